This design comes from an exercise in tuning for small area, a short achievable clock period and few clock cycles on the open sky130 flow, not from production work.
At most, simulation tests tie the RTL to the original design; equivalence was not proved.
Runs are listed by start time; runs that overlapped did not see each other's results, and the first one shown may already differ from the original design.
Not every run is shown, and edits may drop behaviour that the tests do not exercise.
Only the layout flow was run in runs 2 to 12, 15 and 22; the RTL was not checked for function there.
Power figures rest on the tool's default switching activity, not on a simulated workload.

## design/flow/config.mk

```make
export PLATFORM = sky130hd
export DESIGN_NAME = ALU
export DESIGN_NICKNAME = ALU
export VERILOG_FILES = /design/flow/design.v
export SDC_FILE = /design/flow/constraint.sdc
export NUM_CORES = 4
export LEC_CHECK = 0
export CAP_MARGIN = 20
export CORE_MARGIN = 2
export CORE_UTILIZATION = 40
export PLACE_DENSITY = 0.6
export SLEW_MARGIN = 20
```

## design/flow/design.v

```verilog
module ALU #(
    parameter DATA_W = 32
)
(
    input                       i_clk,    
    input                       i_rst_n,  
    input                       i_valid,  
    input [DATA_W - 1 : 0]      i_A,      
    input [DATA_W - 1 : 0]      i_B,      
    input [         2 : 0]      i_inst,   
    output [2*DATA_W - 1 : 0]   o_data,   
    output                      o_done    
);
    parameter S_IDLE           = 2'd0;
    parameter S_ONE_CYCLE_OP   = 2'd1;
    parameter S_MULTI_CYCLE_OP = 2'd2;
    parameter ADD  = 3'd0;
    parameter SUB  = 3'd1;
    parameter AND  = 3'd2;
    parameter OR   = 3'd3;
    parameter SLT  = 3'd4;
    parameter SRA  = 3'd5;
    parameter MUL  = 3'd6;
    parameter DIV  = 3'd7;
    reg done, done_nxt;
    reg [2*DATA_W - 1 : 0] shift_register, shift_register_nxt;
    reg [4:0] counter , counter_nxt;
    reg [32:0] alu_out;
    reg div_control;
    reg  [1: 0] state, state_nxt;  
    reg  [DATA_W-1: 0] operand_a, operand_a_nxt;
    reg  [DATA_W-1: 0] operand_b, operand_b_nxt;
    reg  [2: 0] inst, inst_nxt;
    assign o_done = done;
    assign o_data = shift_register;
    always @(*) begin
        if (i_valid) begin
            operand_a_nxt = i_A;
            operand_b_nxt = i_B;
            inst_nxt      = i_inst;
        end
        else begin
            operand_a_nxt = operand_a;
            operand_b_nxt = operand_b;
            inst_nxt      = inst;
        end
    end
    always @(*) begin
        case(state)
            S_IDLE: begin
                if (i_valid) begin
                    if (i_inst <= 3'd5) begin
                        state_nxt = S_ONE_CYCLE_OP;
                    end else begin
                        state_nxt = S_MULTI_CYCLE_OP;
                    end
                end else begin
                    state_nxt = S_IDLE;
                end
            end
            S_ONE_CYCLE_OP: begin
                state_nxt = S_IDLE;
            end
            S_MULTI_CYCLE_OP: begin
                if (counter == 5'd31) begin
                    state_nxt = S_IDLE;
                end else begin
                    state_nxt = state;
                end
            end
            default : state_nxt = state;
        endcase
    end
    always @(*) begin
        if (state == S_MULTI_CYCLE_OP) begin
            counter_nxt = counter + 1'b1;
        end else begin
            counter_nxt = 5'b0;
        end
    end
    always @(*) begin
        div_control = 1'b0;
        alu_out = 33'd0;
        case(state)
            S_ONE_CYCLE_OP: begin
                div_control = 1'b0;
                if (inst == ADD) begin
                    alu_out = $signed(shift_register[31:0]) + $signed(operand_b);
                    if ($signed(shift_register[31:0]) > 0 && $signed(operand_b) > 0 && $signed(alu_out[31:0]) < 0) begin
                        alu_out[31:0] = {1'b0, {31{1'b1}}};
                    end else if ($signed(shift_register[31:0]) < 0 && $signed(operand_b) < 0 && $signed(alu_out[31:0]) >= 0) begin
                        alu_out[31:0] = {1'b1, {31{1'b0}}};
                    end else begin
                        alu_out[31:0] = $signed(shift_register[31:0]) + $signed(operand_b);
                    end
                end 
                else if (inst == SUB) begin
                    alu_out = $signed(shift_register[31:0]) - $signed(operand_b);
                    if ($signed(shift_register[31:0]) >= 0 && $signed(operand_b) < 0 && $signed(alu_out[31:0]) < 0) begin
                        alu_out[31:0] = {1'b0, {31{1'b1}}};
                    end else if ($signed(shift_register[31:0]) < 0 && $signed(operand_b) > 0 && $signed(alu_out[31:0]) > 0) begin
                        alu_out[31:0] = {1'b1, {31{1'b0}}};
                    end else begin
                        alu_out[31:0] = $signed(shift_register[31:0]) - $signed(operand_b);
                    end 
                end 
                else if (inst == AND) begin
                    alu_out[31:0] = shift_register[31:0] & operand_b;
                end 
                else if (inst == OR) begin
                    alu_out[31:0] = shift_register[31:0] | operand_b;
                end 
                else if (inst == SLT) begin
                    if ($signed(shift_register[31:0]) < $signed(operand_b)) begin
                        alu_out = 33'd1;
                    end else begin
                        alu_out = 33'd0;
                    end
                end
                else begin
                    alu_out[31:0] = $signed(shift_register[31:0]) >>> operand_b;
                end
            end
            S_MULTI_CYCLE_OP: begin
                if (inst == MUL) begin
                    div_control = 1'b0;
                    if (shift_register[0] == 1'b1) begin
                        alu_out = shift_register[63:32] + operand_b;
                    end else begin
                        alu_out = shift_register[63:32];
                    end
                end
                else begin
                    div_control = shift_register[63:32] >= operand_b;
                    if (div_control) begin
                        alu_out = shift_register[63:32] - operand_b;
                    end else begin
                        alu_out = shift_register[63:32];
                    end
                end
            end
            default: begin
                div_control = 1'b0;
                alu_out = 33'd0;
            end
        endcase
    end
    always @(*) begin
        case(state) 
            S_ONE_CYCLE_OP: begin
                done_nxt = 1'b1;
            end
            S_MULTI_CYCLE_OP: begin
                if (counter == 31) begin
                    done_nxt = 1'b1;
                end else begin
                    done_nxt = 1'b0;
                end
            end
            default: done_nxt = 1'b0;
        endcase
    end
    always @(*) begin
        shift_register_nxt = shift_register;
        case(state)
            S_IDLE: begin
                if (i_valid) begin
                    if (i_inst == DIV) begin
                        shift_register_nxt = {31'd0, i_A, 1'b0};
                    end else begin
                        shift_register_nxt = {32'd0, i_A};
                    end
                end else begin
                    shift_register_nxt = 64'd0;
                end
            end
            S_ONE_CYCLE_OP: begin
                shift_register_nxt = {{32{1'b0}}, alu_out[31:0]}; 
            end
            S_MULTI_CYCLE_OP: begin
                if (inst == MUL) begin
                    shift_register_nxt = {alu_out, shift_register[31:1]};
                end else begin
                    if (div_control) begin
                        shift_register_nxt[32:0] = {shift_register[31:0], 1'b1};
                    end else begin
                        shift_register_nxt[32:0] = {shift_register[31:0], 1'b0};
                    end
                    if (counter == 31) begin
                        shift_register_nxt[63:32] = alu_out;
                    end else begin
                        shift_register_nxt[63:33] = alu_out[30:0];
                    end
                end
            end
            default: begin
                shift_register_nxt = shift_register;
            end
        endcase
    end
    always @(posedge i_clk or negedge i_rst_n) begin
        if (!i_rst_n) begin
            state       <= S_IDLE;
            operand_a   <= 32'd0;
            operand_b   <= 32'd0;
            inst        <= 3'd0;
            done        <= 1'b0;
            counter     <= 5'd0;
            shift_register <= 64'd0;
        end else begin
            state       <= state_nxt;
            operand_a   <= operand_a_nxt;
            operand_b   <= operand_b_nxt;
            inst        <= inst_nxt;
            done        <= done_nxt;
            counter     <= counter_nxt;
            shift_register <= shift_register_nxt;
        end
    end
endmodule
```

## design/flow/run.sh

```bash
#!/bin/bash
# synth_recipe.tcl (not shown) runs the flow's synth.tcl, then flattens the netlist and writes it again
# the make line also repeats each setting of config.mk as NAME=value (left out here)
make -C /OpenROAD-flow-scripts/flow DESIGN_CONFIG=/design/flow/config.mk WORK_HOME=/design/flow/orfs CLKGATE_MAP_FILE= SYNTH_SCRIPT=/design/flow/synth_recipe.tcl finish
```

## design/flow/constraint.sdc

```tcl
create_clock -name core_clock -period 8.0 [get_ports {i_clk}]
set_input_delay 1.6000 -clock core_clock [delete_from_list [all_inputs] [get_ports {i_clk}]]
set_output_delay 1.6000 -clock core_clock [all_outputs]
set_load 0.01 [all_outputs]
```

==> results of run 1 <==
## final cells by class
class / instances / area (µm²) / share of cell area
inverters: 142 / 533 / 0.0256
clock buffers: 9 / 225 / 0.0108
multi-input cells: 2199 / 14800 / 0.709
diodes: 4 / 10.0 / 0.000481
well taps: 607 / 759 / 0.0365
clock inverters: 7 / 116 / 0.00559
flip-flops and latches: 107 / 2680 / 0.129
repair buffers: 186 / 1740 / 0.0834
## placed cells by master, fill, tap and decap left out, drive strengths merged, types with 23 or more instances in the layout
cell	count
a31oi	37
nand2b	28
a211oi	58
nor4	40
nor2b	32
a221oi	23
o22ai	58
nor3	75
clkdlybuf4s50	132
inv	141
xnor2	60
mux2i	72
a21oi	263
nand4	23
nor2	278
ha	165
o21ai	203
nand2	228
buf	54
o211ai	42
a21o	32
o31ai	31
nand3	45
dfrtp	107
## worst reg2reg max path, stage by stage, from the launching register on
cell	delay, ps
dfrtp_2	420
inv_1	620
ha_1	580
o211ai_1	260
a21oi_1	110
o21ai_0	760
nand2_1	260
a21oi_2	380
o41a_1	720
o21ai_0	620
o21ai_0	370
a21oi_1	180
a31oi_1	610
o21ai_0	230
a21boi_0	190
## worst paths after layout
check,start,endpoint,slack (ps),cells after the start
min in group asynchronous,i_rst_n,operand_b[1],1270,1
max in group asynchronous,i_rst_n,shift_register[58],5320,2
worst max-delay path,operand_b[2],shift_register[23],1580,14
worst min register to register,counter[0],counter[0],470,1
worst max register to register,operand_b[2],shift_register[23],1580,14
worst min-delay path,counter[0],counter[0],470,1
## logic make-up (layout without fill, tap and decap cells)
family,count (synthesis),count (layout),share of synthesized area
AOI/OAI and AO/OA,1018,1018,0.367
xor gates and xnor gates,71,71,0.0334
adders and majority gates,169,169,0.115
buffers and inverters,320,344,0.0668
DFF,107,107,0.144
muxes,93,93,0.0587
other,0,4,0
and+or+nand+nor,848,848,0.215
## registers in the layout (all words and copies together), names as in the netlist
signal,flops
done,1
counter,5
operand_b,32
inst,3
shift_register,64
state,2
## layer usage
metal / share of wire / global-route usage / vias to the layer above
met1: 0.40 / 0.581 / 11300
met3: 0.10 / 0.0842 / 313
met5: 0.00012 / 0 / -
met4: 0.066 / 0.252 / 2
li1: - / - / 9854
met2: 0.43 / 0.668 / 1708
## synth_stat cells, types with 32 or more instances
cell,n
xnor2_1,60
nand3_1,44
o211ai_1,41
o22ai_1,58
inv_1,134
clkbuf_1,148
nor3_1,74
a211oi_1,56
a31oi_1,37
dfrtp_1,107
nor4_1,38
nor2_1,278
nor2b_1,32
nand2_1,228
a21oi_1,258
mux2i_1,72
ha_1,165
a21o_1,32
o21ai_0,198
## power by group
part | total, µW | switching (µW) | internal, µW
Clock | 561 | 276 | 285
Combinational | 2890 | 1960 | 936
Sequential | 773 | 179 | 593
## stage by stage
stage	hold slack [ps]	power [µW]	instance area, µm²	setup slack, ps	util
2_1_floorplan	425	2410	18600	3430	-
3_3_place_gp	452	3530	20400	1980	0.441
3_5_place_dp	467	3520	20400	1960	0.442
4_1_cts	480	4080	20800	1940	0.449
5_1_grt	503	4370	20800	1570	0.450
6_report	468	4230	20800	1580	0.450
==> results.py, run 1 <==
metrics = {
    "run_status": {
        "outcome": "timing/DRC/antenna clean",
    },
    "detailed_routing": {
        "wire_per_inst_um": 33.3,
        "vias": 23200,
        "antenna_left": 0,
        "drt_iter0_drc": 3618,
        "route.detailed.drc": 0,
        "wl_um": 109000,
        "drt-vias-per-instance": 7.10,
        "first_pass_iters": 7,
    },
    "logic_synthesis": {
        "syn_nets": 2865,
        "seq_area_frac_synth": 0.144,
        "ys_ff_latch": 107,
        "ys.warnings.count": 1,
        "ys_async_sr_fraction": 1.00,
        "synth.area.top_cells": "dfrtp_1, ha_1, a21oi_1, nor2_1, o21ai_0",
        "syn_avg_cell_area_um2": 7.09,
        "synth_ff_type": "dfrtp_1",
        "postSynthCellCount": 2626,
        "syn_area_mm2": 0.0186,
        "yosysUniqueCellTypes": 102,
        "synth_top_cell_by_area": "dfrtp_1",
        "synth_edf_count": 0,
        "synth_top_area_share": 0.144,
    },
    "place": {
        "place_congestion": 1.07,
        "port_buffers": 134,
        "placed_cells": 3241,
        "dp.final_hpwl_um": 85600,
    },
    "clock_tree": {
        "hold_buffers": 0,
        "htreeDepth": 3,
        "postCtsResizedCells": 0,
        "clkSlewWorstSetupHoldPaths_ps": 100,
        "cts_tree": "built",
        "post_cts_buffers": 0,
        "cts_root_buf": "clkbuf_16",
        "clk_path_buf_depth": 2,
        "cts_sinks": 107,
        "numCtsBuffers": 9,
        "insertion_delay_ps": 410,
    },
    "critical_path": {
        "critPathCaptureType": "register",
        "cp_data_required_time_ps": 8260,
        "arrival_ps": 6680,
        "cp_max_fo": 17,
        "critPathSlowestCell": "o21ai_0",
        "crit_path_max_incr_delay_ps": 760,
        "path_buf_inv": 1,
        "startpoint_type": "register",
        "crit_path_frequent_cell": "o21ai_0",
        "cpLargestDelayFamily": "compound AO/OA/AOI/OAI gates",
        "crit_type": "register to register",
        "crit_chain": "inv_1, ha_1, o211ai_1, a21oi_1, o21ai_0, nand2_1, a21oi_2, o41a_1, o21ai_0, o21ai_0, a21oi_1, a31oi_1, o21ai_0, a21boi_0",
    },
    "global_route": {
        "grt_usage": 0.440,
        "grt_pass1_wl_um": 154000,
        "grt_pass1_vias": 21300,
        "antenna_found_initial": 3,
        "grt_max_degree": 70,
        "grt.overflow.total": 0,
    },
    "cells_and_area": {
        "drive_above_1_share": 0.0589,
        "n_fill_cell": 4891,
        "fin_cells": 3261,
        "area_growth_pct": 11.8,
        "final_nets": 2884,
    },
    "floorplan": {
        "rows": 79,
        "die_area_mm2": 0.0483,
        "initial_core_util": 0.402,
        "core-area_mm2": 0.0463,
        "fp.dieH_um": 220,
        "pin_count": 135,
        "die_w_um": 220,
    },
    "sta": {
        "fin_worst_skew_ps": 21.9,
        "drv_slew": 0,
        "finalCritPeriodShare": 0.803,
        "slew_headroom": 0.184,
        "tightest_slew_ps": 1210,
        "hold_viol_final": 0,
        "rsz0062_at_grt": "false",
        "fin_crit_ps": 6420,
        "setup_violations": 0,
        "fmax_mhz": 156,
        "setup_tns_ps": 0,
    },
    "hold_path": {
        "hp-class": "register to register",
    },
    "run": {
        "maxCapViolations": 0,
    },
    "power_and_ir_drop": {
        "vdd_drop_max_v": 0.000110,
        "p_leak_uw": 0.00862,
        "power_density_mw_per_mm2": 203,
    },
}
Testbench counts, summed over its fixed seeds: cycles 45,816.
==> run 2: changes to the inputs <==
==> design/flow/design.v (replaced) <==
module ALU #(
    parameter DATA_W = 32
)
(
    input                       i_clk,    
    input                       i_rst_n,  
    input                       i_valid,  
    input [DATA_W - 1 : 0]      i_A,      
    input [DATA_W - 1 : 0]      i_B,      
    input [         2 : 0]      i_inst,   
    output [2*DATA_W - 1 : 0]   o_data,   
    output                      o_done    
);
    localparam ADD  = 3'd0;
    localparam SUB  = 3'd1;
    localparam AND  = 3'd2;
    localparam OR   = 3'd3;
    localparam SLT  = 3'd4;
    localparam SRA  = 3'd5;
    localparam MUL  = 3'd6;
    localparam DIV  = 3'd7;
    reg        s_ex;     
    reg        s_mul;    
    reg        s_mulf;   
    reg        s_div;    
    reg        s_al;     
    reg        done;
    reg [63:0] R;        
    reg [31:0] D;        
    reg [31:0] C;        
    reg        ci;       
    reg [2:0]  inst;
    reg [4:0]  cnt;
    wire idle = ~(s_ex | s_mul | s_mulf | s_div);
    assign o_done = done;
    assign o_data = R;
    wire [31:0] Rhi = R[63:32];
    wire [31:0] Rlo = R[31:0];
    wire        sub  = s_div | (inst == SUB) | (inst == SLT);
    wire [31:0] ax   = (s_div | s_mulf) ? Rhi : Rlo;
    wire [31:0] ay   = (s_mulf ? C : D) ^ {32{sub & ~s_mulf}};
    wire        acin = s_mulf ? ci : sub;
    wire [32:0] asum = {1'b0, ax} + {1'b0, ay} + {32'd0, acin};
    wire        ovf  = (ax[31] == ay[31]) & (asum[31] != ax[31]);
    wire [31:0] sat  = ovf ? {ax[31], {31{~ax[31]}}} : asum[31:0];
    wire [4:0]  shamt = (|D[31:5]) ? 5'd31 : D[4:0];
    wire [31:0] sra  = $signed(Rlo) >>> shamt;
    reg  [31:0] res;
    always @(*) begin
        case (inst)
            AND:     res = Rlo & D;
            OR:      res = Rlo | D;
            SLT:     res = {31'd0, asum[31] ^ ovf};
            SRA:     res = sra;
            default: res = sat;
        endcase
    end
    wire [35:0] pp0 = {4'd0, D & {32{Rlo[0]}}};
    wire [35:0] pp1 = {3'd0, D & {32{Rlo[1]}}, ci};
    wire [35:0] pp2 = {2'd0, D & {32{Rlo[2]}}, 2'd0};
    wire [35:0] pp3 = {1'd0, D & {32{Rlo[3]}}, 3'd0};
    wire [35:0] ps  = {4'd0, Rhi};
    wire [35:0] pc  = {4'd0, C};
    wire [35:0] a1 = pp0 ^ pp1 ^ pp2;
    wire [35:0] b1 = {(pp0 & pp1) | (pp0 & pp2) | (pp1 & pp2), 1'b0};
    wire [35:0] a2 = pp3 ^ ps ^ pc;
    wire [35:0] b2 = {(pp3 & ps) | (pp3 & pc) | (ps & pc), 1'b0};
    wire [35:0] a3 = a1 ^ b1 ^ a2;
    wire [35:0] b3 = {(a1 & b1) | (a1 & a2) | (b1 & a2), 1'b0};
    wire [35:0] mu = a3 ^ b3 ^ b2;
    wire [35:0] mv = {(a3 & b3) | (a3 & b2) | (b3 & b2), 1'b0};
    wire [4:0]  mlo = {1'b0, mu[3:0]} + {1'b0, mv[3:0]};
    wire [31:0] m0 = Rhi;
    wire [31:0] m1 = m0 | (m0 >> 1);
    wire [31:0] m2 = m1 | (m1 >> 2);
    wire [31:0] m3 = m2 | (m2 >> 4);
    wire [31:0] m4 = m3 | (m3 >> 8);
    wire [31:0] mA = m4 | (m4 >> 16);
    wire dzero = ~|D;
    wire ok8   = ~|(D & ~(mA >> 8));
    wire ok1   = ~|(D & ~(mA >> 1));
    wire q     = asum[32];
    always @(posedge i_clk or negedge i_rst_n) begin
        if (!i_rst_n) begin
            s_ex   <= 1'b0;
            s_mul  <= 1'b0;
            s_mulf <= 1'b0;
            s_div  <= 1'b0;
            s_al   <= 1'b0;
            done   <= 1'b0;
        end else begin
            done <= 1'b0;
            if (idle) begin
                if (i_valid) begin
                    s_ex  <= (i_inst != MUL) & (i_inst != DIV);
                    s_mul <= (i_inst == MUL);
                    s_div <= (i_inst == DIV);
                    s_al  <= 1'b0;
                end
            end
            if (s_ex) begin
                s_ex <= 1'b0;
                done <= 1'b1;
            end
            if (s_mul && cnt == 5'd7) begin
                s_mul  <= 1'b0;
                s_mulf <= 1'b1;
            end
            if (s_mulf) begin
                s_mulf <= 1'b0;
                done   <= 1'b1;
            end
            if (s_div) begin
                if (!s_al) begin
                    if (dzero) begin
                        s_div <= 1'b0;
                        done  <= 1'b1;
                    end else if (!ok8 && !ok1) begin
                        s_al <= 1'b1;
                        if (cnt == 5'd0) begin
                            s_div <= 1'b0;
                            done  <= 1'b1;
                        end
                    end
                end else if (cnt == 5'd0) begin
                    s_div <= 1'b0;
                    done  <= 1'b1;
                end
            end
        end
    end
    always @(posedge i_clk) begin
        if (idle) begin
            R    <= (i_inst == DIV) ? {i_A, 32'd0} : {32'd0, i_A};
            D    <= i_B;
            C    <= 32'd0;
            ci   <= 1'b0;
            inst <= i_inst;
            cnt  <= 5'd0;
        end
        if (s_ex) begin
            R <= {32'd0, res};
        end
        if (s_mul) begin
            R   <= {mu[35:4], mlo[3:0], Rlo[31:4]};
            C   <= mv[35:4];
            ci  <= mlo[4];
            cnt <= cnt + 5'd1;
        end
        if (s_mulf) begin
            R[63:32] <= asum[31:0];
        end
        if (s_div) begin
            if (!s_al && dzero) begin
                R[31:0] <= 32'hffffffff;
            end else if (!s_al && ok8) begin
                D   <= D << 8;
                cnt <= cnt + 5'd8;
            end else if (!s_al && ok1) begin
                D   <= D << 1;
                cnt <= cnt + 5'd1;
            end else begin
                if (q) R[63:32] <= asum[31:0];
                R[31:0] <= {Rlo[30:0], q};
                D   <= D >> 1;
                cnt <= cnt - 5'd1;
            end
        end
    end
endmodule
==> run 2 against run 1 <==
  * Still clean
  * Via count is 15% lower
  * Sequential share of layout area is 2.8 points higher
  * Wire length is 21% lower
  * Cell count is 3.9% lower
  * Worst setup slack worse by 38 ps
  * Global-route usage is 8.1 points lower
  * Fmax is 0.58% lower
  * Register-to-register slack worse by 40 ps
  * Synthesized area hardly changed
  * Critical endpoint is now R[0]
  * Largest cell class unchanged
==> results.py, run 2 <==
metrics = {
    "sta": {
        "tightest_slew_ps": 1110,
        "setup_tns_ps": 0,
        "finalCritPeriodShare": 0.808,
        "fin_crit_ps": 6460,
        "setup_violations": 0,
        "hold_viol_final": 0,
        "rsz0062_at_grt": "false",
        "fmax_mhz": 155,
        "fin_worst_skew_ps": 10.5,
        "drv_slew": 0,
        "slew_headroom": 0.260,
    },
    "place": {
        "port_buffers": 134,
        "dpl_cell_area_mm2": 0.0204,
        "place_congestion": 1.01,
        "dp.final_hpwl_um": 63400,
    },
    "critical_path": {
        "cp_max_fo": 36,
        "arrival_ps": 6830,
        "startpoint_type": "register",
        "critPathCaptureType": "register",
        "cp_data_required_time_ps": 8370,
        "crit_type": "register to register",
    },
    "floorplan": {
        "rows": 79,
        "die_area_mm2": 0.0483,
        "core-area_mm2": 0.0463,
        "initial_core_util": 0.402,
        "die_w_um": 220,
        "pin_count": 135,
        "fp.dieH_um": 220,
    },
    "logic_synthesis": {
        "synth_common_cells": "nand2_1, a21oi_1, nor2_1",
        "synth_top_cell_by_area": "fa_1",
        "synth_top_area_share": 0.138,
        "synthAdderAreaFrac": 0.182,
        "synthMostInstantiatedCell": "nand2_1",
        "synth_top_family_by_area": "compound AO/OA/AOI/OAI gates",
        "syn_area_mm2": 0.0186,
        "seq_area_frac_synth": 0.176,
        "synth.area.top_cells": "fa_1, dfxtp_1, edfxtp_1, nand2_1, a21oi_1",
        "yosysUniqueCellTypes": 88,
        "synthMuxAreaShare": 0.0607,
        "postSynthCellCount": 2517,
        "synth_ff_type": "dfxtp_1",
        "syn_nets": 2759,
        "ys.warnings.count": 1,
        "yosys.area_share.xor_xnor": 0.0315,
        "syn_avg_cell_area_um2": 7.40,
        "synth_edf_count": 39,
        "synth-simple-area-share": 0.229,
        "ys_async_sr_fraction": 0.0420,
        "synth_compound_area_frac": 0.230,
        "ys_ff_latch": 143,
    },
    "global_route": {
        "grt_usage": 0.359,
        "grt_pass1_vias": 18900,
        "grt_max_degree": 70,
        "grt_pass1_wl_um": 128000,
        "use_met1": 0.482,
        "gr-usage-met3": 0.0657,
        "top_usage_layer": "met2",
        "grtUsageMet2": 0.544,
        "grt.overflow.total": 0,
        "antenna_found_initial": 2,
    },
    "cells_and_area": {
        "reg.largest.list": "R x64, C x32, D x32",
        "design_area_mm2": 0.0210,
        "drive_above_1_share": 0.0606,
        "area_growth_pct": 12.9,
        "regMostFlops": "R",
        "final_nets": 2755,
        "n_fill_cell": 4721,
        "layout_commonest_cell": "nand2_1",
        "fin_util": 0.454,
        "final_cell_mix": "nand2_1, a21oi_1, nor2_1, inv_1, o21ai_0",
        "largest_reg_flops": 64,
    },
    "clock_tree": {
        "htreeDepth": 4,
        "cts_root_buf": "clkbuf_16",
        "cts_sinks": 143,
        "clkSlewWorstSetupHoldPaths_ps": 70,
        "post_cts_buffers": 0,
        "hold_buffers": 0,
        "numCtsBuffers": 17,
        "insertion_delay_ps": 480,
        "cts_tree": "built",
        "clk_path_buf_depth": 2,
        "postCtsResizedCells": 0,
    },
    "hold_path": {
        "hp-class": "register to register",
    },
    "detailed_routing": {
        "wire_per_inst_um": 27.5,
        "route.detailed.drc": 0,
        "drt-vias-per-instance": 6.30,
        "antenna_left": 0,
        "first_pass_iters": 6,
        "wl_um": 86100,
        "drt_iter0_drc": 2483,
        "vias": 19700,
    },
    "run": {
        "maxCapViolations": 0,
    },
    "run_status": {
        "outcome": "timing/DRC/antenna clean",
    },
}
==> run 2: stage by stage <==
stage	instances	hold WS, ps	setup slack, ps
3_3_place_gp	3101	596	1830
3_5_place_dp	3101	618	1760
6_report	3135	625	1540
2_1_floorplan	2517	489	2040
4_1_cts	3133	634	1730
5_1_grt	3133	675	1250
==> run 2: cell families after synthesis <==
family	Yosys count
adder cells (fa/ha/maj)	200
flip-flops	143
AO/OA/AOI/OAI	686
buffers and inverters	424
XOR/XNOR	67
AND/OR/NAND/NOR	888
multiplexers	109
==> run 2: routing by layer <==
layer / vias up / wire, µm
met5: - / 0
met4: 0 / 5140
li1: 8680 / -
met3: 229 / 8910
met2: 1186 / 37400
met1: 9643 / 34700
==> run 2: area by class of cell <==
class / instances / area [µm²] / area share
multi-input cells: 1950 / 13700 / 0.652
diodes: 2 / 5.00 / 0.000238
flip-flops and latches: 143 / 3290 / 0.156
repair buffers: 207 / 1890 / 0.0899
clock inverters: 4 / 95.1 / 0.00453
clock buffers: 28 / 538 / 0.0256
well taps: 607 / 759 / 0.0361
inverters: 194 / 728 / 0.0347
==> run 2: path summary, 6_finish.rpt <==
kind	from	end	slack [ps]	cells past startpoint
max	s_div	R[0]	1540	21
min	cnt[4]	cnt[4]	620	2
max reg2reg	s_div	R[0]	1540	21
min reg2reg	cnt[4]	cnt[4]	620	2
max in group asynchronous	i_rst_n	s_mul	6130	1
min in group asynchronous	i_rst_n	s_mul	1470	1
==> run 2: worst max-delay path: stages (launching register included) <==
cell and delay [ps]:
dfrtp_1 450, buf_4 310, or2_2 650, nand2_1 150, a21boi_0 170, fa_1 450, nand2b_1 180, a21oi_1 360
o21ai_0 280, a311oi_1 370, o21ai_0 250, o221a_2 330, o21ai_0 180, a21oi_1 120, fa_1 640, xnor2_1 110
nor2_1 640, buf_4 280, o21ai_0 80, nand2_1 110, a31oi_1 40, o22a_1 180
Power of run 2 is not shown: the default activity estimate is doubtful for this run.
==> run 3: changes to the inputs <==
==> design/flow/design.v (replaced) <==
module ALU #(
    parameter DATA_W = 32
)
(
    input                       i_clk,    
    input                       i_rst_n,  
    input                       i_valid,  
    input [DATA_W - 1 : 0]      i_A,      
    input [DATA_W - 1 : 0]      i_B,      
    input [         2 : 0]      i_inst,   
    output [2*DATA_W - 1 : 0]   o_data,   
    output                      o_done    
);
    localparam ADD  = 3'd0;
    localparam SUB  = 3'd1;
    localparam AND  = 3'd2;
    localparam OR   = 3'd3;
    localparam SLT  = 3'd4;
    localparam SRA  = 3'd5;
    localparam MUL  = 3'd6;
    localparam DIV  = 3'd7;
    reg        s_ex;     
    reg        s_mul;    
    reg        s_div;    
    reg        s_al;     
    reg        done;
    reg [63:0] R;        
    reg [31:0] D;        
    reg [2:0]  inst;
    reg [4:0]  cnt;
    wire idle = ~(s_ex | s_mul | s_div);
    assign o_done = done;
    assign o_data = R;
    wire [31:0] Rhi = R[63:32];
    wire [31:0] Rlo = R[31:0];
    wire        sub = s_div | (inst == SUB) | (inst == SLT);
    wire [32:0] y1  = s_mul ? {1'b0, D & {32{Rlo[0]}}} : {1'b0, D ^ {32{sub}}};
    wire [32:0] y2  = {D & {32{s_mul & Rlo[1]}}, 1'b0};
    wire [32:0] x0  = {1'b0, Rhi};
    wire [32:0] cs  = x0 ^ y1 ^ y2;
    wire [33:0] cc  = {(x0 & y1) | (x0 & y2) | (y1 & y2), 1'b0};
    wire [33:0] sum = {1'b0, cs} + cc + {33'd0, sub};
    wire        ovf = (Rhi[31] == y1[31]) & (sum[31] != Rhi[31]);
    wire [31:0] sat = ovf ? {Rhi[31], {31{~Rhi[31]}}} : sum[31:0];
    wire [4:0]  shamt = (|D[31:5]) ? 5'd31 : D[4:0];
    wire [31:0] sra = $signed(Rhi) >>> shamt;
    reg  [31:0] res;
    always @(*) begin
        case (inst)
            SLT:     res = {31'd0, sum[31] ^ ovf};
            SRA:     res = sra;
            default: res = sat;
        endcase
    end
    wire [31:0] m0 = Rhi;
    wire [31:0] m1 = m0 | (m0 >> 1);
    wire [31:0] m2 = m1 | (m1 >> 2);
    wire [31:0] m3 = m2 | (m2 >> 4);
    wire [31:0] m4 = m3 | (m3 >> 8);
    wire [31:0] mA = m4 | (m4 >> 16);
    wire dzero = ~|D;
    wire ok8   = ~|(D & ~(mA >> 8));
    wire ok1   = ~|(D & ~(mA >> 1));
    wire q     = sum[32];
    wire i_logic = (i_inst == AND) | (i_inst == OR);
    wire [31:0] ld_lo = (i_inst == AND) ? (i_A & i_B) :
                        (i_inst == OR)  ? (i_A | i_B) :
                        (i_A & {32{i_inst != DIV}});
    wire [31:0] ld_hi = i_A & {32{~i_logic & (i_inst != MUL)}};
    always @(posedge i_clk or negedge i_rst_n) begin
        if (!i_rst_n) begin
            s_ex  <= 1'b0;
            s_mul <= 1'b0;
            s_div <= 1'b0;
            s_al  <= 1'b0;
            done  <= 1'b0;
        end else begin
            done <= 1'b0;
            if (idle && i_valid) begin
                s_ex  <= ~i_logic & (i_inst != MUL) & (i_inst != DIV);
                s_mul <= (i_inst == MUL);
                s_div <= (i_inst == DIV);
                s_al  <= 1'b0;
                done  <= i_logic;
            end
            if (s_ex) begin
                s_ex <= 1'b0;
                done <= 1'b1;
            end
            if (s_mul && cnt == 5'd15) begin
                s_mul <= 1'b0;
                done  <= 1'b1;
            end
            if (s_div) begin
                if (!s_al) begin
                    if (dzero) begin
                        s_div <= 1'b0;
                        done  <= 1'b1;
                    end else if (!ok8 && !ok1) begin
                        s_al <= 1'b1;
                        if (cnt == 5'd0) begin
                            s_div <= 1'b0;
                            done  <= 1'b1;
                        end
                    end
                end else if (cnt == 5'd0) begin
                    s_div <= 1'b0;
                    done  <= 1'b1;
                end
            end
        end
    end
    always @(posedge i_clk) begin
        if (idle) begin
            R    <= {ld_hi, ld_lo};
            D    <= i_B;
            inst <= i_inst;
            cnt  <= 5'd0;
        end
        if (s_ex) begin
            R <= {32'd0, res};
        end
        if (s_mul) begin
            R   <= {sum[33:2], sum[1:0], Rlo[31:2]};
            cnt <= cnt + 5'd1;
        end
        if (s_div) begin
            if (!s_al && dzero) begin
                R[31:0] <= 32'hffffffff;
            end else if (!s_al && ok8) begin
                D   <= D << 8;
                cnt <= cnt + 5'd8;
            end else if (!s_al && ok1) begin
                D   <= D << 1;
                cnt <= cnt + 5'd1;
            end else begin
                if (q) R[63:32] <= sum[31:0];
                R[31:0] <= {Rlo[30:0], q};
                D   <= D >> 1;
                cnt <= cnt - 5'd1;
            end
        end
    end
endmodule
--- a/design/flow/config.mk
+++ b/design/flow/config.mk
@@ -9,4 +9,5 @@
 export CORE_MARGIN = 2
 export CORE_UTILIZATION = 40
 export PLACE_DENSITY = 0.6
+export SETUP_SLACK_MARGIN = 4.0
 export SLEW_MARGIN = 20
==> run 3 against run 2 <==
  * Clock skew rose by 7.1 ps
  * Wire length fell by 24%
  * Critical path type unchanged
  * Worst setup slack improved by 1500 ps
  * Utilization rose by 4.8 points
  * Largest cell class unchanged
  * Via count fell by 21%
  * Synthesized cell count fell by 26%
  * Hold slack got worse by 64 ps
  * Highest routed layer is now met5
==> results.py, run 3 <==
metrics = {
    "cells_and_area": {
        "final_cell_mix": "nand2_1, a21oi_1, nor2_1, clkdlybuf4s50_1, inv_1",
        "reg.largest.list": "R x64, D x32, cnt x5",
        "multi_input_area_mm2": 0.0102,
        "area_growth_pct": 22.9,
        "drive_above_1_share": 0.140,
        "largest_reg_flops": 64,
        "layout_commonest_cell": "nand2_1",
        "regArea_mm2": 0.00227,
        "regMostFlops": "R",
        "n_fill_cell": 3223,
        "fin_util": 0.502,
        "final_nets": 2065,
    },
    "sta": {
        "setup_ws_ps": 3010,
        "finalCritPeriodShare": 0.623,
        "slew_headroom": 0.295,
        "tightest_slew_ps": 1050,
        "hold_viol_final": 0,
        "fmax_mhz": 201,
        "setup_tns_ps": 0,
        "rsz0062_at_grt": "true",
        "fin_crit_ps": 4990,
        "holdWs_ps": 560,
        "fin_worst_skew_ps": 17.7,
        "drv_slew": 0,
        "setup_violations": 0,
    },
    "critical_path": {
        "cp_data_required_time_ps": 8270,
        "cp_max_fo": 8,
        "startpoint_type": "register",
        "crit_type": "register to register",
        "critPathCaptureType": "register",
        "arrival_ps": 5260,
    },
    "logic_synthesis": {
        "postSynthCellCount": 1851,
        "synth_compound_area_frac": 0.332,
        "synth_top_cell_by_area": "dfxtp_1",
        "synth_top_family_by_area": "compound AO/OA/AOI/OAI gates",
        "synth_edf_count": 6,
        "synth_top_area_share": 0.151,
        "syn_area_mm2": 0.0130,
        "synth-simple-area-share": 0.211,
        "synth_ff_type": "dfxtp_1",
        "seq_area_frac_synth": 0.175,
        "yosys.area_share.xor_xnor": 0.0200,
        "syn_nets": 1992,
        "ys.warnings.count": 1,
        "synth_common_cells": "nand2_1, a21oi_1, nor2_1",
        "ys_ff_latch": 109,
        "synthMuxAreaShare": 0.0832,
        "synthAdderAreaFrac": 0.0871,
        "ys_async_sr_fraction": 0.0459,
        "yosysUniqueCellTypes": 95,
        "syn_avg_cell_area_um2": 7.00,
        "synth.area.top_cells": "dfxtp_1, a21oi_1, nand2_1, mux2i_1, fa_1",
        "synthMostInstantiatedCell": "nand2_1",
    },
    "floorplan": {
        "core-area_mm2": 0.0317,
        "initial_core_util": 0.409,
        "rows": 65,
        "die_w_um": 184,
        "die_area_mm2": 0.0339,
        "pin_count": 135,
        "fp.dieH_um": 184,
    },
    "detailed_routing": {
        "wl_um": 65000,
        "drt_iter0_drc": 2354,
        "vias": 15700,
        "route.detailed.drc": 0,
        "drt-vias-per-instance": 6.72,
        "antenna_left": 0,
        "first_pass_iters": 9,
        "wire_per_inst_um": 27.9,
    },
    "clock_tree": {
        "clk_path_buf_depth": 2,
        "cts_sinks": 109,
        "clkSlewWorstSetupHoldPaths_ps": 90,
        "cts_tree": "built",
        "insertion_delay_ps": 400,
        "numCtsBuffers": 9,
        "cts_root_buf": "clkbuf_16",
        "htreeDepth": 3,
    },
    "place": {
        "port_buffers": 134,
        "pre_cts_slack_ps": 2110,
        "place_congestion": 1.05,
        "dp.final_hpwl_um": 47100,
    },
    "global_route": {
        "grt_pass1_wl_um": 94400,
        "grt.overflow.total": 0,
        "antenna_found_initial": 4,
        "grt_usage": 0.375,
        "grt_max_degree": 82,
        "grt_pass1_vias": 14500,
    },
    "run": {
        "maxCapViolations": 0,
    },
    "run_status": {
        "outcome": "timing/DRC/antenna clean",
    },
    "hold_path": {
        "hp-class": "register to register",
    },
}
run 3: cell types whose count changed after synthesis, moves of 46 or more:
| cell | before | now |
|---|---|---|
| fa_1 | 128 | 32 |
| nand2_1 | 309 | 263 |
| and2_1 | 161 | 9 |
| inv_1 | 191 | 119 |
| clkbuf_1 | 186 | 113 |
| o21ai_0 | 171 | 117 |
run 3: repair_timing:
action,in CTS,in global routing
endpoints found under the setup margin,68,64
hold buffers,0,0
gates resized for setup,53,81
cloned,2,1
pin swaps,22,40
buffers inserted,30,20
run 3: area by class of cell:
class	instances	share of cell area
antenna	1	0.000157
clock buffer	12	0.0167
clock inverter	4	0.00189
inverter	122	0.0288
multi-input combinational	1457	0.642
sequential	109	0.143
tap	402	0.0316
timing repair buffer	225	0.136
run 3: worst max-delay path, stage by stage (launching register included):
cell	delay [ps]
edfxtp_1	450
xnor2_2	220
o21bai_4	80
buf_12	160
o21ai_4	250
buf_12	170
a21oi_4	50
fa_1	590
inv_2	60
ha_4	280
a211oi_4	60
o211ai_1	320
nand3_2	190
a2111oi_4	470
buf_4	190
o31a_1	170
or2_4	170
o41ai_4	80
buf_6	180
nand2b_4	140
a311oi_4	410
a21oi_1	130
run 3: worst paths after layout:
kind / from / end / slack, ps / cells past startpoint
worst max-delay path: inst[0] / R[10] / 3010 / 21
worst min-delay path: R[22] / R[23] / 560 / 2
worst max register to register: inst[0] / R[10] / 3010 / 21
worst min register to register: R[22] / R[23] / 560 / 2
max in group asynchronous: i_rst_n / s_mul / 6330 / 1
min in group asynchronous: i_rst_n / s_al / 1430 / 1
run 3: metrics by stage:
stage / instances / instance area [µm²]
2_1_floorplan: 1851 / 13200
3_3_place_gp: 2262 / 14600
3_5_place_dp: 2262 / 14600
5_1_grt: 2332 / 15900
4_1_cts: 2310 / 15400
6_report: 2332 / 15900
run 3: metal layers:
layer | share of wire | up-vias | track usage | routed length, µm
met5 | 0.00078 | - | 0 | 51
met4 | 0.043 | 8 | 0.156 | 2770
met3 | 0.13 | 204 | 0.0882 | 8280
met2 | 0.43 | 1131 | 0.572 | 28200
met1 | 0.40 | 7432 | 0.506 | 25800
li1 | - | 6888 | - | -
run 3: kinds of logic (layout without fill, tap and decap cells):
group / Yosys count / after routing
buffers and inverters: 287 / 363
muxes: 94 / 94
AOI/OAI and AO/OA: 658 / 659
xor gates and xnor gates: 28 / 28
and+or+nand+nor: 604 / 605
adders and majority gates: 71 / 71
DFF: 109 / 109
other: 0 / 1
Power of run 3 is left out: the tool's default activity adds up to more than one toggle a clock period on the data nets, which glitch-free logic cannot reach.
==> run 4: changes to the inputs <==
==> design/flow/design.v (replaced) <==
module ALU #(
    parameter DATA_W = 32
)
(
    input                       i_clk,    
    input                       i_rst_n,  
    input                       i_valid,  
    input [DATA_W - 1 : 0]      i_A,      
    input [DATA_W - 1 : 0]      i_B,      
    input [         2 : 0]      i_inst,   
    output [2*DATA_W - 1 : 0]   o_data,   
    output                      o_done    
);
    localparam ADD  = 3'd0;
    localparam SUB  = 3'd1;
    localparam AND  = 3'd2;
    localparam OR   = 3'd3;
    localparam SLT  = 3'd4;
    localparam SRA  = 3'd5;
    localparam MUL  = 3'd6;
    localparam DIV  = 3'd7;
    reg        s_ex;     
    reg        s_mul;    
    reg        s_mulf;   
    reg        s_div;    
    reg        s_al;     
    reg        done;
    reg [63:0] R;        
    reg        Sx;       
    reg [31:0] D;        
    reg        Dx;       
    reg        f_sub;    
    reg        f_slt;    
    reg [4:0]  cnt;
    wire idle = ~(s_ex | s_mul | s_mulf | s_div);
    assign o_done = done;
    assign o_data = R;
    wire [31:0] Rhi = R[63:32];
    wire [31:0] Rlo = R[31:0];
    reg b0_one, b0_two, b0_neg, b1_one, b1_two, b1_neg;
    function [2:0] booth;   
        input hi, mid, lo;
        booth = {mid ^ lo, (hi & ~mid & ~lo) | (~hi & mid & lo), hi};
    endfunction
    wire [36:0] dext = {{5{Dx}}, D};
    wire [36:0] p0 = (({37{b0_one}} & dext) | ({37{b0_two}} & {dext[35:0], 1'b0})) ^ {37{b0_neg}};
    wire [36:0] p1m = (({37{b1_one}} & dext) | ({37{b1_two}} & {dext[35:0], 1'b0})) ^ {37{b1_neg}};
    wire [36:0] p1 = {p1m[34:0], b1_neg, b0_neg};
    wire [36:0] x0 = {{5{Sx}}, Rhi};
    wire [36:0] cs = x0 ^ p0 ^ p1;
    wire [36:0] cc = {(x0[35:0] & p0[35:0]) | (x0[35:0] & p1[35:0]) | (p0[35:0] & p1[35:0]), b1_neg};
    wire [36:0] T  = cs + cc + {36'd0, b1_neg};
    wire        ovf = T[32] ^ T[31];
    wire [31:0] sat = ovf ? {T[36], {31{~T[36]}}} : T[31:0];
    wire [31:0] res = f_slt ? {31'd0, T[36]} : sat;
    wire [31:0] m0 = Rhi;
    wire [31:0] m1 = m0 | (m0 >> 1);
    wire [31:0] m2 = m1 | (m1 >> 2);
    wire [31:0] m3 = m2 | (m2 >> 4);
    wire [31:0] m4 = m3 | (m3 >> 8);
    wire [31:0] mA = m4 | (m4 >> 16);
    wire dzero = ~|D;
    wire ok8   = ~|(D & ~(mA >> 8));
    wire ok1   = ~|(D & ~(mA >> 1));
    wire q     = ~T[36];
    wire i_and = (i_inst == AND);
    wire i_or  = (i_inst == OR);
    wire i_sra = (i_inst == SRA);
    wire i_mul = (i_inst == MUL);
    wire i_div = (i_inst == DIV);
    wire i_one = i_and | i_or | i_sra;             
    wire i_sgn = ~i_one & ~i_mul & ~i_div;          
    wire [4:0]  shamt = (|i_B[31:5]) ? 5'd31 : i_B[4:0];
    wire [31:0] i_sr  = $signed(i_A) >>> shamt;
    wire [31:0] ld_lo = i_and ? (i_A & i_B) :
                        i_or  ? (i_A | i_B) :
                        i_sra ? i_sr :
                        (i_A & {32{~i_div}});
    wire [31:0] ld_hi = i_A & {32{i_sgn | i_div}};
    always @(posedge i_clk or negedge i_rst_n) begin
        if (!i_rst_n) begin
            s_ex   <= 1'b0;
            s_mul  <= 1'b0;
            s_mulf <= 1'b0;
            s_div  <= 1'b0;
            s_al   <= 1'b0;
            done   <= 1'b0;
        end else begin
            done <= 1'b0;
            if (idle && i_valid) begin
                s_ex  <= i_sgn;
                s_mul <= i_mul;
                s_div <= i_div;
                s_al  <= 1'b0;
                done  <= i_one;
            end
            if (s_ex) begin
                s_ex <= 1'b0;
                done <= 1'b1;
            end
            if (s_mul && cnt == 5'd7) begin
                s_mul  <= 1'b0;
                s_mulf <= Rlo[3];
                done   <= ~Rlo[3];
            end
            if (s_mulf) begin
                s_mulf <= 1'b0;
                done   <= 1'b1;
            end
            if (s_div) begin
                if (!s_al) begin
                    if (dzero) begin
                        s_div <= 1'b0;
                        done  <= 1'b1;
                    end else if (!ok8 && !ok1) begin
                        s_al <= 1'b1;
                        if (cnt == 5'd0) begin
                            s_div <= 1'b0;
                            done  <= 1'b1;
                        end
                    end
                end else if (cnt == 5'd0) begin
                    s_div <= 1'b0;
                    done  <= 1'b1;
                end
            end
        end
    end
    always @(posedge i_clk) begin
        if (idle) begin
            R     <= {ld_hi, ld_lo};
            Sx    <= i_sgn & i_A[31];
            D     <= i_B;
            Dx    <= i_sgn & i_B[31];
            f_sub <= (i_inst == SUB) | (i_inst == SLT);
            f_slt <= (i_inst == SLT);
            cnt   <= 5'd0;
            if (i_mul) begin
                {b0_one, b0_two, b0_neg} <= booth(i_A[1], i_A[0], 1'b0);
                {b1_one, b1_two, b1_neg} <= booth(i_A[3], i_A[2], i_A[1]);
            end else begin
                {b0_one, b0_two, b0_neg} <= {1'b1, 1'b0, i_div | (i_inst == SUB) | (i_inst == SLT)};
                {b1_one, b1_two, b1_neg} <= 3'b000;
            end
        end
        if (s_ex) begin
            R <= {32'd0, res};
        end
        if (s_mul) begin
            R   <= {T[35:4], T[3:0], Rlo[31:4]};
            Sx  <= T[36];
            cnt <= cnt + 5'd1;
            if (cnt == 5'd7) begin
                {b0_one, b0_two, b0_neg} <= {Rlo[3], 2'b00};
                {b1_one, b1_two, b1_neg} <= 3'b000;
            end else begin
                {b0_one, b0_two, b0_neg} <= booth(Rlo[5], Rlo[4], Rlo[3]);
                {b1_one, b1_two, b1_neg} <= booth(Rlo[7], Rlo[6], Rlo[5]);
            end
        end
        if (s_mulf) begin
            R[63:32] <= T[31:0];
        end
        if (s_div) begin
            if (!s_al && dzero) begin
                R[31:0] <= 32'hffffffff;
            end else if (!s_al && ok8) begin
                D   <= D << 8;
                cnt <= cnt + 5'd8;
            end else if (!s_al && ok1) begin
                D   <= D << 1;
                cnt <= cnt + 5'd1;
            end else begin
                if (q) R[63:32] <= T[31:0];
                R[31:0] <= {Rlo[30:0], q};
                D   <= D >> 1;
                cnt <= cnt - 5'd1;
            end
        end
    end
endmodule
--- a/design/flow/config.mk
+++ b/design/flow/config.mk
@@ -7,7 +7,7 @@
 export LEC_CHECK = 0
 export CAP_MARGIN = 20
 export CORE_MARGIN = 2
-export CORE_UTILIZATION = 40
-export PLACE_DENSITY = 0.6
+export CORE_UTILIZATION = 35
+export PLACE_DENSITY = 0.5
 export SETUP_SLACK_MARGIN = 4.0
 export SLEW_MARGIN = 20
==> run 4 against run 3 <==
  * Clock skew down 8.1 ps
  * Worst setup slack better by 410 ps
  * Register-to-register slack better by 410 ps
  * Synthesized area up 9.7%
  * Die area up 25%
==> results.py, run 4 <==
metrics = {
    "global_route": {
        "grt_pass1_wl_um": 115000,
        "grt.overflow.total": 0,
        "grt_max_degree": 50,
        "antenna_found_initial": 1,
        "grt_pass1_vias": 16900,
        "grt_usage": 0.371,
    },
    "sta": {
        "setup_ws_ps": 3420,
        "tightest_slew_ps": 1130,
        "hold_viol_final": 0,
        "fin_worst_skew_ps": 9.54,
        "setup_tns_ps": 0,
        "fin_crit_ps": 4580,
        "setup_violations": 0,
        "slew_headroom": 0.243,
        "finalCritPeriodShare": 0.572,
        "fmax_mhz": 218,
        "rsz0062_at_grt": "true",
        "drv_slew": 0,
    },
    "place": {
        "dp.final_hpwl_um": 55800,
        "port_buffers": 134,
        "pre_cts_slack_ps": 1920,
        "place_congestion": 0.952,
    },
    "detailed_routing": {
        "vias": 17800,
        "wire_per_inst_um": 30.9,
        "drt_iter0_drc": 2408,
        "route.detailed.drc": 0,
        "wl_um": 80400,
        "first_pass_iters": 9,
        "drt-vias-per-instance": 6.83,
        "antenna_left": 0,
    },
    "critical_path": {
        "arrival_ps": 4900,
        "crit_type": "input pin to register",
        "r2r-start": "b1_one",
        "rr_endpoint": "R[20]",
        "r2r_slack_ps": 3420,
        "cp_max_fo": 5,
        "rr_worst_depth": 17,
        "critPathCaptureType": "register",
        "startpoint_type": "input pin",
        "cp_data_required_time_ps": 8330,
    },
    "run_status": {
        "outcome": "timing/DRC/antenna clean",
    },
    "cells_and_area": {
        "n_fill_cell": 3891,
        "reg.largest.list": "R x64, D x32, cnt x5",
        "regMostFlops": "R",
        "antenna_cells": 0,
        "final_cell_mix": "nor2_1, a21oi_1, nand2_1, clkdlybuf4s50_1, o21ai_0",
        "final_nets": 2209,
        "largest_reg_flops": 64,
        "drive_above_1_share": 0.223,
        "area_growth_pct": 36.1,
        "layout_commonest_cell": "nor2_1",
    },
    "clock_tree": {
        "cts_sinks": 116,
        "htreeDepth": 4,
        "clkSlewWorstSetupHoldPaths_ps": 60,
        "hold_buffers": 0,
        "clk_path_buf_depth": 2,
        "numCtsBuffers": 17,
        "cts_root_buf": "clkbuf_16",
        "insertion_delay_ps": 440,
        "cts_tree": "built",
    },
    "logic_synthesis": {
        "synth_common_cells": "nor2_1, a21oi_1, clkbuf_1",
        "ys_ff_latch": 116,
        "seq_area_frac_synth": 0.174,
        "synth_top_cell_by_area": "dfxtp_1",
        "yosysUniqueCellTypes": 84,
        "synth_top_area_share": 0.138,
        "syn_avg_cell_area_um2": 7.34,
        "ys_async_sr_fraction": 0.0517,
        "synthMostInstantiatedCell": "nor2_1",
        "syn_area_mm2": 0.0142,
        "postSynthCellCount": 1938,
        "synth_edf_count": 12,
        "syn_nets": 2084,
        "synth_ff_type": "dfxtp_1",
        "synth.area.top_cells": "dfxtp_1, a21oi_1, mux2i_1, xnor2_1, fa_1",
        "ys.warnings.count": 1,
    },
    "floorplan": {
        "die_area_mm2": 0.0422,
        "die_w_um": 206,
        "pin_count": 135,
        "fp.dieH_um": 206,
        "rows": 73,
        "initial_core_util": 0.356,
        "core-area_mm2": 0.0399,
    },
    "run": {
        "maxCapViolations": 0,
    },
    "hold_path": {
        "hold_depth": 2,
        "worstHoldStart": "R[1]",
        "min_to": "R[2]",
        "hp-class": "register to register",
    },
}
==> run 4: cell types whose count changed in the layout (fill, tap and decap cells not counted), sizes merged, moves of 18 or more <==
cell           delta
a211oi           -26
a21oi            -33
a22oi            +69
a32oi            +18
buf              +73
clkdlybuf4s50    -28
dlygate4sd2      +19
inv              -54
nand2           -113
nor2             +19
xnor2            +67
==> run 4: worst max path at each step <==
stage	start	endpoint	cells past startpoint
2_1_floorplan	i_B[16]	R[0]	13
3_3_place_gp	i_B[16]	R[17]	11
3_5_place_dp	i_B[16]	R[15]	11
4_1_cts	b1_one	R[54]	17
5_1_grt	b1_one	R[58]	18
6_report	i_B[16]	R[14]	13
==> run 4: cell families (layout without fill, tap and decap cells) <==
logic type | after synthesis | after routing | synth area share
buffers and inverters | 256 | 391 | 0.0704
XOR/XNOR | 105 | 105 | 0.0647
adder cells (fa/ha/maj) | 81 | 81 | 0.0889
AND/OR/NAND/NOR | 547 | 549 | 0.178
AO/OA/AOI/OAI | 734 | 735 | 0.352
multiplexers | 99 | 99 | 0.0720
flip-flops | 116 | 116 | 0.174
==> run 4: layout make-up <==
cell class                      count  area, µm²  share of cell area
Clock inverter                     13        181             0.00938
Inverter                           65        246              0.0127
Tap cell                          525        657              0.0340
Sequential cell                   116       2490               0.129
Clock buffer                       19        433              0.0224
Timing Repair Buffer              294       3130               0.162
Multi-Input combinational cell   1569      12200               0.631
==> run 4: through the flow <==
step / util / instances / hold slack (ps) / cell area, µm²
finish: 0.485 / 2601 / 553 / 19300
global route: 0.485 / 2601 / 581 / 19300
CTS: 0.469 / 2583 / 546 / 18700
detailed placement: 0.400 / 2448 / 531 / 16000
global placement: 0.400 / 2448 / 539 / 16000
floorplan: - / 1938 / 481 / 14500
==> run 4: routing by layer <==
metal	track usage	part of all wire	vias up
li1	-	-	7564
met1	0.480	0.39	8606
met2	0.567	0.44	1276
met3	0.0749	0.10	313
met4	0.228	0.067	2
met5	0	0.00015	-
==> run 4: critical path, stage by stage <==
cell      delay (ps)
buf_8            110
or4_4            610
or4_4            590
nor2_8           200
buf_12           130
buf_16           110
mux2i_1          220
mux2_4           190
mux2i_2           90
o22a_1           270
a31oi_2          240
o221ai_1         170
o32a_1           360
==> run 4: repair_timing <==
| item | 4_1_cts | 5_1_grt |
|---|---|---|
| setup endpoints to repair | 70 | 69 |
| gates cloned | 14 | 3 |
| pin swaps | 81 | 24 |
| resized for setup | 284 | 102 |
| buffers inserted | 89 | 15 |
Power of run 4 is left out for the same reason.
==> run 5: changes to the inputs <==
--- a/design/flow/design.v
+++ b/design/flow/design.v
@@ -33,8 +33,14 @@
     reg        f_slt;    
     reg [4:0]  cnt;
     wire idle = ~(s_ex | s_mul | s_mulf | s_div);
+    reg        fmt_sat;  
+    reg        fmt_slt;  
+    reg        fmt_sgn;  
     assign o_done = done;
-    assign o_data = R;
+    assign o_data[63:32] = R[63:32];
+    assign o_data[31]    = fmt_sat ? fmt_sgn : R[31] & ~fmt_slt;
+    assign o_data[30:1]  = fmt_sat ? {30{~fmt_sgn}} : R[30:1] & {30{~fmt_slt}};
+    assign o_data[0]     = fmt_sat ? ~fmt_sgn : (fmt_slt ? fmt_sgn : R[0]);
     wire [31:0] Rhi = R[63:32];
     wire [31:0] Rlo = R[31:0];
     reg b0_one, b0_two, b0_neg, b1_one, b1_two, b1_neg;
@@ -50,9 +56,6 @@
     wire [36:0] cs = x0 ^ p0 ^ p1;
     wire [36:0] cc = {(x0[35:0] & p0[35:0]) | (x0[35:0] & p1[35:0]) | (p0[35:0] & p1[35:0]), b1_neg};
     wire [36:0] T  = cs + cc + {36'd0, b1_neg};
-    wire        ovf = T[32] ^ T[31];
-    wire [31:0] sat = ovf ? {T[36], {31{~T[36]}}} : T[31:0];
-    wire [31:0] res = f_slt ? {31'd0, T[36]} : sat;
     wire [31:0] m0 = Rhi;
     wire [31:0] m1 = m0 | (m0 >> 1);
     wire [31:0] m2 = m1 | (m1 >> 2);
@@ -60,7 +63,7 @@
     wire [31:0] m4 = m3 | (m3 >> 8);
     wire [31:0] mA = m4 | (m4 >> 16);
     wire dzero = ~|D;
-    wire ok8   = ~|(D & ~(mA >> 8));
+    wire ok4   = ~|(D & ~(mA >> 4));
     wire ok1   = ~|(D & ~(mA >> 1));
     wire q     = ~T[36];
     wire i_and = (i_inst == AND);
@@ -112,7 +115,7 @@
                     if (dzero) begin
                         s_div <= 1'b0;
                         done  <= 1'b1;
-                    end else if (!ok8 && !ok1) begin
+                    end else if (!ok4 && !ok1) begin
                         s_al <= 1'b1;
                         if (cnt == 5'd0) begin
                             s_div <= 1'b0;
@@ -143,8 +146,11 @@
                 {b1_one, b1_two, b1_neg} <= 3'b000;
             end
         end
+        fmt_sat <= s_ex & ~f_slt & (T[32] ^ T[31]);
+        fmt_slt <= s_ex & f_slt;
+        fmt_sgn <= T[36];
         if (s_ex) begin
-            R <= {32'd0, res};
+            R <= {32'd0, T[31:0]};
         end
         if (s_mul) begin
             R   <= {T[35:4], T[3:0], Rlo[31:4]};
@@ -164,9 +170,9 @@
         if (s_div) begin
             if (!s_al && dzero) begin
                 R[31:0] <= 32'hffffffff;
-            end else if (!s_al && ok8) begin
-                D   <= D << 8;
-                cnt <= cnt + 5'd8;
+            end else if (!s_al && ok4) begin
+                D   <= D << 4;
+                cnt <= cnt + 5'd4;
             end else if (!s_al && ok1) begin
                 D   <= D << 1;
                 cnt <= cnt + 5'd1;
--- a/design/flow/config.mk
+++ b/design/flow/config.mk
@@ -9,5 +9,4 @@
 export CORE_MARGIN = 2
 export CORE_UTILIZATION = 35
 export PLACE_DENSITY = 0.5
-export SETUP_SLACK_MARGIN = 4.0
 export SLEW_MARGIN = 20
==> run 5 against run 4 <==
  * Still clean on timing, DRC and antenna
  * Sequential share of layout area increased by 2.0 points
  * Global-route usage is 2.2 points lower
  * Die area grew 6.1%
  * Clock skew increased by 7.1 ps
  * Worst setup slack got worse by 1300 ps
  * Largest cell class unchanged
  * Highest routed layer is now met4
==> results.py, run 5 <==
metrics = {
    "clock_tree": {
        "post_cts_buffers": 0,
        "insertion_delay_ps": 450,
        "postCtsResizedCells": 0,
        "clk_path_buf_depth": 2,
        "cts_sinks": 119,
        "clkSlewWorstSetupHoldPaths_ps": 60,
        "hold_buffers": 0,
        "cts_tree": "built",
        "cts_root_buf": "clkbuf_16",
        "numCtsBuffers": 17,
        "htreeDepth": 4,
    },
    "floorplan": {
        "pin_count": 135,
        "initial_core_util": 0.353,
        "die_w_um": 212,
        "core-area_mm2": 0.0428,
        "fp.dieH_um": 212,
        "die_area_mm2": 0.0448,
        "rows": 76,
    },
    "sta": {
        "drv_slew": 0,
        "hold_viol_final": 0,
        "rsz0062_at_grt": "false",
        "slew_headroom": 0.218,
        "fmax_mhz": 170,
        "tightest_slew_ps": 1160,
        "setup_tns_ps": 0,
        "fin_crit_ps": 5900,
        "finalCritPeriodShare": 0.737,
        "fin_worst_skew_ps": 16.6,
        "setup_violations": 0,
    },
    "logic_synthesis": {
        "synthMuxAreaShare": 0.107,
        "postSynthCellCount": 2009,
        "ys_async_sr_fraction": 0.0504,
        "syn_nets": 2159,
        "synth_top_cell_by_area": "dfxtp_1",
        "syn_avg_cell_area_um2": 7.51,
        "synth_ff_type": "dfxtp_1",
        "synth.area.top_cells": "dfxtp_1, mux2i_1, xnor2_1, fa_1, o21ai_0",
        "synth_edf_count": 11,
        "synth_top_family_by_area": "compound AO/OA/AOI/OAI gates",
        "synth_top_area_share": 0.135,
        "synthAdderAreaFrac": 0.0837,
        "yosysUniqueCellTypes": 96,
        "ys.warnings.count": 1,
        "syn_area_mm2": 0.0151,
        "synth-simple-area-share": 0.159,
        "ys_ff_latch": 119,
        "yosys.area_share.xor_xnor": 0.0615,
        "synth_common_cells": "nand2_1, clkbuf_1, nor2_1",
        "synthMostInstantiatedCell": "nand2_1",
        "synth_compound_area_frac": 0.330,
        "seq_area_frac_synth": 0.167,
    },
    "detailed_routing": {
        "route.detailed.drc": 0,
        "drt_iter0_drc": 2130,
        "first_pass_iters": 10,
        "drt-vias-per-instance": 6.66,
        "vias": 16900,
        "wire_per_inst_um": 31.1,
        "antenna_left": 0,
        "wl_um": 79100,
    },
    "run_status": {
        "outcome": "timing/DRC/antenna clean",
    },
    "cells_and_area": {
        "area_growth_pct": 12.9,
        "largest_reg_flops": 64,
        "reg.largest.list": "R x64, D x32, cnt x5",
        "final_nets": 2134,
        "regMostFlops": "R",
        "final_cell_mix": "nand2_1, o21ai_0, nor2_1, mux2i_1, a21oi_1",
        "drive_above_1_share": 0.0746,
        "layout_commonest_cell": "nand2_1",
    },
    "place": {
        "dp.final_hpwl_um": 59300,
        "place_congestion": 1.00,
        "port_buffers": 134,
    },
    "critical_path": {
        "cp_data_required_time_ps": 8390,
        "startpoint_type": "input pin",
        "cp_max_fo": 24,
        "crit_type": "input pin to register",
        "critPathCaptureType": "register",
        "arrival_ps": 6280,
    },
    "global_route": {
        "grt_pass1_wl_um": 114000,
        "grt_usage": 0.349,
        "antenna_found_initial": 1,
        "grt_max_degree": 65,
        "grt.overflow.total": 0,
        "grt_pass1_vias": 16000,
    },
    "hold_path": {
        "hp-class": "register to register",
    },
    "run": {
        "maxCapViolations": 0,
    },
}
[run 5: critical path, stage by stage]
cell and delay [ps]:
clkdlybuf4s50_1 670, nor4_2 1080, nand3_1 400, nor2_4 570
buf_4 450, nor2_1 120, a22oi_1 300, o21a_1 170
o221ai_1 110, a21oi_1 400, o311ai_0 240, a21oi_1 160
[run 5: per-stage QoR]
stage / cells / util / area, µm² / hold WS, ps / worst slack [ps]
after global placement: 2511 / 0.385 / 16500 / 462 / 1750
final: 2544 / 0.398 / 17000 / 490 / 2100
after floorplan: 2009 / - / 15100 / 407 / 3210
after global routing: 2543 / 0.398 / 17000 / 476 / 2020
after CTS: 2543 / 0.398 / 17000 / 471 / 2310
after detailed placement: 2511 / 0.385 / 16500 / 454 / 1840
[run 5: worst paths after layout]
path                       cells after the start  endpoint     from  slack (ps)
setup reg to reg                              16     R[35]   b0_one        2550
setup / recovery                              12     R[10]  i_B[14]        2100
hold reg to reg                                1   fmt_sat    f_slt         490
min in group asynchronous                      1     s_mul  i_rst_n        1430
hold / removal                                 1   fmt_sat    f_slt         490
max in group asynchronous                      1      s_ex  i_rst_n        6270
[run 5: layout make-up]
| cell class | instances | area, µm² |
|---|---|---|
| fill | 4484 | 25700 |
| multi-input combinational | 1580 | 11200 |
| sequential | 119 | 2520 |
| timing repair buffer | 182 | 1700 |
| tap | 546 | 683 |
| clock buffer | 20 | 489 |
| inverter | 84 | 315 |
| clock inverter | 12 | 87.6 |
| antenna | 1 | 2.50 |
[run 5: kinds of logic (layout without fill, tap and decap cells)]
logic type                 count (synthesis)  count (layout)
muxes                                    157             157
and+or+nand+nor                          506             506
other                                      0               1
AOI/OAI and AO/OA                        731             731
adders and majority gates                 80              80
DFF                                      119             119
xor gates and xnor gates                 106             106
buffers and inverters                    310             298
[run 5: routing by layer]
metal	vias up	GRT usage	wire [µm]
met2	1005	0.532	34000
li1	7374	-	-
met5	-	0	0
met1	8312	0.461	33000
met3	240	0.0573	6740
met4	0	0.215	5420
Power of run 5 is left out for the same reason.
==> run 6: changes to the inputs <==
--- a/design/flow/config.mk
+++ b/design/flow/config.mk
@@ -5,6 +5,7 @@
 export SDC_FILE = /design/flow/constraint.sdc
 export NUM_CORES = 4
 export LEC_CHECK = 0
+export ABC_AREA = 1
 export CAP_MARGIN = 20
 export CORE_MARGIN = 2
 export CORE_UTILIZATION = 35
==> run 6 against run 5 <==
  * Fmax rose by 4.6%
  * Global-route usage rose by 0.17 points
  * Wire length rose by 6.4%
  * Utilization rose by 0.65 points
  * Critical path depth rose by 6
  * Still clean
  * Cell area rose by 5.5%
  * Clock skew fell by 5.0 ps
  * Die area rose by 4.9%
  * Cell count rose by 28%
==> results.py, run 6 <==
metrics = {
    "clock_tree": {
        "htreeDepth": 4,
        "cts_tree": "built",
        "cts_root_buf": "clkbuf_16",
        "numCtsBuffers": 17,
        "cts_sinks": 119,
        "hold_buffers": 0,
        "postCtsResizedCells": 0,
        "insertion_delay_ps": 460,
        "clkSlewWorstSetupHoldPaths_ps": 60,
        "clk_path_buf_depth": 2,
        "post_cts_buffers": 0,
    },
    "detailed_routing": {
        "drt_iter0_drc": 2238,
        "antenna_left": 0,
        "vias": 19600,
        "wl_um": 84200,
        "drt-vias-per-instance": 5.99,
        "wire_per_inst_um": 25.8,
        "route.detailed.drc": 0,
        "first_pass_iters": 6,
    },
    "logic_synthesis": {
        "synth_common_cells": "nand2_1, inv_1, nand3_1",
        "synth_edf_count": 11,
        "ys_ff_latch": 119,
        "yosysUniqueCellTypes": 56,
        "synth_top_area_share": 0.159,
        "synth_top_cell_by_area": "nand2_1",
        "ys_async_sr_fraction": 0.0504,
        "synthAdderAreaFrac": 0.0797,
        "postSynthCellCount": 2655,
        "syn_avg_cell_area_um2": 5.97,
        "ys.warnings.count": 1,
        "synth.area.top_cells": "nand2_1, dfxtp_1, inv_1, nand3_1, o21ai_0",
        "yosys.area_share.xor_xnor": 0.0574,
        "synthMuxAreaShare": 0.000632,
        "syn_area_mm2": 0.0158,
        "synth_compound_area_frac": 0.255,
        "synth-simple-area-share": 0.312,
        "synthMostInstantiatedCell": "nand2_1",
        "seq_area_frac_synth": 0.159,
        "syn_nets": 2805,
        "synth_top_family_by_area": "simple AND/OR/NAND/NOR gates",
        "synth_ff_type": "dfxtp_1",
    },
    "sta": {
        "tightest_slew_ps": 1220,
        "hold_viol_final": 0,
        "setup_violations": 0,
        "slew_headroom": 0.173,
        "drv_slew": 0,
        "fin_worst_skew_ps": 11.6,
        "setup_tns_ps": 0,
        "fin_crit_ps": 5640,
        "rsz0062_at_grt": "false",
        "fmax_mhz": 177,
        "finalCritPeriodShare": 0.705,
    },
    "global_route": {
        "use_met1": 0.459,
        "grt_max_degree": 82,
        "grt_pass1_vias": 18500,
        "antenna_found_initial": 2,
        "grt_usage": 0.351,
        "gr-usage-met3": 0.0534,
        "grtUsageMet2": 0.566,
        "grt.overflow.total": 0,
        "top_usage_layer": "met2",
        "grt_pass1_wl_um": 122000,
    },
    "critical_path": {
        "critPathCaptureType": "register",
        "startpoint_type": "input pin",
        "arrival_ps": 6040,
        "cp_data_required_time_ps": 8400,
        "cp_max_fo": 48,
        "crit_type": "input pin to register",
    },
    "place": {
        "place_congestion": 1.04,
        "port_buffers": 134,
        "dp.final_hpwl_um": 67600,
    },
    "cells_and_area": {
        "reg.largest.list": "R x64, D x32, cnt x5",
        "final_cell_mix": "nand2_1, inv_1, nand3_1, nor2_1, o21ai_0",
        "layout_commonest_cell": "nand2_1",
        "drive_above_1_share": 0.0389,
        "regMostFlops": "R",
        "area_growth_pct": 13.5,
        "largest_reg_flops": 64,
        "final_nets": 2812,
    },
    "floorplan": {
        "core-area_mm2": 0.0444,
        "die_area_mm2": 0.0470,
        "pin_count": 135,
        "fp.dieH_um": 217,
        "die_w_um": 217,
        "rows": 77,
        "initial_core_util": 0.357,
    },
    "hold_path": {
        "hp-class": "register to register",
    },
    "run": {
        "maxCapViolations": 0,
    },
    "run_status": {
        "outcome": "timing/DRC/antenna clean",
    },
}
[run 6: changes by cell type in the layout (fill, tap and decap cells not counted), moves of 23 or more]
| cell | previous run | this run |
|---|---|---|
| o22ai_1 | 17 | 86 |
| inv_1 | 79 | 332 |
| a22oi_1 | 74 | 10 |
| nor2_1 | 137 | 180 |
| a21o_1 | 43 | 2 |
| mux2i_1 | 136 | 1 |
| a221oi_1 | 29 | 6 |
| xor2_1 | 21 | 94 |
| o21ai_0 | 139 | 174 |
| a21oi_1 | 135 | 160 |
| nand2_1 | 152 | 673 |
| xnor2_1 | 85 | 8 |
| o211ai_1 | 11 | 47 |
| nand3_1 | 37 | 189 |
[run 6: final timing paths]
path | from | to | slack [ps] | cells past startpoint
worst max-delay path | i_B[28] | R[8] | 2360 | 18
worst min-delay path | f_slt | fmt_sat | 460 | 1
worst max register to register | b0_one | R[61] | 2460 | 18
worst min register to register | f_slt | fmt_sat | 460 | 1
max in group asynchronous | i_rst_n | s_mul | 6350 | 1
min in group asynchronous | i_rst_n | s_mul | 1400 | 1
[run 6: area by class of cell]
type | instances | area, µm²
fill | 4889 | 26400
multi-input combinational | 2014 | 11200
sequential | 119 | 2520
timing repair buffer | 165 | 1570
inverter | 345 | 1300
tap | 592 | 741
clock buffer | 21 | 482
clock inverter | 11 | 135
antenna | 1 | 2.50
[run 6: logic make-up after synthesis]
kind of cell	after synthesis
and+or+nand+nor	1164
AOI/OAI and AO/OA	666
buffers and inverters	522
DFF	119
xor gates and xnor gates	103
adders and majority gates	80
muxes	1
[run 6: per-stage QoR]
step            util  setup slack (ps)  instances  hold WS [ps]  area [µm²]
3_3_place_gp   0.391              1930       3235           465       17400
6_report       0.405              2360       3268           465       18000
3_5_place_dp   0.391              2010       3235           459       17400
5_1_grt        0.405              2120       3267           486       18000
2_1_floorplan      -              4110       2655           414       15800
4_1_cts        0.405              2470       3267           471       18000
[run 6: routing by layer]
layer / vias up / share of wire / routed length [µm]
met3: 157 / 0.085 / 7160
li1: 8946 / - / -
met2: 1123 / 0.45 / 38000
met4: 0 / 0.050 / 4230
met5: - / 0 / 0
met1: 9335 / 0.41 / 34800
[run 6: critical path: stages]
cell             delay (ps)
clkdlybuf4s50_1         430
nor2_1                  110
nand2_1                 190
inv_1                   100
nand2_1                  50
nor2_1                  180
nand3_2                 790
o21ai_0                1020
nand2_1                 180
nand3_1                 140
a21oi_1                  90
o21ai_0                 620
nand2_1                 110
nand2_1                 110
nand2_1                  50
nand2_1                  60
nand3_1                 100
nand2_1                  70
Power of run 6 is left out for the same reason.
==> run 7: changes to the inputs <==
--- a/design/flow/config.mk
+++ b/design/flow/config.mk
@@ -5,9 +5,9 @@
 export SDC_FILE = /design/flow/constraint.sdc
 export NUM_CORES = 4
 export LEC_CHECK = 0
-export ABC_AREA = 1
 export CAP_MARGIN = 20
 export CORE_MARGIN = 2
 export CORE_UTILIZATION = 35
 export PLACE_DENSITY = 0.5
+export SETUP_SLACK_MARGIN = 3.3
 export SLEW_MARGIN = 20
==> run 7 against run 6 <==
  * Via count decreased by 13%
  * Critical path depth decreased by 5
  * Synthesized area fell by 4.7%
  * Cell area up 1.6%
  * Cell count shrank 20%
  * Critical path type unchanged
  * Utilization grew 2.2 points
  * Sequential cell count is the same
  * Still clean on timing, DRC and antenna
  * Sequential share of layout area is 0.19 points lower
  * Worst setup slack improved by 990 ps
  * Fmax rose by 21%
  * Global-route usage decreased by 0.58 points
  * Critical endpoint is now R[5]
  * Hold slack got worse by 6.1 ps
==> results.py, run 7 <==
metrics = {
    "hold_path": {
        "worstHoldStart": "f_slt",
        "hp-class": "register to register",
    },
    "sta": {
        "setup_tns_ps": 0,
        "setup_ws_ps": 3360,
        "finalCritPeriodShare": 0.580,
        "drv_slew": 0,
        "tightest_slew_ps": 1130,
        "hold_viol_final": 0,
        "setup_violations": 0,
        "fin_worst_skew_ps": 22.9,
        "rsz0062_at_grt": "true",
        "slew_headroom": 0.244,
        "fmax_mhz": 215,
        "fin_crit_ps": 4640,
    },
    "global_route": {
        "grt_max_degree": 73,
        "grt_usage": 0.345,
        "grt.overflow.total": 0,
        "grt_pass1_vias": 16000,
        "antenna_found_initial": 0,
        "grt_pass1_wl_um": 113000,
    },
    "place": {
        "pre_cts_slack_ps": 1740,
        "dp.final_hpwl_um": 58000,
        "place_congestion": 0.995,
        "port_buffers": 134,
    },
    "clock_tree": {
        "cts_root_buf": "clkbuf_16",
        "numCtsBuffers": 17,
        "cts_tree": "built",
        "cts_sinks": 119,
        "insertion_delay_ps": 460,
        "clk_path_buf_depth": 2,
        "clkSlewWorstSetupHoldPaths_ps": 60,
        "htreeDepth": 4,
        "hold_buffers": 0,
    },
    "detailed_routing": {
        "top_layer": "met4",
        "wire_per_inst_um": 30.3,
        "wl_met3_um": 6180,
        "wl_met1_um": 32700,
        "wl_um": 79000,
        "vias": 17100,
        "drt-vias-per-instance": 6.55,
        "met2_length_um": 34900,
        "antenna_left": 0,
        "drt_iter0_drc": 2295,
        "first_pass_iters": 8,
        "route.detailed.drc": 0,
    },
    "logic_synthesis": {
        "seq_area_frac_synth": 0.167,
        "synthMostInstantiatedCell": "nand2_1",
        "ys_async_sr_fraction": 0.0504,
        "synth_ff_type": "dfxtp_1",
        "ys.warnings.count": 1,
        "synth_top_area_share": 0.135,
        "yosysUniqueCellTypes": 96,
        "synth.area.top_cells": "dfxtp_1, mux2i_1, xnor2_1, fa_1, o21ai_0",
        "postSynthCellCount": 2009,
        "ys_ff_latch": 119,
        "synth_common_cells": "nand2_1, clkbuf_1, nor2_1",
        "syn_area_mm2": 0.0151,
        "synth_edf_count": 11,
        "syn_nets": 2159,
        "synth_top_cell_by_area": "dfxtp_1",
        "syn_avg_cell_area_um2": 7.51,
    },
    "critical_path": {
        "crit_start": "i_B[7]",
        "crit_path_max_incr_delay_ps": 700,
        "crit_type": "input pin to register",
        "endpoint": "R[5]",
        "cp_max_fo": 7,
        "cp_data_required_time_ps": 8330,
        "critPathSlowestCell": "clkdlybuf4s50_1",
        "r2r_slack_ps": 3460,
        "critPathCaptureType": "register",
        "arrival_ps": 4970,
        "r2r-start": "s_ex",
        "startpoint_type": "input pin",
        "rr_worst_depth": 10,
        "crit_path_frequent_cell": "buf_4",
        "crit_chain": "clkdlybuf4s50_1, nor4_2, nand3_2, nor2_4, buf_4, buf_4, mux2i_2, mux2i_1, o22a_1, a31oi_1, o21ai_0, a221oi_1, nor2_1",
        "rr_endpoint": "R[63]",
    },
    "floorplan": {
        "core-area_mm2": 0.0428,
        "die_area_mm2": 0.0448,
        "fp.dieH_um": 212,
        "rows": 76,
        "die_w_um": 212,
        "initial_core_util": 0.353,
        "pin_count": 135,
    },
    "cells_and_area": {
        "largest_reg_flops": 64,
        "antenna_cells": 0,
        "final_cell_mix": "nand2_1, nor2_1, o21ai_0, a21oi_1, mux2i_1",
        "regMostFlops": "R",
        "multi_input_area_mm2": 0.0118,
        "final_nets": 2200,
        "layout_commonest_cell": "nand2_1",
        "area_growth_pct": 21.0,
        "regArea_mm2": 0.00253,
        "reg.largest.list": "R x64, D x32, cnt x5",
        "drive_above_1_share": 0.137,
        "n_fill_cell": 4349,
    },
    "run_status": {
        "outcome": "timing/DRC/antenna clean",
    },
    "run": {
        "maxCapViolations": 0,
    },
}
==> run 7: changes by cell type after synthesis, moves of 64 or more <==
| cell | before | now |
|---|---|---|
| xnor2_1 | 8 | 85 |
| a22oi_1 | 10 | 74 |
| inv_1 | 333 | 80 |
| xor2_1 | 94 | 21 |
| nand2_1 | 673 | 152 |
| mux2i_1 | 1 | 136 |
| o22ai_1 | 86 | 17 |
| nand3_1 | 191 | 37 |
==> run 7: worst max-delay path, delay by kind of cell <==
kind / cells / cell delay (ps)
buffers and inverters: 3 / 1070
AOI/OAI and AO/OA: 4 / 1000
and+or+nand+nor: 4 / 830
muxes: 2 / 460
==> run 7: kinds of logic after synthesis <==
logic type | synth area share
AOI/OAI and AO/OA | 0.330
xor gates and xnor gates | 0.0615
adders and majority gates | 0.0837
buffers and inverters | 0.0913
DFF | 0.167
muxes | 0.107
and+or+nand+nor | 0.159
==> run 7: worst min-delay path by stage <==
stage / endpoint / cells after the start / slack, ps
final: fmt_sat / 1 / 460
after global routing: fmt_sat / 1 / 470
after CTS: fmt_sat / 1 / 460
after floorplan: fmt_sat / 1 / 410
after global placement: fmt_sat / 1 / 430
after detailed placement: fmt_sat / 1 / 460
==> run 7: cell type report <==
class,count,area share
Tap cell,546,0.0374
Clock buffer,22,0.0260
Timing Repair Buffer,245,0.132
Multi-Input combinational cell,1583,0.644
Clock inverter,10,0.00514
Sequential cell,119,0.138
Inverter,84,0.0176
==> run 7: metrics by stage <==
stage / hold WS [ps] / instances / utilization / instance area, µm²
floorplan: 407 / 2009 / - / 15100
global placement: 431 / 2499 / 0.382 / 16400
global route: 473 / 2609 / 0.427 / 18300
finish: 459 / 2609 / 0.427 / 18300
CTS: 456 / 2566 / 0.411 / 17600
detailed placement: 463 / 2500 / 0.383 / 16400
==> run 7: per-layer routing <==
layer  vias up  track usage
met1      8328        0.457
met3       241       0.0476
met5         -            0
met4         0        0.186
li1       7505            -
met2      1010        0.543
==> run 7: repair_timing <==
action	4_1_cts	5_1_grt
resized for setup	55	72
gates cloned	3	2
setup endpoints to repair	67	60
setup buffers	31	41
pin swaps	14	14
Power of run 7 is left out for the same reason.
==> run 8: changes to the inputs <==
--- a/design/flow/config.mk
+++ b/design/flow/config.mk
@@ -5,9 +5,10 @@
 export SDC_FILE = /design/flow/constraint.sdc
 export NUM_CORES = 4
 export LEC_CHECK = 0
+export ABC_AREA = 1
 export CAP_MARGIN = 20
 export CORE_MARGIN = 2
 export CORE_UTILIZATION = 35
 export PLACE_DENSITY = 0.5
-export SETUP_SLACK_MARGIN = 3.3
+export SETUP_SLACK_MARGIN = 4.0
 export SLEW_MARGIN = 20
==> run 8 against run 7 <==
  * Synthesized area increased by 5.0%
  * Cell area increased by 20%
  * Register-to-register slack improved by 390 ps
  * Count of clock-buffer cells in the layout decreased by 1
  * Clock skew decreased by 10 ps
  * Largest cell class unchanged
  * Critical path depth increased by 8
==> results.py, run 8 <==
metrics = {
    "clock_tree": {
        "hold_buffers": 0,
        "insertion_delay_ps": 460,
        "numCtsBuffers": 17,
        "cts_root_buf": "clkbuf_16",
        "cts_tree": "built",
        "htreeDepth": 4,
        "clk_path_buf_depth": 2,
        "clkSlewWorstSetupHoldPaths_ps": 60,
        "cts_sinks": 119,
    },
    "run": {
        "maxCapViolations": 0,
    },
    "logic_synthesis": {
        "syn_avg_cell_area_um2": 5.97,
        "postSynthCellCount": 2655,
        "synth_edf_count": 11,
        "synth_ff_type": "dfxtp_1",
        "yosysUniqueCellTypes": 56,
        "ys.warnings.count": 1,
        "syn_area_mm2": 0.0158,
        "synth_common_cells": "nand2_1, inv_1, nand3_1",
        "ys_async_sr_fraction": 0.0504,
        "synth.area.top_cells": "nand2_1, dfxtp_1, inv_1, nand3_1, o21ai_0",
        "syn_nets": 2805,
        "synth_top_cell_by_area": "nand2_1",
        "synth_top_area_share": 0.159,
        "ys_ff_latch": 119,
        "synthMostInstantiatedCell": "nand2_1",
        "seq_area_frac_synth": 0.159,
    },
    "cells_and_area": {
        "regMostFlops": "R",
        "multi_input_area_mm2": 0.0135,
        "reg.largest.list": "R x64, D x32, cnt x5",
        "layout_commonest_cell": "nand2_1",
        "fin_util": 0.494,
        "fin_cells": 3425,
        "final_cell_mix": "nand2_1, inv_1, nand3_1, nor2_1",
        "n_fill_cell": 4480,
        "drive_above_1_share": 0.208,
        "regArea_mm2": 0.00253,
        "area_growth_pct": 38.4,
        "largest_reg_flops": 64,
        "final_nets": 2969,
    },
    "critical_path": {
        "critPathCaptureType": "register",
        "critPathSlowestCell": "fa_1",
        "startpoint_type": "register",
        "crit_path_frequent_cell": "buf_12",
        "cp_max_fo": 10,
        "cp_data_required_time_ps": 8350,
        "r2r_slack_ps": 3850,
        "arrival_ps": 4500,
        "crit_chain": "clkinvlp_4, buf_12, buf_4, o22ai_2, xor2_1, fa_1, ha_4, nand2_2, nor2_1, nand4_1, nand2_1, nand4_1, nand2_2, xor2_4, buf_12, nand3_4, buf_12, nand2_8, nand2_1, o21ai_2, inv_1",
        "crit_type": "register to register",
        "crit_path_max_incr_delay_ps": 500,
        "path_buf_inv": 6,
        "cpLargestDelayFamily": "simple AND/OR/NAND/NOR gates",
    },
    "detailed_routing": {
        "drt-vias-per-instance": 6.10,
        "route.detailed.drc": 0,
        "wl_um": 93000,
        "drt_iter0_drc": 2630,
        "wire_per_inst_um": 27.1,
        "first_pass_iters": 6,
        "antenna_left": 0,
        "vias": 20900,
    },
    "sta": {
        "tightest_slew_ps": 1050,
        "hold_viol_final": 0,
        "drv_slew": 0,
        "rsz0062_at_grt": "true",
        "finalCritPeriodShare": 0.519,
        "setup_violations": 0,
        "slew_headroom": 0.288,
        "fmax_mhz": 241,
        "fin_worst_skew_ps": 12.6,
        "fin_crit_ps": 4150,
        "setup_tns_ps": 0,
    },
    "global_route": {
        "grt_pass1_wl_um": 130000,
        "grt_pass1_vias": 19400,
        "grt_usage": 0.373,
        "antenna_found_initial": 4,
        "grt_max_degree": 82,
        "grt.overflow.total": 0,
    },
    "place": {
        "placed_cells": 3235,
        "port_buffers": 134,
        "dp.final_hpwl_um": 67600,
        "place_congestion": 1.04,
    },
    "floorplan": {
        "initial_core_util": 0.357,
        "rows": 77,
        "pin_count": 135,
        "die_area_mm2": 0.0470,
        "die_w_um": 217,
        "core-area_mm2": 0.0444,
        "fp.dieH_um": 217,
    },
    "hold_path": {
        "hp-class": "register to register",
    },
    "run_status": {
        "outcome": "timing/DRC/antenna clean",
    },
}
-- run 8: per-layer routing --
layer  part of all wire  global-route usage
met1               0.39               0.476
met3              0.090              0.0587
met5                  0                   0
met4              0.066               0.207
met2               0.45               0.603
-- run 8: logic make-up after synthesis --
group	Yosys count	synth area share
flip-flops	119	0.159
XOR/XNOR	103	0.0574
AO/OA/AOI/OAI	666	0.255
AND/OR/NAND/NOR	1164	0.312
multiplexers	1	0.000632
adder cells (fa/ha/maj)	80	0.0797
buffers and inverters	522	0.135
-- run 8: what timing repair did --
action,in CTS,in global routing
cloned,17,14
resized for setup,241,337
setup endpoints to repair,100,76
setup buffers,71,55
pin swaps,43,146
-- run 8: area by class of cell --
cell class              instances  area share
clock buffers                  21      0.0220
inverters                     345      0.0619
repair inverters               11     0.00377
clock inverters                11     0.00616
multi-input cells            2025       0.616
repair buffers                300       0.141
flip-flops and latches        119       0.115
diodes                          1    0.000114
well taps                     592      0.0338
-- run 8: worst paths after layout --
check,start,end,cells past startpoint
worst max-delay path,b1_one,R[63],21
worst min-delay path,f_slt,fmt_sat,1
worst max register to register,b1_one,R[63],21
worst min register to register,f_slt,fmt_sat,1
max in group asynchronous,i_rst_n,s_mul,1
min in group asynchronous,i_rst_n,s_div,1
-- run 8: worst register-to-register path: cells and delay by family (launching register included) --
kind	cells	cell delay (ps)
xor+xnor	2	380
compound gates	2	210
simple gates	9	1270
flops	1	460
buf+inv	6	860
fa+ha+maj	2	850
-- run 8: metrics by stage --
| step | setup WS [ps] | hold slack, ps | cell area, µm² |
|---|---|---|---|
| after floorplan | 4110 | 414 | 15800 |
| after global placement | 1930 | 465 | 17400 |
| after detailed placement | 2010 | 459 | 17400 |
| after CTS | 3950 | 462 | 19800 |
| after global routing | 3710 | 477 | 21900 |
| final | 3850 | 463 | 21900 |
Power of run 8 is left out for the same reason.
==> run 9: changes to the inputs <==
--- a/design/flow/design.v
+++ b/design/flow/design.v
@@ -19,7 +19,6 @@
     localparam SRA  = 3'd5;
     localparam MUL  = 3'd6;
     localparam DIV  = 3'd7;
-    reg        s_ex;     
     reg        s_mul;    
     reg        s_mulf;   
     reg        s_div;    
@@ -28,19 +27,27 @@
     reg [63:0] R;        
     reg        Sx;       
     reg [31:0] D;        
-    reg        Dx;       
-    reg        f_sub;    
-    reg        f_slt;    
     reg [4:0]  cnt;
-    wire idle = ~(s_ex | s_mul | s_mulf | s_div);
-    reg        fmt_sat;  
+    reg        fmt_add;  
     reg        fmt_slt;  
-    reg        fmt_sgn;  
+    reg        c16;      
+    wire idle = ~(s_mul | s_mulf | s_div);
+    wire [16:0] o_hi  = {R[31], R[31:16]} + {D[31], D[31:16]} + {16'd0, c16};
+    wire        o_sgn = o_hi[16];
+    wire        o_ovf = o_hi[16] ^ o_hi[15];
+    reg  [31:0] o_lo;
+    always @(*) begin
+        if (fmt_slt)
+            o_lo = {31'd0, o_sgn};
+        else if (fmt_add & o_ovf)
+            o_lo = {o_sgn, {31{~o_sgn}}};
+        else if (fmt_add)
+            o_lo = {o_hi[15:0], R[15:0]};
+        else
+            o_lo = R[31:0];
+    end
     assign o_done = done;
-    assign o_data[63:32] = R[63:32];
-    assign o_data[31]    = fmt_sat ? fmt_sgn : R[31] & ~fmt_slt;
-    assign o_data[30:1]  = fmt_sat ? {30{~fmt_sgn}} : R[30:1] & {30{~fmt_slt}};
-    assign o_data[0]     = fmt_sat ? ~fmt_sgn : (fmt_slt ? fmt_sgn : R[0]);
+    assign o_data = {R[63:32], o_lo};
     wire [31:0] Rhi = R[63:32];
     wire [31:0] Rlo = R[31:0];
     reg b0_one, b0_two, b0_neg, b1_one, b1_two, b1_neg;
@@ -48,7 +55,7 @@
         input hi, mid, lo;
         booth = {mid ^ lo, (hi & ~mid & ~lo) | (~hi & mid & lo), hi};
     endfunction
-    wire [36:0] dext = {{5{Dx}}, D};
+    wire [36:0] dext = {5'd0, D};
     wire [36:0] p0 = (({37{b0_one}} & dext) | ({37{b0_two}} & {dext[35:0], 1'b0})) ^ {37{b0_neg}};
     wire [36:0] p1m = (({37{b1_one}} & dext) | ({37{b1_two}} & {dext[35:0], 1'b0})) ^ {37{b1_neg}};
     wire [36:0] p1 = {p1m[34:0], b1_neg, b0_neg};
@@ -71,18 +78,21 @@
     wire i_sra = (i_inst == SRA);
     wire i_mul = (i_inst == MUL);
     wire i_div = (i_inst == DIV);
-    wire i_one = i_and | i_or | i_sra;             
-    wire i_sgn = ~i_one & ~i_mul & ~i_div;          
+    wire i_slt = (i_inst == SLT);
+    wire i_sub = (i_inst == SUB) | i_slt;
+    wire i_as  = ~i_and & ~i_or & ~i_sra & ~i_mul & ~i_div;    
+    wire [31:0] i_bx  = i_B ^ {32{i_sub}};
+    wire [16:0] i_sum = {1'b0, i_A[15:0]} + {1'b0, i_bx[15:0]} + {16'd0, i_sub};
     wire [4:0]  shamt = (|i_B[31:5]) ? 5'd31 : i_B[4:0];
     wire [31:0] i_sr  = $signed(i_A) >>> shamt;
     wire [31:0] ld_lo = i_and ? (i_A & i_B) :
                         i_or  ? (i_A | i_B) :
                         i_sra ? i_sr :
-                        (i_A & {32{~i_div}});
-    wire [31:0] ld_hi = i_A & {32{i_sgn | i_div}};
+                        i_div ? 32'd0 :
+                        i_mul ? i_A : {i_A[31:16], i_sum[15:0]};
+    wire [31:0] ld_hi = i_A & {32{i_div}};
     always @(posedge i_clk or negedge i_rst_n) begin
         if (!i_rst_n) begin
-            s_ex   <= 1'b0;
             s_mul  <= 1'b0;
             s_mulf <= 1'b0;
             s_div  <= 1'b0;
@@ -91,15 +101,10 @@
         end else begin
             done <= 1'b0;
             if (idle && i_valid) begin
-                s_ex  <= i_sgn;
                 s_mul <= i_mul;
                 s_div <= i_div;
                 s_al  <= 1'b0;
-                done  <= i_one;
-            end
-            if (s_ex) begin
-                s_ex <= 1'b0;
-                done <= 1'b1;
+                done  <= ~i_mul & ~i_div;
             end
             if (s_mul && cnt == 5'd7) begin
                 s_mul  <= 1'b0;
@@ -130,27 +135,21 @@
         end
     end
     always @(posedge i_clk) begin
+        fmt_add <= idle & i_valid & i_as & ~i_slt;
+        fmt_slt <= idle & i_valid & i_slt;
+        c16     <= i_sum[16];
         if (idle) begin
             R     <= {ld_hi, ld_lo};
-            Sx    <= i_sgn & i_A[31];
-            D     <= i_B;
-            Dx    <= i_sgn & i_B[31];
-            f_sub <= (i_inst == SUB) | (i_inst == SLT);
-            f_slt <= (i_inst == SLT);
+            Sx    <= 1'b0;
+            D     <= {i_bx[31:16], i_B[15:0]};
             cnt   <= 5'd0;
             if (i_mul) begin
                 {b0_one, b0_two, b0_neg} <= booth(i_A[1], i_A[0], 1'b0);
                 {b1_one, b1_two, b1_neg} <= booth(i_A[3], i_A[2], i_A[1]);
             end else begin
-                {b0_one, b0_two, b0_neg} <= {1'b1, 1'b0, i_div | (i_inst == SUB) | (i_inst == SLT)};
+                {b0_one, b0_two, b0_neg} <= 3'b101;
                 {b1_one, b1_two, b1_neg} <= 3'b000;
             end
-        end
-        fmt_sat <= s_ex & ~f_slt & (T[32] ^ T[31]);
-        fmt_slt <= s_ex & f_slt;
-        fmt_sgn <= T[36];
-        if (s_ex) begin
-            R <= {32'd0, T[31:0]};
         end
         if (s_mul) begin
             R   <= {T[35:4], T[3:0], Rlo[31:4]};
==> design/flow/config.mk (replaced) <==
export PLATFORM = sky130hd
export DESIGN_NAME = ALU
export DESIGN_NICKNAME = ALU
export VERILOG_FILES = /design/flow/design.v
export SDC_FILE = /design/flow/constraint.sdc
export NUM_CORES = 4
export LEC_CHECK = 0
export CAP_MARGIN = 20
export CORE_MARGIN = 2
export CORE_UTILIZATION = 35
export PLACE_DENSITY = 0.5
export SETUP_SLACK_MARGIN = 3.3
export SLEW_MARGIN = 20
==> run 9 against run 8 <==
  * Count of clock-buffer cells in the layout is 3 higher
  * Synthesized cell count decreased by 15%
  * Register-to-register slack worse by 450 ps
==> results.py, run 9 <==
metrics = {
    "critical_path": {
        "cp_max_fo": 9,
        "critPathCaptureType": "output pin",
        "crit_type": "register to output pin",
        "cp_data_required_time_ps": 6400,
        "arrival_ps": 3460,
        "startpoint_type": "register",
    },
    "clock_tree": {
        "cts_root_buf": "clkbuf_16",
        "numCtsBuffers": 17,
        "insertion_delay_ps": 450,
        "clkSlewWorstSetupHoldPaths_ps": 60,
        "htreeDepth": 4,
        "cts_tree": "built",
        "cts_sinks": 116,
        "clk_path_buf_depth": 2,
    },
    "global_route": {
        "grt_usage": 0.320,
        "grt_max_degree": 55,
        "grt_pass1_wl_um": 119000,
        "antenna_found_initial": 3,
        "grt_pass1_vias": 18200,
        "grt.overflow.total": 0,
    },
    "logic_synthesis": {
        "synthMostInstantiatedCell": "nand2_1",
        "syn_avg_cell_area_um2": 7.44,
        "syn_nets": 2429,
        "seq_area_frac_synth": 0.146,
        "synth_top_cell_by_area": "dfxtp_1",
        "synth_common_cells": "nand2_1, a21oi_1, clkbuf_1",
        "synth_edf_count": 9,
        "syn_area_mm2": 0.0167,
        "yosysUniqueCellTypes": 92,
        "ys.warnings.count": 1,
        "synth.area.top_cells": "dfxtp_1, xnor2_1, ha_1, mux2i_1, nand2_1",
        "postSynthCellCount": 2244,
        "ys_ff_latch": 116,
        "ys_async_sr_fraction": 0.0431,
        "synth_top_area_share": 0.122,
        "synth_ff_type": "dfxtp_1",
    },
    "cells_and_area": {
        "layout_commonest_cell": "nand2_1",
        "area_growth_pct": 22.1,
        "regMostFlops": "R",
        "fin_util": 0.430,
        "drive_above_1_share": 0.178,
        "final_nets": 2491,
        "final_cell_mix": "nand2_1, a21oi_1, inv_1, o21ai_0, nor2_1",
        "largest_reg_flops": 64,
        "design_area_mm2": 0.0204,
        "reg.largest.list": "R x64, D x32, cnt x5",
        "n_fill_cell": 4935,
    },
    "run": {
        "maxCapViolations": 0,
    },
    "run_status": {
        "outcome": "timing/DRC/antenna clean",
    },
    "sta": {
        "slew_headroom": 0.218,
        "setup_tns_ps": 0,
        "fmax_mhz": 198,
        "tightest_slew_ps": 1170,
        "fin_worst_skew_ps": 10.1,
        "setup_ws_ps": 2940,
        "hold_viol_final": 0,
        "setup_violations": 0,
        "drv_slew": 0,
        "fin_crit_ps": 5060,
        "finalCritPeriodShare": 0.632,
        "rsz0062_at_grt": "true",
    },
    "floorplan": {
        "die_w_um": 222,
        "rows": 80,
        "fp.dieH_um": 222,
        "pin_count": 135,
        "initial_core_util": 0.352,
        "core-area_mm2": 0.0474,
        "die_area_mm2": 0.0495,
    },
    "detailed_routing": {
        "wl_um": 81900,
        "drt_iter0_drc": 2428,
        "drt-vias-per-instance": 6.46,
        "route.detailed.drc": 0,
        "wire_per_inst_um": 27.9,
        "vias": 19000,
        "first_pass_iters": 7,
        "antenna_left": 0,
    },
    "hold_path": {
        "hp-class": "register to register",
    },
    "place": {
        "dpl_cell_area_mm2": 0.0183,
        "dp.final_hpwl_um": 57700,
        "pre_cts_slack_ps": 1820,
        "port_buffers": 134,
        "place_congestion": 0.985,
    },
}
[run 9: cell count changes after synthesis, moves of 47 or more]
cell and delta:
a22oi_1 +55, clkbuf_1 +50, inv_1 -186, mux2i_1 +86
nand2_1 -447, nand3_1 -148, nor2_1 -47, o22ai_1 -54
xnor2_1 +109, xor2_1 -49
[run 9: cell type report]
class / instances / area, µm² / area share
tap: 615 / 769 / 0.0377
timing repair buffer: 271 / 2610 / 0.128
antenna: 1 / 2.50 / 0.000123
multi-input combinational: 1750 / 13300 / 0.653
clock inverter: 8 / 93.8 / 0.00460
inverter: 150 / 602 / 0.0295
clock buffer: 24 / 504 / 0.0247
sequential: 116 / 2490 / 0.122
[run 9: timing repair]
action	4_1_cts	5_1_grt
setup endpoints to repair	97	82
endpoints found under the hold margin	0	0
setup buffers	50	22
hold buffers	0	0
resized for setup	270	108
pin swaps	31	29
gates cloned	7	3
[run 9: through the flow]
stage | std cells | hold WS (ps)
after CTS | 2909 | 555
after detailed placement | 2820 | 542
after floorplan | 2244 | 501
final | 2935 | 559
after global placement | 2820 | 531
after global routing | 2934 | 575
[run 9: logic make-up (layout without fill, tap and decap cells)]
group | count (synthesis) | after routing | synth area share
AO/OA/AOI/OAI | 746 | 746 | 0.299
AND/OR/NAND/NOR | 580 | 581 | 0.163
buffers and inverters | 379 | 453 | 0.0949
XOR/XNOR | 162 | 162 | 0.0850
multiplexers | 141 | 141 | 0.106
adder cells (fa/ha/maj) | 120 | 120 | 0.106
flip-flops | 116 | 116 | 0.146
other | 0 | 1 | 0
[run 9: layer usage]
| layer | up-vias | GRT usage | wire length [µm] |
|---|---|---|---|
| met3 | 280 | 0.0623 | 8330 |
| li1 | 8303 | - | - |
| met4 | 2 | 0.185 | 5260 |
| met1 | 9125 | 0.420 | 33000 |
| met5 | - | 0 | 8 |
| met2 | 1258 | 0.488 | 35300 |
[run 9: final timing paths]
check | start | slack, ps | cells after the start | to
max in group asynchronous | i_rst_n | 6270 | 1 | s_mul
min reg2reg | s_al | 560 | 1 | s_al
min in group asynchronous | i_rst_n | 1440 | 1 | s_div
max | D[16] | 2940 | 16 | o_data[27]
min | s_al | 560 | 1 | s_al
max reg2reg | b1_one | 3400 | 17 | R[37]
[run 9: worst max-delay path, cell delays in order (launching register included)]
cell and delay, ps:
dfxtp_4 360, fa_2 410, a21o_1 180, a21oi_2 160
o21a_1 190, o21ai_2 90, nand2_1 100, o2111ai_2 130
o211ai_1 170, buf_4 170, mux2i_4 230, buf_4 140
buf_6 100, nand2b_4 80, buf_12 150, a211oi_2 180
buf_2 170
Power of run 9 is left out for the same reason.
==> run 10: changes to the inputs <==
--- a/design/flow/design.v
+++ b/design/flow/design.v
@@ -20,7 +20,6 @@
     localparam MUL  = 3'd6;
     localparam DIV  = 3'd7;
     reg        s_mul;    
-    reg        s_mulf;   
     reg        s_div;    
     reg        s_al;     
     reg        done;
@@ -31,7 +30,7 @@
     reg        fmt_add;  
     reg        fmt_slt;  
     reg        c16;      
-    wire idle = ~(s_mul | s_mulf | s_div);
+    wire idle = ~(s_mul | s_div);
     wire [16:0] o_hi  = {R[31], R[31:16]} + {D[31], D[31:16]} + {16'd0, c16};
     wire        o_sgn = o_hi[16];
     wire        o_ovf = o_hi[16] ^ o_hi[15];
@@ -50,19 +49,23 @@
     assign o_data = {R[63:32], o_lo};
     wire [31:0] Rhi = R[63:32];
     wire [31:0] Rlo = R[31:0];
-    reg b0_one, b0_two, b0_neg, b1_one, b1_two, b1_neg;
+    reg b0_one, b0_two, b0_neg, b1_one, b1_two, b1_neg, b2_one, b2_two, b2_neg;
     function [2:0] booth;   
         input hi, mid, lo;
         booth = {mid ^ lo, (hi & ~mid & ~lo) | (~hi & mid & lo), hi};
     endfunction
-    wire [36:0] dext = {5'd0, D};
-    wire [36:0] p0 = (({37{b0_one}} & dext) | ({37{b0_two}} & {dext[35:0], 1'b0})) ^ {37{b0_neg}};
-    wire [36:0] p1m = (({37{b1_one}} & dext) | ({37{b1_two}} & {dext[35:0], 1'b0})) ^ {37{b1_neg}};
-    wire [36:0] p1 = {p1m[34:0], b1_neg, b0_neg};
-    wire [36:0] x0 = {{5{Sx}}, Rhi};
-    wire [36:0] cs = x0 ^ p0 ^ p1;
-    wire [36:0] cc = {(x0[35:0] & p0[35:0]) | (x0[35:0] & p1[35:0]) | (p0[35:0] & p1[35:0]), b1_neg};
-    wire [36:0] T  = cs + cc + {36'd0, b1_neg};
+    wire [38:0] dext = {7'd0, D};
+    wire [38:0] p0  = (({39{b0_one}} & dext) | ({39{b0_two}} & {dext[37:0], 1'b0})) ^ {39{b0_neg}};
+    wire [38:0] p1m = (({39{b1_one}} & dext) | ({39{b1_two}} & {dext[37:0], 1'b0})) ^ {39{b1_neg}};
+    wire [38:0] p2m = (({39{b2_one}} & dext) | ({39{b2_two}} & {dext[37:0], 1'b0})) ^ {39{b2_neg}};
+    wire [38:0] p1 = {p1m[36:0], b2_neg, b0_neg};
+    wire [38:0] p2 = {p2m[34:0], b2_neg, b2_neg, b1_neg, b1_neg};
+    wire [38:0] x0 = {{7{Sx}}, Rhi};
+    wire [38:0] s1 = x0 ^ p0 ^ p1;
+    wire [38:0] c1 = {(x0[37:0] & p0[37:0]) | (x0[37:0] & p1[37:0]) | (p0[37:0] & p1[37:0]), b2_neg};
+    wire [38:0] s2 = s1 ^ c1 ^ p2;
+    wire [38:0] c2 = {(s1[37:0] & c1[37:0]) | (s1[37:0] & p2[37:0]) | (c1[37:0] & p2[37:0]), b2_neg};
+    wire [38:0] T  = s2 + c2 + {38'd0, b1_neg};
     wire [31:0] m0 = Rhi;
     wire [31:0] m1 = m0 | (m0 >> 1);
     wire [31:0] m2 = m1 | (m1 >> 2);
@@ -72,7 +75,7 @@
     wire dzero = ~|D;
     wire ok4   = ~|(D & ~(mA >> 4));
     wire ok1   = ~|(D & ~(mA >> 1));
-    wire q     = ~T[36];
+    wire q     = ~T[38];
     wire i_and = (i_inst == AND);
     wire i_or  = (i_inst == OR);
     wire i_sra = (i_inst == SRA);
@@ -94,7 +97,6 @@
     always @(posedge i_clk or negedge i_rst_n) begin
         if (!i_rst_n) begin
             s_mul  <= 1'b0;
-            s_mulf <= 1'b0;
             s_div  <= 1'b0;
             s_al   <= 1'b0;
             done   <= 1'b0;
@@ -106,14 +108,9 @@
                 s_al  <= 1'b0;
                 done  <= ~i_mul & ~i_div;
             end
-            if (s_mul && cnt == 5'd7) begin
-                s_mul  <= 1'b0;
-                s_mulf <= Rlo[3];
-                done   <= ~Rlo[3];
-            end
-            if (s_mulf) begin
-                s_mulf <= 1'b0;
-                done   <= 1'b1;
+            if (s_mul && cnt == 5'd5) begin
+                s_mul <= 1'b0;
+                done  <= 1'b1;
             end
             if (s_div) begin
                 if (!s_al) begin
@@ -146,25 +143,31 @@
             if (i_mul) begin
                 {b0_one, b0_two, b0_neg} <= booth(i_A[1], i_A[0], 1'b0);
                 {b1_one, b1_two, b1_neg} <= booth(i_A[3], i_A[2], i_A[1]);
+                {b2_one, b2_two, b2_neg} <= booth(i_A[5], i_A[4], i_A[3]);
             end else begin
                 {b0_one, b0_two, b0_neg} <= 3'b101;
                 {b1_one, b1_two, b1_neg} <= 3'b000;
+                {b2_one, b2_two, b2_neg} <= 3'b000;
             end
         end
         if (s_mul) begin
-            R   <= {T[35:4], T[3:0], Rlo[31:4]};
-            Sx  <= T[36];
             cnt <= cnt + 5'd1;
-            if (cnt == 5'd7) begin
-                {b0_one, b0_two, b0_neg} <= {Rlo[3], 2'b00};
-                {b1_one, b1_two, b1_neg} <= 3'b000;
+            if (cnt == 5'd5) begin
+                R  <= {T[33:2], T[1:0], Rlo[31:2]};
+                Sx <= T[38];
             end else begin
-                {b0_one, b0_two, b0_neg} <= booth(Rlo[5], Rlo[4], Rlo[3]);
-                {b1_one, b1_two, b1_neg} <= booth(Rlo[7], Rlo[6], Rlo[5]);
+                R  <= {T[37:6], T[5:0], Rlo[31:6]};
+                Sx <= T[38];
             end
-        end
-        if (s_mulf) begin
-            R[63:32] <= T[31:0];
+            if (cnt == 5'd4) begin
+                {b0_one, b0_two, b0_neg} <= booth(Rlo[7], Rlo[6], Rlo[5]);
+                {b1_one, b1_two, b1_neg} <= {Rlo[7], 2'b00};
+                {b2_one, b2_two, b2_neg} <= 3'b000;
+            end else begin
+                {b0_one, b0_two, b0_neg} <= booth(Rlo[7], Rlo[6], Rlo[5]);
+                {b1_one, b1_two, b1_neg} <= booth(Rlo[9], Rlo[8], Rlo[7]);
+                {b2_one, b2_two, b2_neg} <= booth(Rlo[11], Rlo[10], Rlo[9]);
+            end
         end
         if (s_div) begin
             if (!s_al && dzero) begin
==> run 10 against run 9 <==
  * Still clean on timing, DRC and antenna
  * Global-route usage fell by 1.5 points
  * First-iteration DRC count fell by 1.7%
  * Sequential share of layout area fell by 0.87 points
  * Critical path type unchanged
  * Critical endpoint is now o_data[6]
==> results.py, run 10 <==
metrics = {
    "run_status": {
        "outcome": "timing/DRC/antenna clean",
    },
    "sta": {
        "fin_worst_skew_ps": 14.0,
        "tightest_slew_ps": 1150,
        "hold_viol_final": 0,
        "finalCritPeriodShare": 0.664,
        "fin_crit_ps": 5320,
        "fmax_mhz": 188,
        "slew_headroom": 0.234,
        "setup_violations": 0,
        "rsz0062_at_grt": "true",
        "setup_tns_ps": 0,
        "setup_ws_ps": 2680,
        "drv_slew": 0,
    },
    "logic_synthesis": {
        "yosysUniqueCellTypes": 84,
        "ys.warnings.count": 1,
        "synth_common_cells": "nand2_1, a21oi_1, clkbuf_1",
        "syn_nets": 2549,
        "synth_edf_count": 12,
        "synth_top_cell_by_area": "dfxtp_1",
        "synthMostInstantiatedCell": "nand2_1",
        "syn_area_mm2": 0.0181,
        "synth_top_area_share": 0.113,
        "syn_avg_cell_area_um2": 7.79,
        "ys_async_sr_fraction": 0.0339,
        "postSynthCellCount": 2324,
        "ys_ff_latch": 118,
        "seq_area_frac_synth": 0.138,
        "synth.area.top_cells": "dfxtp_1, fa_1, xnor2_1, a22oi_1, mux2i_1",
        "synth_ff_type": "dfxtp_1",
    },
    "cells_and_area": {
        "regArea_mm2": 0.00255,
        "reg.largest.list": "R x64, D x32, cnt x5",
        "final_cell_mix": "nand2_1, a21oi_1, xnor2_1, o21ai_0, a22oi_1",
        "n_fill_cell": 5085,
        "multi_input_area_mm2": 0.0154,
        "layout_commonest_cell": "nand2_1",
        "largest_reg_flops": 64,
        "regMostFlops": "R",
        "drive_above_1_share": 0.192,
        "design_area_mm2": 0.0226,
        "area_growth_pct": 24.6,
        "final_nets": 2601,
    },
    "critical_path": {
        "arrival_ps": 3720,
        "crit_type": "register to output pin",
        "cpLargestDelayFamily": "compound AO/OA/AOI/OAI gates",
        "critPathSlowestCell": "fa_2",
        "cp_max_fo": 5,
        "critPathCaptureType": "output pin",
        "startpoint_type": "register",
        "crit_chain": "fa_2, inv_2, fa_2, nor2b_2, o21a_1, o21ai_2, a21oi_4, o311ai_4, a21oi_2, buf_4, a32oi_4, o32ai_2, buf_6, buf_6, buf_12, o21a_1, buf_2",
        "cp_data_required_time_ps": 6400,
        "crit_path_max_incr_delay_ps": 400,
        "path_buf_inv": 6,
    },
    "clock_tree": {
        "cts_sinks": 118,
        "htreeDepth": 4,
        "clk_path_buf_depth": 2,
        "insertion_delay_ps": 460,
        "hold_buffers": 0,
        "cts_root_buf": "clkbuf_16",
        "clkSlewWorstSetupHoldPaths_ps": 60,
        "cts_tree": "built",
        "numCtsBuffers": 17,
    },
    "floorplan": {
        "initial_core_util": 0.354,
        "pin_count": 135,
        "rows": 83,
        "fp.dieH_um": 231,
        "die_area_mm2": 0.0536,
        "core-area_mm2": 0.0512,
        "die_w_um": 231,
    },
    "place": {
        "port_buffers": 134,
        "pre_cts_slack_ps": 1840,
        "place_congestion": 0.998,
        "dp.final_hpwl_um": 61200,
        "dpl_cell_area_mm2": 0.0197,
    },
    "global_route": {
        "grt.overflow.total": 0,
        "grt_pass1_wl_um": 123000,
        "grt_pass1_vias": 18800,
        "antenna_found_initial": 4,
        "grt_usage": 0.304,
        "grt_max_degree": 59,
    },
    "detailed_routing": {
        "drt-vias-per-instance": 6.43,
        "antenna_left": 0,
        "drt_iter0_drc": 2386,
        "first_pass_iters": 6,
        "vias": 19800,
        "route.detailed.drc": 0,
        "wire_per_inst_um": 27.8,
        "wl_um": 85400,
    },
    "run": {
        "maxCapViolations": 0,
    },
    "hold_path": {
        "hp-class": "register to register",
    },
}
## run 10: cell type report
cell class | count | area share
flip-flops and latches | 118 | 0.113
well taps | 680 | 0.0377
multi-input cells | 1867 | 0.683
clock inverters | 7 | 0.00521
clock buffers | 24 | 0.0223
repair buffers | 267 | 0.120
diodes | 6 | 0.000666
inverters | 105 | 0.0177
## run 10: metal layers
metal	up-vias	wire length, µm	global-route usage
met1	9696	35100	0.406
met4	0	4610	0.145
met3	256	7230	0.0464
met2	1139	38500	0.480
li1	8665	-	-
met5	-	0	0
## run 10: cell families after synthesis
kind of cell               after synthesis  synth area share
adders and majority gates              161             0.142
AOI/OAI and AO/OA                      837             0.309
DFF                                    118             0.138
muxes                                  142            0.0970
and+or+nand+nor                        525             0.138
xor gates and xnor gates               201            0.0972
buffers and inverters                  340            0.0789
## run 10: final timing paths
check                      startpoint         to  slack, ps  cells after the start
setup / recovery                R[16]  o_data[6]       2680                     17
hold / removal                   R[4]       R[5]        590                      2
setup reg to reg               b0_one      R[57]       3070                     19
hold reg to reg                  R[4]       R[5]        590                      2
max in group asynchronous     i_rst_n       done       6430                      1
min in group asynchronous     i_rst_n      s_div       1370                      1
## run 10: per-stage QoR
stage,cells,utilization,hold slack (ps)
final,3074,0.441,592
after global routing,3068,0.440,621
after CTS,3034,0.419,585
after detailed placement,2953,0.385,577
after global placement,2953,0.385,588
after floorplan,2324,-,482
## run 10: timing repair
action                                  4_1_cts  5_1_grt
buffers inserted                             45       26
endpoints found under the hold margin         0        0
endpoints found under the setup margin       97       91
gates resized for setup                     313      168
pin swaps                                    44       59
cloned                                        5        8
## run 10: worst register-to-register path: cells and delay by family, from the launching register on
family,cells,cell delay [ps]
fa+ha+maj,3,1280
flops,1,510
buf+inv,4,670
compound gates,9,2050
simple gates,2,140
xor+xnor,1,170
Power of run 10 is left out for the same reason.
==> run 11: changes to the inputs <==
--- a/design/flow/design.v
+++ b/design/flow/design.v
@@ -29,11 +29,11 @@
     reg [4:0]  cnt;
     reg        fmt_add;  
     reg        fmt_slt;  
-    reg        c16;      
+    reg        c24;      
     wire idle = ~(s_mul | s_div);
-    wire [16:0] o_hi  = {R[31], R[31:16]} + {D[31], D[31:16]} + {16'd0, c16};
-    wire        o_sgn = o_hi[16];
-    wire        o_ovf = o_hi[16] ^ o_hi[15];
+    wire [8:0]  o_hi  = {R[31], R[31:24]} + {D[31], D[31:24]} + {8'd0, c24};
+    wire        o_sgn = o_hi[8];
+    wire        o_ovf = o_hi[8] ^ o_hi[7];
     reg  [31:0] o_lo;
     always @(*) begin
         if (fmt_slt)
@@ -41,7 +41,7 @@
         else if (fmt_add & o_ovf)
             o_lo = {o_sgn, {31{~o_sgn}}};
         else if (fmt_add)
-            o_lo = {o_hi[15:0], R[15:0]};
+            o_lo = {o_hi[7:0], R[23:0]};
         else
             o_lo = R[31:0];
     end
@@ -85,14 +85,14 @@
     wire i_sub = (i_inst == SUB) | i_slt;
     wire i_as  = ~i_and & ~i_or & ~i_sra & ~i_mul & ~i_div;    
     wire [31:0] i_bx  = i_B ^ {32{i_sub}};
-    wire [16:0] i_sum = {1'b0, i_A[15:0]} + {1'b0, i_bx[15:0]} + {16'd0, i_sub};
+    wire [24:0] i_sum = {1'b0, i_A[23:0]} + {1'b0, i_bx[23:0]} + {24'd0, i_sub};
     wire [4:0]  shamt = (|i_B[31:5]) ? 5'd31 : i_B[4:0];
     wire [31:0] i_sr  = $signed(i_A) >>> shamt;
     wire [31:0] ld_lo = i_and ? (i_A & i_B) :
                         i_or  ? (i_A | i_B) :
                         i_sra ? i_sr :
                         i_div ? 32'd0 :
-                        i_mul ? i_A : {i_A[31:16], i_sum[15:0]};
+                        i_mul ? i_A : {i_A[31:24], i_sum[23:0]};
     wire [31:0] ld_hi = i_A & {32{i_div}};
     always @(posedge i_clk or negedge i_rst_n) begin
         if (!i_rst_n) begin
@@ -134,11 +134,11 @@
     always @(posedge i_clk) begin
         fmt_add <= idle & i_valid & i_as & ~i_slt;
         fmt_slt <= idle & i_valid & i_slt;
-        c16     <= i_sum[16];
+        c24     <= i_sum[24];
         if (idle) begin
             R     <= {ld_hi, ld_lo};
             Sx    <= 1'b0;
-            D     <= {i_bx[31:16], i_B[15:0]};
+            D     <= {i_bx[31:24], i_B[23:0]};
             cnt   <= 5'd0;
             if (i_mul) begin
                 {b0_one, b0_two, b0_neg} <= booth(i_A[1], i_A[0], 1'b0);
==> run 11 against run 10 <==
  * Critical path depth unchanged
  * Cell area increased by 6.6%
  * Synthesized cell count increased by 4.6%
  * Wire length increased by 22%
  * Synthesized area increased by 1.1%
  * Clock skew increased by 1.5 ps
==> results.py, run 11 <==
metrics = {
    "critical_path": {
        "path_buf_inv": 5,
        "cpLargestDelayFamily": "compound AO/OA/AOI/OAI gates",
        "r2r-start": "b1_two",
        "rr_worst_depth": 20,
        "crit_type": "register to output pin",
        "cp_data_required_time_ps": 6400,
        "critPathSlowestCell": "fa_2",
        "startpoint_type": "register",
        "cp_max_fo": 8,
        "cp.depth": 17,
        "critPathCaptureType": "output pin",
        "crit_chain": "fa_2, inv_2, fa_2, nor2b_4, o21ai_2, a21boi_2, o21ai_1, nand2b_1, a211o_1, mux2i_4, and2_4, a21oi_4, buf_6, buf_8, buf_6, o211a_1, buf_2",
        "crit_start": "R[24]",
        "arrival_ps": 3600,
        "crit_path_max_incr_delay_ps": 420,
    },
    "floorplan": {
        "initial_core_util": 0.355,
        "fp.dieH_um": 233,
        "pin_count": 135,
        "core-area_mm2": 0.0515,
        "die_area_mm2": 0.0541,
        "rows": 83,
        "die_w_um": 233,
    },
    "clock_tree": {
        "insertion_delay_ps": 500,
        "cts_root_buf": "clkbuf_16",
        "htreeDepth": 4,
        "clk_path_buf_depth": 2,
        "cts_sinks": 118,
        "numCtsBuffers": 17,
        "hold_buffers": 0,
        "cts_tree": "built",
        "clkSlewWorstSetupHoldPaths_ps": 60,
    },
    "logic_synthesis": {
        "ys.warnings.count": 1,
        "synth_top_area_share": 0.112,
        "synth_ff_type": "dfxtp_1",
        "ys_ff_latch": 118,
        "syn_avg_cell_area_um2": 7.53,
        "synthAdderAreaFrac": 0.140,
        "syn_nets": 2657,
        "ys_async_sr_fraction": 0.0339,
        "yosysUniqueCellTypes": 85,
        "synthMostInstantiatedCell": "nand2_1",
        "synth_edf_count": 12,
        "synthMuxAreaShare": 0.0757,
        "synth-simple-area-share": 0.157,
        "synth_top_cell_by_area": "dfxtp_1",
        "syn_area_mm2": 0.0183,
        "synth.area.top_cells": "dfxtp_1, fa_1, xnor2_1, a21oi_1, a22oi_1",
        "seq_area_frac_synth": 0.137,
        "synth_common_cells": "nand2_1, a21oi_1, clkbuf_1",
        "yosys.area_share.xor_xnor": 0.0923,
        "synth_top_family_by_area": "compound AO/OA/AOI/OAI gates",
        "postSynthCellCount": 2432,
        "synth_compound_area_frac": 0.319,
    },
    "place": {
        "dpl_cell_area_mm2": 0.0201,
        "port_buffers": 134,
        "place_congestion": 1.06,
        "pre_cts_slack_ps": 1800,
        "placed_cells": 3076,
        "dp.final_hpwl_um": 71800,
    },
    "sta": {
        "fin_crit_ps": 5200,
        "slew_headroom": 0.217,
        "finalCritPeriodShare": 0.650,
        "fin_worst_skew_ps": 15.5,
        "setup_ws_ps": 2800,
        "rsz0062_at_grt": "true",
        "fmax_mhz": 192,
        "drv_slew": 0,
        "setup_violations": 0,
        "hold_viol_final": 0,
        "setup_tns_ps": 0,
        "tightest_slew_ps": 1170,
    },
    "global_route": {
        "grt_pass1_wl_um": 146000,
        "grt_max_degree": 61,
        "antenna_found_initial": 2,
        "grt_pass1_vias": 20600,
        "grt_usage": 0.374,
        "grt.overflow.total": 0,
    },
    "hold_path": {
        "worstHoldStart": "R[22]",
        "hold_depth": 2,
        "hp-class": "register to register",
    },
    "cells_and_area": {
        "final_nets": 2790,
        "largest_reg_flops": 64,
        "layout_commonest_cell": "nand2_1",
        "design_area_mm2": 0.0241,
        "area_growth_pct": 31.4,
        "drive_above_1_share": 0.226,
        "final_cell_mix": "nand2_1, a21oi_1, buf_4, xnor2_1, nor2_1",
        "regMostFlops": "R",
        "fin_cells": 3260,
        "reg.largest.list": "R x64, D x32, cnt x5",
    },
    "detailed_routing": {
        "route.detailed.drc": 0,
        "wire_per_inst_um": 32.0,
        "wl_um": 104000,
        "vias": 21800,
        "drt-vias-per-instance": 6.69,
        "antenna_left": 0,
        "drt_iter0_drc": 2813,
        "first_pass_iters": 7,
    },
    "run_status": {
        "outcome": "timing/DRC/antenna clean",
    },
    "run": {
        "maxCapViolations": 0,
    },
}
==> run 11: changes by cell type in the layout (fill, tap and decap cells not counted), moves of 12 or more <==
cell	delta
nand3_1	+19
buf_4	+66
o211ai_1	-14
a211oi_1	+12
o21ai_0	-25
mux2i_1	-24
a31oi_1	+15
a21oi_1	+21
xnor2_1	-12
nor2_1	+15
nand2_1	+51
==> run 11: worst min-delay path, cell delays in order, from the launching register on <==
cell	delay, ps
dfxtp_1	370
nor2_1	130
a21oi_1	50
==> run 11: worst paths after layout <==
check	endpoint	slack, ps
max in group asynchronous	s_div	6450
worst max register to register	R[63]	3030
worst max-delay path	o_data[24]	2800
min in group asynchronous	s_al	1340
worst min register to register	R[23]	590
worst min-delay path	R[23]	590
==> run 11: layer usage <==
metal  GRT usage  up-vias  part of all wire
li1            -     9238                 -
met1       0.463    10700              0.38
met2       0.581     1483              0.44
met3      0.0843      398              0.10
met4       0.249        0             0.082
met5           0        -                 0
==> run 11: area by class of cell <==
| type | instances | area (µm²) |
|---|---|---|
| Antenna cell | 2 | 5.00 |
| Clock buffer | 19 | 433 |
| Clock inverter | 13 | 181 |
| Fill cell | 5124 | 27500 |
| Inverter | 107 | 412 |
| Multi-Input combinational cell | 1967 | 16000 |
| Sequential cell | 118 | 2540 |
| Tap cell | 680 | 851 |
| Timing Repair Buffer | 354 | 3610 |
==> run 11: stage by stage <==
stage / utilization / hold slack [ps]
after CTS: 0.447 / 587
after floorplan: - / 454
final: 0.467 / 587
after global routing: 0.467 / 602
after detailed placement: 0.390 / 573
after global placement: 0.390 / 581
==> run 11: cell families after synthesis <==
group / after synthesis
AO/OA/AOI/OAI: 875
AND/OR/NAND/NOR: 627
buffers and inverters: 349
XOR/XNOR: 193
adder cells (fa/ha/maj): 159
flip-flops: 118
multiplexers: 111
==> run 11: repair_timing <==
| item | CTS | global route |
|---|---|---|
| gates cloned | 17 | 4 |
| endpoints found under the hold margin | 0 | 0 |
| endpoints found under the setup margin | 98 | 88 |
| pin swaps | 105 | 70 |
| buffers inserted | 103 | 26 |
| gates resized for setup | 413 | 153 |
Power of run 11 is left out for the same reason.
==> run 12: changes to the inputs <==
--- a/design/flow/design.v
+++ b/design/flow/design.v
@@ -20,6 +20,7 @@
     localparam MUL  = 3'd6;
     localparam DIV  = 3'd7;
     reg        s_mul;    
+    reg        s_mulf;   
     reg        s_div;    
     reg        s_al;     
     reg        done;
@@ -30,7 +31,7 @@
     reg        fmt_add;  
     reg        fmt_slt;  
     reg        c24;      
-    wire idle = ~(s_mul | s_div);
+    wire idle = ~(s_mul | s_mulf | s_div);
     wire [8:0]  o_hi  = {R[31], R[31:24]} + {D[31], D[31:24]} + {8'd0, c24};
     wire        o_sgn = o_hi[8];
     wire        o_ovf = o_hi[8] ^ o_hi[7];
@@ -49,23 +50,19 @@
     assign o_data = {R[63:32], o_lo};
     wire [31:0] Rhi = R[63:32];
     wire [31:0] Rlo = R[31:0];
-    reg b0_one, b0_two, b0_neg, b1_one, b1_two, b1_neg, b2_one, b2_two, b2_neg;
+    reg b0_one, b0_two, b0_neg, b1_one, b1_two, b1_neg;
     function [2:0] booth;   
         input hi, mid, lo;
         booth = {mid ^ lo, (hi & ~mid & ~lo) | (~hi & mid & lo), hi};
     endfunction
-    wire [38:0] dext = {7'd0, D};
-    wire [38:0] p0  = (({39{b0_one}} & dext) | ({39{b0_two}} & {dext[37:0], 1'b0})) ^ {39{b0_neg}};
-    wire [38:0] p1m = (({39{b1_one}} & dext) | ({39{b1_two}} & {dext[37:0], 1'b0})) ^ {39{b1_neg}};
-    wire [38:0] p2m = (({39{b2_one}} & dext) | ({39{b2_two}} & {dext[37:0], 1'b0})) ^ {39{b2_neg}};
-    wire [38:0] p1 = {p1m[36:0], b2_neg, b0_neg};
-    wire [38:0] p2 = {p2m[34:0], b2_neg, b2_neg, b1_neg, b1_neg};
-    wire [38:0] x0 = {{7{Sx}}, Rhi};
-    wire [38:0] s1 = x0 ^ p0 ^ p1;
-    wire [38:0] c1 = {(x0[37:0] & p0[37:0]) | (x0[37:0] & p1[37:0]) | (p0[37:0] & p1[37:0]), b2_neg};
-    wire [38:0] s2 = s1 ^ c1 ^ p2;
-    wire [38:0] c2 = {(s1[37:0] & c1[37:0]) | (s1[37:0] & p2[37:0]) | (c1[37:0] & p2[37:0]), b2_neg};
-    wire [38:0] T  = s2 + c2 + {38'd0, b1_neg};
+    wire [36:0] dext = {5'd0, D};
+    wire [36:0] p0 = (({37{b0_one}} & dext) | ({37{b0_two}} & {dext[35:0], 1'b0})) ^ {37{b0_neg}};
+    wire [36:0] p1m = (({37{b1_one}} & dext) | ({37{b1_two}} & {dext[35:0], 1'b0})) ^ {37{b1_neg}};
+    wire [36:0] p1 = {p1m[34:0], b1_neg, b0_neg};
+    wire [36:0] x0 = {{5{Sx}}, Rhi};
+    wire [36:0] cs = x0 ^ p0 ^ p1;
+    wire [36:0] cc = {(x0[35:0] & p0[35:0]) | (x0[35:0] & p1[35:0]) | (p0[35:0] & p1[35:0]), b1_neg};
+    wire [36:0] T  = cs + cc + {36'd0, b1_neg};
     wire [31:0] m0 = Rhi;
     wire [31:0] m1 = m0 | (m0 >> 1);
     wire [31:0] m2 = m1 | (m1 >> 2);
@@ -75,7 +72,7 @@
     wire dzero = ~|D;
     wire ok4   = ~|(D & ~(mA >> 4));
     wire ok1   = ~|(D & ~(mA >> 1));
-    wire q     = ~T[38];
+    wire q     = ~T[36];
     wire i_and = (i_inst == AND);
     wire i_or  = (i_inst == OR);
     wire i_sra = (i_inst == SRA);
@@ -86,8 +83,8 @@
     wire i_as  = ~i_and & ~i_or & ~i_sra & ~i_mul & ~i_div;    
     wire [31:0] i_bx  = i_B ^ {32{i_sub}};
     wire [24:0] i_sum = {1'b0, i_A[23:0]} + {1'b0, i_bx[23:0]} + {24'd0, i_sub};
-    wire [4:0]  shamt = (|i_B[31:5]) ? 5'd31 : i_B[4:0];
-    wire [31:0] i_sr  = $signed(i_A) >>> shamt;
+    wire [31:0] i_sh  = $signed(i_A) >>> i_B[4:0];
+    wire [31:0] i_sr  = (|i_B[31:5]) ? {32{i_A[31]}} : i_sh;
     wire [31:0] ld_lo = i_and ? (i_A & i_B) :
                         i_or  ? (i_A | i_B) :
                         i_sra ? i_sr :
@@ -97,6 +94,7 @@
     always @(posedge i_clk or negedge i_rst_n) begin
         if (!i_rst_n) begin
             s_mul  <= 1'b0;
+            s_mulf <= 1'b0;
             s_div  <= 1'b0;
             s_al   <= 1'b0;
             done   <= 1'b0;
@@ -108,9 +106,14 @@
                 s_al  <= 1'b0;
                 done  <= ~i_mul & ~i_div;
             end
-            if (s_mul && cnt == 5'd5) begin
-                s_mul <= 1'b0;
-                done  <= 1'b1;
+            if (s_mul && cnt == 5'd7) begin
+                s_mul  <= 1'b0;
+                s_mulf <= Rlo[3];
+                done   <= ~Rlo[3];
+            end
+            if (s_mulf) begin
+                s_mulf <= 1'b0;
+                done   <= 1'b1;
             end
             if (s_div) begin
                 if (!s_al) begin
@@ -143,31 +146,25 @@
             if (i_mul) begin
                 {b0_one, b0_two, b0_neg} <= booth(i_A[1], i_A[0], 1'b0);
                 {b1_one, b1_two, b1_neg} <= booth(i_A[3], i_A[2], i_A[1]);
-                {b2_one, b2_two, b2_neg} <= booth(i_A[5], i_A[4], i_A[3]);
             end else begin
                 {b0_one, b0_two, b0_neg} <= 3'b101;
                 {b1_one, b1_two, b1_neg} <= 3'b000;
-                {b2_one, b2_two, b2_neg} <= 3'b000;
             end
         end
         if (s_mul) begin
+            R   <= {T[35:4], T[3:0], Rlo[31:4]};
+            Sx  <= T[36];
             cnt <= cnt + 5'd1;
-            if (cnt == 5'd5) begin
-                R  <= {T[33:2], T[1:0], Rlo[31:2]};
-                Sx <= T[38];
+            if (cnt == 5'd7) begin
+                {b0_one, b0_two, b0_neg} <= {Rlo[3], 2'b00};
+                {b1_one, b1_two, b1_neg} <= 3'b000;
             end else begin
-                R  <= {T[37:6], T[5:0], Rlo[31:6]};
-                Sx <= T[38];
+                {b0_one, b0_two, b0_neg} <= booth(Rlo[5], Rlo[4], Rlo[3]);
+                {b1_one, b1_two, b1_neg} <= booth(Rlo[7], Rlo[6], Rlo[5]);
             end
-            if (cnt == 5'd4) begin
-                {b0_one, b0_two, b0_neg} <= booth(Rlo[7], Rlo[6], Rlo[5]);
-                {b1_one, b1_two, b1_neg} <= {Rlo[7], 2'b00};
-                {b2_one, b2_two, b2_neg} <= 3'b000;
-            end else begin
-                {b0_one, b0_two, b0_neg} <= booth(Rlo[7], Rlo[6], Rlo[5]);
-                {b1_one, b1_two, b1_neg} <= booth(Rlo[9], Rlo[8], Rlo[7]);
-                {b2_one, b2_two, b2_neg} <= booth(Rlo[11], Rlo[10], Rlo[9]);
-            end
+        end
+        if (s_mulf) begin
+            R[63:32] <= T[31:0];
         end
         if (s_div) begin
             if (!s_al && dzero) begin
==> run 12 against run 11 <==
  * Utilization decreased by 4.3 points
  * Worst setup slack improved by 110 ps
  * Global-route usage decreased by 6.6 points
  * Non-clock buffer count decreased by 96
  * Hold slack got worse by 28 ps
  * Synthesized area decreased by 11%
  * Sequential share of layout area increased by 2.0 points
  * Register-to-register slack improved by 340 ps
  * Clock skew increased by 2.4 ps
  * Fmax increased by 2.1%
  * Sequential cell count decreased by 2
  * Cell area decreased by 18%
  * Largest cell class unchanged
==> results.py, run 12 <==
metrics = {
    "sta": {
        "fin_crit_ps": 5090,
        "setup_violations": 0,
        "hold_viol_final": 0,
        "fin_worst_skew_ps": 18.0,
        "rsz0062_at_grt": "true",
        "setup_tns_ps": 0,
        "slew_headroom": 0.323,
        "drv_slew": 0,
        "tightest_slew_ps": 1010,
        "finalCritPeriodShare": 0.636,
        "fmax_mhz": 196,
    },
    "logic_synthesis": {
        "synth_top_area_share": 0.125,
        "syn_nets": 2403,
        "synth_common_cells": "nor2_1, nand2_1, a21oi_1",
        "syn_avg_cell_area_um2": 7.37,
        "yosysUniqueCellTypes": 99,
        "ys_ff_latch": 116,
        "ys.warnings.count": 1,
        "synth_edf_count": 9,
        "seq_area_frac_synth": 0.149,
        "synth_top_cell_by_area": "dfxtp_1",
        "postSynthCellCount": 2218,
        "syn_area_mm2": 0.0163,
        "synthMostInstantiatedCell": "nor2_1",
        "synth.area.top_cells": "dfxtp_1, xnor2_1, ha_1, a21oi_1, nor2_1",
        "ys_async_sr_fraction": 0.0431,
        "synth_ff_type": "dfxtp_1",
    },
    "critical_path": {
        "r2r-start": "b1_two",
        "startpoint_type": "register",
        "arrival_ps": 3490,
        "crit_type": "register to output pin",
        "critPathCaptureType": "output pin",
        "crit_start": "c24",
        "cp_max_fo": 6,
        "cp_data_required_time_ps": 6400,
    },
    "clock_tree": {
        "htreeDepth": 4,
        "clk_path_buf_depth": 2,
        "hold_buffers": 0,
        "clkSlewWorstSetupHoldPaths_ps": 70,
        "cts_root_buf": "clkbuf_16",
        "numCtsBuffers": 17,
        "insertion_delay_ps": 450,
        "cts_tree": "built",
        "cts_sinks": 116,
    },
    "floorplan": {
        "rows": 79,
        "die_area_mm2": 0.0484,
        "core-area_mm2": 0.0464,
        "pin_count": 135,
        "die_w_um": 220,
        "initial_core_util": 0.352,
        "fp.dieH_um": 220,
    },
    "detailed_routing": {
        "vias": 18100,
        "wl_um": 76100,
        "antenna_left": 0,
        "drt_iter0_drc": 1957,
        "route.detailed.drc": 0,
        "wire_per_inst_um": 26.2,
        "first_pass_iters": 6,
        "drt-vias-per-instance": 6.26,
    },
    "place": {
        "port_buffers": 134,
        "place_congestion": 0.972,
        "dp.final_hpwl_um": 55300,
    },
    "global_route": {
        "grt.overflow.total": 0,
        "grt_pass1_wl_um": 111000,
        "antenna_found_initial": 4,
        "grt_max_degree": 56,
        "grt_usage": 0.308,
        "grt_pass1_vias": 17200,
    },
    "hold_path": {
        "hp-class": "register to register",
        "worstHoldStart": "R[24]",
    },
    "cells_and_area": {
        "area_growth_pct": 20.3,
        "final_cell_mix": "nand2_1, nor2_1, a21oi_1, inv_1, o21ai_0",
        "layout_commonest_cell": "nand2_1",
        "reg.largest.list": "R x64, D x32, cnt x5",
        "final_nets": 2464,
        "largest_reg_flops": 64,
        "antenna_cells": 0,
        "regMostFlops": "R",
        "drive_above_1_share": 0.162,
    },
    "run_status": {
        "outcome": "timing/DRC/antenna clean",
    },
    "run": {
        "maxCapViolations": 0,
    },
}
[run 12: per-layer routing]
layer / track usage / vias to the layer above / share of wire / wire length (µm)
li1: - / 8174 / - / -
met1: 0.405 / 8846 / 0.42 / 31600
met2: 0.496 / 943 / 0.45 / 34400
met3: 0.0385 / 169 / 0.079 / 5980
met4: 0.157 / 4 / 0.053 / 4060
met5: 0 / - / 0.00032 / 24
[run 12: timing repair]
item | in CTS | in global routing
gates resized for setup | 218 | 119
setup buffers | 54 | 24
gates cloned | 6 | 1
pin swaps | 29 | 52
setup endpoints to repair | 90 | 83
[run 12: cells by family (layout without fill, tap and decap cells)]
kind of cell,after synthesis,in the layout,synth area share
AO/OA/AOI/OAI,732,733,0.307
XOR/XNOR,158,158,0.0847
adder cells (fa/ha/maj),121,121,0.109
buffers and inverters,370,442,0.0969
flip-flops,116,116,0.149
multiplexers,97,97,0.0825
AND/OR/NAND/NOR,624,625,0.171
[run 12: worst max-delay path: stages (launching register included)]
cell and delay [ps]:
dfxtp_4 370, fa_2 400, inv_2 70, fa_2 210, nor2b_2 50, o21ai_2 140, a21boi_2 80, o21a_1 220
o21ai_2 180, a21boi_2 80, or3_4 390, a21oi_4 210, buf_6 130, buf_6 80, buf_6 110, nor2_1 40
nor2_1 110, buf_2 130
[run 12: final cells by class]
| cell class | count | area (µm²) |
|---|---|---|
| clock buffer | 17 | 425 |
| clock inverter | 15 | 179 |
| sequential | 116 | 2460 |
| timing repair buffer | 258 | 2390 |
| inverter | 152 | 584 |
| multi-input combinational | 1734 | 12900 |
| tap | 607 | 759 |
| fill | 4805 | 26700 |
[run 12: final timing paths]
path / to / slack [ps] / depth (start not counted)
min in group asynchronous: s_div / 1460 / 1
max in group asynchronous: s_mul / 6210 / 1
worst min register to register: R[25] / 560 / 2
worst max-delay path: o_data[3] / 2910 / 17
worst max register to register: R[59] / 3370 / 18
worst min-delay path: R[25] / 560 / 2
[run 12: through the flow]
| step | utilization | instance area [µm²] | cells | hold WS [ps] | setup slack, ps |
|---|---|---|---|---|---|
| floorplan | - | 16500 | 2218 | 478 | 3260 |
| global placement | 0.384 | 17800 | 2782 | 551 | 1980 |
| detailed placement | 0.384 | 17800 | 2782 | 549 | 1900 |
| CTS | 0.411 | 19100 | 2874 | 553 | 2960 |
| global route | 0.424 | 19700 | 2899 | 577 | 2780 |
| finish | 0.424 | 19700 | 2899 | 559 | 2910 |
Power of run 12 is left out for the same reason.
==> run 13: changes to the inputs <==
--- a/design/flow/design.v
+++ b/design/flow/design.v
@@ -19,6 +19,7 @@
     localparam SRA  = 3'd5;
     localparam MUL  = 3'd6;
     localparam DIV  = 3'd7;
+    reg        s_ex;     
     reg        s_mul;    
     reg        s_mulf;   
     reg        s_div;    
@@ -27,27 +28,19 @@
     reg [63:0] R;        
     reg        Sx;       
     reg [31:0] D;        
+    reg        Dx;       
+    reg        f_sub;    
+    reg        f_slt;    
     reg [4:0]  cnt;
-    reg        fmt_add;  
+    wire idle = ~(s_ex | s_mul | s_mulf | s_div);
+    reg        fmt_sat;  
     reg        fmt_slt;  
-    reg        c24;      
-    wire idle = ~(s_mul | s_mulf | s_div);
-    wire [8:0]  o_hi  = {R[31], R[31:24]} + {D[31], D[31:24]} + {8'd0, c24};
-    wire        o_sgn = o_hi[8];
-    wire        o_ovf = o_hi[8] ^ o_hi[7];
-    reg  [31:0] o_lo;
-    always @(*) begin
-        if (fmt_slt)
-            o_lo = {31'd0, o_sgn};
-        else if (fmt_add & o_ovf)
-            o_lo = {o_sgn, {31{~o_sgn}}};
-        else if (fmt_add)
-            o_lo = {o_hi[7:0], R[23:0]};
-        else
-            o_lo = R[31:0];
-    end
+    reg        fmt_sgn;  
     assign o_done = done;
-    assign o_data = {R[63:32], o_lo};
+    assign o_data[63:32] = R[63:32];
+    assign o_data[31]    = fmt_sat ? fmt_sgn : R[31] & ~fmt_slt;
+    assign o_data[30:1]  = fmt_sat ? {30{~fmt_sgn}} : R[30:1] & {30{~fmt_slt}};
+    assign o_data[0]     = fmt_sat ? ~fmt_sgn : (fmt_slt ? fmt_sgn : R[0]);
     wire [31:0] Rhi = R[63:32];
     wire [31:0] Rlo = R[31:0];
     reg b0_one, b0_two, b0_neg, b1_one, b1_two, b1_neg;
@@ -55,7 +48,7 @@
         input hi, mid, lo;
         booth = {mid ^ lo, (hi & ~mid & ~lo) | (~hi & mid & lo), hi};
     endfunction
-    wire [36:0] dext = {5'd0, D};
+    wire [36:0] dext = {{5{Dx}}, D};
     wire [36:0] p0 = (({37{b0_one}} & dext) | ({37{b0_two}} & {dext[35:0], 1'b0})) ^ {37{b0_neg}};
     wire [36:0] p1m = (({37{b1_one}} & dext) | ({37{b1_two}} & {dext[35:0], 1'b0})) ^ {37{b1_neg}};
     wire [36:0] p1 = {p1m[34:0], b1_neg, b0_neg};
@@ -78,21 +71,18 @@
     wire i_sra = (i_inst == SRA);
     wire i_mul = (i_inst == MUL);
     wire i_div = (i_inst == DIV);
-    wire i_slt = (i_inst == SLT);
-    wire i_sub = (i_inst == SUB) | i_slt;
-    wire i_as  = ~i_and & ~i_or & ~i_sra & ~i_mul & ~i_div;    
-    wire [31:0] i_bx  = i_B ^ {32{i_sub}};
-    wire [24:0] i_sum = {1'b0, i_A[23:0]} + {1'b0, i_bx[23:0]} + {24'd0, i_sub};
+    wire i_one = i_and | i_or | i_sra;             
+    wire i_sgn = ~i_one & ~i_mul & ~i_div;          
     wire [31:0] i_sh  = $signed(i_A) >>> i_B[4:0];
     wire [31:0] i_sr  = (|i_B[31:5]) ? {32{i_A[31]}} : i_sh;
     wire [31:0] ld_lo = i_and ? (i_A & i_B) :
                         i_or  ? (i_A | i_B) :
                         i_sra ? i_sr :
-                        i_div ? 32'd0 :
-                        i_mul ? i_A : {i_A[31:24], i_sum[23:0]};
-    wire [31:0] ld_hi = i_A & {32{i_div}};
+                        (i_A & {32{~i_div}});
+    wire [31:0] ld_hi = i_A & {32{i_sgn | i_div}};
     always @(posedge i_clk or negedge i_rst_n) begin
         if (!i_rst_n) begin
+            s_ex   <= 1'b0;
             s_mul  <= 1'b0;
             s_mulf <= 1'b0;
             s_div  <= 1'b0;
@@ -101,10 +91,15 @@
         end else begin
             done <= 1'b0;
             if (idle && i_valid) begin
+                s_ex  <= i_sgn;
                 s_mul <= i_mul;
                 s_div <= i_div;
                 s_al  <= 1'b0;
-                done  <= ~i_mul & ~i_div;
+                done  <= i_one;
+            end
+            if (s_ex) begin
+                s_ex <= 1'b0;
+                done <= 1'b1;
             end
             if (s_mul && cnt == 5'd7) begin
                 s_mul  <= 1'b0;
@@ -135,21 +130,27 @@
         end
     end
     always @(posedge i_clk) begin
-        fmt_add <= idle & i_valid & i_as & ~i_slt;
-        fmt_slt <= idle & i_valid & i_slt;
-        c24     <= i_sum[24];
         if (idle) begin
             R     <= {ld_hi, ld_lo};
-            Sx    <= 1'b0;
-            D     <= {i_bx[31:24], i_B[23:0]};
+            Sx    <= i_sgn & i_A[31];
+            D     <= i_B;
+            Dx    <= i_sgn & i_B[31];
+            f_sub <= (i_inst == SUB) | (i_inst == SLT);
+            f_slt <= (i_inst == SLT);
             cnt   <= 5'd0;
             if (i_mul) begin
                 {b0_one, b0_two, b0_neg} <= booth(i_A[1], i_A[0], 1'b0);
                 {b1_one, b1_two, b1_neg} <= booth(i_A[3], i_A[2], i_A[1]);
             end else begin
-                {b0_one, b0_two, b0_neg} <= 3'b101;
+                {b0_one, b0_two, b0_neg} <= {1'b1, 1'b0, i_div | (i_inst == SUB) | (i_inst == SLT)};
                 {b1_one, b1_two, b1_neg} <= 3'b000;
             end
+        end
+        fmt_sat <= s_ex & ~f_slt & (T[32] ^ T[31]);
+        fmt_slt <= s_ex & f_slt;
+        fmt_sgn <= T[36];
+        if (s_ex) begin
+            R <= {32'd0, T[31:0]};
         end
         if (s_mul) begin
             R   <= {T[35:4], T[3:0], Rlo[31:4]};
==> run 13 against run 12 <==
  * Count of clock-buffer cells in the layout is 2 higher
  * Sequential share of layout area grew 2.3 points
  * Via count is 12% lower
  * Hold slack worse by 130 ps
  * Sequential cell count increased by 3
  * Synthesized cell count fell by 15%
  * Cell count shrank 16%
  * Non-clock buffer count fell by 74
  * Register-to-register slack better by 40 ps
  * Critical path type is now input pin to register
==> results.py, run 13 <==
metrics = {
    "critical_path": {
        "startpoint_type": "input pin",
        "rr_worst_depth": 15,
        "crit_path_frequent_cell": "a21oi_1",
        "critPathCaptureType": "register",
        "crit_path_max_incr_delay_ps": 660,
        "crit_chain": "clkdlybuf4s50_1, nor4_1, nand4_1, or3_1, o211ai_1, a21oi_1, or4_1, o21ai_0, a221oi_1, a21oi_1",
        "crit_type": "input pin to register",
        "critPathSlowestCell": "clkdlybuf4s50_1",
        "arrival_ps": 5000,
        "cp_max_fo": 7,
        "cp_data_required_time_ps": 8370,
    },
    "logic_synthesis": {
        "postSynthCellCount": 1892,
        "syn_avg_cell_area_um2": 7.79,
        "synth_edf_count": 11,
        "synth_top_cell_by_area": "dfxtp_1",
        "synth_common_cells": "a21oi_1, nand2_1, clkbuf_1",
        "yosysUniqueCellTypes": 91,
        "ys_async_sr_fraction": 0.0504,
        "seq_area_frac_synth": 0.171,
        "syn_area_mm2": 0.0147,
        "syn_nets": 2042,
        "synth_top_area_share": 0.139,
        "ys_ff_latch": 119,
        "synthMostInstantiatedCell": "a21oi_1",
        "synth_ff_type": "dfxtp_1",
        "ys.warnings.count": 1,
        "synth.area.top_cells": "dfxtp_1, a21oi_1, mux2i_1, xnor2_1, mux4_2",
    },
    "sta": {
        "setup_violations": 0,
        "fmax_mhz": 216,
        "slew_headroom": 0.228,
        "tightest_slew_ps": 1160,
        "fin_worst_skew_ps": 15.4,
        "drv_slew": 0,
        "setup_tns_ps": 0,
        "rsz0062_at_grt": "false",
        "hold_viol_final": 0,
        "fin_crit_ps": 4630,
        "finalCritPeriodShare": 0.578,
    },
    "floorplan": {
        "die_area_mm2": 0.0438,
        "rows": 75,
        "core-area_mm2": 0.0418,
        "initial_core_util": 0.353,
        "die_w_um": 209,
        "pin_count": 135,
        "fp.dieH_um": 209,
    },
    "detailed_routing": {
        "antenna_left": 0,
        "first_pass_iters": 9,
        "vias": 16000,
        "wire_per_inst_um": 29.1,
        "drt-vias-per-instance": 6.54,
        "wl_um": 71000,
        "drt_iter0_drc": 2249,
        "route.detailed.drc": 0,
    },
    "cells_and_area": {
        "drive_above_1_share": 0.123,
        "reg.largest.list": "R x64, D x32, cnt x5",
        "regArea_mm2": 0.00253,
        "antenna_cells": 0,
        "regMostFlops": "R",
        "final_nets": 2037,
        "layout_commonest_cell": "a21oi_1",
        "final_cell_mix": "a21oi_1, nand2_1, clkdlybuf4s50_1, o21ai_0, nor2_1",
        "n_fill_cell": 4184,
        "area_growth_pct": 16.1,
        "largest_reg_flops": 64,
        "multi_input_area_mm2": 0.0112,
    },
    "global_route": {
        "grt_pass1_wl_um": 103000,
        "grt.overflow.total": 0,
        "antenna_found_initial": 3,
        "grt_max_degree": 61,
        "grt_usage": 0.316,
        "grt_pass1_vias": 14800,
    },
    "clock_tree": {
        "clk_path_buf_depth": 2,
        "htreeDepth": 4,
        "clkSlewWorstSetupHoldPaths_ps": 70,
        "cts_root_buf": "clkbuf_16",
        "cts_tree": "built",
        "numCtsBuffers": 17,
        "cts_sinks": 119,
        "insertion_delay_ps": 450,
    },
    "place": {
        "port_buffers": 134,
        "dp.final_hpwl_um": 53000,
        "place_congestion": 0.981,
    },
    "run_status": {
        "outcome": "timing/DRC/antenna clean",
    },
    "run": {
        "maxCapViolations": 0,
    },
    "hold_path": {
        "hp-class": "register to register",
        "hold_depth": 1,
    },
}
## run 13: changes by cell type after synthesis, moves of 13 or more
cell,change
nor2_1,-109
inv_1,-66
nand2_1,-61
ha_1,-32
o21ai_0,-31
and3_1,+29
mux2_2,+28
xor2_1,-27
a311o_1,-25
mux2i_1,+25
xnor2_1,-23
o22ai_1,-21
a221oi_1,+14
buf_1,+13
## run 13: area by class of cell
type / count / area share
inverters: 85 / 0.0188
repair buffers: 184 / 0.105
multi-input cells: 1480 / 0.652
clock buffers: 19 / 0.0259
clock inverters: 13 / 0.0112
well taps: 539 / 0.0394
flip-flops and latches: 119 / 0.148
## run 13: worst paths after layout
check | slack, ps | startpoint | end
min in group asynchronous | 1550 | i_rst_n | done
setup / recovery | 3370 | i_B[30] | R[0]
max in group asynchronous | 6010 | i_rst_n | s_mul
hold / removal | 430 | f_slt | fmt_sat
hold reg to reg | 430 | f_slt | fmt_sat
setup reg to reg | 3410 | b0_one | R[63]
## run 13: worst max-delay path, delay by kind of cell
family,cells,cell delay (ps)
compound gates,5,870
buf+inv,1,660
simple gates,4,1860
## run 13: per-layer routing
layer | vias up | share of wire | track usage
li1 | 6990 | - | -
met1 | 7820 | 0.42 | 0.435
met2 | 978 | 0.43 | 0.476
met3 | 165 | 0.097 | 0.0601
met4 | 4 | 0.050 | 0.146
met5 | - | 0.00076 | 0
## run 13: timing repair
| action | CTS | global route |
|---|---|---|
| cloned | 1 | 1 |
| endpoints found under the setup margin | 49 | 56 |
| resized for setup | 12 | 42 |
| hold endpoints to repair | 0 | 0 |
| pin swaps | 1 | 3 |
| hold buffers | 0 | 0 |
| buffers inserted | 17 | 5 |
## run 13: per-stage QoR
step | area, µm² | util | setup WS, ps | hold WS [ps] | std cells
floorplan | 14700 | - | 3340 | 406 | 1892
global placement | 16000 | 0.384 | 2650 | 425 | 2383
detailed placement | 16000 | 0.384 | 2570 | 437 | 2383
CTS | 16900 | 0.404 | 3310 | 436 | 2433
global route | 17100 | 0.410 | 3270 | 448 | 2439
finish | 17100 | 0.410 | 3370 | 432 | 2439
## run 13: logic make-up after synthesis
group,count (synthesis),share of synthesized area
DFF,119,0.171
and+or+nand+nor,495,0.163
AOI/OAI and AO/OA,639,0.291
buffers and inverters,295,0.0871
muxes,155,0.137
xor gates and xnor gates,108,0.0642
adders and majority gates,81,0.0864
Testbench counts for the RTL of run 13, summed over its fixed seeds: cycles 13,895.
Power of run 13 is left out for the same reason.
==> run 14: changes to the inputs <==
--- a/design/flow/design.v
+++ b/design/flow/design.v
@@ -19,7 +19,6 @@
     localparam SRA  = 3'd5;
     localparam MUL  = 3'd6;
     localparam DIV  = 3'd7;
-    reg        s_ex;     
     reg        s_mul;    
     reg        s_mulf;   
     reg        s_div;    
@@ -28,19 +27,29 @@
     reg [63:0] R;        
     reg        Sx;       
     reg [31:0] D;        
-    reg        Dx;       
-    reg        f_sub;    
-    reg        f_slt;    
     reg [4:0]  cnt;
-    wire idle = ~(s_ex | s_mul | s_mulf | s_div);
-    reg        fmt_sat;  
+    reg        fmt_add;  
     reg        fmt_slt;  
-    reg        fmt_sgn;  
+    reg        c24;      
+    reg        sg0, sg1;  
+    reg        ov0, ov1;  
+    wire idle = ~(s_mul | s_mulf | s_div);
+    wire [7:0]  o_top = c24 ? D[31:24] : R[31:24];
+    wire        o_sgn = c24 ? sg1 : sg0;
+    wire        o_ovf = c24 ? ov1 : ov0;
+    reg  [31:0] o_lo;
+    always @(*) begin
+        if (fmt_slt)
+            o_lo = {31'd0, o_sgn};
+        else if (fmt_add & o_ovf)
+            o_lo = {o_sgn, {31{~o_sgn}}};
+        else if (fmt_add)
+            o_lo = {o_top, R[23:0]};
+        else
+            o_lo = R[31:0];
+    end
     assign o_done = done;
-    assign o_data[63:32] = R[63:32];
-    assign o_data[31]    = fmt_sat ? fmt_sgn : R[31] & ~fmt_slt;
-    assign o_data[30:1]  = fmt_sat ? {30{~fmt_sgn}} : R[30:1] & {30{~fmt_slt}};
-    assign o_data[0]     = fmt_sat ? ~fmt_sgn : (fmt_slt ? fmt_sgn : R[0]);
+    assign o_data = {R[63:32], o_lo};
     wire [31:0] Rhi = R[63:32];
     wire [31:0] Rlo = R[31:0];
     reg b0_one, b0_two, b0_neg, b1_one, b1_two, b1_neg;
@@ -48,7 +57,7 @@
         input hi, mid, lo;
         booth = {mid ^ lo, (hi & ~mid & ~lo) | (~hi & mid & lo), hi};
     endfunction
-    wire [36:0] dext = {{5{Dx}}, D};
+    wire [36:0] dext = {5'd0, D};
     wire [36:0] p0 = (({37{b0_one}} & dext) | ({37{b0_two}} & {dext[35:0], 1'b0})) ^ {37{b0_neg}};
     wire [36:0] p1m = (({37{b1_one}} & dext) | ({37{b1_two}} & {dext[35:0], 1'b0})) ^ {37{b1_neg}};
     wire [36:0] p1 = {p1m[34:0], b1_neg, b0_neg};
@@ -71,18 +80,23 @@
     wire i_sra = (i_inst == SRA);
     wire i_mul = (i_inst == MUL);
     wire i_div = (i_inst == DIV);
-    wire i_one = i_and | i_or | i_sra;             
-    wire i_sgn = ~i_one & ~i_mul & ~i_div;          
+    wire i_slt = (i_inst == SLT);
+    wire i_sub = (i_inst == SUB) | i_slt;
+    wire i_as  = ~i_and & ~i_or & ~i_sra & ~i_mul & ~i_div;    
+    wire [31:0] i_bx  = i_B ^ {32{i_sub}};
+    wire [24:0] i_sum = {1'b0, i_A[23:0]} + {1'b0, i_bx[23:0]} + {24'd0, i_sub};
+    wire [8:0]  i_hi0 = {i_A[31], i_A[31:24]} + {i_bx[31], i_bx[31:24]};
+    wire [8:0]  i_hi1 = {i_A[31], i_A[31:24]} + {i_bx[31], i_bx[31:24]} + 9'd1;
     wire [31:0] i_sh  = $signed(i_A) >>> i_B[4:0];
     wire [31:0] i_sr  = (|i_B[31:5]) ? {32{i_A[31]}} : i_sh;
     wire [31:0] ld_lo = i_and ? (i_A & i_B) :
                         i_or  ? (i_A | i_B) :
                         i_sra ? i_sr :
-                        (i_A & {32{~i_div}});
-    wire [31:0] ld_hi = i_A & {32{i_sgn | i_div}};
+                        i_div ? 32'd0 :
+                        i_mul ? i_A : {i_hi0[7:0], i_sum[23:0]};
+    wire [31:0] ld_hi = i_A & {32{i_div}};
     always @(posedge i_clk or negedge i_rst_n) begin
         if (!i_rst_n) begin
-            s_ex   <= 1'b0;
             s_mul  <= 1'b0;
             s_mulf <= 1'b0;
             s_div  <= 1'b0;
@@ -91,15 +105,10 @@
         end else begin
             done <= 1'b0;
             if (idle && i_valid) begin
-                s_ex  <= i_sgn;
                 s_mul <= i_mul;
                 s_div <= i_div;
                 s_al  <= 1'b0;
-                done  <= i_one;
-            end
-            if (s_ex) begin
-                s_ex <= 1'b0;
-                done <= 1'b1;
+                done  <= ~i_mul & ~i_div;
             end
             if (s_mul && cnt == 5'd7) begin
                 s_mul  <= 1'b0;
@@ -130,27 +139,25 @@
         end
     end
     always @(posedge i_clk) begin
+        fmt_add <= idle & i_valid & i_as & ~i_slt;
+        fmt_slt <= idle & i_valid & i_slt;
+        c24     <= i_sum[24];
+        sg0     <= i_hi0[8];
+        sg1     <= i_hi1[8];
+        ov0     <= i_hi0[8] ^ i_hi0[7];
+        ov1     <= i_hi1[8] ^ i_hi1[7];
         if (idle) begin
             R     <= {ld_hi, ld_lo};
-            Sx    <= i_sgn & i_A[31];
-            D     <= i_B;
-            Dx    <= i_sgn & i_B[31];
-            f_sub <= (i_inst == SUB) | (i_inst == SLT);
-            f_slt <= (i_inst == SLT);
+            Sx    <= 1'b0;
+            D     <= {(i_as ? i_hi1[7:0] : i_B[31:24]), i_B[23:0]};
             cnt   <= 5'd0;
             if (i_mul) begin
                 {b0_one, b0_two, b0_neg} <= booth(i_A[1], i_A[0], 1'b0);
                 {b1_one, b1_two, b1_neg} <= booth(i_A[3], i_A[2], i_A[1]);
             end else begin
-                {b0_one, b0_two, b0_neg} <= {1'b1, 1'b0, i_div | (i_inst == SUB) | (i_inst == SLT)};
+                {b0_one, b0_two, b0_neg} <= 3'b101;
                 {b1_one, b1_two, b1_neg} <= 3'b000;
             end
-        end
-        fmt_sat <= s_ex & ~f_slt & (T[32] ^ T[31]);
-        fmt_slt <= s_ex & f_slt;
-        fmt_sgn <= T[36];
-        if (s_ex) begin
-            R <= {32'd0, T[31:0]};
         end
         if (s_mul) begin
             R   <= {T[35:4], T[3:0], Rlo[31:4]};
==> run 14 against run 13 <==
  * Still clean
  * Sequential share of layout area decreased by 1.8 points
  * Synthesized area increased by 15%
  * Via count increased by 16%
  * Cell area increased by 14%
  * Global-route usage decreased by 1.7 points
  * Non-clock buffer count increased by 17
  * Synthesized cell count increased by 21%
  * Die area increased by 15%
  * Wire length increased by 8.1%
  * Fmax decreased by 1.8%
==> results.py, run 14 <==
metrics = {
    "sta": {
        "hold_viol_final": 0,
        "fin_crit_ps": 4710,
        "finalCritPeriodShare": 0.589,
        "rsz0062_at_grt": "false",
        "drv_slew": 0,
        "fin_worst_skew_ps": 10.6,
        "tightest_slew_ps": 1050,
        "setup_tns_ps": 0,
        "setup_violations": 0,
        "fmax_mhz": 212,
        "slew_headroom": 0.300,
    },
    "global_route": {
        "grt_pass1_wl_um": 114000,
        "antenna_found_initial": 1,
        "grt_usage": 0.299,
        "grt.overflow.total": 0,
        "grt_max_degree": 60,
        "grt_pass1_vias": 17800,
    },
    "run_status": {
        "outcome": "timing/DRC/antenna clean",
    },
    "floorplan": {
        "die_area_mm2": 0.0503,
        "core-area_mm2": 0.0478,
        "pin_count": 135,
        "rows": 80,
        "die_w_um": 224,
        "initial_core_util": 0.355,
        "fp.dieH_um": 224,
    },
    "logic_synthesis": {
        "synth_common_cells": "nand2_1, nor2_1, a21oi_1",
        "postSynthCellCount": 2293,
        "ys_async_sr_fraction": 0.0417,
        "syn_nets": 2479,
        "synth.area.top_cells": "dfxtp_1, xnor2_1, ha_1, nand2_1, a21oi_1",
        "ys_ff_latch": 120,
        "syn_area_mm2": 0.0170,
        "synth_top_cell_by_area": "dfxtp_1",
        "yosysUniqueCellTypes": 98,
        "synth_edf_count": 9,
        "ys.warnings.count": 1,
        "seq_area_frac_synth": 0.148,
        "synth_top_area_share": 0.125,
        "synthMostInstantiatedCell": "nand2_1",
        "synth_ff_type": "dfxtp_1",
        "syn_avg_cell_area_um2": 7.40,
    },
    "clock_tree": {
        "insertion_delay_ps": 460,
        "cts_root_buf": "clkbuf_16",
        "cts_sinks": 120,
        "htreeDepth": 4,
        "cts_tree": "built",
        "numCtsBuffers": 17,
        "clk_path_buf_depth": 2,
        "clkSlewWorstSetupHoldPaths_ps": 70,
    },
    "critical_path": {
        "crit_path_max_incr_delay_ps": 930,
        "crit_type": "input pin to register",
        "critPathSlowestCell": "clkdlybuf4s50_1",
        "cp_data_required_time_ps": 8330,
        "crit_chain": "clkdlybuf4s50_1, mux4_2, mux2_2, mux2i_1, nand2_1, a221oi_1, o21ai_0, o311ai_0, a31oi_1",
        "cp_max_fo": 9,
        "startpoint_type": "input pin",
        "critPathCaptureType": "register",
        "arrival_ps": 5040,
    },
    "detailed_routing": {
        "wl_um": 76700,
        "antenna_left": 0,
        "vias": 18400,
        "wire_per_inst_um": 26.3,
        "first_pass_iters": 6,
        "route.detailed.drc": 0,
        "drt-vias-per-instance": 6.31,
        "drt_iter0_drc": 2034,
    },
    "place": {
        "dpl_cell_area_mm2": 0.0183,
        "port_buffers": 134,
        "dp.final_hpwl_um": 57300,
        "place_congestion": 0.966,
    },
    "cells_and_area": {
        "largest_reg_flops": 64,
        "final_cell_mix": "nand2_1, nor2_1, a21oi_1, inv_1, clkdlybuf4s50_1",
        "area_growth_pct": 15.1,
        "design_area_mm2": 0.0195,
        "regMostFlops": "R",
        "n_fill_cell": 4990,
        "reg.largest.list": "R x64, D x32, cnt x5",
        "final_nets": 2481,
        "drive_above_1_share": 0.102,
        "layout_commonest_cell": "nand2_1",
    },
    "run": {
        "maxCapViolations": 0,
    },
    "hold_path": {
        "hp-class": "register to register",
    },
}
run 14: cell count changes after synthesis, sizes merged, moves of 34 or more:
cell / change
a31oi: +34
ha: +34
inv: +64
mux2i: -36
nand2: +67
nor2: +100
run 14: kinds of logic after synthesis:
logic type	share of synthesized area
buffers and inverters	0.0934
muxes	0.0809
AOI/OAI and AO/OA	0.313
xor gates and xnor gates	0.0862
and+or+nand+nor	0.175
adders and majority gates	0.103
DFF	0.148
run 14: area by class of cell:
type | instances | area (µm²) | area share
Antenna cell | 1 | 2.50 | 0.000128
Clock buffer | 19 | 464 | 0.0238
Clock inverter | 12 | 115 | 0.00589
Inverter | 149 | 576 | 0.0295
Multi-Input combinational cell | 1805 | 13100 | 0.671
Sequential cell | 120 | 2530 | 0.129
Tap cell | 615 | 769 | 0.0394
Timing Repair Buffer | 201 | 1970 | 0.101
Timing Repair inverter | 1 | 5.00 | 0.000256
run 14: path summary, 6_finish.rpt:
| path | from | to | slack (ps) | cells after the start |
|---|---|---|---|---|
| max in group asynchronous | i_rst_n | s_mul | 6370 | 1 |
| worst min-delay path | R[15] | R[11] | 560 | 2 |
| worst min register to register | R[15] | R[11] | 560 | 2 |
| min in group asynchronous | i_rst_n | done | 1390 | 1 |
| worst max register to register | b1_neg | R[62] | 3490 | 17 |
| worst max-delay path | i_A[16] | R[16] | 3290 | 9 |
run 14: per-stage QoR:
stage | hold slack [ps] | util | std cells | setup WS [ps]
floorplan | 457 | - | 2293 | 3300
global placement | 537 | 0.383 | 2857 | 1960
detailed placement | 548 | 0.383 | 2857 | 1860
CTS | 558 | 0.405 | 2916 | 3310
global route | 589 | 0.408 | 2922 | 3280
finish | 563 | 0.408 | 2923 | 3290
run 14: critical path, delay by kind of cell:
| kind | cells | cell delay [ps] |
|---|---|---|
| multiplexers | 3 | 1230 |
| AO/OA/AOI/OAI | 4 | 1180 |
| buffers and inverters | 1 | 930 |
| AND/OR/NAND/NOR | 1 | 100 |
run 14: timing repair:
action | in CTS | in global routing
gates cloned | 2 | 1
setup endpoints to repair | 71 | 49
setup buffers | 26 | 4
hold buffers | 0 | 0
gates resized for setup | 41 | 39
pin swaps | 13 | 15
run 14: routing by layer:
| metal | part of all wire | up-vias | global-route usage |
|---|---|---|---|
| met4 | 0.045 | 2 | 0.135 |
| met3 | 0.067 | 171 | 0.0376 |
| li1 | - | 8383 | - |
| met5 | 0.00017 | - | 0 |
| met2 | 0.47 | 865 | 0.495 |
| met1 | 0.42 | 9013 | 0.388 |
Testbench counts for the RTL of run 14, summed over its fixed seeds: cycles 12,085.
Power of run 14 is left out for the same reason.
==> run 15: changes to the inputs <==
--- a/design/flow/design.v
+++ b/design/flow/design.v
@@ -71,7 +71,6 @@
     wire [31:0] m3 = m2 | (m2 >> 4);
     wire [31:0] m4 = m3 | (m3 >> 8);
     wire [31:0] mA = m4 | (m4 >> 16);
-    wire dzero = ~|D;
     wire ok4   = ~|(D & ~(mA >> 4));
     wire ok1   = ~|(D & ~(mA >> 1));
     wire q     = ~T[36];
@@ -82,6 +81,8 @@
     wire i_div = (i_inst == DIV);
     wire i_slt = (i_inst == SLT);
     wire i_sub = (i_inst == SUB) | i_slt;
+    wire i_bz  = ~|i_B;                                
+    wire i_dlt = (i_A < i_B);                          
     wire i_as  = ~i_and & ~i_or & ~i_sra & ~i_mul & ~i_div;    
     wire [31:0] i_bx  = i_B ^ {32{i_sub}};
     wire [24:0] i_sum = {1'b0, i_A[23:0]} + {1'b0, i_bx[23:0]} + {24'd0, i_sub};
@@ -92,7 +93,7 @@
     wire [31:0] ld_lo = i_and ? (i_A & i_B) :
                         i_or  ? (i_A | i_B) :
                         i_sra ? i_sr :
-                        i_div ? 32'd0 :
+                        i_div ? {32{i_bz}} :
                         i_mul ? i_A : {i_hi0[7:0], i_sum[23:0]};
     wire [31:0] ld_hi = i_A & {32{i_div}};
     always @(posedge i_clk or negedge i_rst_n) begin
@@ -106,9 +107,9 @@
             done <= 1'b0;
             if (idle && i_valid) begin
                 s_mul <= i_mul;
-                s_div <= i_div;
+                s_div <= i_div & ~i_dlt & ~i_bz;
                 s_al  <= 1'b0;
-                done  <= ~i_mul & ~i_div;
+                done  <= ~i_mul & (~i_div | i_dlt | i_bz);
             end
             if (s_mul && cnt == 5'd7) begin
                 s_mul  <= 1'b0;
@@ -121,10 +122,7 @@
             end
             if (s_div) begin
                 if (!s_al) begin
-                    if (dzero) begin
-                        s_div <= 1'b0;
-                        done  <= 1'b1;
-                    end else if (!ok4 && !ok1) begin
+                    if (!ok4 && !ok1) begin
                         s_al <= 1'b1;
                         if (cnt == 5'd0) begin
                             s_div <= 1'b0;
@@ -175,9 +173,7 @@
             R[63:32] <= T[31:0];
         end
         if (s_div) begin
-            if (!s_al && dzero) begin
-                R[31:0] <= 32'hffffffff;
-            end else if (!s_al && ok4) begin
+            if (!s_al && ok4) begin
                 D   <= D << 4;
                 cnt <= cnt + 5'd4;
             end else if (!s_al && ok1) begin
==> run 15 against run 14 <==
  * Die area grew 6.4%
  * Sequential cell count is the same
  * Via count grew 4.2%
  * First-iteration DRC count grew 24%
  * Register-to-register slack worse by 20 ps
  * Critical path type unchanged
  * Clock skew about the same
==> results.py, run 15 <==
metrics = {
    "run_status": {
        "outcome": "timing/DRC/antenna clean",
    },
    "clock_tree": {
        "htreeDepth": 4,
        "cts_tree": "built",
        "insertion_delay_ps": 470,
        "numCtsBuffers": 17,
        "hold_buffers": 0,
        "clkSlewWorstSetupHoldPaths_ps": 60,
        "cts_sinks": 120,
        "cts_root_buf": "clkbuf_16",
        "clk_path_buf_depth": 2,
    },
    "floorplan": {
        "pin_count": 135,
        "rows": 83,
        "core-area_mm2": 0.0512,
        "die_area_mm2": 0.0535,
        "fp.dieH_um": 231,
        "die_w_um": 231,
        "initial_core_util": 0.353,
    },
    "detailed_routing": {
        "drt-vias-per-instance": 6.18,
        "antenna_left": 0,
        "met2_length_um": 37000,
        "vias": 19200,
        "drt_iter0_drc": 2529,
        "wl_met3_um": 6880,
        "first_pass_iters": 9,
        "wl_met1_um": 33600,
        "route.detailed.drc": 0,
        "top_layer": "met4",
        "wl_um": 81700,
        "wire_per_inst_um": 26.3,
    },
    "place": {
        "port_buffers": 134,
        "place_congestion": 0.976,
        "dp.final_hpwl_um": 61000,
    },
    "critical_path": {
        "startpoint_type": "input pin",
        "critPathCaptureType": "register",
        "crit_type": "input pin to register",
        "cp_max_fo": 12,
        "cp_data_required_time_ps": 8350,
        "arrival_ps": 4960,
    },
    "sta": {
        "tightest_slew_ps": 951,
        "holdWs_ps": 524,
        "finalCritPeriodShare": 0.576,
        "hold_viol_final": 0,
        "fin_worst_skew_ps": 10.8,
        "fin_crit_ps": 4610,
        "drv_slew": 0,
        "setup_violations": 0,
        "setup_tns_ps": 0,
        "rsz0062_at_grt": "false",
        "slew_headroom": 0.364,
        "fmax_mhz": 217,
    },
    "logic_synthesis": {
        "seq_area_frac_synth": 0.159,
        "postSynthCellCount": 2400,
        "syn_area_mm2": 0.0181,
        "syn_nets": 2680,
        "synth_edf_count": 44,
        "ys_ff_latch": 120,
        "ys_async_sr_fraction": 0.0417,
        "syn_avg_cell_area_um2": 7.53,
        "synth_top_area_share": 0.120,
        "synth.area.top_cells": "ha_1, dfxtp_1, edfxtp_1, xnor2_1, nand2_1",
        "yosysUniqueCellTypes": 87,
        "synth_top_cell_by_area": "ha_1",
        "synthMostInstantiatedCell": "nand2_1",
        "ys.warnings.count": 1,
        "synth_common_cells": "nand2_1, inv_1, nor2_1",
        "synth_ff_type": "dfxtp_1",
    },
    "hold_path": {
        "hp-class": "register to register",
    },
    "global_route": {
        "grt_max_degree": 60,
        "grt_usage": 0.298,
        "grt_pass1_wl_um": 120000,
        "grt_pass1_vias": 18600,
        "grt.overflow.total": 0,
        "antenna_found_initial": 1,
    },
    "cells_and_area": {
        "area_growth_pct": 16.8,
        "regMostFlops": "R",
        "drive_above_1_share": 0.0952,
        "layout_commonest_cell": "nand2_1",
        "final_cell_mix": "nand2_1, inv_1, nor2_1, a21oi_1, ha_1",
        "final_nets": 2693,
        "reg.largest.list": "R x64, D x32, cnt x5",
        "largest_reg_flops": 64,
    },
    "run": {
        "maxCapViolations": 0,
    },
}
[run 15: layout make-up]
type,instances,area (µm²)
Clock buffer,18,429
Inverter,224,851
Antenna cell,2,5.00
Multi-Input combinational cell,1847,13900
Fill cell,5240,30100
Timing Repair Buffer,203,1960
Clock inverter,14,223
Tap cell,680,851
Sequential cell,120,2870
[run 15: logic make-up (layout without fill, tap and decap cells)]
| logic type | Yosys count | count (layout) | share of synthesized area |
|---|---|---|---|
| buffers and inverters | 435 | 459 | 0.0985 |
| other | 0 | 2 | 0 |
| adders and majority gates | 210 | 210 | 0.161 |
| muxes | 76 | 76 | 0.0649 |
| xor gates and xnor gates | 174 | 174 | 0.0843 |
| AOI/OAI and AO/OA | 743 | 743 | 0.277 |
| DFF | 120 | 120 | 0.159 |
| and+or+nand+nor | 642 | 644 | 0.156 |
[run 15: worst paths after layout]
check                      startpoint      to  slack [ps]  cells after the start
max                            i_A[1]   s_div        3390                     12
min                              R[2]    R[3]         520                      2
max reg2reg                    b1_neg   R[37]        3470                     16
min reg2reg                      R[2]    R[3]         520                      2
max in group asynchronous     i_rst_n   s_mul        6230                      1
min in group asynchronous     i_rst_n  s_mulf        1440                      1
[run 15: repair_timing]
item | 4_1_cts | 5_1_grt
setup buffers | 16 | 10
pin swaps | 17 | 20
setup endpoints to repair | 76 | 51
gates cloned | 2 | 0
gates resized for setup | 60 | 52
[run 15: stage by stage]
stage	cells	instance area (µm²)	worst slack, ps	util
2_1_floorplan	2400	18100	3250	-
3_3_place_gp	3045	19700	1810	0.385
3_5_place_dp	3046	19700	1680	0.385
4_1_cts	3096	20800	3320	0.407
5_1_grt	3106	21100	3270	0.413
6_report	3108	21100	3390	0.413
[run 15: metal layers]
metal | vias up | global-route usage
met5 | - | 0
met4 | 0 | 0.146
met3 | 188 | 0.0541
met2 | 1058 | 0.478
met1 | 9335 | 0.384
li1 | 8625 | -
[run 15: critical path: stages]
cell and delay [ps]:
clkdlybuf4s50_1 1010, inv_1 270, ha_1 350, o21bai_1 70, a21oi_1 150, o21bai_1 110
a21oi_1 170, o21bai_1 90, a221oi_1 390, a41oi_1 190, o21ba_2 280, a32o_1 260
Power of run 15 is left out for the same reason.
==> run 16: changes to the inputs <==
--- a/design/flow/design.v
+++ b/design/flow/design.v
@@ -71,6 +71,7 @@
     wire [31:0] m3 = m2 | (m2 >> 4);
     wire [31:0] m4 = m3 | (m3 >> 8);
     wire [31:0] mA = m4 | (m4 >> 16);
+    wire dzero = ~|D;
     wire ok4   = ~|(D & ~(mA >> 4));
     wire ok1   = ~|(D & ~(mA >> 1));
     wire q     = ~T[36];
@@ -81,8 +82,6 @@
     wire i_div = (i_inst == DIV);
     wire i_slt = (i_inst == SLT);
     wire i_sub = (i_inst == SUB) | i_slt;
-    wire i_bz  = ~|i_B;                                
-    wire i_dlt = (i_A < i_B);                          
     wire i_as  = ~i_and & ~i_or & ~i_sra & ~i_mul & ~i_div;    
     wire [31:0] i_bx  = i_B ^ {32{i_sub}};
     wire [24:0] i_sum = {1'b0, i_A[23:0]} + {1'b0, i_bx[23:0]} + {24'd0, i_sub};
@@ -93,7 +92,7 @@
     wire [31:0] ld_lo = i_and ? (i_A & i_B) :
                         i_or  ? (i_A | i_B) :
                         i_sra ? i_sr :
-                        i_div ? {32{i_bz}} :
+                        i_div ? 32'd0 :
                         i_mul ? i_A : {i_hi0[7:0], i_sum[23:0]};
     wire [31:0] ld_hi = i_A & {32{i_div}};
     always @(posedge i_clk or negedge i_rst_n) begin
@@ -107,9 +106,9 @@
             done <= 1'b0;
             if (idle && i_valid) begin
                 s_mul <= i_mul;
-                s_div <= i_div & ~i_dlt & ~i_bz;
+                s_div <= i_div;
                 s_al  <= 1'b0;
-                done  <= ~i_mul & (~i_div | i_dlt | i_bz);
+                done  <= ~i_mul & ~i_div;
             end
             if (s_mul && cnt == 5'd7) begin
                 s_mul  <= 1'b0;
@@ -122,7 +121,10 @@
             end
             if (s_div) begin
                 if (!s_al) begin
-                    if (!ok4 && !ok1) begin
+                    if (dzero) begin
+                        s_div <= 1'b0;
+                        done  <= 1'b1;
+                    end else if (!ok4 && !ok1) begin
                         s_al <= 1'b1;
                         if (cnt == 5'd0) begin
                             s_div <= 1'b0;
@@ -173,7 +175,9 @@
             R[63:32] <= T[31:0];
         end
         if (s_div) begin
-            if (!s_al && ok4) begin
+            if (!s_al && dzero) begin
+                R[31:0] <= 32'hffffffff;
+            end else if (!s_al && ok4) begin
                 D   <= D << 4;
                 cnt <= cnt + 5'd4;
             end else if (!s_al && ok1) begin
==> design/flow/flow/run.sh (new file) <==
#!/bin/bash
set -euo pipefail
export BUFFER_PORTS_ARGS="-buffer_cell sky130_fd_sc_hd__buf_1"
bash standard.sh finish > layout.log 2>&1
==> design/flow/standard.sh (new file) <==
#!/bin/bash
# synth_recipe.tcl (not shown) runs the flow's synth.tcl, then flattens the netlist and writes it again
# the make line also repeats each setting of config.mk as NAME=value (left out here)
make -C /OpenROAD-flow-scripts/flow DESIGN_CONFIG=/design/flow/config.mk WORK_HOME=/design/flow/orfs CLKGATE_MAP_FILE= SYNTH_SCRIPT=/design/flow/synth_recipe.tcl "${@:-finish}"
removed: design/flow/run.sh
==> run 16 against run 15 <==
  * Fmax shrank 0.38%
  * First-iteration DRC count shrank 5.8%
  * Via count decreased by 4.2%
  * Sequential share of layout area about the same
  * Hold slack gained 41 ps
  * Die area down 6.0%
  * Critical endpoint is now D[31]
  * Clock skew up 2.5 ps
  * Wire length fell by 6.7%
  * Synthesized cell count is 4.5% lower
  * Still clean
  * Worst setup slack worse by 18 ps
==> results.py, run 16 <==
metrics = {
    "run_status": {
        "outcome": "timing/DRC/antenna clean",
    },
    "place": {
        "dp.final_hpwl_um": 57000,
        "pre_cts_slack_ps": 2430,
        "place_congestion": 0.970,
        "placed_cells": 2864,
        "port_buffers": 134,
    },
    "logic_synthesis": {
        "synth-simple-area-share": 0.175,
        "ys_async_sr_fraction": 0.0417,
        "synthMostInstantiatedCell": "nand2_1",
        "synthMuxAreaShare": 0.0809,
        "postSynthCellCount": 2293,
        "synth.area.top_cells": "dfxtp_1, xnor2_1, ha_1, nand2_1, a21oi_1",
        "synth_top_area_share": 0.125,
        "yosys.area_share.xor_xnor": 0.0862,
        "synth_top_cell_by_area": "dfxtp_1",
        "ys.warnings.count": 1,
        "synthAdderAreaFrac": 0.103,
        "syn_area_mm2": 0.0170,
        "syn_nets": 2479,
        "synth_compound_area_frac": 0.313,
        "synth_top_family_by_area": "compound AO/OA/AOI/OAI gates",
        "synth_edf_count": 9,
        "synth_common_cells": "nand2_1, nor2_1, a21oi_1",
        "syn_avg_cell_area_um2": 7.40,
        "yosysUniqueCellTypes": 98,
        "seq_area_frac_synth": 0.148,
        "ys_ff_latch": 120,
        "synth_ff_type": "dfxtp_1",
    },
    "global_route": {
        "grt_usage": 0.294,
        "grt_pass1_wl_um": 112000,
        "grt_max_degree": 60,
        "antenna_found_initial": 3,
        "grt_pass1_vias": 17500,
        "grt.overflow.total": 0,
    },
    "cells_and_area": {
        "final_cell_mix": "nand2_1, nor2_1, a21oi_1, inv_1, buf_1",
        "drive_above_1_share": 0.0916,
        "largest_reg_flops": 64,
        "regMostFlops": "R",
        "antenna_cells": 0,
        "reg.largest.list": "R x64, D x32, cnt x5",
        "fin_cells": 2908,
        "layout_commonest_cell": "nand2_1",
        "fin_util": 0.386,
        "area_growth_pct": 8.94,
        "final_nets": 2466,
    },
    "sta": {
        "finalCritPeriodShare": 0.578,
        "setup_tns_ps": 0,
        "tightest_slew_ps": 1100,
        "fin_worst_skew_ps": 13.4,
        "fin_crit_ps": 4620,
        "slew_headroom": 0.268,
        "rsz0062_at_grt": "true",
        "fmax_mhz": 216,
        "drv_slew": 0,
        "setup_violations": 0,
        "setup_ws_ps": 3380,
        "hold_viol_final": 0,
    },
    "critical_path": {
        "cp_max_fo": 14,
        "r2r-start": "D[10]",
        "crit_type": "input pin to register",
        "arrival_ps": 4920,
        "cp_data_required_time_ps": 8300,
        "crit_path_max_incr_delay_ps": 450,
        "crit_chain": "clkbuf_2, buf_12, xnor2_2, nor2_4, buf_6, xor2_1, ha_1, inv_1, fa_1, nor2b_1, o21a_1, o21ai_0, a21oi_1, nand2_1, nor4_2, xnor2_1, a31oi_1",
        "critPathCaptureType": "register",
        "startpoint_type": "input pin",
        "path_buf_inv": 4,
        "r2r_slack_ps": 3490,
        "crit_start": "i_inst[0]",
        "critPathSlowestCell": "fa_1",
        "cpLargestDelayFamily": "simple AND/OR/NAND/NOR gates",
    },
    "floorplan": {
        "fp.dieH_um": 224,
        "core-area_mm2": 0.0478,
        "pin_count": 135,
        "die_area_mm2": 0.0503,
        "die_w_um": 224,
        "rows": 80,
        "initial_core_util": 0.355,
    },
    "hold_path": {
        "worstHoldStart": "R[30]",
        "hp-class": "register to register",
    },
    "clock_tree": {
        "clkSlewWorstSetupHoldPaths_ps": 60,
        "hold_buffers": 0,
        "htreeDepth": 4,
        "clk_path_buf_depth": 2,
        "cts_root_buf": "clkbuf_16",
        "cts_sinks": 120,
        "cts_tree": "built",
        "numCtsBuffers": 17,
        "insertion_delay_ps": 450,
    },
    "detailed_routing": {
        "first_pass_iters": 6,
        "route.detailed.drc": 0,
        "wire_per_inst_um": 26.2,
        "drt-vias-per-instance": 6.32,
        "antenna_left": 0,
        "vias": 18400,
        "drt_iter0_drc": 2383,
        "wl_um": 76200,
    },
    "run": {
        "maxCapViolations": 0,
    },
}
run 16: logic make-up after synthesis:
kind of cell / count (synthesis)
DFF: 120
xor gates and xnor gates: 167
muxes: 96
and+or+nand+nor: 659
adders and majority gates: 118
buffers and inverters: 368
AOI/OAI and AO/OA: 765
run 16: repair_timing:
action                     4_1_cts  5_1_grt
gates resized for setup         11       34
buffers inserted                 4        6
cloned                           0        2
pin swaps                        1        6
setup endpoints to repair       55       56
run 16: routing by layer:
metal / track usage / routed length, µm / share of wire / vias up
met2: 0.479 / 35300 / 0.46 / 941
met1: 0.387 / 31500 / 0.41 / 8932
met4: 0.126 / 3410 / 0.045 / 2
li1: - / - / - / 8343
met5: 0 / 6 / 0.000079 / -
met3: 0.0456 / 6050 / 0.079 / 174
run 16: worst register-to-register path: cells and delay by family, from the launching register on:
| family | cells | cell delay, ps |
|---|---|---|
| xor gates and xnor gates | 1 | 180 |
| buffers and inverters | 1 | 40 |
| AOI/OAI and AO/OA | 9 | 2370 |
| adders and majority gates | 2 | 850 |
| DFF | 1 | 670 |
| and+or+nand+nor | 1 | 320 |
run 16: metrics by stage:
step | area (µm²) | hold slack (ps)
4_1_cts | 18200 | 566
6_report | 18500 | 565
2_1_floorplan | 17000 | 457
5_1_grt | 18500 | 587
3_5_place_dp | 17600 | 558
3_3_place_gp | 17600 | 544
run 16: final cells by class:
cell class / instances / area (µm²)
Timing Repair Buffer: 186 / 977
Fill cell: 5007 / 29400
Timing Repair inverter: 1 / 5.00
Clock buffer: 21 / 493
Sequential cell: 120 / 2520
Inverter: 149 / 568
Clock inverter: 11 / 109
Multi-Input combinational cell: 1805 / 13000
Tap cell: 615 / 769
run 16: path summary, 6_finish.rpt:
path                               to  cells past startpoint
worst min-delay path            R[31]                      2
worst max-delay path            D[31]                     17
max in group asynchronous       s_mul                      1
min in group asynchronous        done                      1
worst min register to register  R[31]                      2
worst max register to register  R[61]                     14
Testbench counts for the RTL of run 16, summed over its fixed seeds: cycles 12,085.
Power of run 16 is left out for the same reason.
==> run 17: changes to the inputs <==
--- a/design/flow/config.mk
+++ b/design/flow/config.mk
@@ -9,5 +9,5 @@
 export CORE_MARGIN = 2
 export CORE_UTILIZATION = 35
 export PLACE_DENSITY = 0.5
-export SETUP_SLACK_MARGIN = 3.3
+export SETUP_SLACK_MARGIN = 3.5
 export SLEW_MARGIN = 20
==> run 17 against run 16 <==
  * Global-route usage rose by 2.0 points
  * Clock skew up 1.7 ps
  * First-iteration DRC count grew 12%
  * Die area unchanged
  * Utilization up 2.3 points
  * Register-to-register slack improved by 80 ps
  * Fmax grew 3.6%
  * Count of clock-buffer cells in the layout is 2 higher
  * Critical path depth is the same
  * Wire length rose by 7.6%
  * Critical path type unchanged
  * Synthesized cell count did not move
  * Worst setup slack gained 160 ps
==> results.py, run 17 <==
metrics = {
    "sta": {
        "setup_tns_ps": 0,
        "fin_worst_skew_ps": 15.1,
        "drv_slew": 0,
        "slew_headroom": 0.195,
        "setup_violations": 0,
        "setup_ws_ps": 3540,
        "hold_viol_final": 0,
        "finalCritPeriodShare": 0.558,
        "fin_crit_ps": 4460,
        "holdWs_ps": 528,
        "rsz0062_at_grt": "false",
        "fmax_mhz": 224,
        "tightest_slew_ps": 1210,
    },
    "cells_and_area": {
        "regArea_mm2": 0.00252,
        "largest_reg_flops": 64,
        "fin_cells": 2968,
        "final_nets": 2525,
        "layout_commonest_cell": "nand2_1",
        "area_growth_pct": 15.5,
        "reg.largest.list": "R x64, D x32, cnt x5",
        "drive_above_1_share": 0.148,
        "regMostFlops": "R",
        "multi_input_area_mm2": 0.0135,
        "final_cell_mix": "nand2_1, nor2_1, a21oi_1, inv_1, buf_1",
        "n_fill_cell": 5006,
    },
    "floorplan": {
        "fp.dieH_um": 224,
        "die_w_um": 224,
        "pin_count": 135,
        "initial_core_util": 0.355,
        "rows": 80,
        "core-area_mm2": 0.0478,
        "die_area_mm2": 0.0503,
    },
    "critical_path": {
        "r2r-start": "b0_neg",
        "cp_data_required_time_ps": 8320,
        "startpoint_type": "input pin",
        "r2r_slack_ps": 3570,
        "rr_worst_depth": 17,
        "critPathCaptureType": "register",
        "arrival_ps": 4780,
        "rr_endpoint": "R[60]",
        "cp_max_fo": 8,
        "crit_type": "input pin to register",
    },
    "logic_synthesis": {
        "ys.warnings.count": 1,
        "synth_common_cells": "nand2_1, nor2_1, a21oi_1",
        "seq_area_frac_synth": 0.148,
        "synth_top_area_share": 0.125,
        "ys_ff_latch": 120,
        "yosysUniqueCellTypes": 98,
        "synth_ff_type": "dfxtp_1",
        "postSynthCellCount": 2293,
        "syn_avg_cell_area_um2": 7.40,
        "synthMostInstantiatedCell": "nand2_1",
        "synth_top_cell_by_area": "dfxtp_1",
        "syn_area_mm2": 0.0170,
        "ys_async_sr_fraction": 0.0417,
        "synth_edf_count": 9,
        "syn_nets": 2479,
        "synth.area.top_cells": "dfxtp_1, xnor2_1, ha_1, nand2_1, a21oi_1",
    },
    "clock_tree": {
        "hold_buffers": 0,
        "insertion_delay_ps": 450,
        "cts_root_buf": "clkbuf_16",
        "htreeDepth": 4,
        "clk_path_buf_depth": 2,
        "numCtsBuffers": 17,
        "clkSlewWorstSetupHoldPaths_ps": 60,
        "cts_tree": "built",
        "cts_sinks": 120,
    },
    "hold_path": {
        "hp-class": "register to register",
        "hold_depth": 1,
        "worstHoldStart": "R[0]",
        "min_to": "R[1]",
    },
    "run_status": {
        "outcome": "timing/DRC/antenna clean",
    },
    "global_route": {
        "grt_usage": 0.315,
        "grt.overflow.total": 0,
        "grt_max_degree": 60,
        "grt_pass1_vias": 17800,
        "antenna_found_initial": 1,
        "grt_pass1_wl_um": 119000,
    },
    "place": {
        "placed_cells": 2871,
        "dp.final_hpwl_um": 58300,
        "pre_cts_slack_ps": 2300,
        "port_buffers": 134,
        "place_congestion": 0.955,
    },
    "detailed_routing": {
        "vias": 19100,
        "wire_per_inst_um": 27.6,
        "antenna_left": 0,
        "first_pass_iters": 8,
        "drt-vias-per-instance": 6.45,
        "route.detailed.drc": 0,
        "wl_um": 82000,
        "drt_iter0_drc": 2663,
    },
    "run": {
        "maxCapViolations": 0,
    },
}
run 17: cell counts after synthesis:
No cell type changed its count.
run 17: worst max-delay path by stage:
stage / startpoint / end / slack [ps] / cells after the start
floorplan: i_inst[1] / R[22] / 3430 / 17
global placement: i_inst[0] / R[22] / 2360 / 16
detailed placement: i_inst[0] / R[22] / 2300 / 16
CTS: b1_one / R[60] / 3500 / 19
global route: i_inst[0] / R[21] / 3450 / 16
finish: i_inst[0] / R[6] / 3540 / 17
run 17: layout make-up:
cell class	instances	share of cell area
inverters	149	0.0292
well taps	615	0.0393
diodes	1	0.000128
repair inverters	1	0.000255
clock inverters	9	0.00594
clock buffers	23	0.0244
flip-flops and latches	120	0.129
repair buffers	243	0.0809
multi-input cells	1807	0.691
run 17: through the flow:
| step | utilization | area [µm²] |
|---|---|---|
| 2_1_floorplan | - | 17100 |
| 3_3_place_gp | 0.369 | 17600 |
| 3_5_place_dp | 0.369 | 17700 |
| 4_1_cts | 0.395 | 18900 |
| 5_1_grt | 0.410 | 19600 |
| 6_report | 0.410 | 19600 |
run 17: repair_timing:
item                       4_1_cts  5_1_grt
setup endpoints to repair      103       93
pin swaps                        6       45
resized for setup               63      100
cloned                           6        2
setup buffers                   23       33
run 17: critical path, cell delays in order:
cell      delay [ps]
buf_8            100
buf_12           120
xnor2_4          170
nor2_4           290
buf_4            180
xnor2_1          130
ha_2             330
nor2b_2          160
o31a_1           300
buf_4            160
o21ai_0          150
nand2b_1          90
xnor2_1          260
a21oi_1          120
a221o_1          350
o211ai_1         160
a31oi_1          130
run 17: metal layers:
layer | wire [µm] | track usage
met5 | 0 | 0
met4 | 4120 | 0.147
met3 | 7870 | 0.0506
met2 | 34200 | 0.461
met1 | 35700 | 0.450
run 17: cell families (layout without fill, tap and decap cells):
family                   Yosys count  in the layout  share of synthesized area
AO/OA/AOI/OAI                    765            766                      0.313
XOR/XNOR                         167            167                     0.0862
adder cells (fa/ha/maj)          118            118                      0.103
buffers and inverters            368            425                     0.0934
flip-flops                       120            120                      0.148
multiplexers                      96             96                     0.0809
other                              0              1                          0
AND/OR/NAND/NOR                  659            660                      0.175
Power of run 17 is left out for the same reason.
==> run 18: changes to the inputs <==
==> design/flow/design.v: back to that of run 13 <==
--- a/design/flow/config.mk
+++ b/design/flow/config.mk
@@ -9,5 +9,5 @@
 export CORE_MARGIN = 2
 export CORE_UTILIZATION = 35
 export PLACE_DENSITY = 0.5
-export SETUP_SLACK_MARGIN = 3.5
+export SETUP_SLACK_MARGIN = 3.3
 export SLEW_MARGIN = 20
==> run 18 against run 17 <==
  * Cell area down 18%
  * First-iteration DRC count shrank 23%
  * Global-route usage up 0.29 points
  * Die area is 13% lower
  * Critical path depth fell by 2
  * Synthesized cell count fell by 17%
==> results.py, run 18 <==
metrics = {
    "cells_and_area": {
        "layout_commonest_cell": "a21oi_1",
        "regMostFlops": "R",
        "reg.largest.list": "R x64, D x32, cnt x5",
        "largest_reg_flops": 64,
        "final_cell_mix": "a21oi_1, nand2_1, buf_1, nor2_1, o21ai_0",
        "final_nets": 2035,
        "area_growth_pct": 9.23,
        "drive_above_1_share": 0.116,
    },
    "sta": {
        "fin_crit_ps": 4580,
        "rsz0062_at_grt": "true",
        "finalCritPeriodShare": 0.573,
        "setup_tns_ps": 0,
        "slew_headroom": 0.333,
        "setup_violations": 0,
        "tightest_slew_ps": 1000,
        "fin_worst_skew_ps": 28.0,
        "setup_ws_ps": 3420,
        "fmax_mhz": 218,
        "drv_slew": 0,
        "holdWs_ps": 433,
        "hold_viol_final": 0,
    },
    "global_route": {
        "grt_max_degree": 61,
        "grt.overflow.total": 0,
        "grt_pass1_wl_um": 103000,
        "grt_pass1_vias": 14800,
        "antenna_found_initial": 0,
        "grt_usage": 0.318,
    },
    "detailed_routing": {
        "wire_per_inst_um": 29.1,
        "drt-vias-per-instance": 6.50,
        "first_pass_iters": 6,
        "wl_um": 71100,
        "drt_iter0_drc": 2052,
        "vias": 15800,
        "route.detailed.drc": 0,
        "antenna_left": 0,
    },
    "hold_path": {
        "hp-class": "register to register",
        "worstHoldStart": "f_slt",
        "hold_depth": 1,
        "min_to": "fmt_sat",
    },
    "floorplan": {
        "die_w_um": 209,
        "fp.dieH_um": 209,
        "rows": 75,
        "die_area_mm2": 0.0438,
        "initial_core_util": 0.353,
        "core-area_mm2": 0.0418,
        "pin_count": 135,
    },
    "logic_synthesis": {
        "syn_area_mm2": 0.0147,
        "yosysUniqueCellTypes": 91,
        "syn_avg_cell_area_um2": 7.79,
        "postSynthCellCount": 1892,
        "ys.warnings.count": 1,
        "synth_top_area_share": 0.139,
        "seq_area_frac_synth": 0.171,
        "synth_edf_count": 11,
        "syn_nets": 2042,
        "synth_top_cell_by_area": "dfxtp_1",
        "synth_common_cells": "a21oi_1, nand2_1, clkbuf_1",
        "synth_ff_type": "dfxtp_1",
        "synth.area.top_cells": "dfxtp_1, a21oi_1, mux2i_1, xnor2_1, mux4_2",
        "ys_async_sr_fraction": 0.0504,
        "synthMostInstantiatedCell": "a21oi_1",
        "ys_ff_latch": 119,
    },
    "critical_path": {
        "r2r_slack_ps": 3420,
        "r2r-start": "b0_one",
        "crit_type": "register to register",
        "cp_data_required_time_ps": 8330,
        "rr_worst_depth": 15,
        "startpoint_type": "register",
        "arrival_ps": 4910,
        "cp_max_fo": 36,
        "rr_endpoint": "R[63]",
        "critPathCaptureType": "register",
    },
    "place": {
        "port_buffers": 134,
        "dp.final_hpwl_um": 54200,
        "place_congestion": 0.985,
        "pre_cts_slack_ps": 2920,
    },
    "clock_tree": {
        "cts_tree": "built",
        "clk_path_buf_depth": 2,
        "clkSlewWorstSetupHoldPaths_ps": 70,
        "cts_sinks": 119,
        "htreeDepth": 4,
        "hold_buffers": 0,
        "numCtsBuffers": 17,
        "insertion_delay_ps": 460,
        "cts_root_buf": "clkbuf_16",
    },
    "run_status": {
        "outcome": "timing/DRC/antenna clean",
    },
    "run": {
        "maxCapViolations": 0,
    },
}
==> run 18: cell count changes in the layout (fill, tap and decap cells not counted), moves of 17 or more <==
| cell | delta |
|---|---|
| inv_1 | -61 |
| mux2i_1 | +37 |
| o22ai_1 | -17 |
| and3_1 | +29 |
| xnor2_1 | -24 |
| a31oi_1 | -23 |
| a21o_1 | +19 |
| nor2_1 | -93 |
| xor2_1 | -30 |
| mux2_2 | +18 |
| buf_4 | -48 |
| a32oi_1 | -17 |
| nand2_1 | -66 |
==> run 18: how the worst max path moves through the flow <==
stage | startpoint | to | depth (start not counted) | slack [ps]
after detailed placement | b1_one | R[40] | 15 | 2920
after global placement | b1_one | R[40] | 15 | 3020
final | b0_one | R[63] | 15 | 3420
after floorplan | b1_neg | R[41] | 17 | 3340
after global routing | b1_one | R[47] | 14 | 3250
after CTS | b0_neg | R[63] | 14 | 3300
==> run 18: timing repair <==
item                       CTS  global route
resized for setup            4            33
hold endpoints to repair     0             0
pin swaps                    0             7
cloned                       1             1
setup endpoints to repair   33            41
setup buffers                4            13
==> run 18: per-stage QoR <==
stage          cell area [µm²]   util  std cells
3_3_place_gp             15200  0.364       2386
5_1_grt                  16100  0.386       2437
4_1_cts                  15800  0.379       2423
2_1_floorplan            14700      -       1892
6_report                 16100  0.386       2438
3_5_place_dp             15200  0.364       2386
==> run 18: area by class of cell <==
type / count / area (µm²)
fill: 4345 / 25700
clock inverter: 14 / 128
timing repair buffer: 182 / 913
clock buffer: 18 / 439
tap: 539 / 674
sequential: 119 / 2540
multi-input combinational: 1480 / 11100
inverter: 85 / 319
antenna: 1 / 2.50
==> run 18: kinds of logic after synthesis <==
family / count (synthesis) / share of synthesized area
xor+xnor: 108 / 0.0642
compound gates: 639 / 0.291
simple gates: 495 / 0.163
mux: 155 / 0.137
flops: 119 / 0.171
fa+ha+maj: 81 / 0.0864
buf+inv: 295 / 0.0871
==> run 18: per-layer routing <==
layer,wire length (µm),GRT usage,vias up
met1,30700,0.449,7750
met3,6970,0.0576,162
li1,-,-,6971
met5,0,0,-
met2,30200,0.473,966
met4,3180,0.134,0
==> run 18: critical path: stages (launching register included) <==
cell	delay, ps
edfxtp_1	380
buf_6	210
a22oi_1	220
xor2_1	220
fa_1	470
inv_1	80
ha_2	340
a21oi_4	190
o211ai_1	190
a2111oi_4	360
or2_1	220
o211ai_2	130
o2111a_1	300
or4_4	600
nand3_4	180
mux2_2	350
Testbench counts for the RTL of run 18, summed over its fixed seeds: cycles 13,895.
Power of run 18 is left out for the same reason.
==> run 19: changes to the inputs <==
--- a/design/flow/config.mk
+++ b/design/flow/config.mk
@@ -7,7 +7,7 @@
 export LEC_CHECK = 0
 export CAP_MARGIN = 20
 export CORE_MARGIN = 2
-export CORE_UTILIZATION = 35
-export PLACE_DENSITY = 0.5
+export CORE_UTILIZATION = 45
+export PLACE_DENSITY = 0.65
 export SETUP_SLACK_MARGIN = 3.3
 export SLEW_MARGIN = 20
==> run 19 against run 18 <==
  * Cell area is 0.47% lower
  * First-iteration DRC count rose by 13%
  * Synthesized area unchanged
  * Fmax decreased by 0.78%
  * Register-to-register slack worse by 20 ps
  * Clock skew down 19 ps
  * Non-clock buffer count is 2 lower
  * Critical path depth down 9
  * Die area decreased by 22%
  * Critical path type is now input pin to register
  * Highest routed layer is now met5
==> results.py, run 19 <==
metrics = {
    "place": {
        "port_buffers": 134,
        "dp.final_hpwl_um": 48700,
        "place_congestion": 1.03,
    },
    "sta": {
        "drv_slew": 0,
        "fin_worst_skew_ps": 8.86,
        "tightest_slew_ps": 1020,
        "setup_tns_ps": 0,
        "fmax_mhz": 217,
        "finalCritPeriodShare": 0.577,
        "hold_viol_final": 0,
        "fin_crit_ps": 4620,
        "rsz0062_at_grt": "false",
        "slew_headroom": 0.314,
        "setup_violations": 0,
    },
    "clock_tree": {
        "cts_tree": "built",
        "cts_sinks": 119,
        "insertion_delay_ps": 440,
        "htreeDepth": 4,
        "numCtsBuffers": 17,
        "hold_buffers": 0,
        "clk_path_buf_depth": 2,
        "cts_root_buf": "clkbuf_16",
        "clkSlewWorstSetupHoldPaths_ps": 60,
    },
    "logic_synthesis": {
        "ys_ff_latch": 119,
        "postSynthCellCount": 1892,
        "synth.area.top_cells": "dfxtp_1, a21oi_1, mux2i_1, xnor2_1, mux4_2",
        "synth_top_area_share": 0.139,
        "ys_async_sr_fraction": 0.0504,
        "synth_top_cell_by_area": "dfxtp_1",
        "synthMostInstantiatedCell": "a21oi_1",
        "syn_avg_cell_area_um2": 7.79,
        "yosysUniqueCellTypes": 91,
        "seq_area_frac_synth": 0.171,
        "synth_ff_type": "dfxtp_1",
        "syn_area_mm2": 0.0147,
        "ys.warnings.count": 1,
        "synth_edf_count": 11,
        "synth_common_cells": "a21oi_1, nand2_1, clkbuf_1",
        "syn_nets": 2042,
    },
    "floorplan": {
        "pin_count": 135,
        "die_w_um": 185,
        "initial_core_util": 0.455,
        "rows": 66,
        "fp.dieH_um": 185,
        "core-area_mm2": 0.0324,
        "die_area_mm2": 0.0342,
    },
    "cells_and_area": {
        "antenna_cells": 0,
        "final_nets": 2033,
        "regArea_mm2": 0.00253,
        "multi_input_area_mm2": 0.0111,
        "n_fill_cell": 3318,
        "reg.largest.list": "R x64, D x32, cnt x5",
        "area_growth_pct": 8.72,
        "largest_reg_flops": 64,
        "regMostFlops": "R",
        "drive_above_1_share": 0.118,
        "layout_commonest_cell": "a21oi_1",
        "final_cell_mix": "a21oi_1, nand2_1, buf_1, o21ai_0, nor2_1",
    },
    "critical_path": {
        "r2r_slack_ps": 3400,
        "crit_start": "i_inst[1]",
        "endpoint": "R[30]",
        "cp_max_fo": 30,
        "cp_data_required_time_ps": 8300,
        "startpoint_type": "input pin",
        "arrival_ps": 4920,
        "critPathCaptureType": "register",
        "rr_endpoint": "R[40]",
        "r2r-start": "b1_one",
        "crit_type": "input pin to register",
        "rr_worst_depth": 15,
    },
    "global_route": {
        "grt.overflow.total": 0,
        "grt_max_degree": 48,
        "grt_pass1_wl_um": 95200,
        "antenna_found_initial": 2,
        "grt_pass1_vias": 14600,
        "grt_usage": 0.375,
    },
    "hold_path": {
        "hold_depth": 1,
        "worstHoldStart": "f_slt",
        "hp-class": "register to register",
    },
    "detailed_routing": {
        "first_pass_iters": 10,
        "wire_per_inst_um": 27.9,
        "antenna_left": 0,
        "wl_um": 65300,
        "vias": 16100,
        "route.detailed.drc": 0,
        "drt-vias-per-instance": 6.87,
        "drt_iter0_drc": 2320,
    },
    "run": {
        "maxCapViolations": 0,
    },
    "run_status": {
        "outcome": "timing/DRC/antenna clean",
    },
}
-- run 19: area by class of cell --
type	instances	share of cell area
inverters	85	0.0199
flip-flops and latches	119	0.158
multi-input cells	1480	0.695
well taps	442	0.0345
clock inverters	15	0.00890
clock buffers	17	0.0265
repair buffers	180	0.0573
-- run 19: logic make-up after synthesis --
logic type	synth area share
compound gates	0.291
xor+xnor	0.0642
fa+ha+maj	0.0864
buf+inv	0.0871
flops	0.171
mux	0.137
simple gates	0.163
-- run 19: layer usage --
layer	vias up	global-route usage	wire, µm
li1	6976	-	-
met1	7759	0.512	26000
met2	1115	0.555	27700
met3	203	0.0958	8260
met4	4	0.168	3360
met5	-	0	24
-- run 19: repair_timing --
action	in CTS	in global routing
resized for setup	12	36
cloned	2	0
setup endpoints to repair	54	41
pin swaps	0	11
setup buffers	10	6
-- run 19: worst min path at each step --
stage | end
floorplan | fmt_sat
global placement | fmt_sat
detailed placement | fmt_sat
CTS | fmt_sat
global route | fmt_sat
finish | fmt_sat
-- run 19: stage by stage --
step,std cells,hold WS [ps],worst slack [ps],instance area [µm²],utilization
after CTS,2331,446,3300,15800,0.488
after floorplan,1892,406,3340,14700,-
after global routing,2338,474,3300,16000,0.495
final,2338,445,3380,16000,0.495
after global placement,2287,429,2460,15100,0.466
after detailed placement,2287,438,2320,15100,0.466
-- run 19: critical path: stages --
cell,delay [ps]
buf_1,610
and2_1,870
nand2b_1,460
o311ai_0,960
a222oi_1,220
a2bb2oi_1,180
Power of run 19 is left out for the same reason.
==> run 20: changes to the inputs <==
--- a/design/flow/config.mk
+++ b/design/flow/config.mk
@@ -7,7 +7,8 @@
 export LEC_CHECK = 0
 export CAP_MARGIN = 20
 export CORE_MARGIN = 2
-export CORE_UTILIZATION = 45
-export PLACE_DENSITY = 0.65
+export CORE_UTILIZATION = 35
+export CTS_BUF_LIST = sky130_fd_sc_hd__clkbuf_4 sky130_fd_sc_hd__clkbuf_8
+export PLACE_DENSITY = 0.5
 export SETUP_SLACK_MARGIN = 3.3
 export SLEW_MARGIN = 20
==> run 20 against run 19 <==
  * Sequential share of layout area increased by 0.18 points
  * Worst setup slack gained 36 ps
  * Cell area shrank 0.79%
  * Hold slack lost 7.8 ps
  * Synthesized area stayed put
  * Critical endpoint is now R[40]
==> results.py, run 20 <==
metrics = {
    "floorplan": {
        "core-area_mm2": 0.0418,
        "initial_core_util": 0.353,
        "die_w_um": 209,
        "fp.dieH_um": 209,
        "rows": 75,
        "die_area_mm2": 0.0438,
        "pin_count": 135,
    },
    "critical_path": {
        "cp_max_fo": 36,
        "critPathCaptureType": "register",
        "cp_data_required_time_ps": 8360,
        "arrival_ps": 4940,
        "startpoint_type": "register",
        "crit_type": "register to register",
    },
    "logic_synthesis": {
        "syn_nets": 2042,
        "synth_top_cell_by_area": "dfxtp_1",
        "syn_avg_cell_area_um2": 7.79,
        "synth.area.top_cells": "dfxtp_1, a21oi_1, mux2i_1, xnor2_1, mux4_2",
        "seq_area_frac_synth": 0.171,
        "ys_async_sr_fraction": 0.0504,
        "synth_common_cells": "a21oi_1, nand2_1, clkbuf_1",
        "yosysUniqueCellTypes": 91,
        "synth_top_area_share": 0.139,
        "ys.warnings.count": 1,
        "ys_ff_latch": 119,
        "synth_ff_type": "dfxtp_1",
        "syn_area_mm2": 0.0147,
        "postSynthCellCount": 1892,
        "synthMostInstantiatedCell": "a21oi_1",
        "synth_edf_count": 11,
    },
    "global_route": {
        "grt_max_degree": 61,
        "grt_pass1_vias": 14800,
        "antenna_found_initial": 0,
        "grt.overflow.total": 0,
        "grt_pass1_wl_um": 102000,
        "grt_usage": 0.316,
    },
    "cells_and_area": {
        "drive_above_1_share": 0.116,
        "regMostFlops": "R",
        "reg.largest.list": "R x64, D x32, cnt x5",
        "area_growth_pct": 7.86,
        "final_nets": 2030,
        "largest_reg_flops": 64,
        "final_cell_mix": "a21oi_1, nand2_1, buf_1, nor2_1, o21ai_0",
        "design_area_mm2": 0.0159,
        "fin_cells": 2433,
        "layout_commonest_cell": "a21oi_1",
    },
    "sta": {
        "fin_crit_ps": 4580,
        "rsz0062_at_grt": "false",
        "finalCritPeriodShare": 0.573,
        "setup_violations": 0,
        "slew_headroom": 0.360,
        "holdWs_ps": 437,
        "fin_worst_skew_ps": 34.7,
        "tightest_slew_ps": 953,
        "setup_tns_ps": 0,
        "fmax_mhz": 218,
        "hold_viol_final": 0,
        "drv_slew": 0,
    },
    "detailed_routing": {
        "route.detailed.drc": 0,
        "vias": 15900,
        "antenna_left": 0,
        "wl_um": 70900,
        "first_pass_iters": 8,
        "drt-vias-per-instance": 6.52,
        "wire_per_inst_um": 29.1,
        "drt_iter0_drc": 2044,
    },
    "place": {
        "placed_cells": 2386,
        "port_buffers": 134,
        "dpl_cell_area_mm2": 0.0152,
        "place_congestion": 0.985,
        "dp.final_hpwl_um": 54200,
    },
    "clock_tree": {
        "insertion_delay_ps": 500,
        "numCtsBuffers": 17,
        "cts_sinks": 119,
        "cts_tree": "built",
        "cts_root_buf": "clkbuf_8",
        "htreeDepth": 4,
        "clk_path_buf_depth": 2,
        "clkSlewWorstSetupHoldPaths_ps": 90,
    },
    "hold_path": {
        "hp-class": "register to register",
    },
    "run_status": {
        "outcome": "timing/DRC/antenna clean",
    },
    "run": {
        "maxCapViolations": 0,
    },
}
-- run 20: cell types whose count changed in the layout (fill, tap and decap cells not counted), moves of 3 or more --
cell / change
clkbuf_16: -17
dfxtp_1: -7
clkbuf_8: +18
buf_4: -3
ha_2: -5
ha_1: +7
dfxtp_2: +7
-- run 20: timing repair --
| action | in CTS | in global routing |
|---|---|---|
| buffers inserted | 4 | 7 |
| resized for setup | 4 | 38 |
| hold buffers | 0 | 0 |
| cloned | 1 | 1 |
| pin swaps | 0 | 7 |
| setup endpoints to repair | 34 | 41 |
-- run 20: per-layer routing --
metal  global-route usage  up-vias  wire length (µm)
met4                0.131        0              2880
li1                     -     6973                 -
met1                0.446     7774             30300
met3               0.0583      140              7180
met5                    0        -                 0
met2                0.473      974             30500
-- run 20: path summary, 6_finish.rpt --
check | endpoint | depth (start not counted) | slack, ps | start
worst max-delay path | R[40] | 15 | 3420 | b0_one
worst min-delay path | fmt_sat | 1 | 440 | f_slt
worst max register to register | R[40] | 15 | 3420 | b0_one
worst min register to register | fmt_sat | 1 | 440 | f_slt
max in group asynchronous | s_mul | 1 | 6330 | i_rst_n
min in group asynchronous | s_div | 1 | 1130 | i_rst_n
-- run 20: critical path, cell delays in order (launching register included) --
cell and delay (ps):
edfxtp_1 410, buf_8 200, a22oi_1 220, xor2_1 230, fa_1 470, inv_1 80, ha_2 340, a21oi_4 190
o211ai_1 190, a2111oi_4 370, or2_1 220, o211ai_2 130, o2111a_1 290, or4_4 560, nand3_4 180, mux2_2 350
-- run 20: per-stage QoR --
stage                     utilization  setup WS, ps
after floorplan                     -          3340
after global placement          0.364          3020
after detailed placement        0.364          2920
after CTS                       0.375          3300
after global routing            0.381          3300
final                           0.381          3420
-- run 20: cell type report --
| cell class | instances | area (µm²) |
|---|---|---|
| Clock buffer | 18 | 248 |
| Clock inverter | 14 | 128 |
| Tap cell | 539 | 674 |
| Fill cell | 4378 | 25900 |
| Timing Repair Buffer | 177 | 892 |
| Inverter | 85 | 319 |
| Multi-Input combinational cell | 1480 | 11100 |
| Sequential cell | 119 | 2540 |
| Antenna cell | 1 | 2.50 |
-- run 20: cell families (layout without fill, tap and decap cells) --
group,after synthesis,after routing,share of synthesized area
muxes,155,155,0.137
DFF,119,119,0.171
and+or+nand+nor,495,497,0.163
adders and majority gates,81,81,0.0864
other,0,1,0
buffers and inverters,295,294,0.0871
xor gates and xnor gates,108,108,0.0642
AOI/OAI and AO/OA,639,639,0.291
Power of run 20 is left out for the same reason.
==> run 21: changes to the inputs <==
--- a/design/flow/config.mk
+++ b/design/flow/config.mk
@@ -10,5 +10,5 @@
 export CORE_UTILIZATION = 35
 export CTS_BUF_LIST = sky130_fd_sc_hd__clkbuf_4 sky130_fd_sc_hd__clkbuf_8
 export PLACE_DENSITY = 0.5
-export SETUP_SLACK_MARGIN = 3.3
+export SETUP_SLACK_MARGIN = 3.1
 export SLEW_MARGIN = 20
==> run 21 against run 20 <==
  * Hold slack lost 5.1 ps
  * First-iteration DRC count grew 7.7%
  * Via count grew 0.37%
  * Still clean
  * Sequential share of layout area shrank 0.065 points
  * Cell count grew 0.53%
  * Worst setup slack lost 180 ps
  * Cell area grew 0.11%
  * Count of clock-buffer cells in the layout is the same
  * Highest routed layer is now met5
  * Critical path depth shrank 1
  * Global-route usage shrank 0.17 points
==> results.py, run 21 <==
metrics = {
    "run_status": {
        "outcome": "timing/DRC/antenna clean",
    },
    "global_route": {
        "grt.overflow.total": 0,
        "grt_usage": 0.315,
        "grt_max_degree": 67,
        "grt_pass1_wl_um": 102000,
        "grt_pass1_vias": 14700,
        "antenna_found_initial": 2,
    },
    "logic_synthesis": {
        "ys_async_sr_fraction": 0.0504,
        "syn_nets": 2042,
        "synth_top_area_share": 0.139,
        "synth_ff_type": "dfxtp_1",
        "yosysUniqueCellTypes": 91,
        "syn_area_mm2": 0.0147,
        "synth_common_cells": "a21oi_1, nand2_1, clkbuf_1",
        "synth_top_cell_by_area": "dfxtp_1",
        "synthMostInstantiatedCell": "a21oi_1",
        "syn_avg_cell_area_um2": 7.79,
        "postSynthCellCount": 1892,
        "ys_ff_latch": 119,
        "ys.warnings.count": 1,
        "synth.area.top_cells": "dfxtp_1, a21oi_1, mux2i_1, xnor2_1, mux4_2",
        "seq_area_frac_synth": 0.171,
        "synth_edf_count": 11,
    },
    "sta": {
        "hold_viol_final": 0,
        "finalCritPeriodShare": 0.596,
        "rsz0062_at_grt": "true",
        "setup_violations": 0,
        "tightest_slew_ps": 1230,
        "fmax_mhz": 210,
        "fin_worst_skew_ps": 23.4,
        "setup_ws_ps": 3230,
        "slew_headroom": 0.177,
        "setup_tns_ps": 0,
        "holdWs_ps": 432,
        "fin_crit_ps": 4770,
        "drv_slew": 0,
    },
    "cells_and_area": {
        "regArea_mm2": 0.00253,
        "antenna_cells": 0,
        "n_fill_cell": 4372,
        "final_cell_mix": "a21oi_1, nand2_1, buf_1, o21ai_0, nor2_1",
        "largest_reg_flops": 64,
        "layout_commonest_cell": "a21oi_1",
        "multi_input_area_mm2": 0.0110,
        "final_nets": 2044,
        "drive_above_1_share": 0.114,
        "regMostFlops": "R",
        "area_growth_pct": 7.98,
        "reg.largest.list": "R x64, D x32, cnt x5",
        "fin_util": 0.381,
    },
    "place": {
        "port_buffers": 134,
        "place_congestion": 0.969,
        "pre_cts_slack_ps": 2430,
        "dp.final_hpwl_um": 53400,
    },
    "clock_tree": {
        "numCtsBuffers": 17,
        "cts_root_buf": "clkbuf_8",
        "htreeDepth": 4,
        "clkSlewWorstSetupHoldPaths_ps": 90,
        "insertion_delay_ps": 460,
        "cts_tree": "built",
        "hold_buffers": 0,
        "clk_path_buf_depth": 2,
        "cts_sinks": 119,
    },
    "critical_path": {
        "crit_path_max_incr_delay_ps": 570,
        "critPathSlowestCell": "or4_4",
        "startpoint_type": "register",
        "cp_data_required_time_ps": 8330,
        "arrival_ps": 5100,
        "crit_chain": "buf_4, a22oi_1, xnor2_1, fa_1, ha_1, a21oi_1, nand2_1, a2111oi_4, or2_1, o211ai_2, o2111a_1, or4_4, nand3_4, mux2_2",
        "crit_type": "register to register",
        "critPathCaptureType": "register",
        "cp_max_fo": 14,
    },
    "detailed_routing": {
        "wire_per_inst_um": 29.0,
        "route.detailed.drc": 0,
        "wl_um": 71000,
        "drt_iter0_drc": 2201,
        "vias": 15900,
        "drt-vias-per-instance": 6.51,
        "antenna_left": 0,
        "first_pass_iters": 7,
    },
    "floorplan": {
        "pin_count": 135,
        "die_w_um": 209,
        "die_area_mm2": 0.0438,
        "core-area_mm2": 0.0418,
        "rows": 75,
        "initial_core_util": 0.353,
        "fp.dieH_um": 209,
    },
    "run": {
        "maxCapViolations": 0,
    },
    "hold_path": {
        "hp-class": "register to register",
    },
}
[run 21: cell counts after synthesis]
Identical to the previous run, type by type.
[run 21: layout make-up]
class | count | area share
multi-input combinational | 1479 | 0.693
sequential | 119 | 0.159
timing repair buffer | 192 | 0.0607
tap | 539 | 0.0424
inverter | 85 | 0.0200
clock buffer | 18 | 0.0152
clock inverter | 14 | 0.00943
[run 21: per-layer routing]
metal  vias to the layer above  routed length [µm]  GRT usage
li1                       6995                   -          -
met5                         -                  12          0
met4                         2                3310      0.127
met1                      7735               30100      0.437
met3                       172                6710     0.0547
met2                      1015               30900      0.483
[run 21: repair_timing]
item | in CTS | in global routing
setup endpoints to repair | 49 | 39
cloned | 1 | 0
setup buffers | 22 | 8
pin swaps | 1 | 0
gates resized for setup | 0 | 19
[run 21: path summary, 6_finish.rpt]
| kind | startpoint | end | slack (ps) | cells past startpoint |
|---|---|---|---|---|
| max | b0_one | R[40] | 3230 | 14 |
| min | f_slt | fmt_sat | 430 | 1 |
| max reg2reg | b0_one | R[40] | 3230 | 14 |
| min reg2reg | f_slt | fmt_sat | 430 | 1 |
| max in group asynchronous | i_rst_n | s_al | 6520 | 1 |
| min in group asynchronous | i_rst_n | s_ex | 1080 | 1 |
[run 21: worst max-delay path, delay by kind of cell, from the launching register on]
kind,cells,cell delay [ps]
flops,1,520
buf+inv,1,230
fa+ha+maj,2,830
xor+xnor,1,160
compound gates,5,1350
simple gates,4,1160
mux,1,370
[run 21: cell families after synthesis]
logic type / after synthesis / synth area share
compound gates: 639 / 0.291
fa+ha+maj: 81 / 0.0864
buf+inv: 295 / 0.0871
simple gates: 495 / 0.163
flops: 119 / 0.171
mux: 155 / 0.137
xor+xnor: 108 / 0.0642
[run 21: metrics by stage]
stage          std cells  area (µm²)
4_1_cts             2438       15800
2_1_floorplan       1892       14700
3_3_place_gp        2383       15200
6_report            2446       15900
5_1_grt             2446       15900
3_5_place_dp        2383       15200
Power of run 21 is left out for the same reason.
==> run 22: changes to the inputs <==
--- a/design/flow/design.v
+++ b/design/flow/design.v
@@ -80,6 +80,19 @@
                         i_sra ? i_sr :
                         (i_A & {32{~i_div}});
     wire [31:0] ld_hi = i_A & {32{i_sgn | i_div}};
+    wire        d_iter = s_div & (s_al | (~dzero & ~ok4 & ~ok1));   
+    wire        d_zero = s_div & ~s_al & dzero;                     
+    wire [31:0] hi_e = idle ? ld_hi : (s_ex ? 32'd0 : Rhi);
+    wire [31:0] hi_t = s_mul ? T[35:4] : T[31:0];
+    wire        hi_use_t = s_mul | s_mulf | (d_iter & q);
+    wire [31:0] hi_n = hi_use_t ? hi_t : hi_e;
+    wire [31:0] lo_e = idle   ? ld_lo :
+                       s_mul  ? {4'd0, Rlo[31:4]} :
+                       d_zero ? 32'hffffffff :
+                       d_iter ? {Rlo[30:0], 1'b0} : Rlo;
+    wire [31:0] lo_tm = s_ex ? 32'hffffffff : {{4{s_mul}}, 28'd0};   
+    wire [31:0] lo_t  = s_ex ? T[31:0] : {T[3:0], 28'd0};
+    wire [31:0] lo_n  = (lo_tm & lo_t) | (~lo_tm & lo_e) | {31'd0, d_iter & q};
     always @(posedge i_clk or negedge i_rst_n) begin
         if (!i_rst_n) begin
             s_ex   <= 1'b0;
@@ -130,8 +143,8 @@
         end
     end
     always @(posedge i_clk) begin
+        R <= {hi_n, lo_n};
         if (idle) begin
-            R     <= {ld_hi, ld_lo};
             Sx    <= i_sgn & i_A[31];
             D     <= i_B;
             Dx    <= i_sgn & i_B[31];
@@ -149,11 +162,7 @@
         fmt_sat <= s_ex & ~f_slt & (T[32] ^ T[31]);
         fmt_slt <= s_ex & f_slt;
         fmt_sgn <= T[36];
-        if (s_ex) begin
-            R <= {32'd0, T[31:0]};
-        end
         if (s_mul) begin
-            R   <= {T[35:4], T[3:0], Rlo[31:4]};
             Sx  <= T[36];
             cnt <= cnt + 5'd1;
             if (cnt == 5'd7) begin
@@ -164,12 +173,8 @@
                 {b1_one, b1_two, b1_neg} <= booth(Rlo[7], Rlo[6], Rlo[5]);
             end
         end
-        if (s_mulf) begin
-            R[63:32] <= T[31:0];
-        end
         if (s_div) begin
             if (!s_al && dzero) begin
-                R[31:0] <= 32'hffffffff;
             end else if (!s_al && ok4) begin
                 D   <= D << 4;
                 cnt <= cnt + 5'd4;
@@ -177,8 +182,6 @@
                 D   <= D << 1;
                 cnt <= cnt + 5'd1;
             end else begin
-                if (q) R[63:32] <= T[31:0];
-                R[31:0] <= {Rlo[30:0], q};
                 D   <= D >> 1;
                 cnt <= cnt - 5'd1;
             end
--- a/design/flow/config.mk
+++ b/design/flow/config.mk
@@ -10,5 +10,5 @@
 export CORE_UTILIZATION = 35
 export CTS_BUF_LIST = sky130_fd_sc_hd__clkbuf_4 sky130_fd_sc_hd__clkbuf_8
 export PLACE_DENSITY = 0.5
-export SETUP_SLACK_MARGIN = 3.1
+export SETUP_SLACK_MARGIN = 3.3
 export SLEW_MARGIN = 20
==> run 22 against run 21 <==
  * Global-route usage shrank 2.5 points
  * Sequential share of layout area grew 1.8 points
  * Die area grew 1.5%
  * Critical path depth grew 2
  * Hold slack gained 61 ps
  * Utilization grew 0.23 points
  * Critical path type unchanged
  * Highest routed layer unchanged
==> results.py, run 22 <==
metrics = {
    "run_status": {
        "outcome": "timing/DRC/antenna clean",
    },
    "critical_path": {
        "crit_type": "register to register",
        "crit_path_frequent_cell": "buf_4",
        "crit_chain": "a22oi_1, xor2_1, fa_1, inv_1, ha_1, and2_1, a221oi_1, o221ai_1, o21ai_1, a31oi_1, nor3b_2, buf_4, o21bai_2, buf_4, nor2b_1, a221o_1",
        "cpLargestDelayFamily": "compound AO/OA/AOI/OAI gates",
        "r2r_slack_ps": 3510,
        "cp.depth": 16,
        "startpoint_type": "register",
        "rr_endpoint": "R[59]",
        "r2r-start": "D[23]",
        "rr_worst_depth": 16,
        "cp_max_fo": 28,
        "path_buf_inv": 3,
        "critPathSlowestCell": "dfxtp_1",
        "cp_data_required_time_ps": 8210,
        "critPathCaptureType": "register",
        "crit_path_max_incr_delay_ps": 630,
        "arrival_ps": 4700,
    },
    "cells_and_area": {
        "reg.largest.list": "R x64, D x32, cnt x5",
        "regArea_mm2": 0.00285,
        "largest_reg_flops": 64,
        "final_cell_mix": "inv_1, buf_1, nand2_1, a21oi_1, mux2i_1",
        "final_nets": 2037,
        "area_growth_pct": 7.71,
        "antenna_cells": 0,
        "n_fill_cell": 4487,
        "drive_above_1_share": 0.0847,
        "layout_commonest_cell": "inv_1",
        "multi_input_area_mm2": 0.0107,
        "regMostFlops": "R",
    },
    "clock_tree": {
        "cts_root_buf": "clkbuf_8",
        "insertion_delay_ps": 470,
        "cts_tree": "built",
        "clkSlewWorstSetupHoldPaths_ps": 80,
        "htreeDepth": 4,
        "cts_sinks": 119,
        "hold_buffers": 0,
        "numCtsBuffers": 17,
        "clk_path_buf_depth": 2,
    },
    "sta": {
        "rsz0062_at_grt": "false",
        "fmax_mhz": 223,
        "setup_violations": 0,
        "fin_worst_skew_ps": 11.7,
        "finalCritPeriodShare": 0.561,
        "tightest_slew_ps": 1100,
        "hold_viol_final": 0,
        "drv_slew": 0,
        "slew_headroom": 0.260,
        "fin_crit_ps": 4490,
        "setup_tns_ps": 0,
    },
    "logic_synthesis": {
        "synth_top_cell_by_area": "dfxtp_1",
        "ys.warnings.count": 1,
        "synth_edf_count": 43,
        "syn_avg_cell_area_um2": 7.86,
        "syn_area_mm2": 0.0150,
        "synth_top_area_share": 0.0936,
        "seq_area_frac_synth": 0.190,
        "ys_ff_latch": 119,
        "synth_ff_type": "dfxtp_1",
        "synthMostInstantiatedCell": "inv_1",
        "ys_async_sr_fraction": 0.0504,
        "synth_common_cells": "inv_1, clkbuf_1, a21oi_1",
        "postSynthCellCount": 1905,
        "yosysUniqueCellTypes": 87,
        "synth.area.top_cells": "dfxtp_1, edfxtp_1, mux2i_1, fa_1, a21oi_1",
        "syn_nets": 2055,
    },
    "floorplan": {
        "die_w_um": 211,
        "fp.dieH_um": 211,
        "initial_core_util": 0.356,
        "pin_count": 135,
        "core-area_mm2": 0.0420,
        "rows": 75,
        "die_area_mm2": 0.0444,
    },
    "global_route": {
        "grt_usage": 0.290,
        "grt_pass1_vias": 14800,
        "grt.overflow.total": 0,
        "grt_pass1_wl_um": 96800,
        "grt_max_degree": 60,
        "antenna_found_initial": 2,
    },
    "run": {
        "maxCapViolations": 0,
    },
    "place": {
        "port_buffers": 134,
        "place_congestion": 0.967,
        "dp.final_hpwl_um": 51100,
    },
    "hold_path": {
        "min_to": "fmt_sat",
        "hp-class": "register to register",
        "worstHoldStart": "f_slt",
        "hold_depth": 1,
    },
    "detailed_routing": {
        "route.detailed.drc": 0,
        "wire_per_inst_um": 26.9,
        "first_pass_iters": 6,
        "drt_iter0_drc": 2062,
        "antenna_left": 0,
        "drt-vias-per-instance": 6.33,
        "wl_um": 65500,
        "vias": 15400,
    },
}
## run 22: cell types whose count changed in the layout (fill, tap and decap cells not counted), moves of 22 or more
cell,change
edfxtp_1,+32
mux2i_1,+36
mux2_2,-23
a221o_1,+22
inv_1,+87
a21oi_1,-42
dfxtp_1,-30
nand2_1,-30
xnor2_1,-24
## run 22: cell families (layout without fill, tap and decap cells)
| logic type | Yosys count | after routing | share of synthesized area |
|---|---|---|---|
| xor gates and xnor gates | 105 | 105 | 0.0624 |
| and+or+nand+nor | 442 | 442 | 0.146 |
| buffers and inverters | 377 | 372 | 0.107 |
| DFF | 119 | 119 | 0.190 |
| AOI/OAI and AO/OA | 631 | 631 | 0.292 |
| muxes | 151 | 151 | 0.118 |
| adders and majority gates | 80 | 80 | 0.0844 |
## run 22: how the worst max path moves through the flow
stage | start | to | slack (ps)
6_report | D[23] | R[59] | 3510
5_1_grt | D[3] | R[59] | 3300
4_1_cts | b1_neg | R[32] | 3310
3_5_place_dp | b1_neg | R[59] | 2820
3_3_place_gp | b1_neg | R[59] | 2920
2_1_floorplan | b1_neg | R[32] | 3330
## run 22: through the flow
step                      std cells  hold WS [ps]   util  instance area (µm²)  worst slack [ps]
after floorplan                1905           406      -                15000              3330
after global placement         2403           462  0.368                15500              2920
after detailed placement       2403           460  0.368                15500              2820
after CTS                      2439           472  0.381                16000              3310
after global routing           2439           498  0.383                16100              3300
final                          2439           493  0.383                16100              3510
## run 22: cell type report
cell class | instances | area share
multi-input cells | 1409 | 0.661
flip-flops and latches | 119 | 0.177
repair buffers | 170 | 0.0496
well taps | 539 | 0.0418
inverters | 170 | 0.0406
clock inverters | 15 | 0.0155
clock buffers | 17 | 0.0145
## run 22: timing repair
item / 4_1_cts / 5_1_grt
setup endpoints to repair: 72 / 70
resized for setup: 5 / 29
setup buffers: 4 / 0
pin swaps: 1 / 0
## run 22: layer usage
metal	track usage	part of all wire	wire, µm
met1	0.396	0.43	28100
met2	0.467	0.46	29900
met3	0.0398	0.075	4930
met4	0.105	0.039	2550
met5	0	0.00038	25
Power of run 22 is left out for the same reason.
==> run 23: changes to the inputs <==
--- a/design/flow/design.v
+++ b/design/flow/design.v
@@ -80,19 +80,6 @@
                         i_sra ? i_sr :
                         (i_A & {32{~i_div}});
     wire [31:0] ld_hi = i_A & {32{i_sgn | i_div}};
-    wire        d_iter = s_div & (s_al | (~dzero & ~ok4 & ~ok1));   
-    wire        d_zero = s_div & ~s_al & dzero;                     
-    wire [31:0] hi_e = idle ? ld_hi : (s_ex ? 32'd0 : Rhi);
-    wire [31:0] hi_t = s_mul ? T[35:4] : T[31:0];
-    wire        hi_use_t = s_mul | s_mulf | (d_iter & q);
-    wire [31:0] hi_n = hi_use_t ? hi_t : hi_e;
-    wire [31:0] lo_e = idle   ? ld_lo :
-                       s_mul  ? {4'd0, Rlo[31:4]} :
-                       d_zero ? 32'hffffffff :
-                       d_iter ? {Rlo[30:0], 1'b0} : Rlo;
-    wire [31:0] lo_tm = s_ex ? 32'hffffffff : {{4{s_mul}}, 28'd0};   
-    wire [31:0] lo_t  = s_ex ? T[31:0] : {T[3:0], 28'd0};
-    wire [31:0] lo_n  = (lo_tm & lo_t) | (~lo_tm & lo_e) | {31'd0, d_iter & q};
     always @(posedge i_clk or negedge i_rst_n) begin
         if (!i_rst_n) begin
             s_ex   <= 1'b0;
@@ -143,8 +130,8 @@
         end
     end
     always @(posedge i_clk) begin
-        R <= {hi_n, lo_n};
         if (idle) begin
+            R     <= {ld_hi, ld_lo};
             Sx    <= i_sgn & i_A[31];
             D     <= i_B;
             Dx    <= i_sgn & i_B[31];
@@ -162,7 +149,11 @@
         fmt_sat <= s_ex & ~f_slt & (T[32] ^ T[31]);
         fmt_slt <= s_ex & f_slt;
         fmt_sgn <= T[36];
+        if (s_ex) begin
+            R <= {32'd0, T[31:0]};
+        end
         if (s_mul) begin
+            R   <= {T[35:4], T[3:0], Rlo[31:4]};
             Sx  <= T[36];
             cnt <= cnt + 5'd1;
             if (cnt == 5'd7) begin
@@ -173,8 +164,12 @@
                 {b1_one, b1_two, b1_neg} <= booth(Rlo[7], Rlo[6], Rlo[5]);
             end
         end
+        if (s_mulf) begin
+            R[63:32] <= T[31:0];
+        end
         if (s_div) begin
             if (!s_al && dzero) begin
+                R[31:0] <= 32'hffffffff;
             end else if (!s_al && ok4) begin
                 D   <= D << 4;
                 cnt <= cnt + 5'd4;
@@ -182,6 +177,8 @@
                 D   <= D << 1;
                 cnt <= cnt + 5'd1;
             end else begin
+                if (q) R[63:32] <= T[31:0];
+                R[31:0] <= {Rlo[30:0], q};
                 D   <= D >> 1;
                 cnt <= cnt - 5'd1;
             end
--- a/design/flow/config.mk
+++ b/design/flow/config.mk
@@ -7,8 +7,8 @@
 export LEC_CHECK = 0
 export CAP_MARGIN = 20
 export CORE_MARGIN = 2
-export CORE_UTILIZATION = 35
+export CORE_UTILIZATION = 30
 export CTS_BUF_LIST = sky130_fd_sc_hd__clkbuf_4 sky130_fd_sc_hd__clkbuf_8
-export PLACE_DENSITY = 0.5
+export PLACE_DENSITY = 0.42
 export SETUP_SLACK_MARGIN = 3.3
 export SLEW_MARGIN = 20
==> run 23 against run 22 <==
  * Clock skew is 18 ps higher
  * Still clean
  * Synthesized cell count is 0.68% lower
  * Via count is 2.6% higher
  * Cell count is 5.4% higher
  * Global-route usage hardly changed
  * Critical endpoint is now R[40]
==> results.py, run 23 <==
metrics = {
    "detailed_routing": {
        "route.detailed.drc": 0,
        "wl_um": 74900,
        "wire_per_inst_um": 29.1,
        "drt_iter0_drc": 1969,
        "vias": 15800,
        "first_pass_iters": 9,
        "antenna_left": 0,
        "drt-vias-per-instance": 6.16,
    },
    "clock_tree": {
        "cts_tree": "built",
        "insertion_delay_ps": 500,
        "cts_root_buf": "clkbuf_8",
        "hold_buffers": 0,
        "numCtsBuffers": 17,
        "htreeDepth": 4,
        "cts_sinks": 119,
        "clk_path_buf_depth": 2,
        "clkSlewWorstSetupHoldPaths_ps": 80,
    },
    "global_route": {
        "grt_pass1_vias": 14900,
        "grt_max_degree": 76,
        "grt.overflow.total": 0,
        "antenna_found_initial": 1,
        "grt_usage": 0.290,
        "grt_pass1_wl_um": 108000,
    },
    "critical_path": {
        "startpoint_type": "register",
        "crit_type": "register to register",
        "cp_max_fo": 10,
        "critPathCaptureType": "register",
        "cp_data_required_time_ps": 8380,
        "arrival_ps": 4960,
    },
    "cells_and_area": {
        "largest_reg_flops": 64,
        "final_cell_mix": "a21oi_1, nand2_1, buf_1, o21ai_0, nor2_1",
        "regArea_mm2": 0.00253,
        "design_area_mm2": 0.0163,
        "multi_input_area_mm2": 0.0112,
        "drive_above_1_share": 0.121,
        "reg.largest.list": "R x64, D x32, cnt x5",
        "layout_commonest_cell": "a21oi_1",
        "n_fill_cell": 5235,
        "area_growth_pct": 10.3,
        "regMostFlops": "R",
        "final_nets": 2041,
    },
    "sta": {
        "fin_worst_skew_ps": 29.6,
        "fmax_mhz": 219,
        "tightest_slew_ps": 1040,
        "rsz0062_at_grt": "true",
        "fin_crit_ps": 4580,
        "drv_slew": 0,
        "holdWs_ps": 460,
        "setup_tns_ps": 0,
        "setup_violations": 0,
        "slew_headroom": 0.302,
        "finalCritPeriodShare": 0.572,
        "hold_viol_final": 0,
    },
    "hold_path": {
        "hp-class": "register to register",
    },
    "logic_synthesis": {
        "synth_ff_type": "dfxtp_1",
        "synthMostInstantiatedCell": "a21oi_1",
        "ys.warnings.count": 1,
        "syn_area_mm2": 0.0147,
        "syn_avg_cell_area_um2": 7.79,
        "synth.area.top_cells": "dfxtp_1, a21oi_1, mux2i_1, xnor2_1, mux4_2",
        "synth_common_cells": "a21oi_1, nand2_1, clkbuf_1",
        "yosysUniqueCellTypes": 91,
        "postSynthCellCount": 1892,
        "ys_async_sr_fraction": 0.0504,
        "synth_top_cell_by_area": "dfxtp_1",
        "seq_area_frac_synth": 0.171,
        "syn_nets": 2042,
        "synth_top_area_share": 0.139,
        "ys_ff_latch": 119,
        "synth_edf_count": 11,
    },
    "floorplan": {
        "core-area_mm2": 0.0487,
        "die_area_mm2": 0.0509,
        "pin_count": 135,
        "fp.dieH_um": 226,
        "die_w_um": 226,
        "rows": 81,
        "initial_core_util": 0.302,
    },
    "place": {
        "dpl_cell_area_mm2": 0.0154,
        "place_congestion": 0.966,
        "port_buffers": 134,
        "dp.final_hpwl_um": 56600,
    },
    "run": {
        "maxCapViolations": 0,
    },
    "run_status": {
        "outcome": "timing/DRC/antenna clean",
    },
}
==> run 23: cell types whose count changed after synthesis, sizes merged, moves of 17 or more <==
cell and delta:
a21oi +41, a221o -22, a221oi -17, and3 +22, dfxtp +32, edfxtp -32
inv -86, mux2 +26, mux2i -36, nand2 +29, nor2 +19, xnor2 +23
xor2 -19
==> run 23: metrics by stage <==
step,setup WS (ps),cells,util
floorplan,3340,1892,-
global placement,2460,2510,0.315
detailed placement,2500,2511,0.316
CTS,3320,2561,0.329
global route,3200,2568,0.333
finish,3420,2570,0.333
==> run 23: final cells by class <==
class,count,area share
diodes,2,0.000308
clock buffers,18,0.0152
clock inverters,14,0.0113
inverters,85,0.0196
multi-input cells,1480,0.686
flip-flops and latches,119,0.156
well taps,664,0.0511
repair buffers,188,0.0606
==> run 23: logic make-up after synthesis <==
kind of cell	share of synthesized area
AND/OR/NAND/NOR	0.163
XOR/XNOR	0.0642
AO/OA/AOI/OAI	0.291
adder cells (fa/ha/maj)	0.0864
multiplexers	0.137
flip-flops	0.171
buffers and inverters	0.0871
==> run 23: what timing repair did <==
item | in CTS | in global routing
gates resized for setup | 10 | 30
pin swaps | 1 | 9
setup endpoints to repair | 53 | 43
cloned | 2 | 0
setup buffers | 16 | 7
==> run 23: critical path, cell delays in order (launching register included) <==
cell,delay (ps)
edfxtp_1,440
buf_12,170
buf_4,170
a22oi_1,210
xnor2_1,160
fa_1,440
ha_1,380
a21oi_1,180
o211ai_1,170
a2111oi_4,370
or2_4,210
o211ai_2,120
o2111a_1,320
or4_4,570
nand3_4,200
mux2_2,350
==> run 23: path summary, 6_finish.rpt <==
kind                               from  endpoint  slack [ps]  depth (start not counted)
worst max-delay path             b0_one     R[40]        3420                         15
worst min-delay path              f_slt   fmt_sat         460                          1
worst max register to register   b0_one     R[40]        3420                         15
worst min register to register    f_slt   fmt_sat         460                          1
max in group asynchronous       i_rst_n     s_mul        6510                          1
min in group asynchronous       i_rst_n      s_al        1070                          1
==> run 23: routing by layer <==
metal	track usage	part of all wire
met3	0.0415	0.078
met2	0.459	0.45
met4	0.0944	0.033
met1	0.405	0.44
met5	0	0
Testbench counts for the RTL of run 23, summed over its fixed seeds: cycles 13,895.
Power of run 23 is left out for the same reason.
==> run 24: changes to the inputs <==
==> design/flow/config.mk (replaced) <==
export PLATFORM = sky130hd
export DESIGN_NAME = ALU
export DESIGN_NICKNAME = ALU
export VERILOG_FILES = /design/flow/design.v
export SDC_FILE = /design/flow/constraint.sdc
export NUM_CORES = 4
export LEC_CHECK = 0
export ABC_AREA = 1
export CAP_MARGIN = 20
export CORE_MARGIN = 2
export CORE_UTILIZATION = 35
export CTS_BUF_LIST = sky130_fd_sc_hd__clkbuf_4 sky130_fd_sc_hd__clkbuf_8
export PLACE_DENSITY = 0.5
export SETUP_SLACK_MARGIN = 3.3
export SLEW_MARGIN = 20
==> run 24 against run 23 <==
  * Still clean on timing, DRC and antenna
  * Sequential share of layout area decreased by 1.7 points
  * Synthesized area is 15% higher
  * Hold slack improved by 71 ps
  * Critical path depth shrank 10
  * First-iteration DRC count rose by 57%
  * Global-route usage increased by 5.6 points
  * Cell area up 12%
  * Sequential cell count unchanged
  * Critical endpoint is now o_data[0]
  * Largest cell class unchanged
==> results.py, run 24 <==
metrics = {
    "run_status": {
        "outcome": "timing/DRC/antenna clean",
    },
    "critical_path": {
        "endpoint": "o_data[0]",
        "r2r_slack_ps": 3530,
        "rr_worst_depth": 17,
        "cp_data_required_time_ps": 6400,
        "arrival_ps": 2960,
        "rr_endpoint": "R[53]",
        "critPathSlowestCell": "inv_1",
        "r2r-start": "b0_one",
        "crit_chain": "inv_1, nor2_1, inv_1, o21ai_0, buf_1",
        "critPathCaptureType": "output pin",
        "startpoint_type": "register",
        "cp.depth": 5,
        "crit_path_max_incr_delay_ps": 790,
        "path_buf_inv": 3,
        "cpLargestDelayFamily": "buffers and inverters",
        "crit_start": "fmt_sat",
        "cp_max_fo": 31,
        "crit_path_frequent_cell": "inv_1",
        "crit_type": "register to output pin",
    },
    "cells_and_area": {
        "area_growth_pct": 7.36,
        "regArea_mm2": 0.00252,
        "regMostFlops": "R",
        "drive_above_1_share": 0.0491,
        "final_nets": 3151,
        "final_cell_mix": "nand2_1, nand3_1, inv_1, nor2_1, a21oi_1",
        "antenna_cells": 0,
        "fin_util": 0.382,
        "n_fill_cell": 5492,
        "multi_input_area_mm2": 0.0123,
        "largest_reg_flops": 64,
        "reg.largest.list": "R x64, D x32, cnt x5",
        "layout_commonest_cell": "nand2_1",
    },
    "sta": {
        "rsz0062_at_grt": "false",
        "drv_slew": 0,
        "slew_headroom": 0.251,
        "tightest_slew_ps": 1120,
        "setup_tns_ps": 0,
        "finalCritPeriodShare": 0.570,
        "fin_crit_ps": 4560,
        "fin_worst_skew_ps": 26.1,
        "hold_viol_final": 0,
        "setup_violations": 0,
        "fmax_mhz": 219,
    },
    "logic_synthesis": {
        "synthMostInstantiatedCell": "nand2_1",
        "syn_avg_cell_area_um2": 5.68,
        "synth_top_area_share": 0.194,
        "seq_area_frac_synth": 0.148,
        "postSynthCellCount": 2996,
        "synth_ff_type": "dfxtp_1",
        "syn_nets": 3146,
        "yosysUniqueCellTypes": 57,
        "synth.area.top_cells": "nand2_1, dfxtp_1, nand3_1, inv_1, a21oi_1",
        "ys_ff_latch": 119,
        "synth_edf_count": 11,
        "syn_area_mm2": 0.0170,
        "ys_async_sr_fraction": 0.0504,
        "synth_common_cells": "nand2_1, nand3_1, inv_1",
        "ys.warnings.count": 1,
        "synth_top_cell_by_area": "nand2_1",
    },
    "place": {
        "place_congestion": 0.981,
        "port_buffers": 134,
        "dp.final_hpwl_um": 69400,
    },
    "detailed_routing": {
        "wire_per_inst_um": 24.8,
        "route.detailed.drc": 0,
        "first_pass_iters": 8,
        "wl_um": 89900,
        "antenna_left": 0,
        "drt-vias-per-instance": 6.01,
        "vias": 21800,
        "drt_iter0_drc": 3100,
    },
    "clock_tree": {
        "htreeDepth": 4,
        "cts_sinks": 119,
        "numCtsBuffers": 17,
        "clkSlewWorstSetupHoldPaths_ps": 80,
        "cts_root_buf": "clkbuf_8",
        "insertion_delay_ps": 500,
        "cts_tree": "built",
        "clk_path_buf_depth": 2,
    },
    "floorplan": {
        "core-area_mm2": 0.0478,
        "die_w_um": 225,
        "die_area_mm2": 0.0504,
        "pin_count": 135,
        "rows": 80,
        "initial_core_util": 0.356,
        "fp.dieH_um": 225,
    },
    "global_route": {
        "grt_max_degree": 93,
        "grt_pass1_vias": 20000,
        "grt_usage": 0.346,
        "antenna_found_initial": 5,
        "grt_pass1_wl_um": 131000,
        "grt.overflow.total": 0,
    },
    "run": {
        "maxCapViolations": 0,
    },
    "hold_path": {
        "hp-class": "register to register",
    },
}
run 24: changes by cell type in the layout (fill, tap and decap cells not counted), sizes merged, moves of 61 or more:
| cell | delta |
|---|---|
| nand3 | +325 |
| nand2 | +729 |
| nor2 | +107 |
| mux2i | -81 |
| a22oi | -68 |
| xor2 | +61 |
| xnor2 | -82 |
| inv | +242 |
| o22ai | +76 |
| nand4 | +84 |
run 24: tightest hold or removal path, delay by kind of cell, from the launching register on:
family,cells,cell delay [ps]
DFF,1,340
and+or+nand+nor,1,110
AOI/OAI and AO/OA,1,50
run 24: how the worst min path moves through the flow:
stage,end,cells after the start,start
after floorplan,fmt_slt,2,f_slt
after CTS,R[30],2,R[29]
final,R[30],2,R[29]
after global routing,D[28],2,D[28]
after detailed placement,R[30],2,R[29]
after global placement,D[28],2,D[28]
run 24: final cells by class:
class / instances / share of cell area
Clock buffer: 20 / 0.0147
Clock inverter: 12 / 0.00821
Inverter: 348 / 0.0729
Multi-Input combinational cell: 2334 / 0.673
Sequential cell: 119 / 0.138
Tap cell: 615 / 0.0421
Timing Repair Buffer: 177 / 0.0489
Timing Repair inverter: 4 / 0.00164
run 24: cells by family after synthesis:
kind of cell,Yosys count,share of synthesized area
AND/OR/NAND/NOR,1654,0.425
buffers and inverters,543,0.133
AO/OA/AOI/OAI,513,0.175
flip-flops,119,0.148
XOR/XNOR,87,0.0448
adder cells (fa/ha/maj),80,0.0742
run 24: metrics by stage:
step,cells,hold slack [ps],worst slack (ps),area [µm²]
finish,3629,531,3440,18300
global route,3629,537,3320,18300
detailed placement,3577,512,2860,17600
CTS,3628,523,3340,18200
global placement,3577,501,2930,17600
floorplan,2996,424,4290,17000
run 24: per-layer routing:
layer	share of wire	global-route usage	vias up	routed length [µm]
met4	0.047	0.141	4	4190
li1	-	-	9968	-
met2	0.43	0.530	1358	38900
met3	0.10	0.0707	250	9320
met1	0.42	0.473	10200	37500
met5	0.00036	0	-	32
run 24: what timing repair did:
action,4_1_cts,5_1_grt
gates cloned,4,0
setup endpoints to repair,30,33
setup buffers,15,1
hold buffers,0,0
gates resized for setup,14,11
Power of run 24 is left out for the same reason.
==> run 25: changes to the inputs <==
--- a/design/flow/config.mk
+++ b/design/flow/config.mk
@@ -5,7 +5,6 @@
 export SDC_FILE = /design/flow/constraint.sdc
 export NUM_CORES = 4
 export LEC_CHECK = 0
-export ABC_AREA = 1
 export CAP_MARGIN = 20
 export CORE_MARGIN = 2
 export CORE_UTILIZATION = 35
@@ -13,3 +12,4 @@
 export PLACE_DENSITY = 0.5
 export SETUP_SLACK_MARGIN = 3.3
 export SLEW_MARGIN = 20
+export TNS_END_PERCENT = 20
==> run 25 against run 24 <==
  * Worst setup slack got worse by 40 ps
  * Critical endpoint is now R[63]
  * Wire length fell by 21%
  * Cell count fell by 33%
  * Register-to-register slack got worse by 130 ps
==> results.py, run 25 <==
metrics = {
    "run_status": {
        "outcome": "timing/DRC/antenna clean",
    },
    "cells_and_area": {
        "n_fill_cell": 4379,
        "design_area_mm2": 0.0159,
        "largest_reg_flops": 64,
        "reg.largest.list": "R x64, D x32, cnt x5",
        "layout_commonest_cell": "a21oi_1",
        "area_growth_pct": 7.57,
        "regArea_mm2": 0.00254,
        "regMostFlops": "R",
        "final_nets": 2028,
        "antenna_cells": 0,
        "multi_input_area_mm2": 0.0111,
        "final_cell_mix": "a21oi_1, nand2_1, buf_1, nor2_1, o21ai_0",
        "drive_above_1_share": 0.115,
    },
    "logic_synthesis": {
        "synthMostInstantiatedCell": "a21oi_1",
        "synth_top_cell_by_area": "dfxtp_1",
        "synth_ff_type": "dfxtp_1",
        "ys_ff_latch": 119,
        "synth.area.top_cells": "dfxtp_1, a21oi_1, mux2i_1, xnor2_1, mux4_2",
        "synth_common_cells": "a21oi_1, nand2_1, clkbuf_1",
        "synth_edf_count": 11,
        "yosysUniqueCellTypes": 91,
        "syn_area_mm2": 0.0147,
        "syn_avg_cell_area_um2": 7.79,
        "synth_top_area_share": 0.139,
        "ys_async_sr_fraction": 0.0504,
        "ys.warnings.count": 1,
        "seq_area_frac_synth": 0.171,
        "syn_nets": 2042,
        "postSynthCellCount": 1892,
    },
    "sta": {
        "hold_viol_final": 0,
        "drv_slew": 0,
        "fin_crit_ps": 4600,
        "slew_headroom": 0.366,
        "tightest_slew_ps": 944,
        "setup_ws_ps": 3400,
        "rsz0062_at_grt": "true",
        "fmax_mhz": 218,
        "fin_worst_skew_ps": 33.2,
        "setup_tns_ps": 0,
        "setup_violations": 0,
        "finalCritPeriodShare": 0.574,
    },
    "place": {
        "place_congestion": 0.985,
        "pre_cts_slack_ps": 2920,
        "dpl_cell_area_mm2": 0.0152,
        "dp.final_hpwl_um": 54200,
        "port_buffers": 134,
    },
    "detailed_routing": {
        "first_pass_iters": 8,
        "antenna_left": 0,
        "wl_um": 70900,
        "drt_iter0_drc": 2095,
        "wire_per_inst_um": 29.2,
        "route.detailed.drc": 0,
        "vias": 15800,
        "drt-vias-per-instance": 6.51,
    },
    "floorplan": {
        "die_w_um": 209,
        "fp.dieH_um": 209,
        "core-area_mm2": 0.0418,
        "rows": 75,
        "initial_core_util": 0.353,
        "pin_count": 135,
        "die_area_mm2": 0.0438,
    },
    "global_route": {
        "grt.overflow.total": 0,
        "grt_pass1_vias": 14800,
        "grt_max_degree": 61,
        "grt_pass1_wl_um": 102000,
        "antenna_found_initial": 0,
        "grt_usage": 0.316,
    },
    "clock_tree": {
        "numCtsBuffers": 17,
        "insertion_delay_ps": 500,
        "hold_buffers": 0,
        "cts_tree": "built",
        "cts_root_buf": "clkbuf_8",
        "htreeDepth": 4,
        "clk_path_buf_depth": 2,
        "cts_sinks": 119,
        "clkSlewWorstSetupHoldPaths_ps": 90,
    },
    "critical_path": {
        "cp_data_required_time_ps": 8360,
        "path_buf_inv": 2,
        "arrival_ps": 4960,
        "cpLargestDelayFamily": "compound AO/OA/AOI/OAI gates",
        "startpoint_type": "register",
        "critPathCaptureType": "register",
        "critPathSlowestCell": "or4_4",
        "crit_chain": "buf_8, a22oi_1, xor2_1, fa_1, inv_1, ha_2, a21oi_4, o211ai_1, a2111oi_4, or2_1, o211ai_2, o2111a_1, or4_4, nand3_4, mux2_2",
        "cp_max_fo": 36,
        "crit_type": "register to register",
        "crit_path_max_incr_delay_ps": 560,
    },
    "hold_path": {
        "hp-class": "register to register",
    },
    "run": {
        "maxCapViolations": 0,
    },
}
==> run 25: cell types whose count changed after synthesis, moves of 61 or more <==
cell and delta:
xnor2_1 +82, nor2_1 -92, a22oi_1 +68, o22ai_1 -76
mux2i_1 +81, nand4_1 -83, nand3_1 -325, xor2_1 -61
nand2_1 -720, inv_1 -244
==> run 25: per-layer routing <==
| layer | vias up | global-route usage | wire length [µm] |
|---|---|---|---|
| met2 | 988 | 0.473 | 30300 |
| met3 | 156 | 0.0583 | 7320 |
| met1 | 7729 | 0.446 | 30200 |
| met5 | - | 0 | 0 |
| li1 | 6954 | - | - |
| met4 | 0 | 0.131 | 3060 |
==> run 25: worst paths after layout <==
| kind | from | endpoint | slack, ps | cells past startpoint |
|---|---|---|---|---|
| min reg2reg | f_slt | fmt_sat | 440 | 1 |
| max in group asynchronous | i_rst_n | s_mul | 6320 | 1 |
| max reg2reg | b0_one | R[63] | 3400 | 15 |
| min | f_slt | fmt_sat | 440 | 1 |
| max | b0_one | R[63] | 3400 | 15 |
| min in group asynchronous | i_rst_n | s_div | 1130 | 1 |
==> run 25: final cells by class <==
type / instances / area share
clock buffers: 18 / 0.0156
well taps: 539 / 0.0425
repair buffers: 175 / 0.0537
inverters: 85 / 0.0201
flip-flops and latches: 119 / 0.160
clock inverters: 14 / 0.00805
multi-input cells: 1480 / 0.700
==> run 25: timing repair <==
item,in CTS,in global routing
pin swaps,0,7
gates resized for setup,4,38
endpoints found under the setup margin,34,41
setup buffers,4,5
cloned,1,1
==> run 25: logic make-up after synthesis <==
logic type / after synthesis / share of synthesized area
AOI/OAI and AO/OA: 639 / 0.291
and+or+nand+nor: 495 / 0.163
buffers and inverters: 295 / 0.0871
muxes: 155 / 0.137
DFF: 119 / 0.171
xor gates and xnor gates: 108 / 0.0642
adders and majority gates: 81 / 0.0864
==> run 25: stage by stage <==
stage          hold slack, ps  utilization  instances
2_1_floorplan             406            -       1892
3_3_place_gp              425        0.364       2386
3_5_place_dp              433        0.364       2386
4_1_cts                   444        0.375       2423
5_1_grt                   451        0.380       2430
6_report                  437        0.380       2430
Power of run 25 is left out for the same reason.
==> run 26: changes to the inputs <==
--- a/design/flow/config.mk
+++ b/design/flow/config.mk
@@ -12,4 +12,4 @@
 export PLACE_DENSITY = 0.5
 export SETUP_SLACK_MARGIN = 3.3
 export SLEW_MARGIN = 20
-export TNS_END_PERCENT = 20
+export TNS_END_PERCENT = 0
==> run 26 against run 25 <==
  * Via count is 0.33% higher
  * Hold slack better by 1.2 ps
  * Clock skew hardly changed
  * Wire length is 0.15% lower
  * Critical path depth stayed put
  * Fmax is 0.95% lower
  * Synthesized cell count stayed put
  * Largest cell class unchanged
  * Synthesized area stayed put
  * Sequential share of layout area is 0.067 points higher
  * Count of clock-buffer cells in the layout stayed put
==> results.py, run 26 <==
metrics = {
    "place": {
        "dp.final_hpwl_um": 54200,
        "place_congestion": 0.985,
        "port_buffers": 134,
    },
    "cells_and_area": {
        "regMostFlops": "R",
        "n_fill_cell": 4384,
        "final_cell_mix": "a21oi_1, nand2_1, buf_1, nor2_1, o21ai_0",
        "reg.largest.list": "R x64, D x32, cnt x5",
        "antenna_cells": 0,
        "layout_commonest_cell": "a21oi_1",
        "multi_input_area_mm2": 0.0110,
        "regArea_mm2": 0.00253,
        "drive_above_1_share": 0.105,
        "area_growth_pct": 6.81,
        "final_nets": 2025,
        "largest_reg_flops": 64,
    },
    "critical_path": {
        "path_buf_inv": 2,
        "crit_type": "register to register",
        "crit_chain": "buf_4, a22oi_1, xor2_1, fa_1, inv_1, ha_1, a21oi_1, o211ai_1, a2111oi_4, or2_1, o211ai_2, o2111a_1, or4_4, nand3_2, mux2_4",
        "crit_path_max_incr_delay_ps": 590,
        "cp_data_required_time_ps": 8370,
        "cpLargestDelayFamily": "compound AO/OA/AOI/OAI gates",
        "critPathCaptureType": "register",
        "startpoint_type": "register",
        "critPathSlowestCell": "or4_4",
        "arrival_ps": 5010,
        "cp_max_fo": 33,
    },
    "logic_synthesis": {
        "ys_ff_latch": 119,
        "synth_edf_count": 11,
        "synth.area.top_cells": "dfxtp_1, a21oi_1, mux2i_1, xnor2_1, mux4_2",
        "syn_area_mm2": 0.0147,
        "synth_top_cell_by_area": "dfxtp_1",
        "syn_nets": 2042,
        "postSynthCellCount": 1892,
        "synth_ff_type": "dfxtp_1",
        "synth_common_cells": "a21oi_1, nand2_1, clkbuf_1",
        "synthMostInstantiatedCell": "a21oi_1",
        "ys.warnings.count": 1,
        "ys_async_sr_fraction": 0.0504,
        "seq_area_frac_synth": 0.171,
        "synth_top_area_share": 0.139,
        "syn_avg_cell_area_um2": 7.79,
        "yosysUniqueCellTypes": 91,
    },
    "floorplan": {
        "initial_core_util": 0.353,
        "pin_count": 135,
        "die_w_um": 209,
        "fp.dieH_um": 209,
        "core-area_mm2": 0.0418,
        "rows": 75,
        "die_area_mm2": 0.0438,
    },
    "run_status": {
        "outcome": "timing/DRC/antenna clean",
    },
    "detailed_routing": {
        "route.detailed.drc": 0,
        "vias": 15900,
        "antenna_left": 0,
        "wire_per_inst_um": 29.2,
        "first_pass_iters": 9,
        "drt-vias-per-instance": 6.54,
        "drt_iter0_drc": 1976,
        "wl_um": 70800,
    },
    "clock_tree": {
        "htreeDepth": 4,
        "clkSlewWorstSetupHoldPaths_ps": 90,
        "cts_sinks": 119,
        "hold_buffers": 0,
        "cts_root_buf": "clkbuf_8",
        "insertion_delay_ps": 500,
        "clk_path_buf_depth": 2,
        "numCtsBuffers": 17,
        "cts_tree": "built",
    },
    "global_route": {
        "grt_pass1_vias": 14800,
        "grt_max_degree": 61,
        "grt_usage": 0.316,
        "antenna_found_initial": 0,
        "grt_pass1_wl_um": 102000,
        "grt.overflow.total": 0,
    },
    "sta": {
        "drv_slew": 0,
        "finalCritPeriodShare": 0.580,
        "hold_viol_final": 0,
        "fmax_mhz": 216,
        "setup_violations": 0,
        "fin_crit_ps": 4640,
        "tightest_slew_ps": 935,
        "slew_headroom": 0.377,
        "rsz0062_at_grt": "true",
        "fin_worst_skew_ps": 32.7,
        "setup_tns_ps": 0,
    },
    "run": {
        "maxCapViolations": 0,
    },
    "hold_path": {
        "hp-class": "register to register",
    },
}
run 26: cell counts after synthesis:
No cell type changed its count.
run 26: path summary, 6_finish.rpt:
path	startpoint	endpoint	slack, ps	depth (start not counted)
hold reg to reg	f_slt	fmt_sat	440	1
min in group asynchronous	i_rst_n	s_div	1120	1
hold / removal	f_slt	fmt_sat	440	1
max in group asynchronous	i_rst_n	s_mul	6360	1
setup / recovery	b0_two	R[58]	3360	15
setup reg to reg	b0_two	R[58]	3360	15
run 26: kinds of logic (layout without fill, tap and decap cells):
kind of cell	after synthesis	in the layout	synth area share
AOI/OAI and AO/OA	639	639	0.291
DFF	119	119	0.171
buffers and inverters	295	289	0.0871
xor gates and xnor gates	108	108	0.0642
muxes	155	155	0.137
adders and majority gates	81	81	0.0864
and+or+nand+nor	495	497	0.163
run 26: timing repair:
action | in CTS | in global routing
endpoints found under the setup margin | 34 | 41
buffers inserted | 4 | 3
gates cloned | 1 | 1
hold endpoints to repair | 0 | 0
pin swaps | 0 | 1
gates resized for setup | 2 | 18
run 26: cell type report:
cell class                      instances  share of cell area
Tap cell                              539              0.0428
Multi-Input combinational cell       1480               0.702
Sequential cell                       119               0.161
Inverter                               85              0.0203
Clock inverter                         14             0.00811
Timing Repair Buffer                  172              0.0507
Clock buffer                           18              0.0157
run 26: per-layer routing:
layer	vias to the layer above	part of all wire	GRT usage
met5	-	0	0
met3	155	0.097	0.0588
met1	7822	0.43	0.447
met2	939	0.43	0.474
met4	0	0.044	0.129
li1	6964	-	-
run 26: stage by stage:
stage	util	setup slack (ps)	cell area, µm²	hold slack (ps)	cells
finish	0.377	3360	15700	438	2427
global placement	0.364	3020	15200	425	2386
global route	0.377	3210	15700	451	2427
detailed placement	0.364	2920	15200	433	2386
CTS	0.374	3260	15600	444	2423
floorplan	-	3340	14700	406	1892
run 26: worst register-to-register path, cell delays in order (launching register included):
cell	delay, ps
edfxtp_1	370
buf_4	240
a22oi_1	240
xor2_1	350
fa_1	480
inv_1	70
ha_1	330
a21oi_1	190
o211ai_1	190
a2111oi_4	290
or2_1	210
o211ai_2	130
o2111a_1	290
or4_4	590
nand3_2	240
mux2_4	320
Power of run 26 is left out for the same reason.
==> run 27: changes to the inputs <==
--- a/design/flow/config.mk
+++ b/design/flow/config.mk
@@ -10,6 +10,6 @@
 export CORE_UTILIZATION = 35
 export CTS_BUF_LIST = sky130_fd_sc_hd__clkbuf_4 sky130_fd_sc_hd__clkbuf_8
 export PLACE_DENSITY = 0.5
-export SETUP_SLACK_MARGIN = 3.3
+export SETUP_SLACK_MARGIN = 3.6
 export SLEW_MARGIN = 20
 export TNS_END_PERCENT = 0
==> run 27 against run 26 <==
  * Synthesized area unchanged
  * Critical path depth down 1
  * Cell count up 0.70%
  * Hold slack better by 18 ps
  * Non-clock buffer count up 17
  * Sequential cell count unchanged
  * First-iteration DRC count down 3.5%
  * Worst setup slack better by 160 ps
  * Utilization up 1.3 points
  * Fmax up 3.5%
  * Largest cell class unchanged
==> results.py, run 27 <==
metrics = {
    "place": {
        "dp.final_hpwl_um": 53500,
        "dpl_cell_area_mm2": 0.0152,
        "port_buffers": 134,
        "place_congestion": 0.950,
    },
    "floorplan": {
        "initial_core_util": 0.353,
        "die_w_um": 209,
        "pin_count": 135,
        "die_area_mm2": 0.0438,
        "fp.dieH_um": 209,
        "rows": 75,
        "core-area_mm2": 0.0418,
    },
    "sta": {
        "slew_headroom": 0.286,
        "fin_crit_ps": 4480,
        "setup_tns_ps": 0,
        "setup_violations": 0,
        "rsz0062_at_grt": "true",
        "hold_viol_final": 0,
        "tightest_slew_ps": 1070,
        "drv_slew": 0,
        "finalCritPeriodShare": 0.561,
        "fin_worst_skew_ps": 28.0,
        "fmax_mhz": 223,
    },
    "clock_tree": {
        "insertion_delay_ps": 490,
        "cts_sinks": 119,
        "cts_root_buf": "clkbuf_8",
        "clk_path_buf_depth": 2,
        "numCtsBuffers": 17,
        "clkSlewWorstSetupHoldPaths_ps": 90,
        "cts_tree": "built",
        "htreeDepth": 4,
        "hold_buffers": 0,
    },
    "critical_path": {
        "startpoint_type": "register",
        "crit_path_max_incr_delay_ps": 570,
        "critPathSlowestCell": "or4_4",
        "cp_max_fo": 6,
        "path_buf_inv": 1,
        "cpLargestDelayFamily": "compound AO/OA/AOI/OAI gates",
        "critPathCaptureType": "register",
        "arrival_ps": 4850,
        "cp_data_required_time_ps": 8370,
        "crit_chain": "buf_6, a22oi_2, xnor2_1, fa_1, ha_4, a21oi_2, o211ai_1, a2111oi_4, or2_1, o211ai_2, o2111a_2, or4_4, nand3_4, mux2_4",
        "crit_type": "register to register",
    },
    "cells_and_area": {
        "reg.largest.list": "R x64, D x32, cnt x5",
        "fin_util": 0.390,
        "layout_commonest_cell": "a21oi_1",
        "area_growth_pct": 10.4,
        "drive_above_1_share": 0.136,
        "final_nets": 2042,
        "final_cell_mix": "a21oi_1, nand2_1, buf_1, nor2_1, o21ai_0",
        "design_area_mm2": 0.0163,
        "regMostFlops": "R",
        "largest_reg_flops": 64,
        "antenna_cells": 0,
    },
    "logic_synthesis": {
        "synth.area.top_cells": "dfxtp_1, a21oi_1, mux2i_1, xnor2_1, mux4_2",
        "syn_nets": 2042,
        "syn_area_mm2": 0.0147,
        "yosysUniqueCellTypes": 91,
        "synthMostInstantiatedCell": "a21oi_1",
        "seq_area_frac_synth": 0.171,
        "synth_edf_count": 11,
        "synth_ff_type": "dfxtp_1",
        "synth_top_area_share": 0.139,
        "synth_top_cell_by_area": "dfxtp_1",
        "ys_ff_latch": 119,
        "ys.warnings.count": 1,
        "synth_common_cells": "a21oi_1, nand2_1, clkbuf_1",
        "postSynthCellCount": 1892,
        "ys_async_sr_fraction": 0.0504,
        "syn_avg_cell_area_um2": 7.79,
    },
    "detailed_routing": {
        "wl_um": 71000,
        "first_pass_iters": 6,
        "drt-vias-per-instance": 6.47,
        "vias": 15800,
        "drt_iter0_drc": 1906,
        "antenna_left": 0,
        "wire_per_inst_um": 29.0,
        "route.detailed.drc": 0,
    },
    "global_route": {
        "grt_usage": 0.315,
        "grt_pass1_vias": 14700,
        "grt_pass1_wl_um": 102000,
        "grt.overflow.total": 0,
        "antenna_found_initial": 3,
        "grt_max_degree": 62,
    },
    "run": {
        "maxCapViolations": 0,
    },
    "run_status": {
        "outcome": "timing/DRC/antenna clean",
    },
    "hold_path": {
        "hp-class": "register to register",
    },
}
==> run 27: cell types whose count changed in the layout (fill, tap and decap cells not counted), moves of 4 or more <==
cell     previous run  this run
ha_1               44        33
a22oi_1            76        66
a22oi_2             0        10
buf_4              36        43
ha_4                0         7
a21oi_1           168       162
buf_6               2         6
ha_2                1         5
==> run 27: area by class of cell <==
class	instances	area, µm²
clock inverters	14	188
well taps	539	674
multi-input cells	1480	11300
flip-flops and latches	119	2530
inverters	85	322
repair buffers	189	997
clock buffers	18	241
fillers	4396	25500
==> run 27: worst paths after layout <==
path                            to  cells past startpoint  slack (ps)  startpoint
max                          R[40]                     14        3520      b1_two
min                        fmt_sat                      1         460       f_slt
max reg2reg                  R[40]                     14        3520      b1_two
min reg2reg                fmt_sat                      1         460       f_slt
max in group asynchronous    s_mul                      1        6540     i_rst_n
min in group asynchronous   s_mulf                      1        1060     i_rst_n
==> run 27: logic make-up (layout without fill, tap and decap cells) <==
kind of cell / Yosys count / after routing / share of synthesized area
AOI/OAI and AO/OA: 639 / 639 / 0.291
and+or+nand+nor: 495 / 497 / 0.163
buffers and inverters: 295 / 306 / 0.0871
muxes: 155 / 155 / 0.137
DFF: 119 / 119 / 0.171
xor gates and xnor gates: 108 / 108 / 0.0642
adders and majority gates: 81 / 81 / 0.0864
==> run 27: worst register-to-register path: cells and delay by family (launching register included) <==
family                     cells  cell delay [ps]
AOI/OAI and AO/OA              6             1340
adders and majority gates      2              770
buffers and inverters          1              220
muxes                          1              330
xor gates and xnor gates       1              160
DFF                            1              550
and+or+nand+nor                3              990
==> run 27: through the flow <==
stage	hold WS, ps	setup WS [ps]	cells
after floorplan	406	3610	1892
final	456	3520	2444
after CTS	448	3390	2434
after global placement	436	2480	2390
after detailed placement	440	2340	2390
after global routing	462	3370	2444
==> run 27: repair_timing <==
item | in CTS | in global routing
gates cloned | 2 | 2
setup buffers | 10 | 8
resized for setup | 14 | 82
pin swaps | 1 | 25
endpoints found under the setup margin | 59 | 58
==> run 27: layer usage <==
| metal | track usage | vias to the layer above | wire length [µm] |
|---|---|---|---|
| li1 | - | 6989 | - |
| met1 | 0.434 | 7771 | 30100 |
| met2 | 0.470 | 901 | 30400 |
| met3 | 0.0652 | 153 | 6820 |
| met4 | 0.150 | 4 | 3610 |
| met5 | 0 | - | 23 |
Power of run 27 is left out for the same reason.

==> static timing again, ports no longer ideal <==
Ports are ideal in the flow. The routed layouts listed here were re-timed in OpenROAD.
Step 1 (the two cells are an assumption about what drives the block):
set clk [get_ports {i_clk}]
set_driving_cell -lib_cell sky130_fd_sc_hd__clkbuf_16 $clk
set_driving_cell -lib_cell sky130_fd_sc_hd__buf_2 [delete_from_list [all_inputs] $clk]
Step 2 also shifts input and output timing later by t, the mid clock arrival at the registers, as if the neighbouring blocks saw the same clock.
Slacks: ideal / step 1 / step 2; pairs: ideal / step 1.
run	shift t [ns]	setup slack, ns	worst register clock-pin slew, ns
run 1	0.452	1.576 / 1.576 / 1.576	0.10 / 0.10
run 2	0.532	1.538 / 1.538 / 1.538	0.07 / 0.07
run 3	0.439	3.013 / 3.013 / 3.013	0.09 / 0.09
run 4	0.488	3.421 / 3.422 / 2.946	0.06 / 0.06
run 5	0.502	2.104 / 2.137 / 1.636	0.07 / 0.07
run 6	0.506	2.363 / 2.396 / 1.890	0.07 / 0.07
run 7	0.497	3.357 / 3.386 / 2.889	0.07 / 0.07
run 8	0.514	3.851 / 3.851 / 3.523	0.07 / 0.07
run 9	0.494	2.941 / 2.891 / 2.882	0.06 / 0.06
run 10	0.513	2.684 / 2.628 / 2.826	0.06 / 0.06
run 11	0.548	2.802 / 2.748 / 2.634	0.07 / 0.07
run 12	0.506	2.909 / 2.849 / 2.953	0.07 / 0.07
run 13	0.492	3.372 / 3.405 / 2.913	0.07 / 0.07
run 14	0.502	3.285 / 3.310 / 2.808	0.07 / 0.07
run 15	0.520	3.393 / 3.408 / 2.887	0.07 / 0.07
run 16	0.496	3.376 / 3.406 / 2.910	0.07 / 0.07
run 17	0.498	3.535 / 3.546 / 3.048	0.07 / 0.07
run 18	0.504	3.417 / 3.417 / 3.168	0.08 / 0.08
run 19	0.486	3.381 / 3.397 / 2.923	0.06 / 0.06
run 20	0.540	3.417 / 3.417 / 3.199	0.11 / 0.11
run 21	0.506	3.234 / 3.234 / 3.205	0.09 / 0.09
run 22	0.510	3.509 / 3.509 / 3.226	0.09 / 0.09
run 23	0.545	3.424 / 3.424 / 3.072	0.10 / 0.10
run 24	0.543	3.444 / 3.390 / 3.161	0.09 / 0.09
run 25	0.534	3.404 / 3.404 / 3.176	0.11 / 0.11
run 26	0.532	3.360 / 3.360 / 3.141	0.11 / 0.11
run 27	0.525	3.515 / 3.515 / 3.173	0.10 / 0.10
After both steps every run listed still meets setup and hold. For run 15, which loses most, drivers alone change the setup slack by +0.015 ns; drivers and shift together by -0.506 ns.
